Context: an optimization exercise on an open-source flow, tuned for small area. The choices shown serve that exercise and are no tape-out recipe. Function was checked by simulation only, so behaviour that the tests miss may differ from the original. The runs stand in the order in which they began. Some may have run side by side, so a run need not build on the results above it, and the first need not be the original design. Not every run is shown, and edits may drop behaviour that the tests do not exercise. The clock cells of runs 7 to 17 come from the design's own scripts or RTL, not from TritonCTS. The clock input has no modelled driver; a real chip could not lean on it and would need a root buffer or a full tree. No activity file was given, so power comes from the tool's default toggle rates.

`flow/design.v`:
```
`timescale 1ns / 1ps
module i2c_ctrl
#(
parameter DEVICE_ADDR = 7'b1010_000 , 
parameter SYS_CLK_FREQ = 26'd50_000_000 ,
parameter SCL_FREQ = 18'd250_000 
)
(
input wire sys_clk , 
input wire sys_rst_n , 
input wire wr_en , 
input wire rd_en , 
input wire i2c_start , 
input wire addr_num , 
input wire [15:0] byte_addr , 
input wire [7:0] wr_data , 
output reg i2c_clk , 
output wire i2c_tick , 
output reg i2c_end , 
output reg [7:0] rd_data ,
output reg i2c_scl ,
input wire i2c_sda_i , 
output wire i2c_sda_o , 
output wire i2c_sda_oe 
);
parameter CNT_CLK_MAX = (SYS_CLK_FREQ/SCL_FREQ) >> 2'd3 ;
parameter CNT_START_MAX = 8'd100; 
parameter IDLE = 4'd00, 
            START_1 = 4'd01, 
            SEND_D_ADDR = 4'd02, 
            ACK_1 = 4'd03,
            SEND_B_ADDR_H = 4'd04, 
            ACK_2 = 4'd05, 
            SEND_B_ADDR_L = 4'd06, 
            ACK_3 = 4'd07,
            WR_DATA = 4'd08, 
            ACK_4 = 4'd09,
            START_2 = 4'd10, 
            SEND_RD_ADDR = 4'd11, 
            ACK_5 = 4'd12, 
            RD_DATA = 4'd13, 
            N_ACK = 4'd14, 
            STOP = 4'd15; 
wire sda_in ; 
wire sda_en ; 
reg [7:0] cnt_clk ; 
reg [3:0] state ; 
reg cnt_i2c_clk_en ; 
reg [1:0] cnt_i2c_clk ; 
reg [2:0] cnt_bit ; 
reg ack ; 
reg ack_q ; 
reg i2c_sda_reg ; 
reg [7:0] rd_data_reg ; 
always@(posedge sys_clk or negedge sys_rst_n)
    if(sys_rst_n == 1'b0)
        cnt_clk <= 8'd0;
    else if(cnt_clk == CNT_CLK_MAX - 1'b1)
        cnt_clk <= 8'd0;
    else
        cnt_clk <= cnt_clk + 1'b1;
always@(posedge sys_clk or negedge sys_rst_n)
    if(sys_rst_n == 1'b0)
        i2c_clk <= 1'b1;
    else if(cnt_clk == CNT_CLK_MAX - 1'b1)
        i2c_clk <= ~i2c_clk;
always@(posedge sys_clk or negedge sys_rst_n)
    if(sys_rst_n == 1'b0)
        cnt_i2c_clk_en <= 1'b0;
    else if(i2c_tick == 1'b0)
        cnt_i2c_clk_en <= cnt_i2c_clk_en;
    else if((state == STOP) && (cnt_bit == 3'd3) &&(cnt_i2c_clk == 3))
        cnt_i2c_clk_en <= 1'b0;
    else if(i2c_start == 1'b1)
        cnt_i2c_clk_en <= 1'b1;
always@(posedge sys_clk or negedge sys_rst_n)
    if(sys_rst_n == 1'b0)
        cnt_i2c_clk <= 2'd0;
    else if(i2c_tick == 1'b0)
        cnt_i2c_clk <= cnt_i2c_clk;
    else if(cnt_i2c_clk_en == 1'b1)
        cnt_i2c_clk <= cnt_i2c_clk + 1'b1;
always@(posedge sys_clk or negedge sys_rst_n)
     if(sys_rst_n == 1'b0)
        cnt_bit <= 3'd0;
     else if(i2c_tick == 1'b0)
         cnt_bit <= cnt_bit;
     else if((state == IDLE) || (state == START_1) || (state == START_2)
     || (state == ACK_1) || (state == ACK_2) || (state == ACK_3)
     || (state == ACK_4) || (state == ACK_5) || (state == N_ACK))
        cnt_bit <= 3'd0;
     else if((cnt_bit == 3'd7) && (cnt_i2c_clk == 2'd3))
        cnt_bit <= 3'd0;
     else if((cnt_i2c_clk == 2'd3) && (state != IDLE))
        cnt_bit <= cnt_bit + 1'b1;
 always@(posedge sys_clk or negedge sys_rst_n)
     if(sys_rst_n == 1'b0)
            state <= IDLE;
     else if(i2c_tick == 1'b0)
         state <= state;
     else case(state)
         IDLE:
             if(i2c_start == 1'b1)
             state <= START_1;
             else
             state <= state;
         START_1:
             if(cnt_i2c_clk == 3)
             state <= SEND_D_ADDR;
             else
             state <= state;
         SEND_D_ADDR:
             if((cnt_bit == 3'd7) &&(cnt_i2c_clk == 3))
             state <= ACK_1;
             else
             state <= state;
         ACK_1:
             if((cnt_i2c_clk == 3) && (ack == 1'b0))
             begin
             if(addr_num == 1'b1)
             state <= SEND_B_ADDR_H;
             else
             state <= SEND_B_ADDR_L;
             end
             else
             state <= state;
         SEND_B_ADDR_H:
             if((cnt_bit == 3'd7) &&(cnt_i2c_clk == 3))
             state <= ACK_2;
             else
             state <= state;
         ACK_2:
             if((cnt_i2c_clk == 3) && (ack == 1'b0))
             state <= SEND_B_ADDR_L;
             else
             state <= state;
         SEND_B_ADDR_L:
             if((cnt_bit == 3'd7) && (cnt_i2c_clk == 3))
             state <= ACK_3;
             else
             state <= state;
         ACK_3:
             if((cnt_i2c_clk == 3) && (ack == 1'b0))
             begin
             if(wr_en == 1'b1)
             state <= WR_DATA;
             else if(rd_en == 1'b1)
             state <= START_2;
             else
             state <= state;
             end
             else
             state <= state;
         WR_DATA:
             if((cnt_bit == 3'd7) &&(cnt_i2c_clk == 3))
             state <= ACK_4;
             else
             state <= state;
             ACK_4:
             if((cnt_i2c_clk == 3) && (ack == 1'b0))
             state <= STOP;
             else
             state <= state;
             START_2:
             if(cnt_i2c_clk == 3)
             state <= SEND_RD_ADDR;
             else
             state <= state;
         SEND_RD_ADDR:
             if((cnt_bit == 3'd7) &&(cnt_i2c_clk == 3))
             state <= ACK_5;
             else
             state <= state;
             ACK_5:
             if((cnt_i2c_clk == 3) && (ack == 1'b0))
             state <= RD_DATA;
             else
             state <= state;
         RD_DATA:
             if((cnt_bit == 3'd7) &&(cnt_i2c_clk == 3))
             state <= N_ACK;
             else
             state <= state;
         N_ACK:
             if(cnt_i2c_clk == 3)
             state <= STOP;
             else
             state <= state;
         STOP:
             if((cnt_bit == 3'd3) &&(cnt_i2c_clk == 3))
             state <= IDLE;
             else
             state <= state;
         default: state <= IDLE;
     endcase
 always@(*)
     case (state)
     IDLE,START_1,SEND_D_ADDR,SEND_B_ADDR_H,SEND_B_ADDR_L,
     WR_DATA,START_2,SEND_RD_ADDR,RD_DATA,N_ACK:
        ack <= 1'b1;
     ACK_1,ACK_2,ACK_3,ACK_4,ACK_5:
         ack <= ack_q;
     default: ack <= 1'b1;
     endcase
 always@(*)
     case (state)
     IDLE:
         i2c_scl <= 1'b1;
         START_1:
         if(cnt_i2c_clk == 2'd3)
         i2c_scl <= 1'b0;
         else
         i2c_scl <= 1'b1;
     SEND_D_ADDR,ACK_1,SEND_B_ADDR_H,ACK_2,SEND_B_ADDR_L,
     ACK_3,WR_DATA,ACK_4,START_2,SEND_RD_ADDR,ACK_5,RD_DATA,N_ACK:
         if((cnt_i2c_clk == 2'd1) || (cnt_i2c_clk == 2'd2))
         i2c_scl <= 1'b1;
         else
         i2c_scl <= 1'b0;
     STOP:
         if((cnt_bit == 3'd0) &&(cnt_i2c_clk == 2'd0))
         i2c_scl <= 1'b0;
         else
         i2c_scl <= 1'b1;
     default: i2c_scl <= 1'b1;
     endcase
 always@(*)
     case (state)
     IDLE:
         i2c_sda_reg <= 1'b1;
     START_1:
         if(cnt_i2c_clk <= 2'd0)
         i2c_sda_reg <= 1'b1;
         else
         i2c_sda_reg <= 1'b0;
     SEND_D_ADDR:
         if(cnt_bit <= 3'd6)
         i2c_sda_reg <= DEVICE_ADDR[6 - cnt_bit];
         else
         i2c_sda_reg <= 1'b0;
     ACK_1:
         i2c_sda_reg <= 1'b1;
         SEND_B_ADDR_H:
         i2c_sda_reg <= byte_addr[15 - cnt_bit];
     ACK_2:
         i2c_sda_reg <= 1'b1;
         SEND_B_ADDR_L:
         i2c_sda_reg <= byte_addr[7 - cnt_bit];
     ACK_3:
        i2c_sda_reg <= 1'b1;
     WR_DATA:
        i2c_sda_reg <= wr_data[7 - cnt_bit];
     ACK_4:
        i2c_sda_reg <= 1'b1;
     START_2:
     if(cnt_i2c_clk <= 2'd1)
     i2c_sda_reg <= 1'b1;
     else
        i2c_sda_reg <= 1'b0;
     SEND_RD_ADDR:
        if(cnt_bit <= 3'd6)
        i2c_sda_reg <= DEVICE_ADDR[6 - cnt_bit];
        else
        i2c_sda_reg <= 1'b1;
     ACK_5:
        i2c_sda_reg <= 1'b1;
     RD_DATA:
        i2c_sda_reg <= 1'b1;
     N_ACK:
        i2c_sda_reg <= 1'b1;
     STOP:
        if((cnt_bit == 3'd0) && (cnt_i2c_clk < 2'd3))
            i2c_sda_reg <= 1'b0;
        else
            i2c_sda_reg <= 1'b1;
     default:
            i2c_sda_reg <= 1'b1;
     endcase
 always@(posedge sys_clk or negedge sys_rst_n)
     if(sys_rst_n == 1'b0)
        rd_data <= 8'd0;
     else if(i2c_tick == 1'b0)
         rd_data <= rd_data;
     else if((state == RD_DATA)&&(cnt_bit == 3'd7)&&(cnt_i2c_clk == 2'd3))
        rd_data <= rd_data_reg;
 always@(posedge sys_clk or negedge sys_rst_n)
     if(sys_rst_n == 1'b0)
        i2c_end <= 1'b0;
     else if(i2c_tick == 1'b0)
         i2c_end <= i2c_end;
     else if((state == STOP) && (cnt_bit == 3'd3) &&(cnt_i2c_clk == 3))
        i2c_end <= 1'b1;
     else
        i2c_end <= 1'b0;
 assign i2c_tick = (cnt_clk == CNT_CLK_MAX - 1'b1) && (i2c_clk == 1'b0);
 always@(posedge sys_clk or negedge sys_rst_n)
     if(sys_rst_n == 1'b0)
        ack_q <= 1'b1;
     else if((i2c_tick == 1'b1) && (cnt_i2c_clk == 2'd0) &&
     ((state == ACK_1) || (state == ACK_2) || (state == ACK_3)
     || (state == ACK_4) || (state == ACK_5)))
        ack_q <= sda_in;
 always@(posedge sys_clk or negedge sys_rst_n)
     if(sys_rst_n == 1'b0)
        rd_data_reg <= 8'd0;
     else if(i2c_tick == 1'b1) begin
        if(state == IDLE)
            rd_data_reg <= 8'd0;
        else if((state == RD_DATA) && (cnt_i2c_clk == 2'd2))
            rd_data_reg[7 - cnt_bit] <= sda_in;
     end
 assign sda_in = i2c_sda_i;
 assign sda_en = ((state == RD_DATA)||(state == ACK_1)||(state == ACK_2)
 || (state == ACK_3)||(state == ACK_4)||(state == ACK_5)) ? 1'b0 : 1'b1;
 assign i2c_sda_o = i2c_sda_reg;
 assign i2c_sda_oe = sda_en;
 endmodule
module i2c_rw_data
(
input wire sys_clk , 
input wire i2c_tick , 
input wire sys_rst_n , 
input wire write , 
input wire read , 
input wire i2c_end , 
input wire [7:0] rd_data ,
output reg wr_en , 
output reg rd_en , 
output reg i2c_start , 
output reg [15:0] byte_addr , 
output reg [7:0] wr_data , 
output reg [7:0] Data 
);
parameter DATA_NUM = 8'd1 ,
CNT_START_MAX = 11'd1500 ,  
CNT_WR_RD_MAX = 8'd200 ,
CNT_WAIT_MAX = 28'd500_000 ;
reg [7:0] cnt_wr ; 
reg write_valid ; 
reg [7:0] cnt_rd ; 
reg read_valid ; 
reg [10:0] cnt_start ; 
reg [7:0] wr_i2c_data_num ; 
reg [7:0] rd_i2c_data_num ; 
always@(posedge sys_clk or negedge sys_rst_n)
    if(sys_rst_n == 1'b0)
        cnt_wr <= 8'd0;
    else if(write_valid == 1'b0)
        cnt_wr <= 8'd0;
    else if(write_valid == 1'b1)
        cnt_wr <= cnt_wr + 1'b1;
always@(posedge sys_clk or negedge sys_rst_n)
    if(sys_rst_n == 1'b0)
        write_valid <= 1'b0;
    else if(cnt_wr == (CNT_WR_RD_MAX - 1'b1))
        write_valid <= 1'b0;
    else if(write == 1'b1)
        write_valid <= 1'b1;
always@(posedge sys_clk or negedge sys_rst_n)
    if(sys_rst_n == 1'b0)
        cnt_rd <= 8'd0;
    else if(read_valid == 1'b0)
        cnt_rd <= 8'd0;
    else if(read_valid == 1'b1)
        cnt_rd <= cnt_rd + 1'b1;
always@(posedge sys_clk or negedge sys_rst_n)
    if(sys_rst_n == 1'b0)
        read_valid <= 1'b0;
    else if(cnt_rd == (CNT_WR_RD_MAX - 1'b1))
        read_valid <= 1'b0;
    else if(read == 1'b1)
        read_valid <= 1'b1;
always@(posedge sys_clk or negedge sys_rst_n)
    if(sys_rst_n == 1'b0)
        cnt_start <= 11'd0;
    else if(i2c_tick == 1'b0)
        cnt_start <= cnt_start;
    else if((wr_en == 1'b0) && (rd_en == 1'b0))
        cnt_start <= 11'd0;
    else if(cnt_start == (CNT_START_MAX - 1'b1))
        cnt_start <= 11'd0;
    else if((wr_en == 1'b1) || (rd_en == 1'b1))
        cnt_start <= cnt_start + 1'b1;
always@(posedge sys_clk or negedge sys_rst_n)
    if(sys_rst_n == 1'b0)
        i2c_start <= 1'b0;
     else if(i2c_tick == 1'b0)
         i2c_start <= i2c_start;
     else if((cnt_start == (CNT_START_MAX - 1'b1)))
        i2c_start <= 1'b1;
     else
        i2c_start <= 1'b0;
always@(posedge sys_clk or negedge sys_rst_n)
     if(sys_rst_n == 1'b0)
        wr_en <= 1'b0;
     else if(i2c_tick == 1'b0)
         wr_en <= wr_en;
     else if((wr_i2c_data_num == DATA_NUM - 1)
     && (i2c_end == 1'b1) && (wr_en == 1'b1))
        wr_en <= 1'b0;
     else if(write_valid == 1'b1)
        wr_en <= 1'b1;
always@(posedge sys_clk or negedge sys_rst_n)
     if(sys_rst_n == 1'b0)
        wr_i2c_data_num <= 8'd0;
     else if(i2c_tick == 1'b0)
         wr_i2c_data_num <= wr_i2c_data_num;
     else if(wr_en == 1'b0)
        wr_i2c_data_num <= 8'd0;
     else if((wr_en == 1'b1) && (i2c_end == 1'b1))
        wr_i2c_data_num <= wr_i2c_data_num + 1'b1;
 always@(posedge sys_clk or negedge sys_rst_n)
     if(sys_rst_n == 1'b0)
        rd_en <= 1'b0;
     else if(i2c_tick == 1'b0)
         rd_en <= rd_en;
     else if((rd_i2c_data_num == DATA_NUM - 1)
     && (i2c_end == 1'b1) && (rd_en == 1'b1))
        rd_en <= 1'b0;
     else if(read_valid == 1'b1)
        rd_en <= 1'b1;
 always@(posedge sys_clk or negedge sys_rst_n)
     if(sys_rst_n == 1'b0)
        begin
        rd_i2c_data_num <= 8'd0;
        Data <= 8'd0;
        end
     else if(i2c_tick == 1'b0)
         rd_i2c_data_num <= rd_i2c_data_num;
     else if(rd_en == 1'b0)
        rd_i2c_data_num <= 8'd0;
     else if((rd_en == 1'b1) && (i2c_end == 1'b1))
        begin
        rd_i2c_data_num <= rd_i2c_data_num + 1'b1;
        Data <=rd_data;
         end
 always@(posedge sys_clk or negedge sys_rst_n)
     if(sys_rst_n == 1'b0)
        byte_addr <= 16'h00_5A;
     else if(i2c_tick == 1'b0)
         byte_addr <= byte_addr;
     else if((wr_en == 1'b0) && (rd_en == 1'b0))
        byte_addr <= 16'h00_5A;
     else if(((wr_en == 1'b1) || (rd_en == 1'b1)) && (i2c_end == 1'b1))
        byte_addr <= byte_addr + 1'b1;
 always@(posedge sys_clk or negedge sys_rst_n)
     if(sys_rst_n == 1'b0)
        wr_data <= 8'hA5;
     else if(i2c_tick == 1'b0)
         wr_data <= wr_data;
     else if(wr_en == 1'b0)
        wr_data <= 8'hA5;
     else if((wr_en == 1'b1) && (i2c_end == 1'b1))
        wr_data <= wr_data + 1'b1;
endmodule
`timescale 1ns / 1ps
module uart_cmd(
    clk,
    n_reset,
    rx_data,
    rx_done,
    ctrl
);
    input clk;
    input n_reset;
    input [7:0]rx_data;
    input rx_done;
    output reg[3:0]ctrl;
    reg [7:0] data_str [3:0];
    reg [3:0] cnt;
    reg flag;
always@(posedge clk or negedge n_reset)
    begin
        if(!n_reset) 
            begin
                cnt <= 4'b0;  
                flag <=1'b0;
                data_str[0] <= 8'h00;
                data_str[1] <= 8'h00;
                data_str[2] <= 8'h00;
                data_str[3] <= 8'h00;
            end
        else begin
            if(rx_done && flag==1'b0)
                begin
                data_str[cnt] <= rx_data;
                cnt <= cnt +1'b1;
                flag<=flag + 1'b1;
                if(cnt==4'd3) cnt<=4'b0;
            end
            if(rx_done==0) flag<=1'b0;
        end
    end
     reg r_rx_done;   
always@(posedge clk or negedge n_reset)
    if(!n_reset)
        r_rx_done <= 1'b0;
    else
        r_rx_done <= rx_done;
always@(posedge clk or negedge n_reset)
begin
    if(!n_reset) begin
        ctrl <= 4'b0000;
    end else if(r_rx_done)begin
        if((data_str[0] == 8'hAA) && (data_str[1] == 8'hA5) && (data_str[3] == 8'hFF))begin
            ctrl <= (data_str[2]&8'h0F);
        end
    end    
end
endmodule
`timescale 1ns / 1ps
module uart_txrx_test(
    clk,
    n_reset,
    TX_RDY,
    RX_RDY,
    WEN,
    OEN,
    uart_tx,
    uart_rx,
    ctrl,
    sda_i,
    sda_o,
    sda_oe,
    scl,
    key
);
    input [3:0]key;
    input clk;
    input n_reset;
    input TX_RDY;
    input RX_RDY;
    input  [7:0]uart_rx;
    output [7:0]uart_tx;
    output WEN;
    output OEN;
    output [3:0]ctrl;
    wire [7:0] uart_rx;
    reg [7:0] uart_tx;
    wire TX_RDY;
    wire RX_RDY;
    wire [3:0]key;
    reg WEN;
    reg OEN;
    input  wire sda_i;
    output wire sda_o;
    output wire sda_oe;
    output wire scl;
    wire read ; 
    wire write ; 
    wire [7:0] po_data ; 
    wire [7:0] rd_data ; 
    wire wr_en ;
    wire rd_en ;
    wire i2c_end ;
    wire i2c_start ;
    wire [7:0] wr_data ;
    wire [15:0] byte_addr ;
    wire i2c_clk ;
    wire i2c_tick ;
  uart_cmd uart_cmd0(
        .clk(clk),
        .n_reset(n_reset),
        .rx_data(uart_rx),
        .rx_done(RX_RDY),
        .ctrl(ctrl)
    );
    i2c_rw_data i2c_rw_data_inst
    (
        .sys_clk (clk ), 
        .i2c_tick (i2c_tick ),
        .sys_rst_n (n_reset ), 
        .write (key[2] ), 
        .read (key[3] ), 
        .i2c_end (i2c_end ), 
        .rd_data (rd_data ), 
        .wr_en (wr_en ), 
        .rd_en (rd_en ), 
        .i2c_start (i2c_start ), 
        .byte_addr (byte_addr ),
        .wr_data (wr_data ), 
        .Data(po_data ) 
    );
    i2c_ctrl
    #(
    .DEVICE_ADDR (7'b1010_000 ),
    .SYS_CLK_FREQ (26'd50_000_000 ), 
    .SCL_FREQ (18'd250_000 )
    )
    i2c_ctrl_inst
    (
        .sys_clk (clk ), 
        .sys_rst_n (n_reset ), 
        .wr_en (wr_en ), 
        .rd_en (rd_en ), 
        .i2c_start (i2c_start ), 
        .addr_num (1'b1 ), 
        .byte_addr (byte_addr ), 
        .wr_data (wr_data ), 
        .rd_data (rd_data ), 
        .i2c_end (i2c_end ), 
        .i2c_clk (i2c_clk ),
        .i2c_tick (i2c_tick ),
        .i2c_scl (scl ),
        .i2c_sda_i (sda_i ),
        .i2c_sda_o (sda_o ),
        .i2c_sda_oe (sda_oe ) 
    );
always @(posedge clk or negedge n_reset)	begin
		if (!n_reset)
            begin
                uart_tx <=8'b0;
                WEN <= 1'b1;
                OEN <= 1'b1;
            end
		else 
            begin
                if(RX_RDY==1'b1) 
                        begin
                            OEN  <= 1'b0;
                            uart_tx <= po_data;
                             if(TX_RDY==1'b1)
                                begin
                                      WEN<=1'b0;
                                end
                            else
                                begin
                                       WEN <= 1'b1;
                                       OEN <=1'b1;
                                end
                        end
                else  
                            OEN <= 1'b1;
            end
	end
endmodule
```
`flow/run.sh`:
```
#!/bin/bash
# synth_recipe.tcl (not shown) runs the flow's synth.tcl, then flattens the netlist and writes it again
# the make line also repeats each setting of config.mk as NAME=value (left out here)
make -C /OpenROAD-flow-scripts/flow DESIGN_CONFIG=/design/flow/config.mk WORK_HOME=/design/flow/orfs CLKGATE_MAP_FILE= SYNTH_SCRIPT=/design/flow/synth_recipe.tcl finish
```
`flow/config.mk`:
```
export PLATFORM = sky130hd
export DESIGN_NAME = uart_txrx_test
export DESIGN_NICKNAME = uart_txrx_test
export VERILOG_FILES = /design/flow/design.v
export SDC_FILE = /design/flow/constraint.sdc
export NUM_CORES = 4
export LEC_CHECK = 0
export CAP_MARGIN = 20
export CORE_MARGIN = 2
export CORE_UTILIZATION = 40
export PLACE_DENSITY = 0.6
export SLEW_MARGIN = 20
```
`flow/constraint.sdc`:
```
create_clock -name core_clock -period 10.0 [get_ports {clk}]
set_input_delay 2.0000 -clock core_clock [delete_from_list [all_inputs] [get_ports {clk}]]
set_output_delay 2.0000 -clock core_clock [all_outputs]
set_load 0.01 [all_outputs]
```
==> results of run 1 <==
cells by family (layout without fill, tap and decap cells):
kind of cell    after synthesis  count (layout)  synth area share, %
compound gates              109             109                 8.12
xor+xnor                     50              50                 5.27
fa+ha+maj                    29              29                 4.37
buf+inv                      53              94                 2.53
flops                       165             165                 49.9
mux                          70              70                 10.0
simple gates                297             297                 19.8
layer usage:
layer	routed length, microns	share of wire [%]	GRT usage, %	vias up
li1	-	-	-	2841
met1	7790	49	21.2	2881
met2	7610	48	25.1	63
met3	460	2.9	2.88	13
met4	124	0.78	4.86	0
met5	0	0	0	-
cell type report:
class                      count  area [sq um]
fill                        1875         10800
sequential                   165          4140
multi-input combinational    555          3960
inverter                      29           109
clock buffer                  17           425
clock inverter                14           189
timing repair buffer          34           334
tap                          270           338
cells in the final DEF (no fill, tap or decap), types with 4 or more instances in the layout:
cell type and instances:
a21oi_1 15, a31o_2 4, a31oi_1 4, and2_1 21
and3_1 13, clkbuf_16 17, clkdlybuf4s50_1 30, dfrtp_1 153
dfstp_2 12, ha_1 29, inv_1 29, inv_6 7
mux2_2 62, mux4_2 4, nand2_1 58, nand2b_1 6
nand3_1 42, nand4_1 25, nor2_1 53, nor2b_1 10
nor3_1 19, nor3b_1 4, nor4_1 10, o21ai_0 53
o31ai_1 6, xnor2_1 33, xor2_1 17
how the worst min path moves through the flow:
stage	endpoint	slack [ns]	cells after the start
after global placement	i2c_rw_data_inst.cnt_rd[0]	0.45	1
after CTS	i2c_rw_data_inst.cnt_wr[0]	0.47	1
final	i2c_rw_data_inst.cnt_wr[0]	0.46	1
after global routing	i2c_rw_data_inst.cnt_wr[0]	0.47	1
after floorplan	i2c_rw_data_inst.cnt_rd[0]	0.42	1
after detailed placement	i2c_rw_data_inst.cnt_wr[0]	0.46	1
power groups by stage:
stage | Combinational [W] | Clock (W) | Sequential, W
finish | 0.000171 | 0.000687 | 0.000814
global route | 0.000197 | 0.000730 | 0.000826
CTS | 0.000175 | 0.000703 | 0.000813
detailed placement | 0.000175 | 0 | 0.000824
global placement | 0.000169 | 0 | 0.000823
floorplan | 0.000135 | 0 | 0.000810
metrics by stage:
step	hold WS (ns)	utilization [%]	setup slack, ns
2_1_floorplan	0.424	-	5.86
3_3_place_gp	0.447	43.8	5.13
3_5_place_dp	0.455	43.8	5.15
4_1_cts	0.466	46.8	4.67
5_1_grt	0.472	46.8	4.51
6_report	0.460	46.8	4.72
critical path: stages, from the launching register on:
cell	delay, ns
dfrtp_1	0.87
ha_1	0.28
ha_1	0.24
or4_1	0.40
nor2_1	0.09
a31o_2	0.10
a311oi_1	0.10
o2bb2ai_1	0.22
clkdlybuf4s50_1	0.57
==> impl_results.md, run 1 <==
* Worst-skew pair later-pin latency at approximately 0.43 ns
* CTS sink cnt at approximately 170
* Max Buffers Root-to-Sink at 2
* Hold Fails Final Rpt at 0
* Die W at between 100 and 150 microns
* CP Launch Point: i2c_ctrl_inst.cnt_bit[0]
* Clock slew at reported path FFs at 0.06 ns
* #FFs+latches synth at 165
* Number of global-route vias before repair at between 5k and 6k
* Worst Max-Slew Pin Slew at just over 0.9 ns
* Setup bufs post-CTS at 0
* Grt ovf at 0
* Drt first-iter violations at roughly 340
* Wire length per cell at around 15 microns
* TritonRoute pass-1 iters at 4
* Synth cell count leaders: 153 x dfrtp_1, 62 x mux2_2, 58 x nand2_1
* P_sw at between 0.0004 and 0.0005 W
* Setup CP Type: flip-flop to output port
* Arr. time, crit path at about 3.3 ns
* EDFF count, synth at 0
* Reg-to-reg startpoint: i2c_ctrl_inst.cnt_bit[0]
* Outcome: no timing/DRC/antenna violations
* Placed Area at approximately 8900 sq um
* DRT antenna net count at 0
* FFs w/ async S/R, synth at 100%
* R2r endpoint: i2c_ctrl_inst.rd_data_reg[1]
* First-pass GRT wire length at 27,900 microns
* Top-Level Pins at 34
* Reg2reg path depth at 9
* Area Overhead vs Synth at 14.3%
* Dpl hpwl at 10,700 microns
* Fin cells at between 1k and 1.5k
* Post-cts resize count at 0
* DIE HEIGHT at 148 microns
* Num CTS Buffers at 17
* Clock power share at between 40% and 50%
* CTS tree: done
* Comb power frac at between 10% and 20%
* Die footprint at 21,900 sq um
* Max Clock Freq at between 150 and 200 MHz
* Placed cells at ~1.1k
* PwrDens at about 180 nW/um^2
* GPL Wtd Cong at between 0.8 and 0.9
* Final worst path period need at ~5.3 ns
* Final instance area at between 9000 and 10,000 sq um
* Static Leak at between 4 and 5 nW
* Core area at 20,300 sq um
* Max VDD drop at 0.0000895 V
* Relative slew slack at roughly 40%
* Sequential area share after synthesis at between 40% and 50%
* Post-Syn Area per Cell at between 10 and 15 sq um
* Vias at 5,798
* Final Cycle Share at around 53%
* Share of layout cells above drive strength 1 at between 10% and 20%
* Worst-path maximum fanout at 21
* CP endpoint kind: output port
* Vias per inst at approximately 5.3
* Num rows at between 50 and 60
* CP required at about 8 ns
* Critical path capture point: sda_o
* Port-buffer cells at 31
* Hold_sp: i2c_rw_data_inst.cnt_wr[0]
* Layout Skew at roughly 0.014 ns
* R2R setup slack at around 7 ns
* DRC viols at 0
* Synth Net Count at approximately 820
* Int Pwr at approximately 0.0013 W
* Total power at ~0.0017 W
* Warnings, synthesis at 5
* TNS Setup at 0 ns
* Yosys top cell area share at ~46%
* Largest net degree at the start of global routing at 94
* Root Driver: clkbuf_16
* N_diodes at 0
* RSZ-0062 raised after global routing: false
* Total Nets Final at around 850
* Switching part of the total at about a quarter
* Final wirelength at about 16,000 microns
* Setup-failing EPs final at 0
* Initial core utilization at 40.9%
* Post-synth top flop: dfrtp_1
* H-tree depth at 4
* Hold Path Class: flip-flop to flip-flop
* Final Max Slew Viols at 0
* Yosys top cell by area: dfrtp_1
* Critical Path Source Type: flip-flop
* Gr usage total at roughly 15%
* Count leader, synth: dfrtp_1
* Largest register FFs at 28
* Seq pwr share at between 40% and 50%
* Post-CTS Hold Buffers at 0
* Synth unique cells at 70
* Antenna violations before repair at 0
* Largest cells by area after synthesis: dfrtp_1 46%, mux2_2 8.4%, ha_1 4.4%
* Post-synthesis cell area at approximately 8300 sq um
* Post-Synthesis Cells at a little under 800
* Max Cap Viol at 0
==> inputs of run 2 (changes only) <==
==> flow/design.v (replaced) <==
`timescale 1ns / 1ps
module uart_txrx_test(
    input  wire       clk,
    input  wire       n_reset,
    input  wire       TX_RDY,
    input  wire       RX_RDY,
    output reg        WEN,
    output reg        OEN,
    output reg  [7:0] uart_tx,
    input  wire [7:0] uart_rx,
    output reg  [3:0] ctrl,
    input  wire       sda_i,
    output reg        sda_o,
    output wire       sda_oe,
    output reg        scl,
    input  wire [3:0] key
);
    reg  [5:0]  ph;
    wire [15:0] PH_T = 16'h4cb3;
    wire        i2c_tick = ph[5] & ~ph[4] & ~ph[3] & ~ph[2] & ~ph[0];
    always @(posedge clk or negedge n_reset)
        if (!n_reset) ph <= 6'd0;
        else          ph <= {ph[4:0], PH_T[{ph[5], ph[4], ph[3], ph[1]}]};
    reg  [7:0]  tw, tr;
    wire [15:0] TM_T = 16'hac53;
    wire        tw_zero = (tw == 8'd0);
    wire        tr_zero = (tr == 8'd0);
    wire        write_valid = ~tw_zero;
    wire        read_valid  = ~tr_zero;
    always @(posedge clk or negedge n_reset)
        if (!n_reset) begin
            tw <= 8'd0;
            tr <= 8'd0;
        end else begin
            tw <= {tw[6:0], tw_zero ? key[2] : TM_T[{tw[7], tw[6], tw[5], tw[3]}]};
            tr <= {tr[6:0], tr_zero ? key[3] : TM_T[{tr[7], tr[6], tr[5], tr[3]}]};
        end
    reg  [10:0] cs;          
    reg         i2c_start;
    reg         wr_en, rd_en;
    reg         addr_inc;    
    reg  [7:0]  rd_data;     
    reg  [7:0]  po_data;     
    wire        cs_end = cs[0] & cs[1] & cs[2] & ~cs[3] & cs[4] & ~cs[6]
                       & ~cs[7] & ~cs[8] & ~cs[9] & ~cs[10];
    wire        i2c_end;
    always @(posedge clk or negedge n_reset)
        if (!n_reset) begin
            cs        <= 11'd0;
            i2c_start <= 1'b0;
            wr_en     <= 1'b0;
            rd_en     <= 1'b0;
            addr_inc  <= 1'b0;
            po_data   <= 8'd0;
        end else if (i2c_tick) begin
            i2c_start <= cs_end;
            cs <= ((!wr_en && !rd_en) || cs_end) ? 11'd0
                                                 : {cs[9:0], ~(cs[10] ^ cs[8])};
            if (i2c_end && wr_en)  wr_en <= 1'b0;
            else if (write_valid)  wr_en <= 1'b1;
            if (i2c_end && rd_en)  rd_en <= 1'b0;
            else if (read_valid)   rd_en <= 1'b1;
            if (!wr_en && !rd_en)  addr_inc <= 1'b0;
            else if (i2c_end)      addr_inc <= ~addr_inc;
            if (rd_en && i2c_end)  po_data <= rd_data;
        end
    localparam IDLE = 4'd00, START_1 = 4'd01, SEND_D_ADDR = 4'd02,
               ACK_1 = 4'd03, SEND_B_ADDR_H = 4'd04, ACK_2 = 4'd05,
               SEND_B_ADDR_L = 4'd06, ACK_3 = 4'd07, WR_DATA = 4'd08,
               ACK_4 = 4'd09, START_2 = 4'd10, SEND_RD_ADDR = 4'd11,
               ACK_5 = 4'd12, RD_DATA = 4'd13, N_ACK = 4'd14, STOP = 4'd15;
    reg [3:0] state;
    reg [1:0] cnt;
    reg [2:0] cnt_bit;
    reg       ack_q;
    wire is_ack = (state == ACK_1) || (state == ACK_2) || (state == ACK_3)
               || (state == ACK_4) || (state == ACK_5);
    wire last_q    = (cnt == 2'd3);
    wire byte_done = last_q && (cnt_bit == 3'd7);
    assign i2c_end = (state == IDLE) && cnt_bit[2];
    always @(posedge clk or negedge n_reset)
        if (!n_reset) begin
            state   <= IDLE;
            cnt     <= 2'd0;
            cnt_bit <= 3'd0;
            ack_q   <= 1'b1;
            rd_data <= 8'd0;
        end else if (i2c_tick) begin
            if (state != IDLE)
                cnt <= cnt + 1'b1;
            if ((state == IDLE) || (state == START_1) || (state == START_2)
                || is_ack || (state == N_ACK) || byte_done)
                cnt_bit <= 3'd0;
            else if (last_q)
                cnt_bit <= cnt_bit + 1'b1;
            if (is_ack && cnt == 2'd0)
                ack_q <= sda_i;
            if (state == RD_DATA && cnt == 2'd2)
                rd_data <= {rd_data[6:0], sda_i};
            case (state)
                IDLE:          if (i2c_start) state <= START_1;
                START_1:       if (last_q) state <= SEND_D_ADDR;
                SEND_D_ADDR:   if (byte_done) state <= ACK_1;
                ACK_1:         if (last_q && !ack_q) state <= SEND_B_ADDR_H;
                SEND_B_ADDR_H: if (byte_done) state <= ACK_2;
                ACK_2:         if (last_q && !ack_q) state <= SEND_B_ADDR_L;
                SEND_B_ADDR_L: if (byte_done) state <= ACK_3;
                ACK_3:         if (last_q && !ack_q) begin
                                   if (wr_en) state <= WR_DATA;
                                   else if (rd_en) state <= START_2;
                               end
                WR_DATA:       if (byte_done) state <= ACK_4;
                ACK_4:         if (last_q && !ack_q) state <= STOP;
                START_2:       if (last_q) state <= SEND_RD_ADDR;
                SEND_RD_ADDR:  if (byte_done) state <= ACK_5;
                ACK_5:         if (last_q && !ack_q) state <= RD_DATA;
                RD_DATA:       if (byte_done) state <= N_ACK;
                N_ACK:         if (last_q) state <= STOP;
                STOP:          if (last_q && cnt_bit == 3'd3) state <= IDLE;
            endcase
        end
    always @(*) begin
        case (state)
            IDLE:    scl = 1'b1;
            START_1: scl = (cnt != 2'd3);
            STOP:    scl = !((cnt_bit == 3'd0) && (cnt == 2'd0));
            default: scl = (cnt == 2'd1) || (cnt == 2'd2);
        endcase
    end
    wire [7:0] addr_l = {7'b0101101, addr_inc};
    always @(*) begin
        case (state)
            START_1:       sda_o = (cnt == 2'd0);
            SEND_D_ADDR:   sda_o = (cnt_bit == 3'd0) || (cnt_bit == 3'd2);
            SEND_B_ADDR_H: sda_o = 1'b0;
            SEND_B_ADDR_L: sda_o = addr_l[~cnt_bit];
            WR_DATA:       sda_o = (cnt_bit == 3'd0) || (cnt_bit == 3'd2)
                                || (cnt_bit == 3'd5) || (cnt_bit == 3'd7);
            START_2:       sda_o = (cnt <= 2'd1);
            SEND_RD_ADDR:  sda_o = (cnt_bit == 3'd0) || (cnt_bit == 3'd2)
                                || (cnt_bit == 3'd7);
            STOP:          sda_o = !((cnt_bit == 3'd0) && (cnt != 2'd3));
            default:       sda_o = 1'b1;
        endcase
    end
    assign sda_oe = !((state == RD_DATA) || is_ack);
    reg [1:0] slot;
    reg       rx_q;          
    reg       is_aa, is_a5, is_ff;
    reg [3:0] nib;
    always @(posedge clk or negedge n_reset)
        if (!n_reset) begin
            slot  <= 2'd0;
            rx_q  <= 1'b0;
            is_aa <= 1'b0;
            is_a5 <= 1'b0;
            is_ff <= 1'b0;
            nib   <= 4'd0;
            ctrl  <= 4'd0;
        end else begin
            rx_q <= RX_RDY;
            if (RX_RDY && !rx_q) begin
                slot <= slot + 1'b1;
                case (slot)
                    2'd0: is_aa <= (uart_rx == 8'hAA);
                    2'd1: is_a5 <= (uart_rx == 8'hA5);
                    2'd2: nib   <= uart_rx[3:0];
                    2'd3: is_ff <= (uart_rx == 8'hFF);
                endcase
            end
            if (rx_q && is_aa && is_a5 && is_ff)
                ctrl <= nib;
        end
    always @(posedge clk or negedge n_reset)
        if (!n_reset) begin
            uart_tx <= 8'b0;
            WEN     <= 1'b1;
            OEN     <= 1'b1;
        end else begin
            OEN <= ~(RX_RDY & TX_RDY);
            if (RX_RDY) begin
                uart_tx <= po_data;
                WEN     <= ~TX_RDY;
            end
        end
endmodule
==> run 2 against run 1 <==
- still clean
- sequential power shrank 47%
- sequential cell count decreased by 78
- synthesized area fell by 54%
- wire length shrank 58%
- total power shrank 55%
- combinational power shrank 61%
- highest routed layer unchanged
==> impl_results.md, run 2 <==
* Outcome: no timing/DRC/antenna violations
* Post-cts resize count at 0
* R2r endpoint: po_data[7]
* Post-synthesis cell area at 3860 sq um
* DRC viols at 0
* Warnings, synthesis at 1
* Drt first-iter violations at approximately 160
* First-pass GRT wire length at between 10,000 and 15,000 microns
* Max Cap Viol at 0
* Worst-skew pair later-pin latency at between 0.3 and 0.4 ns
* Vias at about 2.5k
* Final Cycle Share at between 40% and 50%
* Largest register FFs at 11
* Critical path cell sequence: ha_1 > ha_1 > a2111oi_0 > nor2_1 > a21oi_1 > o21ai_0 > clkdlybuf4s50_1
* Num CTS Buffers at 9
* Hold Path Class: flip-flop to flip-flop
* Critical Path Source Type: flip-flop
* Area Overhead vs Synth at 15.9%
* TNS Setup at 0 ns
* Final wirelength at ~6800 microns
* Hold EP: ph[2]
* RSZ-0062 raised after global routing: false
* CTS tree: done
* Setup-failing EPs final at 0
* Largest cells by area after synthesis: dfrtp_1 54%, mux2_2 9.9%, ha_1 4.2%
* Max VDD drop at roughly 0.00012 V
* Slowest CP cell: clkdlybuf4s50_1
* Hold Fails Final Rpt at 0
* Yosys top cell by area: dfrtp_1
* Synth Area in XOR/XNOR at under 10%
* GPL Wtd Cong at about 0.83
* Most used cell, CP: ha_1
* Wire length per cell at 13.8 microns
* Top-Level Pins at 34
* Worst Max-Slew Pin Slew at 0.754 ns
* Largest Register: cs
* Synth unique cells at 50
* Share of layout cells above drive strength 1 at between 15 and 20%
* Max Buffers Root-to-Sink at 2
* Fin Hold WS at approximately 0.38 ns
* Reg2reg path depth at 4
* Initial core utilization at between 40% and 50%
* Largest net degree at the start of global routing at 88
* Die footprint at roughly 10,000 sq um
* #FFs+latches synth at 87
* Post-synthesis compound-gate area fraction at a little over a tenth
* Setup bufs post-CTS at 0
* Arr. time, crit path at between 2 and 3 ns
* Static Leak at ~2.0 nW
* Final Max Slew Viols at 0
* Setup CP Type: flip-flop to output port
* PwrDens at ~170 nW/um^2
* DIE HEIGHT at just over 100 microns
* Synth cell count leaders: 84 x dfrtp_1, 36 x nand2_1, 34 x mux2_2
* Reg-to-reg startpoint: state[1]
* H-tree depth at 3
* Post-synth top flop: dfrtp_1
* Post-CTS Hold Buffers at 0
* Post-route setup slack at roughly 5.5 ns
* Dpl hpwl at 4640 microns
* Number of global-route vias before repair at 2,483
* Post-Syn Area per Cell at roughly 12 sq um
* Sequential area share after synthesis at ~57%
* EDFF count, synth at 0
* Max Clock Freq at 220 MHz
* Gr usage total at between 10% and 20%
* Fill count at roughly 900
* FFs w/ async S/R, synth at between 90% and 100%
* Worst hold path stage count at 0
* CP endpoint kind: output port
* Adder-Cell Fraction of Synth Area at under 10%
* Simple-gate share of the synthesized area at 13.1%
* R2R setup slack at ~7.7 ns
* Port-buffer cells at 31
* Num rows at 35
* CP required at around 8.0 ns
* Yosys top cell area share at roughly 54%
* Synth Net Count at 359
* Die W at between 100 and 150 microns
* Core area at between 9000 and 10,000 sq um
* Total Nets Final at around 390
* DRT antenna net count at 0
* Final worst path period need at around 4.5 ns
* Relative slew slack at between 40% and 50%
* Grt ovf at 0
* TritonRoute pass-1 iters at 4
* Layout Skew at roughly 0.012 ns
* Clock slew at reported path FFs at 0.09 ns
* Hold_sp: ph[1]
* Largest family of logic cells by synthesized area: simple AND/OR/NAND/NOR gates
* CTS sink cnt at 87
* Vias per inst at roughly 5.1
* Crit-path max cell delay at 0.49 ns
* Mux cell area share after synthesis at between 10% and 20%
* Antenna violations before repair at 0
* Leading cell type in the layout, fill and taps excluded: dfrtp_1
* Setup WS pre-CTS at just under 6 ns
* N_diodes at 0
* Commonest non-fill, non-tap cells in the layout: 84 x dfrtp_1, 36 x nand2_1, 34 x mux2_2, 30 x clkdlybuf4s50_1, 23 x o21ai_0
* Worst-path maximum fanout at 7
* Post-Synthesis Cells at ~330
* Count leader, synth: dfrtp_1
* Root Driver: clkbuf_8
run 2: stage by stage:
stage                     instance area (sq um)  cells  utilization, %  power, W
after global placement                     4260    475            45.9  0.000499
after global routing                       4470    491            48.2  0.000788
after CTS                                  4470    491            48.1  0.000758
final                                      4470    491            48.2  0.000745
after floorplan                            3860    329               -  0.000472
after detailed placement                   4260    475            45.9  0.000505
run 2: kinds of logic (layout without fill, tap and decap cells):
family,Yosys count,count (layout)
flops,87,87
simple gates,94,94
buf+inv,25,58
compound gates,63,63
fa+ha+maj,13,13
xor+xnor,9,9
mux,38,38
run 2: worst max-delay path, delay by kind of cell (launching register included):
kind	cells	cell delay [ns]
compound gates	3	0.63
simple gates	1	0.10
fa+ha+maj	2	0.51
flops	1	0.46
buf+inv	1	0.49
run 2: worst max path at each step:
stage / to / depth (start not counted) / slack (ns) / start
3_3_place_gp: sda_o / 7 / 5.87 / cnt_bit[0]
5_1_grt: sda_o / 7 / 5.23 / cnt_bit[0]
3_5_place_dp: sda_o / 7 / 5.89 / cnt_bit[0]
2_1_floorplan: sda_o / 6 / 6.47 / state[1]
6_report: sda_o / 7 / 5.46 / cnt_bit[0]
4_1_cts: sda_o / 7 / 5.46 / cnt_bit[0]
run 2: power by group:
part	internal, W	total (W)	switching, W
registers	0.000399	0.000431	0.0000314
clock network	0.000120	0.000248	0.000128
logic	0.0000342	0.0000665	0.0000323
total	0.000553	0.000745	0.000192
run 2: cell type report:
type,instances,area (sq um),share of cell area (%)
tap,129,161,3.61
inverter,11,41.3,0.924
clock inverter,6,76.3,1.71
clock buffer,10,128,2.85
sequential,87,2180,48.8
multi-input combinational,217,1570,35.2
timing repair buffer,31,312,6.97
run 2: routing by layer:
metal | track usage, % | wire length (microns) | vias up | share of wire, %
met4 | 5.13 | 54 | 0 | 0.80
met3 | 3.90 | 169 | 4 | 2.5
met1 | 19.7 | 3360 | 1238 | 50
li1 | - | - | 1233 | -
met2 | 22.0 | 3190 | 28 | 47
met5 | 0 | 0 | - | 0
==> inputs of run 3 (changes only) <==
==> flow/flow/run.sh (new file) <==
#!/bin/bash
# Standard ORFS layout with two changes: the port buffers are the smallest
# buffer cell, and clock tree synthesis uses small clock buffers without
# dummy loads. Everything else (synthesis, floorplan, power grid, tap cells,
# placement, routing) is the standard flow.
set -euo pipefail
export BUFFER_PORTS_ARGS="-buffer_cell sky130_fd_sc_hd__buf_1"
export CTS_ARGS="-sink_clustering_enable -repair_clock_nets -dont_use_dummy_load -buf_list sky130_fd_sc_hd__clkbuf_8"
bash standard.sh finish > standard_flow.log 2>&1
==> flow/standard.sh (new file) <==
#!/bin/bash
# synth_recipe.tcl (not shown) runs the flow's synth.tcl, then flattens the netlist and writes it again
# the make line also repeats each setting of config.mk as NAME=value (left out here)
make -C /OpenROAD-flow-scripts/flow DESIGN_CONFIG=/design/flow/config.mk WORK_HOME=/design/flow/orfs CLKGATE_MAP_FILE= SYNTH_SCRIPT=/design/flow/synth_recipe.tcl "${@:-finish}"
removed: flow/run.sh
==> run 3 against run 2 <==
- still clean
- worst hold slack lost 0.0043 ns
- fmax up 7.8%
- critical path depth is the same
- clock power down 25%
- sequential power is essentially flat
- utilization fell by 2.8 points
==> impl_results.md, run 3 <==
* Post-cts resize count at 0
* Vias per inst at 5.23
* Post-Synthesis Cells at approximately 330
* N_diodes at 0
* Num rows at 35
* Final Max Slew Viols at 0
* CP endpoint kind: output port
* Antenna violations before repair at 0
* Post-CTS Hold Buffers at 0
* Setup bufs post-CTS at 0
* Commonest non-fill, non-tap cells in the layout: 84 x dfrtp_1, 36 x nand2_1, 34 x mux2_2, 30 x buf_1, 23 x o21ai_0
* Slowest CP cell: dfrtp_1
* Final Cycle Share at between 40% and 50%
* Relative slew slack at 48.6%
* Reg-to-reg startpoint: state[1]
* Hold_sp: tw[0]
* Hold Path Class: flip-flop to flip-flop
* Wire length per cell at 14.0 microns
* DRT antenna net count at 0
* Max VDD drop at between 0.0001 and 0.00015 V
* Port-buffer cells at 31
* Max Clock Freq at around 240 MHz
* Synth Net Count at roughly 360
* Post-synth top flop: dfrtp_1
* Largest cells by area after synthesis: dfrtp_1 54%, mux2_2 9.9%, ha_1 4.2%
* First-pass GRT wire length at between 10,000 and 15,000 microns
* Num CTS Buffers at 9
* Dpl hpwl at between 4000 and 5000 microns
* CTS tree: done
* Worst hold path stage count at 0
* Synth unique cells at 50
* Fill count at 884
* DRC viols at 0
* Top-Level Pins at 34
* Final worst path period need at about 4.2 ns
* Area Overhead vs Synth at 9.15%
* Arr. time, crit path at 2.21 ns
* Leading cell type in the layout, fill and taps excluded: dfrtp_1
* Outcome: no timing/DRC/antenna violations
* Yosys top cell area share at ~54%
* Vias at around 2.5k
* Max Cap Viol at 0
* Post-Syn Area per Cell at between 10 and 15 sq um
* Final wirelength at between 6000 and 7000 microns
* Reg2reg path depth at 4
* Sequential area share after synthesis at between 50% and 60%
* Largest net degree at the start of global routing at slightly below 90
* Post-synthesis cell area at about 3900 sq um
* RSZ-0062 raised after global routing: false
* GPL Wtd Cong at slightly below 0.8
* Largest Register: cs
* H-tree depth at 3
* Initial core utilization at about two fifths
* Drt first-iter violations at about 130
* Critical Path Source Type: flip-flop
* Static Leak at 1.88 nW
* Worst Max-Slew Pin Slew at ~0.77 ns
* Warnings, synthesis at 1
* Placed Area at roughly 4000 sq um
* Setup-failing EPs final at 0
* FFs w/ async S/R, synth at between 90% and 100%
* TritonRoute pass-1 iters at 4
* Yosys top cell by area: dfrtp_1
* CTS sink cnt at 87
* Clock slew at reported path FFs at ~0.1 ns
* Die W at a little over 100 microns
* PwrDens at ~160 nW/um^2
* Synth cell count leaders: 84 x dfrtp_1, 36 x nand2_1, 34 x mux2_2
* Final instance area at between 4000 and 5000 sq um
* Most used cell, CP: ha_1
* Crit path max-delay family: compound AO/OA/AOI/OAI gates
* Root Driver: clkbuf_8
* Worst-skew pair later-pin latency at around 0.36 ns
* Layout Skew at 0.0437 ns
* Count leader, synth: dfrtp_1
* R2r endpoint: po_data[0]
* EDFF count, synth at 0
* Critical path cell sequence: ha_1 > ha_1 > a2111oi_0 > nor2_1 > a21oi_1 > o21ai_0 > buf_1
* Gr usage total at ~14%
* Share of layout cells above drive strength 1 at about 16%
* Total Nets Final at 388
* Grt ovf at 0
* Crit-path max cell delay at between 0.4 and 0.5 ns
* CP required at about 8 ns
* Core area at about 9300 sq um
* Worst Path Buf+Inv at 1
* Hold Fails Final Rpt at 0
* TNS Setup at 0 ns
* Largest register FFs at 11
* Setup CP Type: flip-flop to output port
* Hold EP: tw[1]
* Worst-path maximum fanout at 7
* DIE HEIGHT at 102 microns
* Max Buffers Root-to-Sink at 2
* #FFs+latches synth at 87
* Die footprint at 10,400 sq um
* R2R setup slack at 7.71 ns
* Number of global-route vias before repair at ~2.4k
==> run 3: cell counts after synthesis <==
Identical to the previous run, type by type.
==> run 3: through the flow <==
| step | hold WS [ns] | instances | utilization, % | power [W] | setup WS [ns] |
|---|---|---|---|---|---|
| final | 0.376 | 485 | 45.4 | 0.000676 | 5.79 |
| after global routing | 0.397 | 485 | 45.4 | 0.000720 | 5.53 |
| after CTS | 0.381 | 485 | 45.3 | 0.000690 | 5.81 |
| after detailed placement | 0.363 | 476 | 44.0 | 0.000498 | 6.23 |
| after global placement | 0.358 | 476 | 44.0 | 0.000495 | 6.19 |
| after floorplan | 0.354 | 329 | - | 0.000472 | 6.47 |
==> run 3: routing by layer <==
layer | global-route usage [%] | vias to the layer above | part of all wire (%)
li1 | - | 1226 | -
met1 | 20.9 | 1260 | 49
met2 | 21.2 | 46 | 47
met3 | 3.56 | 6 | 3.3
met4 | 4.62 | 0 | 0.87
met5 | 0 | - | 0
==> run 3: report_power, final <==
| group | internal, W | leakage, nW | total, W | switching [W] |
|---|---|---|---|---|
| sequential | 0.000399 | 1.15 | 0.000429 | 0.0000298 |
| clock | 0.0000806 | 0.0647 | 0.000186 | 0.000105 |
| combinational | 0.0000297 | 0.662 | 0.0000611 | 0.0000314 |
| total | 0.000510 | 1.88 | 0.000676 | 0.000166 |
==> run 3: logic make-up after synthesis <==
logic type,count (synthesis),share of synthesized area [%]
muxes,38,11.0
adders and majority gates,13,4.22
DFF,87,56.5
buffers and inverters,25,2.72
AOI/OAI and AO/OA,63,10.4
xor gates and xnor gates,9,2.04
and+or+nand+nor,94,13.1
==> run 3: worst register-to-register path, delay by kind of cell (launching register included) <==
family	cells	cell delay [ns]
AND/OR/NAND/NOR	3	1.20
flip-flops	1	0.59
multiplexers	1	0.39
==> run 3: how the worst max path moves through the flow <==
| stage | startpoint | endpoint | slack, ns | cells past startpoint |
|---|---|---|---|---|
| 6_report | cnt_bit[0] | sda_o | 5.79 | 7 |
| 3_5_place_dp | cnt_bit[0] | sda_o | 6.23 | 7 |
| 2_1_floorplan | state[1] | sda_o | 6.47 | 6 |
| 4_1_cts | cnt_bit[0] | sda_o | 5.81 | 7 |
| 3_3_place_gp | cnt_bit[0] | sda_o | 6.19 | 7 |
| 5_1_grt | cnt_bit[0] | sda_o | 5.53 | 7 |
==> run 3: final cells by class <==
| class | count | area, sq um | share of cell area [%] |
|---|---|---|---|
| Multi-Input combinational cell | 217 | 1570 | 37.3 |
| Tap cell | 129 | 161 | 3.83 |
| Timing Repair Buffer | 32 | 131 | 3.12 |
| Clock buffer | 9 | 124 | 2.94 |
| Inverter | 11 | 41.3 | 0.981 |
| Sequential cell | 87 | 2180 | 51.8 |
==> inputs of run 4 (changes only) <==
--- a/flow/design.v
+++ b/flow/design.v
@@ -71,2 +71,3 @@
                ACK_5 = 4'd12, RD_DATA = 4'd13, N_ACK = 4'd14, STOP = 4'd15;
+    localparam [1:0] Q0 = 2'b00, Q1 = 2'b01, Q2 = 2'b11, Q3 = 2'b10;
     reg [3:0] state;
@@ -74,6 +75,5 @@
     reg [2:0] cnt_bit;
-    reg       ack_q;
     wire is_ack = (state == ACK_1) || (state == ACK_2) || (state == ACK_3)
                || (state == ACK_4) || (state == ACK_5);
-    wire last_q    = (cnt == 2'd3);
+    wire last_q    = (cnt == Q3);
     wire byte_done = last_q && (cnt_bit == 3'd7);
@@ -85,3 +85,2 @@
             cnt_bit <= 3'd0;
-            ack_q   <= 1'b1;
             rd_data <= 8'd0;
@@ -89,5 +88,8 @@
             if (state != IDLE)
-                cnt <= cnt + 1'b1;
-            if ((state == IDLE) || (state == START_1) || (state == START_2)
-                || is_ack || (state == N_ACK) || byte_done)
+                cnt <= {cnt[0], ~cnt[1]};
+            if (is_ack) begin
+                if (cnt == Q0)
+                    cnt_bit <= {2'b00, sda_i};
+            end else if ((state == IDLE) || (state == START_1) || (state == START_2)
+                || (state == N_ACK) || byte_done)
                 cnt_bit <= 3'd0;
@@ -95,5 +97,3 @@
                 cnt_bit <= cnt_bit + 1'b1;
-            if (is_ack && cnt == 2'd0)
-                ack_q <= sda_i;
-            if (state == RD_DATA && cnt == 2'd2)
+            if (state == RD_DATA && cnt == Q2)
                 rd_data <= {rd_data[6:0], sda_i};
@@ -103,7 +103,7 @@
                 SEND_D_ADDR:   if (byte_done) state <= ACK_1;
-                ACK_1:         if (last_q && !ack_q) state <= SEND_B_ADDR_H;
+                ACK_1:         if (last_q && !cnt_bit[0]) state <= SEND_B_ADDR_H;
                 SEND_B_ADDR_H: if (byte_done) state <= ACK_2;
-                ACK_2:         if (last_q && !ack_q) state <= SEND_B_ADDR_L;
+                ACK_2:         if (last_q && !cnt_bit[0]) state <= SEND_B_ADDR_L;
                 SEND_B_ADDR_L: if (byte_done) state <= ACK_3;
-                ACK_3:         if (last_q && !ack_q) begin
+                ACK_3:         if (last_q && !cnt_bit[0]) begin
                                    if (wr_en) state <= WR_DATA;
@@ -112,6 +112,6 @@
                 WR_DATA:       if (byte_done) state <= ACK_4;
-                ACK_4:         if (last_q && !ack_q) state <= STOP;
+                ACK_4:         if (last_q && !cnt_bit[0]) state <= STOP;
                 START_2:       if (last_q) state <= SEND_RD_ADDR;
                 SEND_RD_ADDR:  if (byte_done) state <= ACK_5;
-                ACK_5:         if (last_q && !ack_q) state <= RD_DATA;
+                ACK_5:         if (last_q && !cnt_bit[0]) state <= RD_DATA;
                 RD_DATA:       if (byte_done) state <= N_ACK;
@@ -124,5 +124,5 @@
             IDLE:    scl = 1'b1;
-            START_1: scl = (cnt != 2'd3);
-            STOP:    scl = !((cnt_bit == 3'd0) && (cnt == 2'd0));
-            default: scl = (cnt == 2'd1) || (cnt == 2'd2);
+            START_1: scl = (cnt != Q3);
+            STOP:    scl = !((cnt_bit == 3'd0) && (cnt == Q0));
+            default: scl = cnt[0];
         endcase
@@ -132,3 +132,3 @@
         case (state)
-            START_1:       sda_o = (cnt == 2'd0);
+            START_1:       sda_o = (cnt == Q0);
             SEND_D_ADDR:   sda_o = (cnt_bit == 3'd0) || (cnt_bit == 3'd2);
@@ -138,6 +138,6 @@
                                 || (cnt_bit == 3'd5) || (cnt_bit == 3'd7);
-            START_2:       sda_o = (cnt <= 2'd1);
+            START_2:       sda_o = !cnt[1];
             SEND_RD_ADDR:  sda_o = (cnt_bit == 3'd0) || (cnt_bit == 3'd2)
                                 || (cnt_bit == 3'd7);
-            STOP:          sda_o = !((cnt_bit == 3'd0) && (cnt != 2'd3));
+            STOP:          sda_o = !((cnt_bit == 3'd0) && (cnt != Q3));
             default:       sda_o = 1'b1;
==> flow/flow/run.sh (replaced) <==
#!/bin/bash
# The standard ORFS flow with three changes:
#  - synthesis maps the logic with an area-oriented ABC script (flow/abc_area.script)
#    in place of ORFS's delay-oriented one; everything else in synthesis is the
#    standard script (same passes, same flip-flop mapping and names);
#  - the port buffers are the smallest buffer cell (buf_1);
#  - clock tree synthesis uses clkbuf_8 without dummy loads.
set -euo pipefail
W=$(pwd)
rm -rf "$W/scripts_area"
cp -r "$FLOW_HOME/scripts" "$W/scripts_area"
cp "$W/flow/abc_area.script" "$W/scripts_area/abc_speed.script"
SCRIPTS_DIR="$W/scripts_area" bash standard.sh synth > synth_flow.log 2>&1
export BUFFER_PORTS_ARGS="-buffer_cell sky130_fd_sc_hd__buf_1"
export CTS_ARGS="-sink_clustering_enable -repair_clock_nets -dont_use_dummy_load -buf_list sky130_fd_sc_hd__clkbuf_8"
bash standard.sh finish > layout_flow.log 2>&1
==> flow/flow/abc_area.script (new file) <==
strash
&get -n
&st
&dch
&nf -a -R 1000
&st
&dch
&nf -a -R 1000
&put
topo
dnsize -c
==> run 4 against run 3 <==
- critical path depth down 1
- global-route usage fell by 0.17 points
- register-to-register slack got worse by 0.34 ns
- sequential share of layout area is 2.5 points higher
- fmax increased by 1.8%
- combinational power down 2%
- sequential cell count fell by 1
- cell area fell by 5.8%
- critical endpoint unchanged
==> impl_results.md, run 4 <==
* Outcome: no timing/DRC/antenna violations
* Vias per inst at ~5.3
* Core area at between 8000 and 9000 sq um
* Gr usage total at around 14%
* Post-synthesis compound-gate area fraction at ~10%
* Largest net degree at the start of global routing at 87
* Simple-gate share of the synthesized area at between 10% and 20%
* Arr. time, crit path at 2.13 ns
* EDFF count, synth at 0
* Synth Area in XOR/XNOR at under 10%
* Yosys top cell area share at 58.8%
* Total Nets Final at about 360
* Post-synthesis cell area at 3580 sq um
* Post-cts resize count at 0
* Layout Skew at about 0.021 ns
* Post-synth top flop: dfrtp_1
* Count leader, synth: dfrtp_1
* Hold Path Class: flip-flop to flip-flop
* Largest family of logic cells by synthesized area: simple AND/OR/NAND/NOR gates
* Placed Area at 3840 sq um
* Mux cell area share after synthesis at a little over a tenth
* Initial core utilization at 41.2%
* Worst Max-Slew Pin Slew at ~0.75 ns
* Dpl hpwl at 4260 microns
* Adder-Cell Fraction of Synth Area at around 3.5%
* Synth cell count leaders: 84 x dfrtp_1, 33 x mux2_1, 30 x nand2_1
* DIE HEIGHT at about 99 microns
* Final Max Slew Viols at 0
* H-tree depth at 3
* Final worst path period need at approximately 4.1 ns
* Share of layout cells above drive strength 1 at about 3.9%
* Setup CP Type: flip-flop to output port
* CTS sink cnt at 86
* DRC viols at 0
* Final instance area at around 4000 sq um
* Drt first-iter violations at about 140
* CP endpoint kind: output port
* Static Leak at 1.83 nW
* RSZ-0062 raised after global routing: false
* GPL Wtd Cong at around 0.9
* Num CTS Buffers at 9
* First-pass GRT wire length at roughly 11,000 microns
* Yosys top cell by area: dfrtp_1
* Post-CTS Hold Buffers at 0
* DRT antenna net count at 0
* PwrDens at 167 nW/um^2
* Relative slew slack at 50.1%
* Area Overhead vs Synth at 10.9%
* Fin Hold WS at about 0.36 ns
* Leading cell type in the layout, fill and taps excluded: dfrtp_1
* Max VDD drop at ~0.00011 V
* Commonest non-fill, non-tap cells in the layout: 84 x dfrtp_1, 33 x mux2_1, 30 x nand2_1, 30 x buf_1, 17 x nor2_1
* Hold Fails Final Rpt at 0
* Max Buffers Root-to-Sink at 2
* Setup-failing EPs final at 0
* M2 GR Usage at ~20%
* Largest register FFs at 11
* Register area at roughly 2200 sq um
* Max Clock Freq at roughly 240 MHz
* Wire length per cell at about 14 microns
* N_diodes at 0
* Synth unique cells at 37
* Area of the multi-input gates at between 1000 and 1500 sq um
* Fill count at 840
* FFs w/ async S/R, synth at between 90% and 100%
* #FFs+latches synth at 86
* Max Cap Viol at 0
* Post-Synthesis Cells at 292
* Synth Net Count at between 300 and 400
* Post-Syn Area per Cell at 12.3 sq um
* Busiest layer in global routing: met2
* Antenna violations before repair at 0
* Total power at about 0.00066 W
* Root Driver: clkbuf_8
* Global-route track usage on met1 at roughly 20%
* Largest cells by area after synthesis: dfrtp_1 59%, mux2_1 10%, ha_1 3.5%
* Worst-path maximum fanout at 10
* Top-Level Pins at 34
* CTS tree: done
* Largest Register: cs
* Setup WS pre-CTS at roughly 6.2 ns
* Vias at approximately 2.3k
* Grt ovf at 0
* Port-buffer cells at 31
* Sequential area share after synthesis at 60.2%
* Setup bufs post-CTS at 0
* Warnings, synthesis at 1
* Post-route setup slack at roughly 5.9 ns
* Critical Path Source Type: flip-flop
* Worst-skew pair later-pin latency at around 0.34 ns
* TNS Setup at 0 ns
* Number of global-route vias before repair at around 2.3k
* Met3 Usage GRT at approximately 5.0%
* TritonRoute pass-1 iters at 4
* Die W at a little under 100 microns
* Die footprint at between 9000 and 10,000 sq um
* Final wirelength at just over 6000 microns
* Final Cycle Share at 41.3%
* Num rows at 34
* Clock slew at reported path FFs at 0.08 ns
* CP required at roughly 8 ns
[run 4: layout make-up]
cell class	count	area share, %
Clock buffer	9	3.12
Sequential cell	86	54.3
Inverter	7	0.662
Multi-Input combinational cell	199	35.2
Timing Repair Buffer	32	3.31
Tap cell	108	3.41
[run 4: cells by family after synthesis]
| logic type | after synthesis |
|---|---|
| buf+inv | 7 |
| simple gates | 92 |
| xor+xnor | 7 |
| compound gates | 55 |
| fa+ha+maj | 10 |
| mux | 35 |
| flops | 86 |
[run 4: worst paths after layout]
check / cells past startpoint / from / end / slack, ns
setup / recovery: 6 / state[2] / sda_o / 5.87
min in group asynchronous: 2 / n_reset / is_a5 / 1.82
max in group asynchronous: 2 / n_reset / ph[5] / 7.66
hold reg to reg: 0 / ph[2] / ph[3] / 0.36
setup reg to reg: 5 / ph[3] / po_data[7] / 7.37
hold / removal: 0 / ph[2] / ph[3] / 0.36
[run 4: layer usage]
metal  wire, microns  up-vias
li1                -     1140
met1            3150     1138
met2            2740       39
met3             257        7
met4              64        0
met5               0        -
[run 4: where the power goes]
part           internal [W]  switching (W)  leakage [nW]  total [W]
sequential         0.000395      0.0000293          1.14   0.000424
combinational     0.0000277      0.0000318         0.627  0.0000596
clock             0.0000805      0.0000995        0.0647   0.000180
total              0.000503       0.000161          1.83   0.000664
[run 4: metrics by stage]
step	std cells	utilization (%)
after floorplan	292	-
after global placement	432	44.2
after detailed placement	432	44.2
after CTS	441	45.7
after global routing	441	45.7
final	441	45.7
[run 4: worst max-delay path: stages, from the launching register on]
cell	delay [ns]
dfrtp_1	0.49
nor3_1	0.41
nand2_1	0.21
nand3_1	0.12
o221ai_1	0.11
or3_1	0.32
buf_1	0.13
==> inputs of run 5 (changes only) <==
--- a/flow/design.v
+++ b/flow/design.v
@@ -75,2 +75,16 @@
     reg [2:0] cnt_bit;
+    wire [2:0] cnt_bit_nx = {cnt_bit[1:0],
+                             cnt_bit[2] ^ cnt_bit[1] ^ ~(cnt_bit[1] | cnt_bit[0])};
+    reg [2:0] bpos;
+    always @(*)
+        case (cnt_bit)
+            3'b000: bpos = 3'd0;
+            3'b001: bpos = 3'd1;
+            3'b010: bpos = 3'd2;
+            3'b101: bpos = 3'd3;
+            3'b011: bpos = 3'd4;
+            3'b111: bpos = 3'd5;
+            3'b110: bpos = 3'd6;
+            default: bpos = 3'd7;
+        endcase
     wire is_ack = (state == ACK_1) || (state == ACK_2) || (state == ACK_3)
@@ -78,4 +92,4 @@
     wire last_q    = (cnt == Q3);
-    wire byte_done = last_q && (cnt_bit == 3'd7);
-    assign i2c_end = (state == IDLE) && cnt_bit[2];
+    wire byte_done = last_q && (cnt_bit == 3'b100);
+    assign i2c_end = (state == IDLE) && cnt_bit[0];
     always @(posedge clk or negedge n_reset)
@@ -96,3 +110,3 @@
             else if (last_q)
-                cnt_bit <= cnt_bit + 1'b1;
+                cnt_bit <= cnt_bit_nx;
             if (state == RD_DATA && cnt == Q2)
@@ -118,3 +132,3 @@
                 N_ACK:         if (last_q) state <= STOP;
-                STOP:          if (last_q && cnt_bit == 3'd3) state <= IDLE;
+                STOP:          if (last_q && cnt_bit == 3'b101) state <= IDLE;
             endcase
@@ -133,11 +147,11 @@
             START_1:       sda_o = (cnt == Q0);
-            SEND_D_ADDR:   sda_o = (cnt_bit == 3'd0) || (cnt_bit == 3'd2);
+            SEND_D_ADDR:   sda_o = (bpos == 3'd0) || (bpos == 3'd2);
             SEND_B_ADDR_H: sda_o = 1'b0;
-            SEND_B_ADDR_L: sda_o = addr_l[~cnt_bit];
-            WR_DATA:       sda_o = (cnt_bit == 3'd0) || (cnt_bit == 3'd2)
-                                || (cnt_bit == 3'd5) || (cnt_bit == 3'd7);
+            SEND_B_ADDR_L: sda_o = addr_l[~bpos];
+            WR_DATA:       sda_o = (bpos == 3'd0) || (bpos == 3'd2)
+                                || (bpos == 3'd5) || (bpos == 3'd7);
             START_2:       sda_o = !cnt[1];
-            SEND_RD_ADDR:  sda_o = (cnt_bit == 3'd0) || (cnt_bit == 3'd2)
-                                || (cnt_bit == 3'd7);
-            STOP:          sda_o = !((cnt_bit == 3'd0) && (cnt != Q3));
+            SEND_RD_ADDR:  sda_o = (bpos == 3'd0) || (bpos == 3'd2)
+                                || (bpos == 3'd7);
+            STOP:          sda_o = !((bpos == 3'd0) && (cnt != Q3));
             default:       sda_o = 1'b1;
@@ -162,8 +176,8 @@
             if (RX_RDY && !rx_q) begin
-                slot <= slot + 1'b1;
+                slot <= {slot[0], ~slot[1]};     
                 case (slot)
-                    2'd0: is_aa <= (uart_rx == 8'hAA);
-                    2'd1: is_a5 <= (uart_rx == 8'hA5);
-                    2'd2: nib   <= uart_rx[3:0];
-                    2'd3: is_ff <= (uart_rx == 8'hFF);
+                    2'b00: is_aa <= (uart_rx == 8'hAA);
+                    2'b01: is_a5 <= (uart_rx == 8'hA5);
+                    2'b11: nib   <= uart_rx[3:0];
+                    2'b10: is_ff <= (uart_rx == 8'hFF);
                 endcase
--- a/flow/flow/run.sh
+++ b/flow/flow/run.sh
@@ -14,3 +14,3 @@
 export BUFFER_PORTS_ARGS="-buffer_cell sky130_fd_sc_hd__buf_1"
-export CTS_ARGS="-sink_clustering_enable -repair_clock_nets -dont_use_dummy_load -buf_list sky130_fd_sc_hd__clkbuf_8"
+export CTS_ARGS="-sink_clustering_enable -repair_clock_nets -dont_use_dummy_load -buf_list sky130_fd_sc_hd__clkbuf_16 -sink_clustering_size 100 -sink_clustering_max_diameter 1000"
 bash standard.sh finish > layout_flow.log 2>&1
==> run 5 against run 4 <==
- clock skew down 0.0061 ns
- sequential power about the same
- still clean
- utilization up 2.0 points
- clock-buffer cell count unchanged
- worst setup slack better by 0.14 ns
- synthesized area down 3.1%
- non-clock buffer count unchanged
- cell area down 0.22%
==> impl_results.md, run 5 <==
* Outcome: no timing/DRC/antenna violations
* First-pass GRT wire length at roughly 11,000 microns
* TritonRoute pass-1 iters at 4
* Top-Level Pins at 34
* Count leader, synth: dfrtp_1
* Num CTS Buffers at 9
* CTS tree: done
* Relative slew slack at 43.1%
* Met1 WL at just under 3000 microns
* Vias at between 2k and 2.5k
* Initial core utilization at around two fifths
* Yosys top cell by area: dfrtp_1
* Synth unique cells at 38
* Post-synthesis cell area at around 3500 sq um
* N_diodes at 0
* Static Leak at ~1.8 nW
* Total Nets Final at approximately 340
* Total power at between 0.0007 and 0.0008 W
* Max Cap Viol at 0
* Worst-skew pair later-pin latency at around 0.33 ns
* Die footprint at 9420 sq um
* Switching part of the total at a little over a fifth
* Fill count at between 700 and 800
* Die W at roughly 97 microns
* Critical Path Source Type: flip-flop
* Worst Max-Slew Pin Slew at 0.851 ns
* Synth Net Count at 296
* Post-CTS Hold Buffers at 0
* DR WL met2 at about 2600 microns
* Final wirelength at just under 6000 microns
* FFs w/ async S/R, synth at 100%
* Port-buffer cells at 31
* Leading cell type in the layout, fill and taps excluded: dfrtp_1
* Number of global-route vias before repair at between 2k and 2.5k
* Register area at around 2200 sq um
* Core area at 8300 sq um
* TNS Setup at 0 ns
* Root Driver: clkbuf_16
* PwrDens at between 150 and 200 nW/um^2
* H-tree depth at 3
* Share of layout cells above drive strength 1 at 4.38%
* Clock slew at reported path FFs at 0.05 ns
* Final Max Slew Viols at 0
* Setup-failing EPs final at 0
* CTS sink cnt at 86
* Dpl hpwl at between 4000 and 5000 microns
* Commonest non-fill, non-tap cells in the layout: 84 x dfrtp_1, 33 x mux2_1, 30 x buf_1, 23 x nand2_1, 22 x nor2_1
* Post-cts resize count at 0
* Setup CP Type: flip-flop to output port
* Largest Register: cs
* Max Clock Freq at roughly 250 MHz
* Post-synth top flop: dfrtp_1
* Post-Synthesis Cells at 279
* Antenna violations before repair at 0
* Max VDD drop at ~0.000075 V
* EDFF count, synth at 0
* Largest register FFs at 11
* Int Pwr at around 0.00057 W
* Synth cell count leaders: 84 x dfrtp_1, 33 x mux2_1, 23 x nand2_1
* DRC viols at 0
* Warnings, synthesis at 1
* Met3 wire len at approximately 210 microns
* Setup bufs post-CTS at 0
* CP endpoint kind: output port
* Layout Skew at 0.0153 ns
* Max layer used: met4
* Clock power share at around 36%
* Arr. time, crit path at ~2 ns
* Vias per inst at 5.36
* Num rows at 33
* Final worst path period need at 3.99 ns
* Seq pwr share at between 50% and 60%
* Hold Fails Final Rpt at 0
* Final Cycle Share at around two fifths
* P_sw at between 0.00015 and 0.0002 W
* Max Buffers Root-to-Sink at 2
* Worst-path maximum fanout at 13
* CP required at about 8 ns
* Hold Path Class: flip-flop to flip-flop
* Comb power frac at just over 6%
* GPL Wtd Cong at between 0.8 and 0.9
* Largest cells by area after synthesis: dfrtp_1 61%, mux2_1 11%, a22o_1 2.8%
* Largest net degree at the start of global routing at between 80 and 90
* Area Overhead vs Synth at 14.3%
* DIE HEIGHT at 97.1 microns
* Post-Syn Area per Cell at 12.4 sq um
* Grt ovf at 0
* DRT antenna net count at 0
* Yosys top cell area share at 60.7%
* #FFs+latches synth at between 80 and 90
* RSZ-0062 raised after global routing: false
* Area of the multi-input gates at 1310 sq um
* Wire length per cell at 13.9 microns
* Drt first-iter violations at just under 90
* Gr usage total at ~14%
* Sequential area share after synthesis at 62.2%
==> run 5: cell types whose count changed in the layout (fill, tap and decap cells not counted), sizes merged, moves of 5 or more <==
| cell | change |
|---|---|
| clkinv | -5 |
| nand2 | -7 |
| ha | -10 |
| o21ai | -7 |
| nor2 | +5 |
| a21oi | +5 |
==> run 5: through the flow <==
step / setup WS (ns) / area (sq um) / util, % / hold WS, ns / std cells
3_3_place_gp: 6.40 / 3720 / 44.9 / 0.362 / 416
5_1_grt: 5.88 / 3960 / 47.7 / 0.384 / 425
3_5_place_dp: 6.36 / 3720 / 44.9 / 0.364 / 416
6_report: 6.01 / 3960 / 47.7 / 0.376 / 425
2_1_floorplan: 6.59 / 3460 / - / 0.354 / 279
4_1_cts: 6.01 / 3950 / 47.6 / 0.378 / 425
==> run 5: worst paths after layout <==
kind / start / endpoint / slack, ns / depth (start not counted)
max in group asynchronous: n_reset / cs[7] / 7.64 / 2
hold / removal: tw[4] / tw[5] / 0.38 / 0
setup reg to reg: state[3] / cnt_bit[2] / 7.17 / 9
min in group asynchronous: n_reset / ctrl[0] / 1.81 / 2
hold reg to reg: tw[4] / tw[5] / 0.38 / 0
setup / recovery: state[3] / sda_o / 6.01 / 6
==> run 5: power by group through the flow <==
stage	clock (W)	sequential (W)	combinational, W
detailed placement	0	0.000428	0.0000456
global placement	0	0.000426	0.0000455
global route	0.000292	0.000428	0.0000513
floorplan	0	0.000420	0.0000304
CTS	0.000276	0.000423	0.0000467
finish	0.000266	0.000422	0.0000451
==> run 5: layer usage <==
layer | vias up | GRT usage, %
met5 | - | 0
met3 | 11 | 3.17
met4 | 0 | 6.61
met2 | 41 | 20.7
li1 | 1117 | -
met1 | 1111 | 19.4
==> run 5: cell type report <==
class,instances,area share [%]
flip-flops and latches,86,54.4
multi-input cells,191,33.1
inverters,2,0.190
well taps,105,3.32
clock buffers,9,5.69
repair buffers,32,3.32
==> run 5: cell families after synthesis <==
group | share of synthesized area [%]
AO/OA/AOI/OAI | 11.0
XOR/XNOR | 1.77
buffers and inverters | 0.217
flip-flops | 62.2
multiplexers | 11.3
AND/OR/NAND/NOR | 13.5
==> run 5: worst max-delay path, cell delays in order, from the launching register on <==
cell and delay (ns):
dfrtp_1 0.60, nor2_1 0.16, and2_0 0.21, a211o_1 0.31, a31oi_1 0.14, nand4_1 0.11
buf_1 0.13
==> inputs of run 6 (changes only) <==
--- a/flow/flow/run.sh
+++ b/flow/flow/run.sh
@@ -14,3 +14,3 @@
 export BUFFER_PORTS_ARGS="-buffer_cell sky130_fd_sc_hd__buf_1"
-export CTS_ARGS="-sink_clustering_enable -repair_clock_nets -dont_use_dummy_load -buf_list sky130_fd_sc_hd__clkbuf_16 -sink_clustering_size 100 -sink_clustering_max_diameter 1000"
+export CTS_ARGS="-sink_clustering_enable -repair_clock_nets -dont_use_dummy_load -buf_list sky130_fd_sc_hd__clkbuf_8"
 bash standard.sh finish > layout_flow.log 2>&1
==> run 6 against run 5 <==
- wire length did not move
- worst hold slack improved by 0.0031 ns
- largest cell class unchanged
- register-to-register slack got worse by 0.02 ns
- via count fell by 1.0%
- clock skew rose by 0.0044 ns
- critical path type unchanged
- cell area fell by 2.6%
- highest routed layer unchanged
==> impl_results.md, run 6 <==
* GPL Wtd Cong at 0.845
* H-tree depth at 3
* Largest net degree at the start of global routing at 87
* Share of layout cells above drive strength 1 at under 10%
* Setup-failing EPs final at 0
* Layout Skew at between 0.015 and 0.02 ns
* Post-CTS Hold Buffers at 0
* Max Cap Viol at 0
* Hold Path Class: flip-flop to flip-flop
* #FFs+latches synth at 86
* Initial core utilization at 41.7%
* DRC viols at 0
* R2R setup slack at 7.15 ns
* Post-synth top flop: dfrtp_1
* Post-synthesis cell area at between 3000 and 4000 sq um
* Worst Path Buf+Inv at 1
* Yosys top cell area share at 60.7%
* Largest cells by area after synthesis: dfrtp_1 61%, mux2_1 11%, a22o_1 2.8%
* Root Driver: clkbuf_8
* Area of the multi-input gates at between 1000 and 1500 sq um
* CTS sink cnt at 86
* Gr usage total at between 10 and 15%
* CP required at 8.00 ns
* Drt first-iter violations at slightly below 90
* Static Leak at about 1.8 nW
* Crit path max-delay family: flip-flops
* Vias at about 2.3k
* Num CTS Buffers at 9
* Worst-skew pair later-pin latency at 0.34 ns
* Total power at ~0.00064 W
* Critical path cell sequence: nor2_1 > and2_0 > a211o_1 > a31oi_1 > nand4_1 > buf_1
* Antenna violations before repair at 0
* Commonest non-fill, non-tap cells in the layout: 84 x dfrtp_1, 33 x mux2_1, 30 x buf_1, 23 x nand2_1, 22 x nor2_1
* Final Cycle Share at between 40% and 50%
* WP depth at 6
* Placed cells at between 400 and 500
* Post-cts resize count at 0
* Largest Register: cs
* Relative slew slack at a little over two fifths
* Die footprint at approximately 9400 sq um
* RSZ-0062 raised after global routing: false
* Final Util at about 46%
* Count leader, synth: dfrtp_1
* First-pass GRT wire length at approximately 11,000 microns
* N_diodes at 0
* Arr. time, crit path at 2.03 ns
* Leading cell type in the layout, fill and taps excluded: dfrtp_1
* Post-Synthesis Cells at between 200 and 300
* Synth unique cells at 38
* Port-buffer cells at 31
* CTS tree: done
* Wire length per cell at approximately 14 microns
* Dpl hpwl at 4090 microns
* Sequential area share after synthesis at 62.2%
* Warnings, synthesis at 1
* Crit-path max cell delay at 0.62 ns
* Slowest CP cell: dfrtp_1
* Max Buffers Root-to-Sink at 2
* TritonRoute pass-1 iters at 4
* Outcome: no timing/DRC/antenna violations
* Final Max Slew Viols at 0
* PwrDens at 167 nW/um^2
* Register area at ~2200 sq um
* FFs w/ async S/R, synth at 100%
* EDFF count, synth at 0
* Top-Level Pins at 34
* Grt ovf at 0
* CP endpoint kind: output port
* Fill count at 767
* Fin cells at approximately 430
* Number of global-route vias before repair at 2,323
* Setup bufs post-CTS at 0
* Area Overhead vs Synth at 11.3%
* Largest register FFs at 11
* Hold Fails Final Rpt at 0
* Reg2reg path depth at 9
* DIE HEIGHT at approximately 97 microns
* Vias per inst at around 5.3
* Final worst path period need at about 4 ns
* TNS Setup at 0 ns
* Total Nets Final at about 340
* Post-Syn Area per Cell at ~12 sq um
* Synth Net Count at ~300
* Max VDD drop at 0.0000647 V
* Max Clock Freq at between 200 and 250 MHz
* Setup CP Type: flip-flop to output port
* DRT antenna net count at 0
* Critical Path Source Type: flip-flop
* Die W at between 90 and 100 microns
* Worst Max-Slew Pin Slew at about 0.85 ns
* Worst-path maximum fanout at 13
* Clock slew at reported path FFs at ~0.070 ns
* Worst hold path stage count at 0
* Final wirelength at slightly below 6000 microns
* Num rows at 33
* Fin Hold WS at 0.379 ns
* Synth cell count leaders: 84 x dfrtp_1, 33 x mux2_1, 23 x nand2_1
* Core area at between 8000 and 9000 sq um
* Yosys top cell by area: dfrtp_1
[run 6: cells by family (layout without fill, tap and decap cells)]
group / Yosys count / count (layout) / synth area share (%)
simple gates: 92 / 92 / 13.5
flops: 86 / 86 / 62.2
compound gates: 57 / 57 / 11.0
mux: 35 / 35 / 11.3
xor+xnor: 7 / 7 / 1.77
buf+inv: 2 / 43 / 0.217
[run 6: metal layers]
metal	track usage (%)	routed length, microns
met1	19.2	2920
met2	20.6	2640
met3	3.60	254
met4	6.28	104
met5	0	0
[run 6: cell type report]
cell class / count / share of cell area, %
clock buffers: 9 / 3.21
inverters: 2 / 0.195
multi-input cells: 191 / 33.9
flip-flops and latches: 86 / 55.9
well taps: 105 / 3.41
repair buffers: 32 / 3.41
[run 6: through the flow]
stage / area, sq um / worst slack [ns]
final: 3860 / 5.97
after global routing: 3860 / 5.85
after global placement: 3720 / 6.40
after CTS: 3850 / 5.98
after floorplan: 3460 / 6.59
after detailed placement: 3720 / 6.36
[run 6: final timing paths]
path,end,from
min in group asynchronous,ctrl[0],n_reset
max,sda_o,state[3]
max in group asynchronous,is_a5,n_reset
max reg2reg,cnt_bit[2],state[3]
min reg2reg,tw[5],tw[4]
min,tw[5],tw[4]
[run 6: power breakdown]
group          switching (W)  total [W]  internal, W
registers          0.0000284   0.000421     0.000393
clock network      0.0000983   0.000179    0.0000805
logic              0.0000227  0.0000450    0.0000222
==> inputs of run 7 (changes only) <==
--- a/flow/flow/run.sh
+++ b/flow/flow/run.sh
@@ -1,3 +1,3 @@
 #!/bin/bash
-# The standard ORFS flow with three changes:
+# The standard ORFS flow with these changes:
 #  - synthesis maps the logic with an area-oriented ABC script (flow/abc_area.script)
@@ -6,3 +6,6 @@
 #  - the port buffers are the smallest buffer cell (buf_1);
-#  - clock tree synthesis uses clkbuf_8 without dummy loads.
+#  - the clock tree is built by flow/mycts.tcl (through ORFS's PRE_CTS_TCL hook)
+#    in place of TritonCTS: one root buffer and balanced groups of flip-flops,
+#    each behind its own leaf buffer; the rest of the CTS step (legalisation,
+#    timing repair) is ORFS's.
 set -euo pipefail
@@ -14,3 +17,4 @@
 export BUFFER_PORTS_ARGS="-buffer_cell sky130_fd_sc_hd__buf_1"
-export CTS_ARGS="-sink_clustering_enable -repair_clock_nets -dont_use_dummy_load -buf_list sky130_fd_sc_hd__clkbuf_8"
+export MY_FLOW_DIR="$W/flow"
+export PRE_CTS_TCL="$W/flow/cts_hook.tcl"
 bash standard.sh finish > layout_flow.log 2>&1
==> flow/flow/cts_hook.tcl (new file) <==
# PRE_CTS_TCL hook: clock_tree_synthesis is replaced by the tree of mycts.tcl
# (root buffer plus balanced leaf buffers, smallest tree meeting the slew target).
source [file join $::env(MY_FLOW_DIR) mycts.tcl]
rename clock_tree_synthesis orfs_clock_tree_synthesis
proc clock_tree_synthesis {args} {
  set B sky130_fd_sc_hd__
  set A [dict create clkbuf_2 5.0048 clkbuf_4 7.5072 clkbuf_8 13.7632 clkbuf_16 25.024]
  set cfgs {}
  foreach {leaf Ks} {clkbuf_4 {8 9 10 11 12 13 14 15 16} clkbuf_8 {4 5 6 7 8 9 10}} {
    foreach K $Ks {
      lappend cfgs [list [expr {[dict get $A clkbuf_2] + $K * [dict get $A $leaf]}] ${B}clkbuf_2 ${B}$leaf $K]
    }
  }
  set cfgs [lsort -real -index 0 $cfgs]
  set tries {}
  foreach c $cfgs { lappend tries [lrange $c 1 end] }
  lappend tries [list ${B}clkbuf_8 ${B}clkbuf_16 10]
  my_cts 0.110 $tries
}
==> flow/flow/mycts.tcl (new file) <==
# Clock tree built here in place of TritonCTS: the clock port drives one
# root buffer, which drives K leaf buffers; each leaf drives one group of
# flip-flops (k-means on their placed positions) and sits at the group's
# centre. Trees are tried from the smallest total buffer area up, and the
# first whose worst flip-flop clock-pin slew (placement parasitics) is under
# the target is kept.

proc cts_sinks {} {
  set clk_net [[ord::get_db_block] findNet clk]
  set sinks {}
  foreach it [$clk_net getITerms] { lappend sinks $it }
  return $sinks
}

# balanced clusters by recursive bisection along the longer side
proc cts_bisect {idx pts K} {
  if {$K == 1} { return [list $idx] }
  set xs {}; set ys {}
  foreach i $idx { lappend xs [lindex $pts $i 0]; lappend ys [lindex $pts $i 1] }
  set xs [lsort -integer $xs]; set ys [lsort -integer $ys]
  set dim [expr {([lindex $xs end] - [lindex $xs 0]) >= ([lindex $ys end] - [lindex $ys 0]) ? 0 : 1}]
  set items {}
  foreach i $idx { lappend items [list $i [lindex $pts $i $dim]] }
  set items [lsort -integer -index 1 $items]
  set K1 [expr {$K / 2}]
  set cut [expr {int(round([llength $idx] * double($K1) / $K))}]
  set a {}; set b {}
  set j 0
  foreach it $items { if {$j < $cut} { lappend a [lindex $it 0] } else { lappend b [lindex $it 0] }; incr j }
  return [concat [cts_bisect $a $pts $K1] [cts_bisect $b $pts [expr {$K - $K1}]]]
}

proc cts_balanced {pts K} {
  set idx {}
  for {set i 0} {$i < [llength $pts]} {incr i} { lappend idx $i }
  set groups [cts_bisect $idx $pts $K]
  set asg [lrepeat [llength $pts] 0]
  set cents {}
  set k 0
  foreach g $groups {
    set mx 0; set my 0
    foreach i $g { lset asg $i $k; set mx [expr {$mx + [lindex $pts $i 0]}]; set my [expr {$my + [lindex $pts $i 1]}] }
    set m [llength $g]
    lappend cents [list [expr {int($mx / $m)}] [expr {int($my / $m)}]]
    incr k
  }
  return [list $cents $asg]
}

proc cts_kmeans {pts K} {
  set n [llength $pts]
  set order [lsort -integer -index 0 $pts]
  set cents {}
  for {set k 0} {$k < $K} {incr k} { lappend cents [lindex $order [expr {int(($k + 0.5) * $n / $K)}]] }
  set asg {}
  for {set iter 0} {$iter < 40} {incr iter} {
    set asg {}
    foreach p $pts {
      set best 0; set bd 1e18
      for {set k 0} {$k < $K} {incr k} {
        set c [lindex $cents $k]
        set d [expr {abs([lindex $p 0]-[lindex $c 0]) + abs([lindex $p 1]-[lindex $c 1])}]
        if {$d < $bd} { set bd $d; set best $k }
      }
      lappend asg $best
    }
    set newc {}
    for {set k 0} {$k < $K} {incr k} {
      set mx 0; set my 0; set m 0
      foreach p $pts a $asg { if {$a == $k} { set mx [expr {$mx+[lindex $p 0]}]; set my [expr {$my+[lindex $p 1]}]; incr m } }
      if {$m > 0} { lappend newc [list [expr {int($mx/$m)}] [expr {int($my/$m)}]] } else { lappend newc [lindex $cents $k] }
    }
    set cents $newc
  }
  return [list $cents $asg]
}

# builds the tree; returns the list of created instances and nets
proc cts_build {sinks root_cell leaf_cell K} {
  set block [ord::get_db_block]
  set db [ord::get_db]
  set clk_net [$block findNet clk]
  set pts {}
  foreach it $sinks {
    set loc [[$it getInst] getLocation]
    lappend pts [list [lindex $loc 0] [lindex $loc 1]]
  }
  lassign [cts_balanced $pts $K] cents asg
  set sx 0; set sy 0
  foreach c $cents { set sx [expr {$sx + [lindex $c 0]}]; set sy [expr {$sy + [lindex $c 1]}] }
  set made {}
  set root [odb::dbInst_create $block [$db findMaster $root_cell] "clkbuf_root"]
  $root setLocation [expr {int($sx / $K)}] [expr {int($sy / $K)}]
  $root setPlacementStatus PLACED
  set rnet [odb::dbNet_create $block "clknet_root"]
  $rnet setSigType CLOCK
  [$root findITerm A] connect $clk_net
  [$root findITerm X] connect $rnet
  lappend made $root $rnet
  for {set k 0} {$k < $K} {incr k} {
    set c [lindex $cents $k]
    set leaf [odb::dbInst_create $block [$db findMaster $leaf_cell] "clkbuf_leaf_$k"]
    $leaf setLocation [lindex $c 0] [lindex $c 1]
    $leaf setPlacementStatus PLACED
    set lnet [odb::dbNet_create $block "clknet_leaf_$k"]
    $lnet setSigType CLOCK
    [$leaf findITerm A] connect $rnet
    [$leaf findITerm X] connect $lnet
    lappend made $leaf $lnet
    foreach it $sinks a $asg { if {$a == $k} { $it disconnect; $it connect $lnet } }
  }
  return $made
}

proc cts_undo {sinks made} {
  set clk_net [[ord::get_db_block] findNet clk]
  foreach it $sinks { $it disconnect; $it connect $clk_net }
  foreach o $made {
    if {[string match *_dbInst $o]} { odb::dbInst_destroy $o }
  }
  foreach o $made {
    if {[string match *_dbNet $o]} { odb::dbNet_destroy $o }
  }
}

proc cts_worst_slew {} {
  estimate_parasitics -placement
  set worst 0
  foreach pin [get_pins -hierarchical */CLK] {
    set s [get_property $pin slew_max]
    if {$s > $worst} { set worst $s }
  }
  return $worst
}

proc my_cts {target configs} {
  set sinks [cts_sinks]
  set_propagated_clock [all_clocks]
  foreach cfg $configs {
    lassign $cfg root_cell leaf_cell K
    set made [cts_build $sinks $root_cell $leaf_cell $K]
    set w [cts_worst_slew]
    puts "my_cts: root $root_cell, $K x $leaf_cell: worst clock-pin slew $w"
    if {$w <= $target} { return }
    cts_undo $sinks $made
  }
  error "my_cts: no tree met the slew target"
}
==> run 7 against run 6 <==
- die area unchanged
- clock power is 18% lower
- largest power group unchanged
- register-to-register slack about the same
- first-iteration DRC count shrank 18%
- total power decreased by 5.0%
- wire length rose by 0.79%
- worst setup slack got worse by 0.17 ns
- highest routed layer unchanged
==> impl_results.md, run 7 <==
* Outcome: no timing/DRC/antenna violations
* Gr usage total at about 13%
* Core area at 8300 sq um
* Port-buffer cells at 31
* Int Pwr at roughly 0.00046 W
* Yosys top cell by area: dfrtp_1
* Synth unique cells at 38
* Vias per inst at between 5 and 6
* Final Cycle Share at a little over two fifths
* Largest family of logic cells by synthesized area: simple AND/OR/NAND/NOR gates
* Wire length per cell at between 10 and 15 microns
* TNS Setup at 0 ns
* Mux cell area share after synthesis at 11.3%
* Drt first-iter violations at 73
* Max Cap Viol at 0
* PwrDens at roughly 160 nW/um^2
* Critical path cell sequence: nor2_1 > and2_0 > a211o_1 > a31oi_1 > nand4_1 > buf_1
* Yosys top cell area share at between 60 and 70%
* Post-synth top flop: dfrtp_1
* Number of global-route vias before repair at 2,358
* Switching part of the total at 24.5%
* CP endpoint kind: output port
* Area Overhead vs Synth at 10.1%
* Synth Area in XOR/XNOR at roughly 1.8%
* DRT antenna net count at 0
* Largest register FFs at 11
* Setup CP Type: flip-flop to output port
* Antenna violations before repair at 0
* Fill count at between 700 and 800
* Adder-Cell Fraction of Synth Area at 0%
* Post-cts resize count at 0
* P_sw at ~0.00015 W
* Simple-gate share of the synthesized area at 13.5%
* Max Clock Freq at ~240 MHz
* Post-Syn Area per Cell at approximately 12 sq um
* Seq pwr share at between 60 and 70%
* Synth cell count leaders: 84 x dfrtp_1, 33 x mux2_1, 23 x nand2_1
* DIE HEIGHT at slightly below 100 microns
* Largest Register: cs
* Hold Fails Final Rpt at 0
* RSZ-0062 raised after global routing: false
* Global-route track usage on met1 at between 10% and 20%
* #FFs+latches synth at 86
* Max VDD drop at around 0.00005 V
* CP required at 8.00 ns
* Leading cell type in the layout, fill and taps excluded: dfrtp_1
* Setup-failing EPs final at 0
* Largest cells by area after synthesis: dfrtp_1 61%, mux2_1 11%, a22o_1 2.8%
* Comb power frac at 7.4%
* First-pass GRT wire length at roughly 11,000 microns
* Post-synthesis cell area at 3460 sq um
* Synth Net Count at 296
* GPL Wtd Cong at 0.845
* N_diodes at 0
* Post-CTS Hold Buffers at 0
* EDFF count, synth at 0
* Worst Path Buf+Inv at 1
* Static Leak at about 1.8 nW
* Arr. time, crit path at ~2.2 ns
* Final worst path period need at between 4 and 5 ns
* Count leader, synth: dfrtp_1
* Post-Synthesis Cells at roughly 280
* Largest net degree at the start of global routing at 87
* Relative slew slack at approximately two fifths
* Critical Path Source Type: flip-flop
* Die W at around 97 microns
* Vias at around 2.3k
* Met3 Usage GRT at roughly 1.3%
* Final Max Slew Viols at 0
* Worst Max-Slew Pin Slew at 0.873 ns
* Dpl hpwl at 4090 microns
* TritonRoute pass-1 iters at 4
* Final wirelength at about 6000 microns
* Top-Level Pins at 34
* Crit-path max cell delay at roughly 0.6 ns
* Commonest non-fill, non-tap cells in the layout: 84 x dfrtp_1, 33 x mux2_1, 30 x buf_1, 23 x nand2_1, 22 x nor2_1
* Layout Skew at 0.0119 ns
* Die footprint at ~9400 sq um
* Total power at 0.000612 W
* Clock power share at about a quarter
* Worst-skew pair later-pin latency at between 0.5 and 0.6 ns
* FFs w/ async S/R, synth at 100%
* Crit path max-delay family: flip-flops
* DRC viols at 0
* Total Nets Final at 341
* M2 GR Usage at about a fifth
* Clock slew at reported path FFs at 0.09 ns
* Sequential area share after synthesis at 62.2%
* Warnings, synthesis at 1
* Num rows at 33
* Share of layout cells above drive strength 1 at 4.97%
* Worst-path maximum fanout at 13
* Grt ovf at 0
* Post-synthesis compound-gate area fraction at between 10% and 20%
* Hold Path Class: flip-flop to flip-flop
* Slowest CP cell: dfrtp_1
* Busiest layer in global routing: met2
* Initial core utilization at a little over two fifths
* Setup bufs post-CTS at 0
## run 7: cell types whose count changed in the layout (fill, tap and decap cells not counted)
cell / delta
clkbuf_4: +10
clkbuf_8: -9
clkbuf_2: +1
## run 7: layer usage
metal	up-vias	share of wire, %
li1	1117	-
met1	1126	48
met2	47	45
met3	15	3.9
met4	0	2.7
met5	-	0
## run 7: path summary, 6_finish.rpt
check                      startpoint         end  slack [ns]  cells past startpoint
max                          state[3]       sda_o        5.80                      6
min                             ph[2]       ph[3]        0.38                      0
max reg2reg                  state[3]  cnt_bit[2]        7.16                      9
min reg2reg                     ph[2]       ph[3]        0.38                      0
max in group asynchronous     n_reset  po_data[2]        7.88                      2
min in group asynchronous     n_reset     ctrl[0]        1.61                      2
## run 7: worst register-to-register path, delay by kind of cell, from the launching register on
family           cells  cell delay, ns
flip-flops           1            0.60
AND/OR/NAND/NOR      3            0.45
AO/OA/AOI/OAI        6            1.66
## run 7: cells by family (layout without fill, tap and decap cells)
logic type	after synthesis	in the layout
xor gates and xnor gates	7	7
DFF	86	86
AOI/OAI and AO/OA	57	57
and+or+nand+nor	92	92
buffers and inverters	2	45
muxes	35	35
## run 7: metrics by stage
step	util (%)	std cells	cell area (sq um)	hold slack (ns)	worst slack (ns)
3_3_place_gp	44.9	416	3720	0.362	6.40
6_report	46.0	427	3810	0.377	5.80
5_1_grt	46.0	427	3810	0.380	5.62
2_1_floorplan	-	279	3460	0.354	6.59
4_1_cts	45.8	427	3800	0.373	5.75
3_5_place_dp	44.9	416	3720	0.364	6.36
## run 7: area by class of cell
cell class | instances | area, sq um | area share, %
Buffer | 11 | 80.1 | 2.10
Tap cell | 105 | 131 | 3.44
Multi-Input combinational cell | 191 | 1310 | 34.3
Inverter | 2 | 7.51 | 0.197
Sequential cell | 86 | 2150 | 56.5
Timing Repair Buffer | 32 | 131 | 3.44
## run 7: power by group through the flow
stage	Sequential (W)	Combinational (W)	Clock [W]
floorplan	0.000420	0.0000304	0
global placement	0.000426	0.0000455	0
global route	0.000427	0.0000513	0.000169
detailed placement	0.000428	0.0000456	0
CTS	0.000422	0.0000467	0.000154
finish	0.000420	0.0000453	0.000147
==> inputs of run 8 (changes only) <==
==> flow/flow/abc_area.script (replaced) <==
strash
&get -n
&st
&deepsyn -T 30
&dch
&nf -a -R 1000
&st
&dch
&nf -a -R 1000
&put
topo
dnsize -c
==> run 8 against run 7 <==
- die area decreased by 3.2%
- global-route usage decreased by 0.26 points
- worst hold slack improved by 0.0056 ns
- combinational power increased by 9.9%
- sequential cell count unchanged
- critical path type unchanged
==> impl_results.md, run 8 <==
* Area Overhead vs Synth at 10.5%
* Final Cycle Share at a little over two fifths
* Register area at about 2200 sq um
* Setup-failing EPs final at 0
* Final instance area at around 3700 sq um
* Worst-skew pair later-pin latency at approximately 0.54 ns
* Hold_sp: tr[2]
* Post-Synthesis Cells at about 260
* Placed cells at between 300 and 400
* Placed Area at between 3000 and 4000 sq um
* Largest cells by area after synthesis: dfrtp_1 63%, mux2_1 11%, a22o_1 3.4%
* Vias at 2,124
* R2r endpoint: state[3]
* Hold EP: tr[3]
* Die W at about 96 microns
* Met3 Usage GRT at 1.98%
* Drt first-iter violations at 118
* Total power at roughly 0.00062 W
* Die footprint at 9120 sq um
* Initial core utilization at around two fifths
* Arr. time, crit path at about 2.4 ns
* Dpl hpwl at approximately 3800 microns
* Simple-gate share of the synthesized area at 12.3%
* Post-Syn Area per Cell at about 13 sq um
* CP Launch Point: state[1]
* Fill count at between 700 and 800
* Wire length per cell at between 10 and 15 microns
* Commonest non-fill, non-tap cells in the layout: 84 x dfrtp_1, 33 x mux2_1, 30 x buf_1, 25 x nand2_1, 14 x a21oi_1
* Post-CTS Hold Buffers at 0
* Largest Register: cs
* Leading cell type in the layout, fill and taps excluded: dfrtp_1
* Layout Skew at 0.0108 ns
* Post-synthesis cell area at approximately 3300 sq um
* Worst Max-Slew Pin Slew at between 0.9 and 1 ns
* Count leader, synth: dfrtp_1
* DIE HEIGHT at 95.5 microns
* Gr usage total at roughly an eighth
* Reg-to-reg startpoint: state[1]
* Clock slew at reported path FFs at 0.10 ns
* Static Leak at 1.72 nW
* Worst-path maximum fanout at 11
* Final worst path period need at about 4.4 ns
* TNS Setup at 0 ns
* Core area at just over 8000 sq um
* PwrDens at around 170 nW/um^2
* Yosys top cell area share at between 60% and 70%
* Hold Fails Final Rpt at 0
* Area of the multi-input gates at roughly 1200 sq um
* Total Nets Final at about 320
* Num rows at 33
* Largest net degree at the start of global routing at 87
* Vias per inst at ~5.2
* CP endpoint kind: output port
* Top-Level Pins at 34
* Number of global-route vias before repair at a little over 2k
* R2R setup slack at approximately 6.7 ns
* M2 GR Usage at around a fifth
* Reg2reg path depth at 12
* Post-route setup slack at approximately 5.6 ns
* Outcome: no timing/DRC/antenna violations
* First-pass GRT wire length at around 9600 microns
* Critical Path Source Type: flip-flop
* Worst hold path stage count at 0
* Mux cell area share after synthesis at around an eighth
* GPL Wtd Cong at 0.795
* Post-synth top flop: dfrtp_1
* RSZ-0062 raised after global routing: false
* Grt ovf at 0
* #FFs+latches synth at between 80 and 90
* Warnings, synthesis at 1
* Hold Path Class: flip-flop to flip-flop
* Sequential area share after synthesis at between 60 and 70%
* Setup WS pre-CTS at approximately 6.2 ns
* Yosys top cell by area: dfrtp_1
* FFs w/ async S/R, synth at 100%
* Setup bufs post-CTS at 0
* Largest register FFs at 11
* Post-synthesis compound-gate area fraction at a little over 9%
* DRT antenna net count at 0
* Synth Area in XOR/XNOR at around 2.1%
* Synth cell count leaders: 84 x dfrtp_1, 33 x mux2_1, 25 x nand2_1
* Fin cells at 408
* Final wirelength at 5620 microns
* CP required at ~8.0 ns
* Relative slew slack at between 30% and 40%
* Max Cap Viol at 0
* Share of layout cells above drive strength 1 at under 10%
* Synth Net Count at about 280
* Adder-Cell Fraction of Synth Area at 0%
* Post-cts resize count at 0
* Busiest layer in global routing: met2
* Setup CP Type: flip-flop to output port
* Synth unique cells at 36
* DRC viols at 0
* Max VDD drop at between 0.00008 and 0.00009 V
* Max Clock Freq at between 200 and 250 MHz
* Final Max Slew Viols at 0
* N_diodes at 0
* EDFF count, synth at 0
* Largest family of logic cells by synthesized area: simple AND/OR/NAND/NOR gates
* Port-buffer cells at 31
* Global-route track usage on met1 at a little under a fifth
* Antenna violations before repair at 0
* TritonRoute pass-1 iters at 4
run 8: how the worst max path moves through the flow:
| stage | to | slack, ns | cells after the start |
|---|---|---|---|
| global route | sda_o | 5.39 | 7 |
| finish | sda_o | 5.61 | 7 |
| floorplan | sda_o | 6.53 | 6 |
| detailed placement | sda_o | 6.20 | 7 |
| global placement | sda_o | 6.22 | 7 |
| CTS | sda_o | 5.55 | 7 |
run 8: report_power, final:
part / total (W) / internal, W / switching (W)
Combinational: 0.0000498 / 0.0000242 / 0.0000256
Sequential: 0.000425 / 0.000394 / 0.0000306
Clock: 0.000148 / 0.0000480 / 0.000100
run 8: cell families (layout without fill, tap and decap cells):
kind of cell	Yosys count	count (layout)
flops	86	86
simple gates	81	81
compound gates	45	45
mux	35	35
xor+xnor	8	8
buf+inv	4	48
run 8: per-layer routing:
layer / routed length (microns) / share of wire [%] / vias up
met3: 237 / 4.2 / 8
met5: 0 / 0 / -
met4: 84 / 1.5 / 0
met1: 2750 / 49 / 1058
met2: 2540 / 45 / 33
li1: - / - / 1025
run 8: cell type report:
cell class              instances  share of cell area [%]
multi-input cells             169                    31.9
well taps                     105                    3.55
repair buffers                 33                    3.75
inverters                       4                   0.406
flip-flops and latches         86                    58.2
plain buffers                  11                    2.16
run 8: critical path, stage by stage, from the launching register on:
cell and delay, ns:
dfrtp_1 0.53, o21ai_0 0.13, a22oi_1 0.33, or2_0 0.16, a21oi_1 0.08, a21oi_1 0.30, nand4_1 0.15, buf_1 0.16
run 8: metrics by stage:
stage / util [%] / hold slack [ns]
4_1_cts: 45.2 / 0.385
3_5_place_dp: 44.2 / 0.364
5_1_grt: 45.3 / 0.401
3_3_place_gp: 44.2 / 0.360
6_report: 45.3 / 0.382
2_1_floorplan: - / 0.354
==> inputs of run 9 (changes only) <==
--- a/flow/design.v
+++ b/flow/design.v
@@ -38,3 +38,2 @@
     reg  [10:0] cs;          
-    reg         i2c_start;
     reg         wr_en, rd_en;
@@ -46,2 +45,3 @@
     wire        i2c_end;
+    wire        i2c_start;
     always @(posedge clk or negedge n_reset)
@@ -49,3 +49,2 @@
             cs        <= 11'd0;
-            i2c_start <= 1'b0;
             wr_en     <= 1'b0;
@@ -55,3 +54,2 @@
         end else if (i2c_tick) begin
-            i2c_start <= cs_end;
             cs <= ((!wr_en && !rd_en) || cs_end) ? 11'd0
@@ -93,3 +91,4 @@
     wire byte_done = last_q && (cnt_bit == 3'b100);
-    assign i2c_end = (state == IDLE) && cnt_bit[0];
+    assign i2c_end   = (state == IDLE) && cnt_bit[0];
+    assign i2c_start = cnt_bit[2];
     always @(posedge clk or negedge n_reset)
@@ -106,3 +105,7 @@
                     cnt_bit <= {2'b00, sda_i};
-            end else if ((state == IDLE) || (state == START_1) || (state == START_2)
+            end else if (state == IDLE)
+                cnt_bit <= {cs_end, 2'b00};
+            else if ((state == STOP) && last_q && (cnt_bit == 3'b101))
+                cnt_bit <= {cs_end, 2'b11};
+            else if ((state == START_1) || (state == START_2)
                 || (state == N_ACK) || byte_done)
==> run 9 against run 8 <==
- worst hold slack worse by 0.0037 ns
- total power is 1.5% lower
- first-iteration DRC count is 28% lower
- largest power group unchanged
==> impl_results.md, run 9 <==
* Fill count at around 770
* Sequential area share after synthesis at between 60% and 70%
* Largest Register: cs
* DRT antenna net count at 0
* Largest family of logic cells by synthesized area: simple AND/OR/NAND/NOR gates
* Warnings, synthesis at 1
* Yosys top cell by area: dfrtp_1
* Final worst path period need at about 5 ns
* TritonRoute pass-1 iters at 4
* First-pass GRT wire length at between 10,000 and 15,000 microns
* Post-synthesis compound-gate area fraction at 9.78%
* Final Max Slew Viols at 0
* Antenna violations before repair at 0
* Post-CTS Hold Buffers at 0
* Worst-skew pair later-pin latency at 0.54 ns
* Worst Path Buf+Inv at 1
* Synth cell count leaders: 83 x dfrtp_1, 49 x nand2_1, 26 x mux2_1
* Grt ovf at 0
* Crit path max-delay family: compound AO/OA/AOI/OAI gates
* Gr usage total at a little over an eighth
* CP endpoint kind: output port
* Synth Area in XOR/XNOR at under 10%
* Num rows at 33
* Post-Synthesis Cells at about 280
* Largest net degree at the start of global routing at 86
* Port-buffer cells at 31
* Slowest CP cell: xor2_1
* Clock slew at reported path FFs at ~0.10 ns
* Vias at roughly 2.2k
* Post-cts resize count at 0
* Worst Max-Slew Pin Slew at ~0.97 ns
* Critical Path Source Type: flip-flop
* Arr. time, crit path at 2.88 ns
* Drt first-iter violations at between 80 and 90
* Crit-path max cell delay at between 0.5 and 0.6 ns
* Vias per inst at ~5
* Setup CP Type: flip-flop to output port
* CP required at 8.00 ns
* PwrDens at between 150 and 200 nW/um^2
* Initial core utilization at between 40 and 50%
* Wire length per cell at 13.5 microns
* Core area at between 8000 and 9000 sq um
* Count leader, synth: dfrtp_1
* Critical path cell sequence: o21ai_0 > xor2_1 > xor2_1 > o21ai_0 > a32oi_1 > o2111ai_1 > buf_1
* Yosys top cell area share at roughly 62%
* FFs w/ async S/R, synth at between 90% and 100%
* Total power at 0.000614 W
* Setup bufs post-CTS at 0
* TNS Setup at 0 ns
* Post-synthesis cell area at 3340 sq um
* Final Cycle Share at between 40% and 50%
* #FFs+latches synth at between 80 and 90
* Post-synth top flop: dfrtp_1
* Layout Skew at 0.0171 ns
* Outcome: no timing/DRC/antenna violations
* Share of layout cells above drive strength 1 at ~5%
* Synth unique cells at 36
* Commonest non-fill, non-tap cells in the layout: 83 x dfrtp_1, 49 x nand2_1, 30 x buf_1, 26 x mux2_1, 17 x nor2_1
* Largest cells by area after synthesis: dfrtp_1 62%, mux2_1 8.8%, nand2_1 5.5%
* Dpl hpwl at 3780 microns
* Total Nets Final at 340
* Leading cell type in the layout, fill and taps excluded: dfrtp_1
* EDFF count, synth at 0
* Relative slew slack at 34.6%
* Worst-path maximum fanout at 13
* Adder-Cell Fraction of Synth Area at 0%
* Max VDD drop at around 0.00013 V
* Synth Net Count at 295
* Post-Syn Area per Cell at ~12 sq um
* DIE HEIGHT at 95.4 microns
* Hold Fails Final Rpt at 0
* Register area at 2130 sq um
* Die footprint at 9090 sq um
* Max Clock Freq at around 200 MHz
* Static Leak at 1.72 nW
* Largest register FFs at 11
* GPL Wtd Cong at roughly 0.85
* Max Cap Viol at 0
* Mux cell area share after synthesis at a little under a tenth
* N_diodes at 0
* Top-Level Pins at 34
* Setup-failing EPs final at 0
* Simple-gate share of the synthesized area at between 10% and 20%
* Die W at 95.4 microns
* Hold Path Class: flip-flop to flip-flop
* Final wirelength at a little under 6000 microns
* RSZ-0062 raised after global routing: false
* Area Overhead vs Synth at 10.4%
* Number of global-route vias before repair at 2,130
* DRC viols at 0
* Area of the multi-input gates at approximately 1200 sq um
* R2R setup slack at 7.03 ns
==> run 9: cell count changes after synthesis, moves of 3 or more <==
| cell | previous run | this run |
|---|---|---|
| a21oi_1 | 14 | 8 |
| mux2_1 | 33 | 26 |
| nor3_1 | 8 | 5 |
| nand2_1 | 25 | 49 |
| o21ai_0 | 7 | 16 |
| nor2_1 | 13 | 17 |
==> run 9: through the flow <==
| step | hold WS [ns] | worst slack [ns] | utilization [%] | area [sq um] | instances |
|---|---|---|---|---|---|
| 2_1_floorplan | 0.354 | 6.18 | - | 3340 | 278 |
| 3_3_place_gp | 0.361 | 5.82 | 44.2 | 3600 | 415 |
| 3_5_place_dp | 0.366 | 5.71 | 44.3 | 3600 | 415 |
| 4_1_cts | 0.376 | 5.05 | 45.3 | 3680 | 426 |
| 5_1_grt | 0.387 | 4.84 | 45.3 | 3690 | 426 |
| 6_report | 0.379 | 5.12 | 45.3 | 3690 | 426 |
==> run 9: cell families after synthesis <==
family / after synthesis
buffers and inverters: 6
XOR/XNOR: 9
AO/OA/AOI/OAI: 49
flip-flops: 85
AND/OR/NAND/NOR: 101
multiplexers: 28
==> run 9: per-layer routing <==
metal	up-vias	wire, microns	global-route usage (%)
met1	1026	2840	20.1
met3	6	439	2.45
li1	1082	-	-
met2	76	2420	20.1
met5	-	0	0
met4	0	69	2.29
==> run 9: area by class of cell <==
| type | instances | share of cell area, % |
|---|---|---|
| sequential | 85 | 57.8 |
| tap | 105 | 3.56 |
| timing repair buffer | 32 | 3.56 |
| multi-input combinational | 187 | 32.3 |
| buffer | 11 | 2.17 |
| inverter | 6 | 0.611 |
==> run 9: power by group <==
part	switching [W]	total [W]	internal (W)
Combinational	0.0000228	0.0000464	0.0000235
Clock	0.0000994	0.000147	0.0000480
Sequential	0.0000298	0.000420	0.000390
==> run 9: path summary, 6_finish.rpt <==
check / startpoint / to / cells after the start
max: state[1] / sda_o / 7
min: ph[1] / ph[2] / 0
max reg2reg: state[1] / state[2] / 12
min reg2reg: ph[1] / ph[2] / 0
max in group asynchronous: n_reset / po_data[0] / 2
min in group asynchronous: n_reset / po_data[2] / 2
==> inputs of run 10 (changes only) <==
--- a/flow/config.mk
+++ b/flow/config.mk
@@ -10,2 +10,3 @@
 export CORE_UTILIZATION = 40
+export GPL_TIMING_DRIVEN = 0
 export PLACE_DENSITY = 0.6
==> run 10 against run 9 <==
- utilization is 0.65 points higher
- clock power up 4%
- critical path depth is 2 lower
- register-to-register slack better by 0.26 ns
- still clean
- highest routed layer unchanged
- sequential cell count is the same
- wire length down 1.1%
- clock skew is essentially flat
- first-iteration DRC count fell by 7.1%
- sequential power is essentially flat
- worst hold slack got worse by 0.0011 ns
- die area shrank 0.12%
==> impl_results.md, run 10 <==
* Hold EP: tr[1]
* Comb power frac at approximately 8%
* FFs w/ async S/R, synth at 100%
* Antenna violations before repair at 0
* Num rows at 33
* Reg2reg path depth at 5
* Area Overhead vs Synth at 12.1%
* Outcome: no timing/DRC/antenna violations
* Largest Register: cs
* CP required at approximately 8.0 ns
* M2 GR Usage at 20.8%
* Max VDD drop at 0.0000755 V
* Switching part of the total at between 20% and 30%
* Post-cts resize count at 0
* Post-synth top flop: dfrtp_1
* Hold_sp: tr[0]
* Largest net degree at the start of global routing at 31
* Post-CTS Hold Buffers at 0
* Post-route setup slack at roughly 5.5 ns
* R2R setup slack at 7.29 ns
* WP depth at 5
* Worst-skew pair later-pin latency at approximately 0.55 ns
* Final wirelength at around 5700 microns
* Final worst path period need at 4.47 ns
* Fill count at approximately 750
* Worst-path maximum fanout at 11
* Post-synthesis cell area at about 3300 sq um
* Synth cell count leaders: 83 x dfrtp_1, 36 x mux2_1, 25 x nand2_1
* Core area at slightly above 8000 sq um
* Gr usage total at a little over an eighth
* CP endpoint kind: output port
* TNS Setup at 0 ns
* Top-Level Pins at 34
* Port-buffer cells at 31
* Largest cells by area after synthesis: dfrtp_1 62%, mux2_1 12%, a22o_1 2.9%
* Worst Path Buf+Inv at 2
* Share of layout cells above drive strength 1 at 5.96%
* Int Pwr at about 0.00047 W
* Layout Skew at around 0.017 ns
* Relative slew slack at between 30% and 40%
* Final Max Slew Viols at 0
* Global-route track usage on met1 at between 10% and 20%
* Drt first-iter violations at 79
* Number of global-route vias before repair at ~2.1k
* Max Cap Viol at 0
* RSZ-0062 raised after global routing: false
* Met3 Usage GRT at a little under 2%
* Crit path max-delay family: compound AO/OA/AOI/OAI gates
* Grt ovf at 0
* Hold Fails Final Rpt at 0
* Final Cycle Share at between 40% and 50%
* Leading cell type in the layout, fill and taps excluded: dfrtp_1
* Critical path cell sequence: o21ai_0 > a221oi_1 > clkinv_1 > nand4_1 > buf_1
* R2r endpoint: rd_data[4]
* Static Leak at 1.72 nW
* Setup WS pre-CTS at ~6.1 ns
* Busiest layer in global routing: met2
* Initial core utilization at approximately two fifths
* Yosys top cell area share at 62.3%
* DRT antenna net count at 0
* Critical Path Source Type: flip-flop
* First-pass GRT wire length at between 9000 and 10,000 microns
* Warnings, synthesis at 1
* Hold Path Class: flip-flop to flip-flop
* Setup CP Type: flip-flop to output port
* Total power at roughly 0.00062 W
* Clock power share at approximately 25%
* Worst hold path stage count at 0
* DIE HEIGHT at ~95 microns
* DRC viols at 0
* Clock slew at reported path FFs at roughly 0.090 ns
* Setup-failing EPs final at 0
* Seq pwr share at a little under 70%
* Synth Net Count at around 270
* Vias per inst at between 5 and 6
* Die W at 95.3 microns
* Dpl hpwl at between 4000 and 5000 microns
* Synth unique cells at 37
* Count leader, synth: dfrtp_1
* Slowest CP cell: a221oi_1
* #FFs+latches synth at 85
* Crit-path max cell delay at 0.56 ns
* Vias at around 2.2k
* Placed Area at 3650 sq um
* Yosys top cell by area: dfrtp_1
* EDFF count, synth at 0
* Total Nets Final at roughly 320
* Reg-to-reg startpoint: state[3]
* Arr. time, crit path at ~2.5 ns
* Largest register FFs at 11
* Setup bufs post-CTS at 0
* Post-Syn Area per Cell at between 10 and 15 sq um
* PwrDens at roughly 170 nW/um^2
* Max Clock Freq at 224 MHz
* Commonest non-fill, non-tap cells in the layout: 83 x dfrtp_1, 36 x mux2_1, 30 x buf_1, 25 x nand2_1, 16 x nor2_1
* N_diodes at 0
* P_sw at around 0.00015 W
* Sequential area share after synthesis at between 60% and 70%
* Post-Synthesis Cells at ~260
* Wire length per cell at ~14 microns
* Worst Max-Slew Pin Slew at a little over 0.9 ns
* GPL Wtd Cong at approximately 0.9
* Die footprint at a little over 9000 sq um
* Final instance area at 3740 sq um
* TritonRoute pass-1 iters at 4
run 10: changes by cell type after synthesis, moves of 3 or more:
cell / before / now
nand3_1: 5 / 2
nand2_1: 49 / 25
o21ai_0: 16 / 9
xnor2_1: 4 / 7
xor2_1: 5 / 1
clkinv_1: 6 / 3
mux2_1: 26 / 36
run 10: stage by stage:
| step | hold WS (ns) | cells | util (%) |
|---|---|---|---|
| global placement | 0.363 | 392 | 44.0 |
| CTS | 0.386 | 407 | 46.0 |
| global route | 0.388 | 407 | 46.0 |
| detailed placement | 0.365 | 395 | 44.9 |
| floorplan | 0.354 | 256 | - |
| finish | 0.378 | 407 | 46.0 |
run 10: per-layer routing:
layer  share of wire (%)  wire [microns]  up-vias
met5                   0               0        -
met4                 2.0             116        0
met3                 5.2             297        9
met2                  43            2430       55
met1                  50            2860     1068
li1                    -               -     1032
run 10: worst max-delay path by stage:
stage	end	start	slack, ns
floorplan	sda_o	state[3]	6.46
global route	sda_o	state[3]	5.23
detailed placement	sda_o	state[3]	6.14
CTS	sda_o	state[3]	5.48
global placement	cnt[1]	n_reset	3.59
finish	sda_o	state[3]	5.53
run 10: cell families after synthesis:
family          Yosys count  synth area share [%]
buf+inv                   3                 0.338
flops                    85                  63.9
simple gates             78                  11.8
compound gates           44                  9.16
mux                      38                  12.8
xor+xnor                  8                  2.10
run 10: power by group through the flow:
stage	clock network (W)	registers (W)	logic, W
2_1_floorplan	0	0.000416	0.0000310
3_3_place_gp	0	0.000422	0.0000456
3_5_place_dp	0	0.000423	0.0000505
4_1_cts	0.000164	0.000417	0.0000505
5_1_grt	0.000178	0.000423	0.0000562
6_report	0.000153	0.000417	0.0000489
run 10: area by class of cell:
cell class / count / area, sq um / share of cell area (%)
sequential: 85 / 2130 / 57.0
timing repair buffer: 34 / 185 / 4.95
buffer: 12 / 87.6 / 2.34
multi-input combinational: 168 / 1190 / 31.9
tap: 105 / 131 / 3.51
inverter: 3 / 11.3 / 0.301
==> inputs of run 11 (changes only) <==
--- a/flow/design.v
+++ b/flow/design.v
@@ -42,4 +42,4 @@
     reg  [7:0]  po_data;     
-    wire        cs_end = cs[0] & cs[1] & cs[2] & ~cs[3] & cs[4] & ~cs[6]
-                       & ~cs[7] & ~cs[8] & ~cs[9] & ~cs[10];
+    wire        cs_end = cs[0] & cs[1] & cs[2] & cs[3] & cs[4] & cs[5]
+                       & cs[6] & cs[10];
     wire        i2c_end;
@@ -55,3 +55,3 @@
             cs <= ((!wr_en && !rd_en) || cs_end) ? 11'd0
-                                                 : {cs[9:0], ~(cs[10] ^ cs[8])};
+                                                 : {cs[9:0], ~(cs[10] ^ cs[0])};
             if (i2c_end && wr_en)  wr_en <= 1'b0;
--- a/flow/config.mk
+++ b/flow/config.mk
@@ -10,3 +10,2 @@
 export CORE_UTILIZATION = 40
-export GPL_TIMING_DRIVEN = 0
 export PLACE_DENSITY = 0.6
==> run 11 against run 10 <==
- still clean
- sequential share of layout area is 1.2 points higher
- worst setup slack worse by 0.20 ns
- worst hold slack better by 0.0027 ns
- utilization is 0.95 points lower
- final cell count is 0.49% lower
- fmax is 4.3% lower
- critical endpoint unchanged
- highest routed layer unchanged
==> impl_results.md, run 11 <==
* Outcome: no timing/DRC/antenna violations
* DRC viols at 0
* N_diodes at 0
* Max VDD drop at between 0.00007 and 0.00008 V
* DRT antenna net count at 0
* Reg-to-reg startpoint: state[3]
* Count leader, synth: dfrtp_1
* PwrDens at between 150 and 200 nW/um^2
* Post-CTS Hold Buffers at 0
* Yosys top cell by area: dfrtp_1
* Busiest layer in global routing: met2
* Global-route track usage on met1 at 19.7%
* EDFF count, synth at 0
* Post-synthesis cell area at ~3300 sq um
* Post-Syn Area per Cell at ~13 sq um
* Yosys top cell area share at a little over three fifths
* Max Clock Freq at roughly 210 MHz
* Post-Synthesis Cells at 257
* Largest Register: cs
* Final worst path period need at approximately 4.7 ns
* Critical Path Source Type: flip-flop
* Largest register FFs at 11
* FFs w/ async S/R, synth at 100%
* Gr usage total at around an eighth
* Worst Max-Slew Pin Slew at around 0.74 ns
* GPL Wtd Cong at around 0.91
* Wire length per cell at around 14 microns
* Static Leak at 1.72 nW
* Setup CP Type: flip-flop to output port
* Setup WS pre-CTS at slightly below 6 ns
* Layout Skew at between 0.015 and 0.02 ns
* Synth unique cells at 38
* Final wirelength at 5680 microns
* Num rows at 33
* Share of layout cells above drive strength 1 at roughly 5.3%
* Sequential area share after synthesis at 64.3%
* Final Util at roughly 45%
* Area Overhead vs Synth at 10.5%
* Final Cycle Share at 46.6%
* Synth Net Count at 274
* Post-cts resize count at 0
* Worst-path maximum fanout at 11
* Crit-path max cell delay at between 0.5 and 0.6 ns
* TNS Setup at 0 ns
* Number of global-route vias before repair at approximately 2.1k
* Largest cells by area after synthesis: dfrtp_1 63%, mux2_1 12%, a22o_1 3.2%
* Hold_sp: ph[1]
* Commonest non-fill, non-tap cells in the layout: 83 x dfrtp_1, 34 x mux2_1, 30 x buf_1, 21 x nor2_1, 18 x nand2_1
* Setup-failing EPs final at 0
* Top-Level Pins at 34
* Antenna violations before repair at 0
* Hold Path Class: flip-flop to flip-flop
* Met3 Usage GRT at under 10%
* Leading cell type in the layout, fill and taps excluded: dfrtp_1
* Warnings, synthesis at 1
* Most used cell, CP: a21oi_1
* Worst Path Buf+Inv at 2
* Grt ovf at 0
* DIE HEIGHT at between 90 and 100 microns
* M2 GR Usage at 20.6%
* Die footprint at around 9000 sq um
* Critical path cell sequence: nor3_1 > a21oi_1 > a21oi_1 > clkinv_1 > a21o_1 > a21oi_1 > nor2_1 > o21ai_0 > nand4b_1 > buf_1
* CP Launch Point: state[1]
* Slowest CP cell: dfrtp_1
* CP endpoint kind: output port
* Port-buffer cells at 31
* CP required at 8.00 ns
* Hold Fails Final Rpt at 0
* Total Nets Final at 319
* Largest net degree at the start of global routing at 86
* First-pass GRT wire length at around 9700 microns
* #FFs+latches synth at 85
* Setup bufs post-CTS at 0
* Crit path max-delay family: compound AO/OA/AOI/OAI gates
* Core area at around 8100 sq um
* Vias per inst at 5.30
* RSZ-0062 raised after global routing: false
* Clock slew at reported path FFs at approximately 0.1 ns
* Synth cell count leaders: 83 x dfrtp_1, 34 x mux2_1, 21 x nor2_1
* Worst-skew pair later-pin latency at 0.54 ns
* Initial core utilization at about two fifths
* Relative slew slack at between 40% and 50%
* Post-route setup slack at 5.34 ns
* Arr. time, crit path at around 2.7 ns
* Drt first-iter violations at 79
* Post-synth top flop: dfrtp_1
* TritonRoute pass-1 iters at 4
* Vias at about 2.1k
* Dpl hpwl at 3770 microns
* Die W at 95.0 microns
* Final Max Slew Viols at 0
* Max Cap Viol at 0
==> run 11: changes by cell type after synthesis, moves of 2 or more <==
cell      delta
o31ai_1      -2
and3_1       +2
o211ai_1     -2
nor2_1       +5
a21oi_1      +3
o21a_1       -2
mux2_1       -2
nor2b_1      +2
nand2_1      -7
a211oi_1     +2
xnor2_1      -4
==> run 11: layout make-up <==
| cell class | instances | area (sq um) |
|---|---|---|
| fillers | 762 | 4470 |
| flip-flops and latches | 85 | 2130 |
| repair buffers | 32 | 131 |
| inverters | 4 | 15.0 |
| plain buffers | 11 | 80.1 |
| well taps | 105 | 131 |
| multi-input cells | 168 | 1170 |
==> run 11: where the power goes <==
part | leakage, nW | total [W] | internal, W | switching (W)
Combinational | 0.550 | 0.0000476 | 0.0000236 | 0.0000239
Clock | 0.0502 | 0.000149 | 0.0000480 | 0.000101
Sequential | 1.12 | 0.000420 | 0.000390 | 0.0000301
==> run 11: metrics by stage <==
stage / hold WS, ns / instance area (sq um) / total power, W / std cells
floorplan: 0.354 / 3310 / 0.000451 / 257
global placement: 0.362 / 3570 / 0.000473 / 394
detailed placement: 0.358 / 3570 / 0.000476 / 394
CTS: 0.384 / 3650 / 0.000628 / 405
global route: 0.397 / 3660 / 0.000653 / 405
finish: 0.380 / 3660 / 0.000617 / 405
==> run 11: cell families (layout without fill, tap and decap cells) <==
logic type / count (synthesis) / count (layout) / synth area share [%]
flip-flops: 85 / 85 / 64.3
multiplexers: 36 / 36 / 12.2
buffers and inverters: 4 / 47 / 0.453
AO/OA/AOI/OAI: 48 / 48 / 9.82
AND/OR/NAND/NOR: 79 / 79 / 12.0
XOR/XNOR: 5 / 5 / 1.32
==> run 11: routing by layer <==
| metal | wire length [microns] | share of wire (%) |
|---|---|---|
| met4 | 129 | 2.3 |
| met2 | 2490 | 44 |
| met5 | 0 | 0 |
| met1 | 2780 | 49 |
| met3 | 278 | 4.9 |
==> run 11: worst paths after layout <==
check                              to  slack [ns]  depth (start not counted)
min                             ph[2]        0.38                          0
min in group asynchronous     ctrl[0]        1.61                          2
min reg2reg                     ph[2]        0.38                          0
max in group asynchronous       tr[7]        7.88                          2
max reg2reg                po_data[3]        7.11                          5
max                             sda_o        5.34                         10
==> inputs of run 12 (changes only) <==
--- a/flow/config.mk
+++ b/flow/config.mk
@@ -9,4 +9,4 @@
 export CORE_MARGIN = 2
-export CORE_UTILIZATION = 40
-export PLACE_DENSITY = 0.6
+export CORE_UTILIZATION = 60
+export PLACE_DENSITY = 0.8
 export SLEW_MARGIN = 20
==> run 12 against run 11 <==
- global-route usage increased by 7.1 points
- sequential power about the same
- clock skew up 0.00067 ns
- die area decreased by 32%
- wire length up 0.95%
- final cell count is 8.4% lower
- sequential share of layout area rose by 0.79 points
- cell area down 1.3%
- synthesized area did not move
- via count increased by 1.1%
- synthesized cell count stayed put
- first-iteration DRC count rose by 91%
- critical path type unchanged
- largest cell class unchanged
==> impl_results.md, run 12 <==
* Hold_sp: ph[1]
* Post-synthesis compound-gate area fraction at 9.82%
* CP endpoint kind: output port
* Drt first-iter violations at between 150 and 200
* Setup bufs post-CTS at 0
* Gr usage total at between 20% and 30%
* Largest net degree at the start of global routing at 86
* Final worst path period need at 4.68 ns
* Commonest non-fill, non-tap cells in the layout: 83 x dfrtp_1, 34 x mux2_1, 30 x buf_1, 21 x nor2_1, 18 x nand2_1
* Placed cells at between 300 and 400
* Synth Net Count at between 200 and 300
* Synth unique cells at 38
* Setup CP Type: flip-flop to output port
* Fin cells at between 300 and 400
* Vias at between 2k and 2.5k
* Mux cell area share after synthesis at about 12%
* Setup WS pre-CTS at between 5 and 6 ns
* Sequential area share after synthesis at about 64%
* #FFs+latches synth at between 80 and 90
* Arr. time, crit path at 2.68 ns
* Max Clock Freq at 214 MHz
* Synth Area in XOR/XNOR at 1.32%
* Yosys top cell area share at between 60% and 70%
* Setup-failing EPs final at 0
* N_diodes at 0
* Initial core utilization at slightly above 60%
* Dpl hpwl at 3990 microns
* Area Overhead vs Synth at 9.03%
* Yosys top cell by area: dfrtp_1
* Worst-path maximum fanout at 8
* Post-CTS Hold Buffers at 0
* Max Cap Viol at 0
* Clock slew at reported path FFs at 0.09 ns
* Die W at between 70 and 80 microns
* Adder-Cell Fraction of Synth Area at 0%
* TritonRoute pass-1 iters at 4
* Final Cycle Share at 46.8%
* Total Nets Final at 318
* Final wirelength at 5730 microns
* Reg-to-reg startpoint: state[3]
* Largest Register: cs
* Leading cell type in the layout, fill and taps excluded: dfrtp_1
* PwrDens at ~170 nW/um^2
* Critical Path Source Type: flip-flop
* Outcome: no timing/DRC/antenna violations
* Hold EP: ph[2]
* Core area at ~5400 sq um
* Final Max Slew Viols at 0
* Vias per inst at 5.85
* Worst hold path stage count at 0
* Die footprint at 6130 sq um
* Post-Synthesis Cells at 257
* Top-Level Pins at 34
* Warnings, synthesis at 1
* R2r endpoint: po_data[7]
* Largest register FFs at 11
* Static Leak at between 1.5 and 2 nW
* Layout Skew at 0.0167 ns
* Num rows at 27
* FFs w/ async S/R, synth at 100%
* Relative slew slack at about half
* Simple-gate share of the synthesized area at between 10% and 20%
* Post-synth top flop: dfrtp_1
* EDFF count, synth at 0
* Antenna violations before repair at 0
* Post-synthesis cell area at 3310 sq um
* Hold Fails Final Rpt at 0
* Reg2reg path depth at 5
* First-pass GRT wire length at between 10,000 and 15,000 microns
* Wire length per cell at approximately 15 microns
* Post-cts resize count at 0
* RSZ-0062 raised after global routing: false
* Hold Path Class: flip-flop to flip-flop
* Worst Max-Slew Pin Slew at approximately 0.73 ns
* CP Launch Point: state[3]
* Largest family of logic cells by synthesized area: multiplexers
* DRT antenna net count at 0
* CP required at about 8 ns
* Share of layout cells above drive strength 1 at ~5%
* Grt ovf at 0
* Synth cell count leaders: 83 x dfrtp_1, 34 x mux2_1, 21 x nor2_1
* TNS Setup at 0 ns
* Worst-skew pair later-pin latency at 0.50 ns
* Post-Syn Area per Cell at 12.9 sq um
* Number of global-route vias before repair at between 2k and 2.5k
* DIE HEIGHT at slightly below 80 microns
* DRC viols at 0
* Post-route setup slack at between 5 and 6 ns
* Fin Hold WS at between 0.3 and 0.4 ns
* Max VDD drop at about 0.00011 V
* GPL Wtd Cong at between 0.8 and 0.9
* Largest cells by area after synthesis: dfrtp_1 63%, mux2_1 12%, a22o_1 3.2%
* Count leader, synth: dfrtp_1
* R2R setup slack at 7.13 ns
* Port-buffer cells at 31
run 12: cell counts after synthesis:
No cell type changed its count.
run 12: through the flow:
| step | cell area [sq um] | utilization, % | power [W] |
|---|---|---|---|
| after global placement | 3520 | 65.2 | 0.000472 |
| final | 3610 | 66.8 | 0.000614 |
| after detailed placement | 3520 | 65.2 | 0.000477 |
| after floorplan | 3310 | - | 0.000451 |
| after CTS | 3600 | 66.7 | 0.000623 |
| after global routing | 3610 | 66.8 | 0.000652 |
run 12: worst max-delay path by stage:
stage / endpoint / slack, ns / cells past startpoint
floorplan: sda_o / 6.27 / 9
CTS: sda_o / 5.29 / 10
detailed placement: sda_o / 5.87 / 10
finish: sda_o / 5.32 / 10
global route: sda_o / 5.14 / 10
global placement: sda_o / 5.91 / 10
run 12: per-layer routing:
metal  vias to the layer above  part of all wire, %  global-route usage [%]
met1                      1083                   46                    30.2
li1                       1033                    -                       -
met4                         0                  1.4                    3.33
met5                         -                    0                       0
met2                        47                   49                    33.6
met3                         8                  3.7                    1.72
run 12: logic make-up after synthesis:
logic type,after synthesis
compound gates,48
xor+xnor,5
buf+inv,4
flops,85
mux,36
simple gates,79
run 12: critical path, cell delays in order, from the launching register on:
cell and delay [ns]:
dfrtp_1 0.47, nor3_1 0.39, a21oi_1 0.12, a21oi_1 0.22
clkinv_1 0.13, a21o_1 0.22, a21oi_1 0.14, nor2_1 0.07
o21ai_0 0.16, nand4b_1 0.13, buf_1 0.14
run 12: area by class of cell:
class,instances,area [sq um]
buffer,11,80.1
inverter,4,15.0
multi-input combinational,168,1170
sequential,85,2130
tap,72,90.1
fill,437,1790
timing repair buffer,31,124
run 12: report_power, final:
group / switching, W / internal, W
clock network: 0.0000962 / 0.0000481
logic: 0.0000241 / 0.0000234
registers: 0.0000315 / 0.000390
==> inputs of run 13 (changes only) <==
--- a/flow/design.v
+++ b/flow/design.v
@@ -7,3 +7,3 @@
     output reg        WEN,
-    output reg        OEN,
+    output wire       OEN,
     output reg  [7:0] uart_tx,
@@ -190,2 +190,3 @@
         end
+    assign OEN = ~rx_q | WEN;
     always @(posedge clk or negedge n_reset)
@@ -194,5 +195,3 @@
             WEN     <= 1'b1;
-            OEN     <= 1'b1;
         end else begin
-            OEN <= ~(RX_RDY & TX_RDY);
             if (RX_RDY) begin
--- a/flow/flow/cts_hook.tcl
+++ b/flow/flow/cts_hook.tcl
@@ -17,3 +17,3 @@
   lappend tries [list ${B}clkbuf_8 ${B}clkbuf_16 10]
-  my_cts 0.110 $tries
+  my_cts 0.120 $tries
 }
==> run 13 against run 12 <==
- critical endpoint is now scl
- critical path type unchanged
- register-to-register slack better by 0.25 ns
- global-route usage down 0.92 points
- combinational power barely moved
- first-iteration DRC count down 4.6%
- still clean
- sequential cell count decreased by 1
- sequential share of layout area fell by 0.46 points
- wire length shrank 4.3%
==> impl_results.md, run 13 <==
* Adder-Cell Fraction of Synth Area at 0%
* First-pass GRT wire length at about 9900 microns
* Yosys top cell by area: dfrtp_1
* Mux cell area share after synthesis at between 10% and 20%
* PwrDens at around 170 nW/um^2
* Worst-skew pair later-pin latency at just under 0.5 ns
* Final wirelength at 5490 microns
* Worst Max-Slew Pin Slew at 0.706 ns
* Warnings, synthesis at 1
* Total Nets Final at 322
* Max Clock Freq at between 200 and 250 MHz
* RSZ-0062 raised after global routing: false
* Post-synthesis cell area at between 3000 and 4000 sq um
* Largest net degree at the start of global routing at 85
* Die W at 78.2 microns
* Grt ovf at 0
* Setup-failing EPs final at 0
* Simple-gate share of the synthesized area at 12.0%
* Share of layout cells above drive strength 1 at 4.29%
* Layout Skew at around 0.014 ns
* Synth cell count leaders: 83 x dfrtp_1, 34 x mux2_1, 27 x nor2_1
* Sequential area share after synthesis at between 60% and 70%
* Relative slew slack at between 50 and 60%
* Drt first-iter violations at 144
* Arr. time, crit path at roughly 2.2 ns
* CP required at around 8 ns
* Placed Area at 3510 sq um
* Synth unique cells at 35
* Outcome: no timing/DRC/antenna violations
* Top-Level Pins at 34
* Setup bufs post-CTS at 0
* Vias at 2,188
* Port-buffer cells at 31
* Clock slew at reported path FFs at 0.10 ns
* Final instance area at around 3600 sq um
* Vias per inst at 5.83
* CP endpoint kind: output port
* Synth Area in XOR/XNOR at 1.59%
* Largest Register: cs
* Die footprint at roughly 6000 sq um
* Setup CP Type: flip-flop to output port
* Synth Net Count at around 280
* Gr usage total at between 10% and 20%
* Post-CTS Hold Buffers at 0
* DRC viols at 0
* DRT antenna net count at 0
* Critical Path Source Type: flip-flop
* Num rows at 27
* Post-Synthesis Cells at around 260
* Static Leak at around 1.7 nW
* Hold Path Class: flip-flop to flip-flop
* Dpl hpwl at around 3800 microns
* Core area at 5410 sq um
* Initial core utilization at slightly above 60%
* Commonest non-fill, non-tap cells in the layout: 83 x dfrtp_1, 34 x mux2_1, 30 x buf_1, 27 x nor2_1, 19 x nand2_1
* Post-synth top flop: dfrtp_1
* Area Overhead vs Synth at 8.82%
* Post-synthesis compound-gate area fraction at between 10% and 20%
* Largest register FFs at 11
* N_diodes at 0
* Largest family of logic cells by synthesized area: multiplexers
* TritonRoute pass-1 iters at 4
* DIE HEIGHT at approximately 80 microns
* Worst-path maximum fanout at 13
* Final Cycle Share at 42.0%
* Final Max Slew Viols at 0
* Wire length per cell at 14.6 microns
* Yosys top cell area share at a little over three fifths
* Number of global-route vias before repair at between 2k and 2.5k
* Post-cts resize count at 0
* Hold Fails Final Rpt at 0
* Max Cap Viol at 0
* Post-Syn Area per Cell at around 13 sq um
* Max VDD drop at ~0.00011 V
* FFs w/ async S/R, synth at 100%
* Largest cells by area after synthesis: dfrtp_1 63%, mux2_1 12%, a22o_1 3.2%
* GPL Wtd Cong at approximately 0.90
* Final worst path period need at between 4 and 5 ns
* Antenna violations before repair at 0
* #FFs+latches synth at between 80 and 90
* EDFF count, synth at 0
* Count leader, synth: dfrtp_1
* TNS Setup at 0 ns
* Leading cell type in the layout, fill and taps excluded: dfrtp_1
## run 13: cell type report
type	instances	area (sq um)
sequential	84	2100
fill	417	1810
multi-input combinational	174	1190
timing repair buffer	31	124
tap	72	90.1
buffer	10	72.6
inverter	4	15.0
## run 13: path summary, 6_finish.rpt
path	startpoint	end	slack, ns	cells after the start
min in group asynchronous	n_reset	tw[5]	1.52	1
worst max-delay path	state[3]	scl	5.80	5
worst min-delay path	tr[1]	tr[2]	0.38	0
worst min register to register	tr[1]	tr[2]	0.38	0
worst max register to register	state[3]	rd_data[4]	7.38	7
max in group asynchronous	n_reset	cs[10]	7.98	1
## run 13: kinds of logic after synthesis
kind of cell / count (synthesis)
xor gates and xnor gates: 6
muxes: 36
AOI/OAI and AO/OA: 49
buffers and inverters: 4
DFF: 84
and+or+nand+nor: 83
## run 13: critical path: stages, from the launching register on
cell	delay, ns
dfrtp_1	0.51
or3_1	0.43
nor2_1	0.32
a211oi_1	0.13
nand2b_1	0.13
buf_1	0.17
## run 13: power breakdown
part	switching, W	total, W	internal (W)
combinational	0.0000242	0.0000477	0.0000235
clock	0.0000929	0.000137	0.0000437
sequential	0.0000318	0.000418	0.000386
total	0.000149	0.000602	0.000453
## run 13: per-layer routing
| layer | global-route usage [%] | routed length (microns) |
|---|---|---|
| met1 | 28.8 | 2610 |
| met2 | 30.6 | 2470 |
| met3 | 2.30 | 284 |
| met4 | 5.09 | 124 |
| met5 | 0 | 0 |
## run 13: per-stage QoR
stage	total power (W)	setup WS, ns	utilization (%)	hold slack, ns	std cells
2_1_floorplan	0.000447	6.69	-	0.354	262
5_1_grt	0.000641	5.50	66.5	0.396	375
4_1_cts	0.000611	5.76	66.4	0.382	375
3_3_place_gp	0.000467	6.37	65.0	0.359	365
6_report	0.000602	5.80	66.5	0.382	375
3_5_place_dp	0.000473	6.35	65.0	0.361	365
==> inputs of run 14 (changes only) <==
--- a/flow/config.mk
+++ b/flow/config.mk
@@ -7,3 +7,3 @@
 export LEC_CHECK = 0
-export CAP_MARGIN = 20
+export CAP_MARGIN = 5
 export CORE_MARGIN = 2
@@ -11,2 +11,2 @@
 export PLACE_DENSITY = 0.8
-export SLEW_MARGIN = 20
+export SLEW_MARGIN = 5
==> run 14 against run 13 <==
- via count increased by 0.41%
- critical path depth unchanged
- global-route usage unchanged
- still clean
- utilization decreased by 0.16 points
- clock skew about the same
- largest cell class unchanged
- combinational power about the same
- largest power group unchanged
- worst hold slack about the same
- synthesized area unchanged
- worst setup slack improved by 0.0011 ns
- total power about the same
- first-iteration DRC count decreased by 4.9%
- wire length increased by 0.18%
==> impl_results.md, run 14 <==
* Synth cell count leaders: 83 x dfrtp_1, 34 x mux2_1, 27 x nor2_1
* Synth Net Count at ~280
* Setup WS pre-CTS at around 6.4 ns
* Largest net degree at the start of global routing at 85
* Clock slew at reported path FFs at around 0.1 ns
* Vias at about 2.2k
* #FFs+latches synth at 84
* Wire length per cell at approximately 15 microns
* Post-Synthesis Cells at about 260
* TritonRoute pass-1 iters at 4
* Hold Path Class: flip-flop to flip-flop
* Yosys top cell by area: dfrtp_1
* Placed cells at roughly 370
* TNS Setup at 0 ns
* DIE HEIGHT at 78.2 microns
* Relative slew slack at 22.9%
* First-pass GRT wire length at 9890 microns
* Max VDD drop at around 0.00011 V
* Fin cells at 375
* FFs w/ async S/R, synth at 100%
* Hold Fails Final Rpt at 0
* Final Util at between 60% and 70%
* Layout Skew at between 0.01 and 0.015 ns
* Static Leak at 1.67 nW
* Die footprint at 6120 sq um
* Number of global-route vias before repair at approximately 2.2k
* Drt first-iter violations at around 140
* Worst-skew pair later-pin latency at 0.49 ns
* Setup bufs post-CTS at 0
* Count leader, synth: dfrtp_1
* Post-cts resize count at 0
* Antenna violations before repair at 0
* Commonest non-fill, non-tap cells in the layout: 83 x dfrtp_1, 34 x mux2_1, 30 x buf_1, 27 x nor2_1, 19 x nand2_1
* Worst Max-Slew Pin Slew at roughly 1.1 ns
* Post-synth top flop: dfrtp_1
* EDFF count, synth at 0
* Largest register FFs at 11
* Top-Level Pins at 34
* Grt ovf at 0
* Total Nets Final at between 300 and 400
* Post-route setup slack at around 5.8 ns
* Num rows at 27
* Warnings, synthesis at 1
* Setup CP Type: flip-flop to output port
* Post-CTS Hold Buffers at 0
* Max Cap Viol at 0
* Arr. time, crit path at about 2.2 ns
* Outcome: no timing/DRC/antenna violations
* Worst-path maximum fanout at 10
* Setup-failing EPs final at 0
* Fill count at around 420
* Final Max Slew Viols at 0
* CP required at 8.00 ns
* Gr usage total at 19.3%
* RSZ-0062 raised after global routing: false
* Max Clock Freq at between 200 and 250 MHz
* Yosys top cell area share at between 60% and 70%
* N_diodes at 0
* Final worst path period need at approximately 4.2 ns
* Dpl hpwl at ~3800 microns
* Vias per inst at slightly below 6
* Share of layout cells above drive strength 1 at roughly 4.0%
* CP endpoint kind: output port
* Leading cell type in the layout, fill and taps excluded: dfrtp_1
* Critical Path Source Type: flip-flop
* Final Cycle Share at approximately two fifths
* Sequential area share after synthesis at a little under two thirds
* Final wirelength at roughly 5500 microns
* GPL Wtd Cong at 0.898
* Largest cells by area after synthesis: dfrtp_1 63%, mux2_1 12%, a22o_1 3.2%
* Fin Hold WS at around 0.38 ns
* Port-buffer cells at 31
* Die W at approximately 78 microns
* PwrDens at approximately 170 nW/um^2
* Post-synthesis cell area at 3300 sq um
* DRC viols at 0
* Core area at approximately 5400 sq um
* Initial core utilization at 61.1%
* Largest Register: cs
* Post-Syn Area per Cell at 12.6 sq um
* Area Overhead vs Synth at 8.56%
* DRT antenna net count at 0
* Synth unique cells at 35
[run 14: metal layers]
metal,routed length (microns),vias to the layer above,part of all wire [%],global-route usage [%]
li1,-,1042,-,-
met5,0,-,0,0
met2,2460,62,45,30.6
met3,266,16,4.8,2.30
met1,2650,1077,48,28.8
met4,124,0,2.3,5.09
[run 14: worst paths after layout]
path / start / slack [ns] / to / cells after the start
worst max-delay path: state[1] / 5.80 / scl / 5
worst min-delay path: tr[1] / 0.38 / tr[2] / 0
worst max register to register: state[3] / 7.38 / rd_data[4] / 7
worst min register to register: tr[1] / 0.38 / tr[2] / 0
max in group asynchronous: n_reset / 7.60 / po_data[6] / 1
min in group asynchronous: n_reset / 1.71 / tw[5] / 1
[run 14: where the power goes]
part | switching, W | total [W] | leakage, nW | internal [W]
Clock | 0.0000929 | 0.000137 | 0.0456 | 0.0000437
Combinational | 0.0000242 | 0.0000476 | 0.515 | 0.0000234
Sequential | 0.0000318 | 0.000418 | 1.11 | 0.000386
[run 14: layout make-up]
| type | count | area (sq um) | share of cell area, % |
|---|---|---|---|
| multi-input combinational | 174 | 1190 | 33.1 |
| sequential | 84 | 2100 | 58.6 |
| tap | 72 | 90.1 | 2.51 |
| timing repair buffer | 31 | 120 | 3.35 |
| buffer | 10 | 72.6 | 2.02 |
| inverter | 4 | 15.0 | 0.419 |
[run 14: per-stage QoR]
step,instance area [sq um],power (W)
after floorplan,3300,0.000447
after global placement,3510,0.000467
after detailed placement,3510,0.000473
after CTS,3590,0.000611
after global routing,3590,0.000641
final,3590,0.000602
[run 14: cell families (layout without fill, tap and decap cells)]
kind of cell	count (synthesis)	in the layout	share of synthesized area [%]
mux	36	36	12.2
simple gates	83	83	12.0
flops	84	84	63.7
buf+inv	4	45	0.454
xor+xnor	6	6	1.59
compound gates	49	49	10.1
[run 14: worst max-delay path: stages, from the launching register on]
cell	delay, ns
dfrtp_1	0.50
or3_1	0.45
nor2_1	0.32
a211oi_1	0.13
nand2b_1	0.13
buf_1	0.17
==> inputs of run 15 (changes only) <==
--- a/flow/design.v
+++ b/flow/design.v
@@ -149,7 +149,7 @@
         case (state)
-            START_1:       sda_o = (cnt == Q0);
-            SEND_D_ADDR:   sda_o = (bpos == 3'd0) || (bpos == 3'd2);
-            SEND_B_ADDR_H: sda_o = 1'b0;
-            SEND_B_ADDR_L: sda_o = addr_l[~bpos];
-            WR_DATA:       sda_o = (bpos == 3'd0) || (bpos == 3'd2)
+            IDLE, START_1: sda_o = (state == IDLE) || (cnt == Q0);
+            SEND_D_ADDR, ACK_1:   sda_o = (bpos == 3'd0) || (bpos == 3'd2);
+            SEND_B_ADDR_H, ACK_2: sda_o = 1'b0;
+            SEND_B_ADDR_L, ACK_3: sda_o = addr_l[~bpos];
+            WR_DATA, ACK_4:       sda_o = (bpos == 3'd0) || (bpos == 3'd2)
                                 || (bpos == 3'd5) || (bpos == 3'd7);
--- a/flow/flow/cts_hook.tcl
+++ b/flow/flow/cts_hook.tcl
@@ -17,3 +17,7 @@
   lappend tries [list ${B}clkbuf_8 ${B}clkbuf_16 10]
-  my_cts 0.120 $tries
+  # TritonCTS as it would have run if no tree meets the target
+  if {[catch {my_cts 0.120 $tries} msg]} {
+    puts "my_cts: $msg; running TritonCTS instead"
+    orfs_clock_tree_synthesis {*}$args
+  }
 }
==> run 15 against run 14 <==
- still clean on timing, DRC and antenna
- clock power decreased by 4%
- total power decreased by 1.8%
- combinational power decreased by 5.0%
- first-iteration DRC count increased by 1.5%
- largest cell class unchanged
==> impl_results.md, run 15 <==
* Outcome: no timing/DRC/antenna violations
* N_diodes at 0
* Largest cells by area after synthesis: dfrtp_1 63%, mux2_1 12%, a22o_1 3.5%
* Setup CP Type: flip-flop to output port
* Num rows at 26
* Comb power frac at between 7 and 8%
* Post-cts resize count at 0
* DIE HEIGHT at a little under 80 microns
* Dpl hpwl at between 3000 and 4000 microns
* Area Overhead vs Synth at 8.55%
* Reg-to-reg startpoint: state[3]
* Clock power share at 22.2%
* Seq pwr share at a little over two thirds
* Critical path cell sequence: nor4_1 > a211oi_1 > nand2b_1 > buf_1
* TNS Setup at 0 ns
* Placed cells at approximately 360
* Clock slew at reported path FFs at roughly 0.11 ns
* Post-CTS Hold Buffers at 0
* Int Pwr at ~0.00045 W
* Largest Register: cs
* Largest family of logic cells by synthesized area: multiplexers
* Adder-Cell Fraction of Synth Area at 0%
* Relative slew slack at 26.6%
* Worst-path maximum fanout at 11
* Yosys top cell by area: dfrtp_1
* Final Max Slew Viols at 0
* Core area at ~5200 sq um
* Commonest non-fill, non-tap cells in the layout: 83 x dfrtp_1, 34 x mux2_1, 30 x buf_1, 22 x nand2_1, 17 x nor2_1
* Synth Area in XOR/XNOR at about 1.6%
* Met1 WL at between 2000 and 3000 microns
* Setup bufs post-CTS at 0
* First-pass GRT wire length at 8850 microns
* Initial core utilization at between 60 and 70%
* Final wirelength at approximately 5300 microns
* P_sw at ~0.00014 W
* CP required at roughly 8 ns
* Die footprint at slightly above 6000 sq um
* Post-Synthesis Cells at 253
* Static Leak at roughly 1.7 nW
* Post-synthesis cell area at about 3300 sq um
* Gr usage total at 17.4%
* Leading cell type in the layout, fill and taps excluded: dfrtp_1
* Hold_sp: ph[2]
* #FFs+latches synth at 84
* Top-Level Pins at 34
* Number of global-route vias before repair at about 1.9k
* Fin Hold WS at ~0.37 ns
* Wire length per cell at 14.6 microns
* Synth cell count leaders: 83 x dfrtp_1, 34 x mux2_1, 22 x nand2_1
* Final worst path period need at around 4.1 ns
* CP Launch Point: state[3]
* Largest net degree at the start of global routing at between 80 and 90
* FFs w/ async S/R, synth at between 90% and 100%
* Warnings, synthesis at 1
* Layout Skew at between 0.015 and 0.02 ns
* Arr. time, crit path at 2.13 ns
* Met3 wire len at approximately 250 microns
* Critical Path Source Type: flip-flop
* Post-Syn Area per Cell at 13.0 sq um
* Antenna violations before repair at 0
* Switching part of the total at between 20% and 30%
* Fin cells at between 300 and 400
* Drt first-iter violations at between 100 and 150
* Crit-path max cell delay at approximately 0.64 ns
* Synth Net Count at 270
* DRC viols at 0
* Max VDD drop at roughly 0.00011 V
* TritonRoute pass-1 iters at 4
* Max layer used: met4
* Max Clock Freq at between 200 and 250 MHz
* Vias per inst at 5.78
* Setup-failing EPs final at 0
* Final Cycle Share at between 40% and 50%
* Synth unique cells at 34
* Hold Fails Final Rpt at 0
* Mux cell area share after synthesis at around an eighth
* Worst-skew pair later-pin latency at slightly above 0.5 ns
* Share of layout cells above drive strength 1 at under 10%
* DRT antenna net count at 0
* GPL Wtd Cong at a little under 0.9
* CP endpoint kind: output port
* Sequential area share after synthesis at between 60% and 70%
* PwrDens at 166 nW/um^2
* Simple-gate share of the synthesized area at approximately an eighth
* Largest register FFs at 11
* Max Cap Viol at 0
* Hold Path Class: flip-flop to flip-flop
* Post-synthesis compound-gate area fraction at approximately a tenth
* Port-buffer cells at 31
* DR WL met2 at 2380 microns
* Vias at ~2.1k
* Die W at 77.9 microns
* Worst Max-Slew Pin Slew at 1.09 ns
* Yosys top cell area share at 63.4%
* Total Nets Final at approximately 310
* Grt ovf at 0
* Post-route setup slack at a little under 6 ns
* Count leader, synth: dfrtp_1
* Slowest CP cell: nor4_1
* EDFF count, synth at 0
* Setup WS pre-CTS at around 6.5 ns
* Post-synth top flop: dfrtp_1
* RSZ-0062 raised after global routing: false
* Fill count at 393
## run 15: cell count changes in the layout (fill, tap and decap cells not counted), moves of 3 or more
cell,change
nand2_1,+3
nor2_1,-10
o21ai_0,-4
nand4_1,-3
## run 15: logic make-up after synthesis
logic type | count (synthesis)
buffers and inverters | 5
AND/OR/NAND/NOR | 77
multiplexers | 36
flip-flops | 84
AO/OA/AOI/OAI | 45
XOR/XNOR | 6
## run 15: path summary, 6_finish.rpt
check	slack [ns]	cells past startpoint	to
setup / recovery	5.87	4	scl
max in group asynchronous	7.60	2	cs[0]
min in group asynchronous	1.75	2	nib[2]
hold reg to reg	0.37	0	ph[3]
setup reg to reg	6.97	10	state[3]
hold / removal	0.37	0	ph[3]
## run 15: worst max-delay path: cells and delay by family (launching register included)
family                 cells  cell delay [ns]
DFF                        1             0.51
and+or+nand+nor            2             0.79
buffers and inverters      1             0.16
AOI/OAI and AO/OA          1             0.16
## run 15: final cells by class
class	count	area [sq um]	area share, %
sequential	84	2100	59.1
multi-input combinational	164	1150	32.5
timing repair buffer	32	128	3.59
tap	70	87.6	2.46
buffer	9	65.1	1.83
inverter	5	18.8	0.528
## run 15: layer usage
metal,vias up,GRT usage (%)
met2,46,27.5
met1,1032,26.5
met4,0,3.68
li1,1013,-
met3,12,1.98
met5,-,0
## run 15: metrics by stage
stage / total power (W) / util, % / instance area, sq um
floorplan: 0.000442 / - / 3280
detailed placement: 0.000468 / 67.1 / 3490
global route: 0.000623 / 68.3 / 3560
global placement: 0.000463 / 67.1 / 3490
CTS: 0.000597 / 68.3 / 3560
finish: 0.000591 / 68.3 / 3560
## run 15: power groups by stage
stage | clock network [W] | logic [W] | registers, W
after floorplan | 0 | 0.0000312 | 0.000411
after global placement | 0 | 0.0000452 | 0.000418
after detailed placement | 0 | 0.0000465 | 0.000421
after CTS | 0.000137 | 0.0000465 | 0.000414
after global routing | 0.000151 | 0.0000513 | 0.000421
final | 0.000131 | 0.0000452 | 0.000414
==> inputs of run 16 (changes only) <==
--- a/flow/design.v
+++ b/flow/design.v
@@ -104,3 +104,3 @@
                 if (cnt == Q0)
-                    cnt_bit <= {2'b00, sda_i};
+                    cnt_bit[0] <= sda_i;
             end else if (state == IDLE)
==> run 16 against run 15 <==
- still clean on timing, DRC and antenna
- cell area rose by 0.35%
- worst setup slack got worse by 0.25 ns
- combinational power fell by 2%
- final cell count fell by 0.55%
- clock power rose by 8%
- synthesized area rose by 0.11%
- critical path depth rose by 3
==> impl_results.md, run 16 <==
* Hold Path Class: flip-flop to flip-flop
* Setup CP Type: flip-flop to output port
* Initial core utilization at approximately 63%
* TritonRoute pass-1 iters at 4
* Post-route setup slack at 5.63 ns
* Die footprint at around 6100 sq um
* Clock power share at between 20% and 30%
* Dpl hpwl at ~3700 microns
* Post-cts resize count at 0
* TNS Setup at 0 ns
* Wire length per cell at approximately 15 microns
* DIE HEIGHT at 77.9 microns
* Slowest CP cell: dfrtp_1
* Num rows at 26
* Placed cells at about 360
* Grt ovf at 0
* Reg2reg path depth at 12
* Static Leak at between 1.5 and 2 nW
* Top-Level Pins at 34
* P_sw at between 0.0001 and 0.00015 W
* Fin cells at 362
* Synth unique cells at 34
* Final wirelength at between 5000 and 6000 microns
* Comb power frac at 7.4%
* Max VDD drop at approximately 0.00017 V
* Relative slew slack at 26.2%
* Largest net degree at the start of global routing at 85
* CP required at about 8.0 ns
* Switching part of the total at between 20% and 30%
* Worst Path Buf+Inv at 2
* Count leader, synth: dfrtp_1
* Leading cell type in the layout, fill and taps excluded: dfrtp_1
* EDFF count, synth at 0
* Vias at about 2.1k
* Layout Skew at between 0.01 and 0.015 ns
* Post-synthesis cell area at between 3000 and 4000 sq um
* Crit-path max cell delay at around 0.50 ns
* Fill count at 400
* Commonest non-fill, non-tap cells in the layout: 83 x dfrtp_1, 34 x mux2_1, 30 x buf_1, 22 x nand2_1, 21 x nor2_1
* N_diodes at 0
* CP endpoint kind: output port
* Most used cell, CP: nor2_1
* Worst Max-Slew Pin Slew at around 1.1 ns
* Vias per inst at 5.88
* Die W at around 78 microns
* DRC viols at 0
* Gr usage total at 18.8%
* Post-CTS Hold Buffers at 0
* Hold Fails Final Rpt at 0
* Port-buffer cells at 31
* Core area at around 5200 sq um
* WP depth at 7
* RSZ-0062 raised after global routing: false
* Setup WS pre-CTS at between 6 and 7 ns
* Final worst path period need at 4.37 ns
* Total Nets Final at between 300 and 400
* Max Cap Viol at 0
* Max Clock Freq at about 230 MHz
* Largest Register: cs
* Share of layout cells above drive strength 1 at under 10%
* Final Cycle Share at a little over two fifths
* Area Overhead vs Synth at 8.81%
* Crit path max-delay family: simple AND/OR/NAND/NOR gates
* Synth cell count leaders: 83 x dfrtp_1, 34 x mux2_1, 22 x nand2_1
* Number of global-route vias before repair at roughly 2.2k
* Yosys top cell area share at 63.3%
* Post-synth top flop: dfrtp_1
* Outcome: no timing/DRC/antenna violations
* DRT antenna net count at 0
* Largest cells by area after synthesis: dfrtp_1 63%, mux2_1 12%, a22o_1 3.2%
* Largest register FFs at 11
* #FFs+latches synth at between 80 and 90
* Critical path cell sequence: or3_1 > nor2_1 > a311oi_1 > a21oi_1 > nor2_1 > clkinv_1 > buf_1
* Drt first-iter violations at roughly 100
* Seq pwr share at between 60 and 70%
* Setup-failing EPs final at 0
* Synth Net Count at around 270
* First-pass GRT wire length at around 9600 microns
* Worst-path maximum fanout at 10
* Worst hold path stage count at 0
* Warnings, synthesis at 1
* Yosys top cell by area: dfrtp_1
* Arr. time, crit path at roughly 2.4 ns
* Clock slew at reported path FFs at around 0.090 ns
* Antenna violations before repair at 0
* FFs w/ async S/R, synth at 100%
* Post-Synthesis Cells at around 250
* Final Max Slew Viols at 0
* Sequential area share after synthesis at about 64%
* Post-Syn Area per Cell at between 10 and 15 sq um
* Setup bufs post-CTS at 0
* Int Pwr at approximately 0.00045 W
* GPL Wtd Cong at 0.894
* Worst-skew pair later-pin latency at around 0.46 ns
* PwrDens at 168 nW/um^2
* Critical Path Source Type: flip-flop
-- run 16: changes by cell type after synthesis, moves of 2 or more --
cell	change
o211ai_1	+3
a21boi_0	-2
nor2_1	+4
clkinv_1	-2
nand4_1	+2
and3_1	+3
a31oi_1	-2
nor3_1	-2
a21oi_1	+3
nand2b_1	-2
a21o_1	-2
a32oi_1	-2
-- run 16: power groups by stage --
stage | Combinational (W) | Clock, W | Sequential (W)
after floorplan | 0.0000312 | 0 | 0.000411
after global placement | 0.0000445 | 0 | 0.000418
after detailed placement | 0.0000459 | 0 | 0.000420
after CTS | 0.0000460 | 0.000146 | 0.000414
after global routing | 0.0000524 | 0.000156 | 0.000420
final | 0.0000445 | 0.000141 | 0.000414
-- run 16: cell families after synthesis --
kind of cell           Yosys count  synth area share, %
flip-flops                      84                 64.1
AO/OA/AOI/OAI                   45                 9.61
AND/OR/NAND/NOR                 79                 11.8
multiplexers                    36                 12.3
XOR/XNOR                         7                 1.87
buffers and inverters            3                0.343
-- run 16: stage by stage --
stage | utilization, % | total power [W] | hold slack [ns] | cell area, sq um
after floorplan | - | 0.000442 | 0.354 | 3280
after global placement | 67.2 | 0.000463 | 0.358 | 3500
after detailed placement | 67.2 | 0.000466 | 0.367 | 3500
after CTS | 68.6 | 0.000606 | 0.389 | 3570
after global routing | 68.6 | 0.000629 | 0.399 | 3570
final | 68.6 | 0.000599 | 0.386 | 3570
-- run 16: cell type report --
| class | count | area (sq um) | area share [%] |
|---|---|---|---|
| buffer | 6 | 73.8 | 2.07 |
| tap | 70 | 87.6 | 2.45 |
| multi-input combinational | 167 | 1170 | 32.7 |
| timing repair buffer | 32 | 128 | 3.58 |
| inverter | 3 | 11.3 | 0.315 |
| sequential | 84 | 2100 | 58.9 |
-- run 16: path summary, 6_finish.rpt --
kind / from / endpoint / slack, ns
max: state[1] / scl / 5.63
min: tr[2] / tr[3] / 0.39
max reg2reg: state[1] / state[3] / 6.85
min reg2reg: tr[2] / tr[3] / 0.39
max in group asynchronous: n_reset / cs[5] / 7.58
min in group asynchronous: n_reset / ctrl[2] / 1.81
-- run 16: metal layers --
layer	vias up	share of wire (%)	global-route usage, %
li1	1013	-	-
met1	1052	47	27.1
met2	53	47	31.9
met3	10	4.3	1.28
met4	0	2.0	3.68
met5	-	0	0
==> inputs of run 17 (changes only) <==
--- a/flow/design.v
+++ b/flow/design.v
@@ -62,3 +62,3 @@
             else if (i2c_end)      addr_inc <= ~addr_inc;
-            if (rd_en && i2c_end)  po_data <= rd_data;
+            if (i2c_end)           po_data <= rd_data;
         end
==> flow/flow/abc_area.script (replaced) <==
strash
&get -n
&st
&deepsyn -T 60 -J 50
&dch
&nf -a -R 1000
&st
&dch
&nf -a -R 1000
&put
topo
dnsize -c
==> run 17 against run 16 <==
- synthesized cell count grew 2.0%
- via count shrank 0.19%
- critical path depth shrank 1
- synthesized area grew 0.19%
- combinational power grew 11%
- largest cell class unchanged
- still clean
==> impl_results.md, run 17 <==
* Vias per inst at 5.74
* Setup bufs post-CTS at 0
* Fin cells at 370
* Area of the multi-input gates at 1160 sq um
* Post-synth top flop: dfrtp_1
* Warnings, synthesis at 1
* Core area at about 5200 sq um
* Synth unique cells at 36
* M2 GR Usage at 29.8%
* Max VDD drop at 0.000141 V
* Clock slew at reported path FFs at 0.11 ns
* Largest register FFs at 11
* Gr usage total at a little under a fifth
* Post-synthesis compound-gate area fraction at 9.86%
* Static Leak at 1.67 nW
* Largest Register: cs
* FFs w/ async S/R, synth at 100%
* R2r endpoint: rd_data[4]
* Post-synthesis cell area at about 3300 sq um
* Max Cap Viol at 0
* Reg-to-reg startpoint: ph[3]
* Die W at slightly below 80 microns
* Critical path capture point: sda_o
* Hold Fails Final Rpt at 0
* Final Max Slew Viols at 0
* Post-Synthesis Cells at between 200 and 300
* Worst-path maximum fanout at 7
* TritonRoute pass-1 iters at 4
* DRT antenna net count at 0
* Final wirelength at between 5000 and 6000 microns
* DRC viols at 0
* Dpl hpwl at roughly 3700 microns
* RSZ-0062 raised after global routing: false
* Critical Path Source Type: flip-flop
* Reg2reg path depth at 6
* Largest family of logic cells by synthesized area: multiplexers
* Busiest layer in global routing: met2
* Post-cts resize count at 0
* Setup CP Type: flip-flop to output port
* Adder-Cell Fraction of Synth Area at 0%
* PwrDens at 166 nW/um^2
* Max Clock Freq at 251 MHz
* Synth cell count leaders: 83 x dfrtp_1, 34 x mux2_1, 30 x nand2_1
* Area Overhead vs Synth at 8.53%
* GPL Wtd Cong at around 0.85
* Outcome: no timing/DRC/antenna violations
* Yosys top cell area share at 63.2%
* Yosys top cell by area: dfrtp_1
* Count leader, synth: dfrtp_1
* Total Nets Final at 319
* Commonest non-fill, non-tap cells in the layout: 83 x dfrtp_1, 34 x mux2_1, 30 x nand2_1, 30 x buf_1, 16 x nor2_1
* Largest net degree at the start of global routing at 85
* Drt first-iter violations at approximately 130
* Vias at around 2.1k
* Simple-gate share of the synthesized area at between 10% and 20%
* Relative slew slack at between 20% and 30%
* Layout Skew at approximately 0.017 ns
* Final worst path period need at about 4.0 ns
* Met3 Usage GRT at 1.38%
* Hold Path Class: flip-flop to flip-flop
* Largest cells by area after synthesis: dfrtp_1 63%, mux2_1 12%, nand2_1 3.4%
* CP Launch Point: state[1]
* CP endpoint kind: output port
* Grt ovf at 0
* Number of global-route vias before repair at 2,033
* Sequential area share after synthesis at 64.0%
* Synth Net Count at 276
* Initial core utilization at a little over three fifths
* Num rows at 26
* Mux cell area share after synthesis at between 10% and 20%
* R2R setup slack at ~6.9 ns
* Register area at 2100 sq um
* Port-buffer cells at 31
* Setup-failing EPs final at 0
* Die footprint at 6090 sq um
* Share of layout cells above drive strength 1 at roughly 4%
* N_diodes at 0
* Fill count at slightly above 400
* CP required at 8.00 ns
* Antenna violations before repair at 0
* #FFs+latches synth at 84
* Wire length per cell at between 10 and 15 microns
* Placed cells at around 360
* Post-Syn Area per Cell at about 13 sq um
* Worst Max-Slew Pin Slew at ~1.1 ns
* Global-route track usage on met1 at between 20% and 30%
* Leading cell type in the layout, fill and taps excluded: dfrtp_1
* DIE HEIGHT at just under 80 microns
* EDFF count, synth at 0
* Final Cycle Share at 39.9%
* Worst-skew pair later-pin latency at approximately 0.47 ns
* First-pass GRT wire length at around 9500 microns
* Top-Level Pins at 34
* TNS Setup at 0 ns
* Arr. time, crit path at 1.99 ns
* Post-CTS Hold Buffers at 0
* Synth Area in XOR/XNOR at 2.13%
-- run 17: power by group --
group | total, W | internal [W] | leakage (nW) | switching [W]
Combinational | 0.0000492 | 0.0000237 | 0.520 | 0.0000256
Sequential | 0.000414 | 0.000384 | 1.11 | 0.0000305
Clock | 0.000130 | 0.0000394 | 0.0410 | 0.0000909
Total | 0.000594 | 0.000447 | 1.67 | 0.000147
-- run 17: kinds of logic (layout without fill, tap and decap cells) --
family	after synthesis	in the layout
mux	36	36
simple gates	77	77
buf+inv	7	48
compound gates	47	47
xor+xnor	8	8
flops	84	84
-- run 17: routing by layer --
metal	part of all wire [%]	vias to the layer above
li1	-	1026
met1	47	1044
met2	47	44
met3	3.8	10
met4	2.3	0
met5	0	-
-- run 17: how the worst min path moves through the flow --
| stage | depth (start not counted) | end | start | slack (ns) |
|---|---|---|---|---|
| after floorplan | 0 | ph[2] | ph[1] | 0.35 |
| after global placement | 0 | ph[2] | ph[1] | 0.36 |
| after detailed placement | 0 | tr[5] | tr[4] | 0.37 |
| after CTS | 0 | tw[5] | tw[4] | 0.39 |
| after global routing | 0 | tr[1] | tr[0] | 0.40 |
| final | 0 | ph[3] | ph[2] | 0.38 |
-- run 17: final cells by class --
type,count,area share (%)
Buffer,9,1.82
Inverter,7,0.737
Multi-Input combinational cell,168,32.4
Sequential cell,84,59.0
Tap cell,70,2.46
Timing Repair Buffer,32,3.58
-- run 17: worst max-delay path, stage by stage (launching register included) --
cell and delay [ns]:
dfrtp_1 0.47, clkinv_1 0.14, o31ai_1 0.34, a31oi_1 0.07
a211o_1 0.29, o2111ai_1 0.07, buf_1 0.17
-- run 17: through the flow --
step / instance area [sq um] / total power, W / hold slack, ns / utilization (%) / setup WS (ns)
finish: 3570 / 0.000594 / 0.381 / 68.5 / 6.01
global route: 3570 / 0.000632 / 0.403 / 68.5 / 5.83
CTS: 3570 / 0.000601 / 0.393 / 68.5 / 5.97
detailed placement: 3500 / 0.000471 / 0.369 / 67.3 / 6.41
global placement: 3500 / 0.000466 / 0.359 / 67.3 / 6.42
floorplan: 3290 / 0.000445 / 0.354 / - / 6.76

-- static timing again, ports no longer ideal --
No port has a modelled driver above. Below, the same layouts with a new extraction and two added sets of constraints. Step 1 sets driving cells, clkbuf_16 on the clock port and buf_2 on the other inputs (assumed; they add their load-dependent delay and slew). Step 2 times the ports against the registers' clock, not the clock port: input delays grow and output delays shrink by t, the midpoint of the rising clock arrivals with the driver on. a / b / c = ideal ports / drivers / drivers and shift; a / b = the first two.
run	shift t [ns]	slack for setup (ns)	clock arrival spread, ns	slew at the worst register clock pin (ns)
run 1	0.463	4.720 / 4.679 / 5.142	0.016 / 0.016	0.07 / 0.07
run 2	0.376	5.462 / 5.430 / 5.806	0.011 / 0.011	0.10 / 0.10
run 3	0.369	5.792 / 5.761 / 6.130	0.044 / 0.044	0.10 / 0.10
run 4	0.362	5.866 / 5.835 / 6.197	0.021 / 0.021	0.08 / 0.08
run 5	0.352	6.006 / 5.973 / 6.325	0.016 / 0.016	0.06 / 0.06
run 6	0.361	5.972 / 5.944 / 6.305	0.020 / 0.020	0.08 / 0.08
run 7	0.554	5.799 / 5.772 / 6.327	0.015 / 0.015	0.10 / 0.10
run 8	0.555	5.613 / 5.588 / 6.143	0.011 / 0.012	0.10 / 0.10
run 9	0.555	5.122 / 5.094 / 5.650	0.018 / 0.017	0.10 / 0.10
run 10	0.569	5.535 / 5.508 / 6.077	0.016 / 0.016	0.10 / 0.10
run 11	0.556	5.336 / 5.309 / 5.865	0.018 / 0.017	0.10 / 0.10
run 12	0.520	5.322 / 5.296 / 5.816	0.016 / 0.016	0.10 / 0.10
run 13	0.512	5.801 / 5.775 / 6.287	0.014 / 0.015	0.10 / 0.10
run 14	0.513	5.802 / 5.776 / 6.289	0.014 / 0.014	0.10 / 0.10
run 15	0.526	5.872 / 5.846 / 6.372	0.015 / 0.015	0.11 / 0.11
run 16	0.482	5.627 / 5.601 / 6.084	0.015 / 0.015	0.11 / 0.11
run 17	0.482	6.008 / 5.984 / 6.447	0.017 / 0.018	0.11 / 0.11
After both steps setup and hold are still met in every run listed.
